Source: an optimization exercise on an open RTL-to-GDS flow (aim: small area, a short achievable clock period and few clock cycles per item). Production flows keep margins and buffers that such runs may drop.
Only simulation tests tie the RTL to the original design; equivalence was not proved.
Runs are listed by start time; runs that overlapped did not see each other's results, and the first one shown may already differ from the original design.
Not every run is shown, and edits may drop behaviour that the tests do not exercise.

--- flow/flow/run.sh ---
#!/bin/bash
# Layout flow: the standard flow, with one extra step after synthesis that
# removes redundant inverters around full adders (fixinv.py), and with repair
# aimed at a tighter setup margin than the default. The clock and SDC are the standard flow's.
set -euo pipefail
MARGIN=${MARGIN:-6.3}
LIB=$FLOW_HOME/platforms/sky130hd/lib/sky130_fd_sc_hd__tt_025C_1v80.lib
R=orfs/results/sky130hd/systolic_array_mat_mult_8x8/base

bash standard.sh SETUP_SLACK_MARGIN=$MARGIN synth > log_1_synth.txt 2>&1

# cells the netlist may use instead of their complements (not don't-use ones)
grep -o 'cell ("sky130_fd_sc_hd__[a-z0-9_]*")' $LIB | sed 's/cell ("//;s/")//' \
  | grep -v -e lpflow -e probe > avail_cells.txt
yosys -p "read_liberty -lib $LIB; read_verilog $R/1_2_yosys.v; write_json fix_in.json" > log_2_fix_read.txt 2>&1
python3 flow/fixinv.py fix_in.json fix_out.json avail_cells.txt > log_3_fixinv.txt 2>&1
cp $R/1_2_yosys.v synth_before_fix.v
yosys -p "read_liberty -lib $LIB; read_json fix_out.json; write_verilog -noattr -nohex -nodec $R/1_2_yosys.v" > log_4_fix_write.txt 2>&1
rm -f fix_in.json fix_out.json
rm -f $R/1_synth.odb $R/1_synth.sdc

bash standard.sh SETUP_SLACK_MARGIN=$MARGIN > log_5_layout.txt 2>&1
--- flow/flow/fixinv.py ---
#!/usr/bin/env python3
"""Remove redundant inverters around full adders in a mapped sky130 netlist.

A full adder is self-dual: complementing its three inputs complements both of
its outputs. Synthesis often maps adder trees with arbitrary polarity and puts
inverters between adders. This pass chooses, for every full adder, whether it
works on true or complemented signals, and for a few gate types whether to
use the complementary cell (and2/nand2, xor2/xnor2, ...), so that as few
signals as possible need an inverter. It then rebuilds the inverters: at most
one per signal. Flip-flops, ports and all other cells keep their function.

usage: fixinv.py in.json out.json   (yosys write_json / read_json format)
"""
import json, sys, re, collections

P = "sky130_fd_sc_hd__"
# complementary cell pairs (same inputs, output complemented)
PAIRS = [("and2", "nand2"), ("or2", "nor2"), ("xor2", "xnor2"), ("and3", "nand3"),
         ("or3", "nor3"), ("a21o", "a21oi"), ("o21a", "o21ai"), ("a22o", "a22oi"),
         ("o22a", "o22ai"), ("a211o", "a211oi"), ("o211a", "o211ai"), ("a31o", "a31oi"),
         ("o31a", "o31ai"), ("a221o", "a221oi"), ("a32o", "a32oi"), ("mux2", "mux2i"),
         ("and2b", "nand2b"), ("or2b", "nor2b"), ("xor3", "xnor3"), ("and4", "nand4"),
         ("or4", "nor4")]
COMP = {}
for a, b in PAIRS:
    COMP[a] = b
    COMP[b] = a

def split(t):
    m = re.match(P + r"(\w+?)_(\d+)$", t)
    return (m.group(1), m.group(2)) if m else (None, None)

def main():
    src, dst = sys.argv[1], sys.argv[2]
    d = json.load(open(src))
    mods = [n for n, m in d["modules"].items() if m.get("cells")]
    top = [n for n in mods if d["modules"][n].get("attributes", {}).get("top")]
    top = top[0] if top else mods[0]
    m = d["modules"][top]
    cells = m["cells"]
    cell_exists = set()
    # which cell names the library has, from the types present plus a fixed list
    libcells = set(c["type"] for c in cells.values())
    avail = set(l.strip() for l in open(sys.argv[3])) if len(sys.argv) > 3 else libcells

    port_bits_out = set()
    port_bits_in = set()
    for pn, p in m["ports"].items():
        for b in p["bits"]:
            if isinstance(b, int):
                (port_bits_out if p["direction"] == "output" else port_bits_in).add(b)

    drv = {}
    loads = collections.defaultdict(list)
    for cn, c in cells.items():
        for pin, bits in c["connections"].items():
            dirn = c["port_directions"][pin]
            for i, b in enumerate(bits):
                if not isinstance(b, int):
                    continue
                if dirn == "output":
                    drv[b] = (cn, pin)
                else:
                    loads[b].append((cn, pin, i))

    def is_inv(cn):
        t = cells[cn]["type"]
        return re.match(P + r"(clk)?inv_\d+$", t) is not None

    # transparent inverters: not driving a port
    trans = set()
    for cn, c in cells.items():
        if is_inv(cn):
            y = c["connections"]["Y"][0]
            if isinstance(y, int) and y not in port_bits_out:
                trans.add(cn)

    rootc = {}
    def root(b):
        if not isinstance(b, int):
            return (b, 0)
        if b in rootc:
            return rootc[b]
        chain = []
        x, p = b, 0
        while isinstance(x, int) and x in drv and drv[x][0] in trans:
            chain.append(x)
            x = cells[drv[x][0]]["connections"]["A"][0]
            p ^= 1
        res = (x, p)
        rootc[b] = res
        return res

    # variables
    var = {}
    kind = {}
    for cn, c in cells.items():
        base, size = split(c["type"])
        if base == "fa":
            var[cn] = len(var); kind[cn] = "fa"
        elif base in COMP:
            nb = P + COMP[base] + "_" + size
            alt = [t for t in avail if t.startswith(P + COMP[base] + "_")]
            if nb in avail or alt:
                var[cn] = len(var); kind[cn] = "sw"
    nv = len(var)
    x = [0] * nv

    def fout_var(b):
        # variable whose value complements root bit b, or None
        if isinstance(b, int) and b in drv:
            cn = drv[b][0]
            if cn in var:
                return var[cn]
        return None

    # pins: (root bit, parity, fin var or None, identity)
    pins = []
    for b, ls in loads.items():
        for (cn, pin, i) in ls:
            if cn in trans:
                continue
            r, p = root(b)
            fin = var[cn] if kind.get(cn) == "fa" else None
            pins.append((r, p, fin, (cn, pin, i)))
    for b in port_bits_out:
        # output port bit: its value must stay
        pass
    # group pins by root
    byroot = collections.defaultdict(list)
    for k, (r, p, fin, ident) in enumerate(pins):
        byroot[r].append(k)
    rootvar = {r: fout_var(r) for r in byroot}

    def need(k):
        r, p, fin, ident = pins[k]
        v = p
        fv = rootvar[r]
        if fv is not None:
            v ^= x[fv]
        if fin is not None:
            v ^= x[fin]
        return v

    def rcost(r):
        return 1 if any(need(k) for k in byroot[r]) else 0

    # roots touched by each variable
    touch = collections.defaultdict(set)
    for r, ks in byroot.items():
        if rootvar[r] is not None:
            touch[rootvar[r]].add(r)
        for k in ks:
            if pins[k][2] is not None:
                touch[pins[k][2]].add(r)

    # initial solution: parity union-find over constraints, adder-to-adder first
    parent = list(range(nv)); par = [0] * nv
    def find(a):
        if parent[a] == a:
            return a, 0
        ra, pa = find(parent[a])
        parent[a] = ra; par[a] ^= pa
        return ra, par[a]
    sys.setrecursionlimit(100000)
    edges = []
    for k, (r, p, fin, ident) in enumerate(pins):
        fv = rootvar[r]
        pr = 0 if (fv is not None and fin is not None and kind.get(ident[0]) == "fa") else 1
        edges.append((pr, fv, fin, p))
    # phase 1: join variables that should agree (edges between two variables)
    edges.sort(key=lambda e: e[0])
    for pr, fv, fin, p in edges:
        if fv is None or fin is None or fv == fin:
            continue
        ra, pa = find(fv); rb, pb = find(fin)
        if ra == rb:
            continue
        parent[rb] = ra; par[rb] = pa ^ pb ^ p
    # phase 2: each class takes the parity that most edges to fixed signals want
    vote = collections.Counter()
    for pr, fv, fin, p in edges:
        if (fv is None) == (fin is None):
            continue
        v = fv if fv is not None else fin
        rv, pv = find(v)
        vote[(rv, pv ^ p)] += 1
    for v in range(nv):
        rv, pv = find(v)
        cls_par = 1 if vote[(rv, 1)] > vote[(rv, 0)] else 0
        x[v] = pv ^ cls_par
    classes = collections.defaultdict(list)
    for v in range(nv):
        classes[find(v)[0]].append(v)
    total = sum(rcost(r) for r in byroot)
    print(f"variables {nv}, pins {len(pins)}, roots {len(byroot)}, inverters before {len(trans)}, after union-find {total}")
    # local search
    improved = True
    it = 0
    while improved and it < 20:
        improved = False
        it += 1
        for v in range(nv):
            rs = touch[v]
            before = sum(rcost(r) for r in rs)
            x[v] ^= 1
            after = sum(rcost(r) for r in rs)
            if after < before or (after == before and kind_pref(v, x, var, kind)):
                total += after - before
                improved = improved or after < before
            else:
                x[v] ^= 1
        for cl, vs in classes.items():
            if len(vs) < 2:
                continue
            rs = set()
            for v in vs:
                rs |= touch[v]
            before = sum(rcost(r) for r in rs)
            for v in vs:
                x[v] ^= 1
            after = sum(rcost(r) for r in rs)
            if after < before:
                total += after - before
                improved = True
            else:
                for v in vs:
                    x[v] ^= 1
    print(f"after local search {total}")

    # rebuild
    nextbit = [max([b for b in drv] + [b for b in port_bits_in] + [0]) + 1]
    newcells = {}
    invbit = {}
    ninv = 0
    for r, ks in byroot.items():
        for k in ks:
            rr, p, fin, (cn, pin, i) = pins[k]
            if need(k):
                if r not in invbit:
                    nb = nextbit[0]; nextbit[0] += 1
                    invbit[r] = nb
                    ninv += 1
                    newcells[f"fixinv_{ninv}"] = {
                        "hide_name": 0, "type": P + "inv_1", "parameters": {}, "attributes": {},
                        "port_directions": {"A": "input", "Y": "output"},
                        "connections": {"A": [r], "Y": [nb]}}
                cells[cn]["connections"][pin][i] = invbit[r]
            else:
                cells[cn]["connections"][pin][i] = r
    for cn in trans:
        del cells[cn]
    # swap complemented gates
    inv_var = {v: cn for cn, v in var.items()}
    nsw = 0
    for cn, v in var.items():
        if kind[cn] == "sw" and x[v]:
            c = cells[cn]
            base, size = split(c["type"])
            nbase = COMP[base]
            nt = P + nbase + "_" + size
            if nt not in avail:
                cand = sorted(t for t in avail if t.startswith(P + nbase + "_"))
                nt = cand[0]
            outpin = [p for p, dd in c["port_directions"].items() if dd == "output"][0]
            newpin = "Y" if outpin == "X" else "X"
            c["type"] = nt
            c["connections"][newpin] = c["connections"].pop(outpin)
            c["port_directions"][newpin] = c["port_directions"].pop(outpin)
            nsw += 1
    cells.update(newcells)
    nfa = sum(1 for cn, v in var.items() if kind[cn] == "fa" and x[v])
    print(f"inverters now {ninv}, flipped adders {nfa}, swapped gates {nsw}")
    # drop names of bits that no longer exist
    used = set()
    for c in cells.values():
        for bits in c["connections"].values():
            used.update(b for b in bits if isinstance(b, int))
    used |= port_bits_in | port_bits_out
    for nn in list(m["netnames"].keys()):
        bits = m["netnames"][nn]["bits"]
        if not any(isinstance(b, int) and b in used for b in bits):
            del m["netnames"][nn]
        elif any(isinstance(b, int) and b not in used for b in bits):
            m["netnames"][nn]["bits"] = [b if (not isinstance(b, int) or b in used) else "x" for b in bits]
    d["modules"] = {top: m}
    json.dump(d, open(dst, "w"))

def kind_pref(v, x, var, kind):
    return False

if __name__ == "__main__":
    main()
--- flow/standard.sh ---
#!/bin/bash
# synth_recipe.tcl (not shown) runs the flow's synth.tcl, then flattens the netlist and writes it again
# the make line also repeats each setting of config.mk as NAME=value (left out here)
make -C /OpenROAD-flow-scripts/flow DESIGN_CONFIG=/design/flow/config.mk WORK_HOME=/design/flow/orfs CLKGATE_MAP_FILE= SYNTH_SCRIPT=/design/flow/synth_recipe.tcl "${@:-finish}"
--- flow/config.mk ---
export PLATFORM = sky130hd
export DESIGN_NAME = systolic_array_mat_mult_8x8
export DESIGN_NICKNAME = systolic_array_mat_mult_8x8
export VERILOG_FILES = /design/flow/design.v
export SDC_FILE = /design/flow/constraint.sdc
export NUM_CORES = 4
export LEC_CHECK = 0
export CAP_MARGIN = 20
export CORE_MARGIN = 2
export CORE_UTILIZATION = 40
export GPL_ROUTABILITY_DRIVEN = 0
export GPL_TIMING_DRIVEN = 0
export SLEW_MARGIN = 20
--- flow/constraint.sdc ---
create_clock -name core_clock -period 10.0 [get_ports {clk}]
set_input_delay 2.0000 -clock core_clock [delete_from_list [all_inputs] [get_ports {clk}]]
set_output_delay 2.0000 -clock core_clock [all_outputs]
set_load 0.01 [all_outputs]
--- flow/design.v ---
module dot8 (
  input  logic clk,
  input  logic [31:0] neg,
  input  logic [31:0] one,
  input  logic [31:0] two,
  input  logic [63:0] b,
  output logic [18:0] y
);
  logic p1;
  logic p2;
  logic p3;
  logic p4;
  logic p5;
  logic p6;
  logic p7;
  logic p8;
  logic p9;
  logic p10;
  logic p11;
  logic p12;
  logic p13;
  logic p14;
  logic p15;
  logic p16;
  logic p17;
  logic p18;
  logic p19;
  logic p20;
  logic p21;
  logic p22;
  logic p23;
  logic p24;
  logic p25;
  logic p26;
  logic p27;
  logic p28;
  logic p29;
  logic p30;
  logic p31;
  logic p32;
  logic p33;
  logic p34;
  logic p35;
  logic p36;
  logic p37;
  logic p38;
  logic p39;
  logic p40;
  logic p41;
  logic p42;
  logic p43;
  logic p44;
  logic p45;
  logic p46;
  logic p47;
  logic p48;
  logic p49;
  logic p50;
  logic p51;
  logic p52;
  logic p53;
  logic p54;
  logic p55;
  logic p56;
  logic p57;
  logic p58;
  logic p59;
  logic p60;
  logic p61;
  logic p62;
  logic p63;
  logic p64;
  logic p65;
  logic p66;
  logic p67;
  logic p68;
  logic p69;
  logic p70;
  logic p71;
  logic p72;
  logic p73;
  logic p74;
  logic p75;
  logic p76;
  logic p77;
  logic p78;
  logic p79;
  logic p80;
  logic p81;
  logic p82;
  logic p83;
  logic p84;
  logic p85;
  logic p86;
  logic p87;
  logic p88;
  logic p89;
  logic p90;
  logic p91;
  logic p92;
  logic p93;
  logic p94;
  logic p95;
  logic p96;
  logic p97;
  logic p98;
  logic p99;
  logic p100;
  logic p101;
  logic p102;
  logic p103;
  logic p104;
  logic p105;
  logic p106;
  logic p107;
  logic p108;
  logic p109;
  logic p110;
  logic p111;
  logic p112;
  logic p113;
  logic p114;
  logic p115;
  logic p116;
  logic p117;
  logic p118;
  logic p119;
  logic p120;
  logic p121;
  logic p122;
  logic p123;
  logic p124;
  logic p125;
  logic p126;
  logic p127;
  logic p128;
  logic p129;
  logic p130;
  logic p131;
  logic p132;
  logic p133;
  logic p134;
  logic p135;
  logic p136;
  logic p137;
  logic p138;
  logic p139;
  logic p140;
  logic p141;
  logic p142;
  logic p143;
  logic p144;
  logic p145;
  logic p146;
  logic p147;
  logic p148;
  logic p149;
  logic p150;
  logic p151;
  logic p152;
  logic p153;
  logic p154;
  logic p155;
  logic p156;
  logic p157;
  logic p158;
  logic p159;
  logic p160;
  logic p161;
  logic p162;
  logic p163;
  logic p164;
  logic p165;
  logic p166;
  logic p167;
  logic p168;
  logic p169;
  logic p170;
  logic p171;
  logic p172;
  logic p173;
  logic p174;
  logic p175;
  logic p176;
  logic p177;
  logic p178;
  logic p179;
  logic p180;
  logic p181;
  logic p182;
  logic p183;
  logic p184;
  logic p185;
  logic p186;
  logic p187;
  logic p188;
  logic p189;
  logic p190;
  logic p191;
  logic p192;
  logic p193;
  logic p194;
  logic p195;
  logic p196;
  logic p197;
  logic p198;
  logic p199;
  logic p200;
  logic p201;
  logic p202;
  logic p203;
  logic p204;
  logic p205;
  logic p206;
  logic p207;
  logic p208;
  logic p209;
  logic p210;
  logic p211;
  logic p212;
  logic p213;
  logic p214;
  logic p215;
  logic p216;
  logic p217;
  logic p218;
  logic p219;
  logic p220;
  logic p221;
  logic p222;
  logic p223;
  logic p224;
  logic p225;
  logic p226;
  logic p227;
  logic p228;
  logic p229;
  logic p230;
  logic p231;
  logic p232;
  logic p233;
  logic p234;
  logic p235;
  logic p236;
  logic p237;
  logic p238;
  logic p239;
  logic p240;
  logic p241;
  logic p242;
  logic p243;
  logic p244;
  logic p245;
  logic p246;
  logic p247;
  logic p248;
  logic p249;
  logic p250;
  logic p251;
  logic p252;
  logic p253;
  logic p254;
  logic p255;
  logic p256;
  logic p257;
  logic p258;
  logic p259;
  logic p260;
  logic p261;
  logic p262;
  logic p263;
  logic p264;
  logic p265;
  logic p266;
  logic p267;
  logic p268;
  logic p269;
  logic p270;
  logic p271;
  logic p272;
  logic p273;
  logic p274;
  logic p275;
  logic p276;
  logic p277;
  logic p278;
  logic p279;
  logic p280;
  logic p281;
  logic p282;
  logic p283;
  logic p284;
  logic p285;
  logic p286;
  logic p287;
  logic p288;
  logic s289;
  logic c290;
  logic s291;
  logic c292;
  logic s293;
  logic c294;
  logic s295;
  logic c296;
  logic s297;
  logic c298;
  logic s299;
  logic c300;
  logic s301;
  logic c302;
  logic s303;
  logic c304;
  logic s305;
  logic c306;
  logic s307;
  logic c308;
  logic s309;
  logic c310;
  logic s311;
  logic c312;
  logic s313;
  logic c314;
  logic s315;
  logic c316;
  logic s317;
  logic c318;
  logic s319;
  logic c320;
  logic s321;
  logic c322;
  logic s323;
  logic c324;
  logic s325;
  logic c326;
  logic s327;
  logic c328;
  logic s329;
  logic c330;
  logic s331;
  logic c332;
  logic s333;
  logic c334;
  logic s335;
  logic c336;
  logic s337;
  logic c338;
  logic s339;
  logic c340;
  logic s341;
  logic c342;
  logic s343;
  logic c344;
  logic s345;
  logic c346;
  logic s347;
  logic c348;
  logic s349;
  logic c350;
  logic s351;
  logic c352;
  logic s353;
  logic c354;
  logic s355;
  logic c356;
  logic s357;
  logic c358;
  logic s359;
  logic c360;
  logic s361;
  logic c362;
  logic s363;
  logic c364;
  logic s365;
  logic c366;
  logic s367;
  logic c368;
  logic s369;
  logic c370;
  logic s371;
  logic c372;
  logic s373;
  logic c374;
  logic s375;
  logic c376;
  logic s377;
  logic c378;
  logic s379;
  logic c380;
  logic s381;
  logic c382;
  logic s383;
  logic c384;
  logic s385;
  logic c386;
  logic s387;
  logic c388;
  logic s389;
  logic c390;
  logic s391;
  logic c392;
  logic s393;
  logic c394;
  logic s395;
  logic c396;
  logic s397;
  logic c398;
  logic s399;
  logic c400;
  logic s401;
  logic c402;
  logic s403;
  logic c404;
  logic s405;
  logic c406;
  logic s407;
  logic c408;
  logic s409;
  logic c410;
  logic s411;
  logic c412;
  logic s413;
  logic c414;
  logic s415;
  logic c416;
  logic s417;
  logic c418;
  logic s419;
  logic c420;
  logic s421;
  logic c422;
  logic s423;
  logic c424;
  logic s425;
  logic c426;
  logic s427;
  logic c428;
  logic s429;
  logic c430;
  logic s431;
  logic c432;
  logic s433;
  logic c434;
  logic s435;
  logic c436;
  logic s437;
  logic c438;
  logic s439;
  logic c440;
  logic s441;
  logic c442;
  logic s443;
  logic c444;
  logic s445;
  logic c446;
  logic s447;
  logic c448;
  logic s449;
  logic c450;
  logic s451;
  logic c452;
  logic s453;
  logic c454;
  logic s455;
  logic c456;
  logic s457;
  logic c458;
  logic s459;
  logic c460;
  logic s461;
  logic c462;
  logic s463;
  logic c464;
  logic s465;
  logic c466;
  logic s467;
  logic c468;
  logic s469;
  logic c470;
  logic s471;
  logic c472;
  logic s473;
  logic c474;
  logic s475;
  logic c476;
  logic s477;
  logic c478;
  logic s479;
  logic c480;
  logic s481;
  logic c482;
  logic s483;
  logic c484;
  logic s485;
  logic c486;
  logic s487;
  logic c488;
  logic s489;
  logic c490;
  logic s491;
  logic c492;
  logic s493;
  logic c494;
  logic s495;
  logic c496;
  logic s497;
  logic c498;
  logic s499;
  logic c500;
  logic s501;
  logic c502;
  logic s503;
  logic c504;
  logic s505;
  logic c506;
  logic s507;
  logic c508;
  logic s509;
  logic c510;
  logic s511;
  logic c512;
  logic s513;
  logic c514;
  logic s515;
  logic c516;
  logic s517;
  logic c518;
  logic s519;
  logic c520;
  logic s521;
  logic c522;
  logic s523;
  logic c524;
  logic s525;
  logic c526;
  logic s527;
  logic c528;
  logic s529;
  logic c530;
  logic s531;
  logic c532;
  logic s533;
  logic c534;
  logic s535;
  logic c536;
  logic s537;
  logic c538;
  logic s539;
  logic c540;
  logic s541;
  logic c542;
  logic s543;
  logic c544;
  logic s545;
  logic c546;
  logic s547;
  logic c548;
  logic s549;
  logic c550;
  logic s551;
  logic c552;
  logic s553;
  logic c554;
  logic s555;
  logic c556;
  logic s557;
  logic c558;
  logic s559;
  logic c560;
  logic s561;
  logic c562;
  logic s563;
  logic c564;
  logic s565;
  logic c566;
  logic s567;
  logic c568;
  logic s569;
  logic c570;
  logic s571;
  logic c572;
  logic s573;
  logic c574;
  logic s575;
  logic c576;
  logic s577;
  logic c578;
  logic s579;
  logic c580;
  logic s581;
  logic c582;
  logic s583;
  logic c584;
  logic s585;
  logic c586;
  logic s587;
  logic c588;
  logic s589;
  logic c590;
  logic s591;
  logic c592;
  logic s593;
  logic c594;
  logic s595;
  logic c596;
  logic s597;
  logic c598;
  logic s599;
  logic c600;
  logic s601;
  logic c602;
  logic s603;
  logic c604;
  logic s605;
  logic c606;
  logic s607;
  logic c608;
  logic s609;
  logic c610;
  logic s611;
  logic c612;
  logic s613;
  logic c614;
  logic s615;
  logic c616;
  logic s617;
  logic c618;
  logic s619;
  logic c620;
  logic s621;
  logic c622;
  logic s623;
  logic c624;
  logic s625;
  logic c626;
  logic s627;
  logic c628;
  logic s629;
  logic c630;
  logic s631;
  logic c632;
  logic s633;
  logic c634;
  logic s635;
  logic c636;
  logic s637;
  logic c638;
  logic s639;
  logic c640;
  logic s641;
  logic c642;
  logic s643;
  logic c644;
  logic s645;
  logic c646;
  logic s647;
  logic c648;
  logic s649;
  logic c650;
  logic s651;
  logic c652;
  logic s653;
  logic c654;
  logic s655;
  logic c656;
  logic s657;
  logic c658;
  logic s659;
  logic c660;
  logic s661;
  logic c662;
  logic s663;
  logic c664;
  logic s665;
  logic c666;
  logic s667;
  logic c668;
  logic s669;
  logic c670;
  logic s671;
  logic c672;
  logic s673;
  logic c674;
  logic s675;
  logic c676;
  logic s677;
  logic c678;
  logic s679;
  logic c680;
  logic s681;
  logic c682;
  logic s683;
  logic c684;
  logic s685;
  logic c686;
  logic s687;
  logic c688;
  logic s689;
  logic c690;
  logic s691;
  logic c692;
  logic s693;
  logic c694;
  logic s695;
  logic c696;
  logic s697;
  logic c698;
  logic s699;
  logic c700;
  logic s701;
  logic c702;
  logic s703;
  logic c704;
  logic s705;
  logic c706;
  logic s707;
  logic c708;
  logic s709;
  logic c710;
  logic s711;
  logic c712;
  logic s713;
  logic c714;
  logic s715;
  logic c716;
  logic s717;
  logic c718;
  logic s719;
  logic c720;
  logic s721;
  logic c722;
  logic s723;
  logic c724;
  logic s725;
  logic c726;
  logic s727;
  logic c728;
  logic s729;
  logic c730;
  logic s731;
  logic c732;
  logic s733;
  logic c734;
  logic s735;
  logic c736;
  logic s737;
  logic c738;
  logic s739;
  logic c740;
  logic s741;
  logic c742;
  logic s743;
  logic c744;
  logic s745;
  logic c746;
  logic s747;
  logic c748;
  logic s749;
  logic c750;
  logic s751;
  logic c752;
  logic s753;
  logic c754;
  logic s755;
  logic c756;
  logic s757;
  logic c758;
  logic s759;
  logic c760;
  logic s761;
  logic c762;
  logic s763;
  logic c764;
  logic s765;
  logic c766;
  logic s767;
  logic c768;
  logic s769;
  logic c770;
  logic s771;
  logic c772;
  logic s773;
  logic c774;
  logic m775;
  logic m776;
  logic m777;
  logic m778;
  logic m779;
  logic m780;
  logic m781;
  logic m782;
  logic m783;
  logic m784;
  logic m785;
  logic m786;
  logic m787;
  logic m788;
  logic m789;
  logic m790;
  logic m791;
  logic m792;
  logic m793;
  logic m794;
  logic m795;
  logic m796;
  logic m797;
  logic m798;
  logic m799;
  logic m800;
  logic m801;
  logic m802;
  logic m803;
  logic m804;
  logic m805;
  logic m806;
  logic m807;
  logic m808;
  logic m809;
  logic m810;
  logic m811;
  logic m812;
  logic m813;
  logic m814;
  logic m815;
  logic m816;
  logic m817;
  logic m818;
  logic m819;
  logic m820;
  logic m821;
  logic m822;
  logic m823;
  logic m824;
  logic m825;
  logic m826;
  logic m827;
  logic m828;
  logic m829;
  logic m830;
  logic m831;
  logic m832;
  logic m833;
  logic m834;
  logic m835;
  logic m836;
  logic m837;
  logic m838;
  logic m839;
  logic m840;
  logic m841;
  logic m842;
  logic m843;
  logic m844;
  logic m845;
  logic m846;
  logic m847;
  logic m848;
  logic m849;
  logic m850;
  logic m851;
  logic m852;
  logic m853;
  logic m854;
  logic m855;
  logic m856;
  logic m857;
  logic m858;
  logic m859;
  logic m860;
  logic m861;
  logic m862;
  logic m863;
  logic m864;
  logic m865;
  logic m866;
  logic m867;
  logic m868;
  logic m869;
  logic m870;
  logic s871;
  logic c872;
  logic s873;
  logic c874;
  logic s875;
  logic c876;
  logic s877;
  logic c878;
  logic s879;
  logic c880;
  logic s881;
  logic c882;
  logic s883;
  logic c884;
  logic s885;
  logic c886;
  logic s887;
  logic c888;
  logic s889;
  logic c890;
  logic s891;
  logic c892;
  logic s893;
  logic c894;
  logic s895;
  logic c896;
  logic s897;
  logic c898;
  logic s899;
  logic c900;
  logic s901;
  logic c902;
  logic s903;
  logic c904;
  logic s905;
  logic c906;
  logic s907;
  logic c908;
  logic s909;
  logic c910;
  logic s911;
  logic c912;
  logic s913;
  logic c914;
  logic s915;
  logic c916;
  logic s917;
  logic c918;
  logic s919;
  logic c920;
  logic s921;
  logic c922;
  logic s923;
  logic c924;
  logic s925;
  logic c926;
  logic s927;
  logic c928;
  logic s929;
  logic c930;
  logic s931;
  logic c932;
  logic s933;
  logic c934;
  logic s935;
  logic c936;
  logic s937;
  logic c938;
  logic s939;
  logic c940;
  logic s941;
  logic c942;
  logic s943;
  logic c944;
  logic s945;
  logic c946;
  logic s947;
  logic c948;
  logic s949;
  logic c950;
  logic s951;
  logic c952;
  logic s953;
  logic c954;
  logic s955;
  logic c956;
  logic s957;
  logic c958;
  logic s959;
  logic c960;
  logic s961;
  logic c962;
  logic s963;
  logic c964;
  logic s965;
  logic c966;
  logic s967;
  logic c968;
  logic s969;
  logic c970;
  logic s971;
  logic c972;
  logic s973;
  logic c974;
  logic s975;
  logic c976;
  logic s977;
  logic c978;
  logic s979;
  logic c980;
  logic s981;
  logic c982;
  logic s983;
  logic c984;
  logic s985;
  logic c986;
  logic s987;
  logic c988;
  logic s989;
  logic c990;
  logic s991;
  logic c992;
  logic s993;
  logic c994;
  logic s995;
  logic c996;
  logic s997;
  logic c998;
  logic s999;
  logic c1000;
  logic [18:0] r1, r2;
  assign p1 = ((b[0] & one[0])) ^ neg[0];
  assign p2 = ((b[1] & one[0]) | (b[0] & two[0])) ^ neg[0];
  assign p3 = ((b[2] & one[0]) | (b[1] & two[0])) ^ neg[0];
  assign p4 = ((b[3] & one[0]) | (b[2] & two[0])) ^ neg[0];
  assign p5 = ((b[4] & one[0]) | (b[3] & two[0])) ^ neg[0];
  assign p6 = ((b[5] & one[0]) | (b[4] & two[0])) ^ neg[0];
  assign p7 = ((b[6] & one[0]) | (b[5] & two[0])) ^ neg[0];
  assign p8 = ((b[7] & one[0]) | (b[6] & two[0])) ^ neg[0];
  assign p9 = ~(((b[7] & one[0]) | (b[7] & two[0])) ^ neg[0]);
  assign p10 = ((b[0] & one[1])) ^ neg[1];
  assign p11 = ((b[1] & one[1]) | (b[0] & two[1])) ^ neg[1];
  assign p12 = ((b[2] & one[1]) | (b[1] & two[1])) ^ neg[1];
  assign p13 = ((b[3] & one[1]) | (b[2] & two[1])) ^ neg[1];
  assign p14 = ((b[4] & one[1]) | (b[3] & two[1])) ^ neg[1];
  assign p15 = ((b[5] & one[1]) | (b[4] & two[1])) ^ neg[1];
  assign p16 = ((b[6] & one[1]) | (b[5] & two[1])) ^ neg[1];
  assign p17 = ((b[7] & one[1]) | (b[6] & two[1])) ^ neg[1];
  assign p18 = ~(((b[7] & one[1]) | (b[7] & two[1])) ^ neg[1]);
  assign p19 = ((b[0] & one[2])) ^ neg[2];
  assign p20 = ((b[1] & one[2]) | (b[0] & two[2])) ^ neg[2];
  assign p21 = ((b[2] & one[2]) | (b[1] & two[2])) ^ neg[2];
  assign p22 = ((b[3] & one[2]) | (b[2] & two[2])) ^ neg[2];
  assign p23 = ((b[4] & one[2]) | (b[3] & two[2])) ^ neg[2];
  assign p24 = ((b[5] & one[2]) | (b[4] & two[2])) ^ neg[2];
  assign p25 = ((b[6] & one[2]) | (b[5] & two[2])) ^ neg[2];
  assign p26 = ((b[7] & one[2]) | (b[6] & two[2])) ^ neg[2];
  assign p27 = ~(((b[7] & one[2]) | (b[7] & two[2])) ^ neg[2]);
  assign p28 = ((b[0] & one[3])) ^ neg[3];
  assign p29 = ((b[1] & one[3]) | (b[0] & two[3])) ^ neg[3];
  assign p30 = ((b[2] & one[3]) | (b[1] & two[3])) ^ neg[3];
  assign p31 = ((b[3] & one[3]) | (b[2] & two[3])) ^ neg[3];
  assign p32 = ((b[4] & one[3]) | (b[3] & two[3])) ^ neg[3];
  assign p33 = ((b[5] & one[3]) | (b[4] & two[3])) ^ neg[3];
  assign p34 = ((b[6] & one[3]) | (b[5] & two[3])) ^ neg[3];
  assign p35 = ((b[7] & one[3]) | (b[6] & two[3])) ^ neg[3];
  assign p36 = ~(((b[7] & one[3]) | (b[7] & two[3])) ^ neg[3]);
  assign p37 = ((b[8] & one[4])) ^ neg[4];
  assign p38 = ((b[9] & one[4]) | (b[8] & two[4])) ^ neg[4];
  assign p39 = ((b[10] & one[4]) | (b[9] & two[4])) ^ neg[4];
  assign p40 = ((b[11] & one[4]) | (b[10] & two[4])) ^ neg[4];
  assign p41 = ((b[12] & one[4]) | (b[11] & two[4])) ^ neg[4];
  assign p42 = ((b[13] & one[4]) | (b[12] & two[4])) ^ neg[4];
  assign p43 = ((b[14] & one[4]) | (b[13] & two[4])) ^ neg[4];
  assign p44 = ((b[15] & one[4]) | (b[14] & two[4])) ^ neg[4];
  assign p45 = ~(((b[15] & one[4]) | (b[15] & two[4])) ^ neg[4]);
  assign p46 = ((b[8] & one[5])) ^ neg[5];
  assign p47 = ((b[9] & one[5]) | (b[8] & two[5])) ^ neg[5];
  assign p48 = ((b[10] & one[5]) | (b[9] & two[5])) ^ neg[5];
  assign p49 = ((b[11] & one[5]) | (b[10] & two[5])) ^ neg[5];
  assign p50 = ((b[12] & one[5]) | (b[11] & two[5])) ^ neg[5];
  assign p51 = ((b[13] & one[5]) | (b[12] & two[5])) ^ neg[5];
  assign p52 = ((b[14] & one[5]) | (b[13] & two[5])) ^ neg[5];
  assign p53 = ((b[15] & one[5]) | (b[14] & two[5])) ^ neg[5];
  assign p54 = ~(((b[15] & one[5]) | (b[15] & two[5])) ^ neg[5]);
  assign p55 = ((b[8] & one[6])) ^ neg[6];
  assign p56 = ((b[9] & one[6]) | (b[8] & two[6])) ^ neg[6];
  assign p57 = ((b[10] & one[6]) | (b[9] & two[6])) ^ neg[6];
  assign p58 = ((b[11] & one[6]) | (b[10] & two[6])) ^ neg[6];
  assign p59 = ((b[12] & one[6]) | (b[11] & two[6])) ^ neg[6];
  assign p60 = ((b[13] & one[6]) | (b[12] & two[6])) ^ neg[6];
  assign p61 = ((b[14] & one[6]) | (b[13] & two[6])) ^ neg[6];
  assign p62 = ((b[15] & one[6]) | (b[14] & two[6])) ^ neg[6];
  assign p63 = ~(((b[15] & one[6]) | (b[15] & two[6])) ^ neg[6]);
  assign p64 = ((b[8] & one[7])) ^ neg[7];
  assign p65 = ((b[9] & one[7]) | (b[8] & two[7])) ^ neg[7];
  assign p66 = ((b[10] & one[7]) | (b[9] & two[7])) ^ neg[7];
  assign p67 = ((b[11] & one[7]) | (b[10] & two[7])) ^ neg[7];
  assign p68 = ((b[12] & one[7]) | (b[11] & two[7])) ^ neg[7];
  assign p69 = ((b[13] & one[7]) | (b[12] & two[7])) ^ neg[7];
  assign p70 = ((b[14] & one[7]) | (b[13] & two[7])) ^ neg[7];
  assign p71 = ((b[15] & one[7]) | (b[14] & two[7])) ^ neg[7];
  assign p72 = ~(((b[15] & one[7]) | (b[15] & two[7])) ^ neg[7]);
  assign p73 = ((b[16] & one[8])) ^ neg[8];
  assign p74 = ((b[17] & one[8]) | (b[16] & two[8])) ^ neg[8];
  assign p75 = ((b[18] & one[8]) | (b[17] & two[8])) ^ neg[8];
  assign p76 = ((b[19] & one[8]) | (b[18] & two[8])) ^ neg[8];
  assign p77 = ((b[20] & one[8]) | (b[19] & two[8])) ^ neg[8];
  assign p78 = ((b[21] & one[8]) | (b[20] & two[8])) ^ neg[8];
  assign p79 = ((b[22] & one[8]) | (b[21] & two[8])) ^ neg[8];
  assign p80 = ((b[23] & one[8]) | (b[22] & two[8])) ^ neg[8];
  assign p81 = ~(((b[23] & one[8]) | (b[23] & two[8])) ^ neg[8]);
  assign p82 = ((b[16] & one[9])) ^ neg[9];
  assign p83 = ((b[17] & one[9]) | (b[16] & two[9])) ^ neg[9];
  assign p84 = ((b[18] & one[9]) | (b[17] & two[9])) ^ neg[9];
  assign p85 = ((b[19] & one[9]) | (b[18] & two[9])) ^ neg[9];
  assign p86 = ((b[20] & one[9]) | (b[19] & two[9])) ^ neg[9];
  assign p87 = ((b[21] & one[9]) | (b[20] & two[9])) ^ neg[9];
  assign p88 = ((b[22] & one[9]) | (b[21] & two[9])) ^ neg[9];
  assign p89 = ((b[23] & one[9]) | (b[22] & two[9])) ^ neg[9];
  assign p90 = ~(((b[23] & one[9]) | (b[23] & two[9])) ^ neg[9]);
  assign p91 = ((b[16] & one[10])) ^ neg[10];
  assign p92 = ((b[17] & one[10]) | (b[16] & two[10])) ^ neg[10];
  assign p93 = ((b[18] & one[10]) | (b[17] & two[10])) ^ neg[10];
  assign p94 = ((b[19] & one[10]) | (b[18] & two[10])) ^ neg[10];
  assign p95 = ((b[20] & one[10]) | (b[19] & two[10])) ^ neg[10];
  assign p96 = ((b[21] & one[10]) | (b[20] & two[10])) ^ neg[10];
  assign p97 = ((b[22] & one[10]) | (b[21] & two[10])) ^ neg[10];
  assign p98 = ((b[23] & one[10]) | (b[22] & two[10])) ^ neg[10];
  assign p99 = ~(((b[23] & one[10]) | (b[23] & two[10])) ^ neg[10]);
  assign p100 = ((b[16] & one[11])) ^ neg[11];
  assign p101 = ((b[17] & one[11]) | (b[16] & two[11])) ^ neg[11];
  assign p102 = ((b[18] & one[11]) | (b[17] & two[11])) ^ neg[11];
  assign p103 = ((b[19] & one[11]) | (b[18] & two[11])) ^ neg[11];
  assign p104 = ((b[20] & one[11]) | (b[19] & two[11])) ^ neg[11];
  assign p105 = ((b[21] & one[11]) | (b[20] & two[11])) ^ neg[11];
  assign p106 = ((b[22] & one[11]) | (b[21] & two[11])) ^ neg[11];
  assign p107 = ((b[23] & one[11]) | (b[22] & two[11])) ^ neg[11];
  assign p108 = ~(((b[23] & one[11]) | (b[23] & two[11])) ^ neg[11]);
  assign p109 = ((b[24] & one[12])) ^ neg[12];
  assign p110 = ((b[25] & one[12]) | (b[24] & two[12])) ^ neg[12];
  assign p111 = ((b[26] & one[12]) | (b[25] & two[12])) ^ neg[12];
  assign p112 = ((b[27] & one[12]) | (b[26] & two[12])) ^ neg[12];
  assign p113 = ((b[28] & one[12]) | (b[27] & two[12])) ^ neg[12];
  assign p114 = ((b[29] & one[12]) | (b[28] & two[12])) ^ neg[12];
  assign p115 = ((b[30] & one[12]) | (b[29] & two[12])) ^ neg[12];
  assign p116 = ((b[31] & one[12]) | (b[30] & two[12])) ^ neg[12];
  assign p117 = ~(((b[31] & one[12]) | (b[31] & two[12])) ^ neg[12]);
  assign p118 = ((b[24] & one[13])) ^ neg[13];
  assign p119 = ((b[25] & one[13]) | (b[24] & two[13])) ^ neg[13];
  assign p120 = ((b[26] & one[13]) | (b[25] & two[13])) ^ neg[13];
  assign p121 = ((b[27] & one[13]) | (b[26] & two[13])) ^ neg[13];
  assign p122 = ((b[28] & one[13]) | (b[27] & two[13])) ^ neg[13];
  assign p123 = ((b[29] & one[13]) | (b[28] & two[13])) ^ neg[13];
  assign p124 = ((b[30] & one[13]) | (b[29] & two[13])) ^ neg[13];
  assign p125 = ((b[31] & one[13]) | (b[30] & two[13])) ^ neg[13];
  assign p126 = ~(((b[31] & one[13]) | (b[31] & two[13])) ^ neg[13]);
  assign p127 = ((b[24] & one[14])) ^ neg[14];
  assign p128 = ((b[25] & one[14]) | (b[24] & two[14])) ^ neg[14];
  assign p129 = ((b[26] & one[14]) | (b[25] & two[14])) ^ neg[14];
  assign p130 = ((b[27] & one[14]) | (b[26] & two[14])) ^ neg[14];
  assign p131 = ((b[28] & one[14]) | (b[27] & two[14])) ^ neg[14];
  assign p132 = ((b[29] & one[14]) | (b[28] & two[14])) ^ neg[14];
  assign p133 = ((b[30] & one[14]) | (b[29] & two[14])) ^ neg[14];
  assign p134 = ((b[31] & one[14]) | (b[30] & two[14])) ^ neg[14];
  assign p135 = ~(((b[31] & one[14]) | (b[31] & two[14])) ^ neg[14]);
  assign p136 = ((b[24] & one[15])) ^ neg[15];
  assign p137 = ((b[25] & one[15]) | (b[24] & two[15])) ^ neg[15];
  assign p138 = ((b[26] & one[15]) | (b[25] & two[15])) ^ neg[15];
  assign p139 = ((b[27] & one[15]) | (b[26] & two[15])) ^ neg[15];
  assign p140 = ((b[28] & one[15]) | (b[27] & two[15])) ^ neg[15];
  assign p141 = ((b[29] & one[15]) | (b[28] & two[15])) ^ neg[15];
  assign p142 = ((b[30] & one[15]) | (b[29] & two[15])) ^ neg[15];
  assign p143 = ((b[31] & one[15]) | (b[30] & two[15])) ^ neg[15];
  assign p144 = ~(((b[31] & one[15]) | (b[31] & two[15])) ^ neg[15]);
  assign p145 = ((b[32] & one[16])) ^ neg[16];
  assign p146 = ((b[33] & one[16]) | (b[32] & two[16])) ^ neg[16];
  assign p147 = ((b[34] & one[16]) | (b[33] & two[16])) ^ neg[16];
  assign p148 = ((b[35] & one[16]) | (b[34] & two[16])) ^ neg[16];
  assign p149 = ((b[36] & one[16]) | (b[35] & two[16])) ^ neg[16];
  assign p150 = ((b[37] & one[16]) | (b[36] & two[16])) ^ neg[16];
  assign p151 = ((b[38] & one[16]) | (b[37] & two[16])) ^ neg[16];
  assign p152 = ((b[39] & one[16]) | (b[38] & two[16])) ^ neg[16];
  assign p153 = ~(((b[39] & one[16]) | (b[39] & two[16])) ^ neg[16]);
  assign p154 = ((b[32] & one[17])) ^ neg[17];
  assign p155 = ((b[33] & one[17]) | (b[32] & two[17])) ^ neg[17];
  assign p156 = ((b[34] & one[17]) | (b[33] & two[17])) ^ neg[17];
  assign p157 = ((b[35] & one[17]) | (b[34] & two[17])) ^ neg[17];
  assign p158 = ((b[36] & one[17]) | (b[35] & two[17])) ^ neg[17];
  assign p159 = ((b[37] & one[17]) | (b[36] & two[17])) ^ neg[17];
  assign p160 = ((b[38] & one[17]) | (b[37] & two[17])) ^ neg[17];
  assign p161 = ((b[39] & one[17]) | (b[38] & two[17])) ^ neg[17];
  assign p162 = ~(((b[39] & one[17]) | (b[39] & two[17])) ^ neg[17]);
  assign p163 = ((b[32] & one[18])) ^ neg[18];
  assign p164 = ((b[33] & one[18]) | (b[32] & two[18])) ^ neg[18];
  assign p165 = ((b[34] & one[18]) | (b[33] & two[18])) ^ neg[18];
  assign p166 = ((b[35] & one[18]) | (b[34] & two[18])) ^ neg[18];
  assign p167 = ((b[36] & one[18]) | (b[35] & two[18])) ^ neg[18];
  assign p168 = ((b[37] & one[18]) | (b[36] & two[18])) ^ neg[18];
  assign p169 = ((b[38] & one[18]) | (b[37] & two[18])) ^ neg[18];
  assign p170 = ((b[39] & one[18]) | (b[38] & two[18])) ^ neg[18];
  assign p171 = ~(((b[39] & one[18]) | (b[39] & two[18])) ^ neg[18]);
  assign p172 = ((b[32] & one[19])) ^ neg[19];
  assign p173 = ((b[33] & one[19]) | (b[32] & two[19])) ^ neg[19];
  assign p174 = ((b[34] & one[19]) | (b[33] & two[19])) ^ neg[19];
  assign p175 = ((b[35] & one[19]) | (b[34] & two[19])) ^ neg[19];
  assign p176 = ((b[36] & one[19]) | (b[35] & two[19])) ^ neg[19];
  assign p177 = ((b[37] & one[19]) | (b[36] & two[19])) ^ neg[19];
  assign p178 = ((b[38] & one[19]) | (b[37] & two[19])) ^ neg[19];
  assign p179 = ((b[39] & one[19]) | (b[38] & two[19])) ^ neg[19];
  assign p180 = ~(((b[39] & one[19]) | (b[39] & two[19])) ^ neg[19]);
  assign p181 = ((b[40] & one[20])) ^ neg[20];
  assign p182 = ((b[41] & one[20]) | (b[40] & two[20])) ^ neg[20];
  assign p183 = ((b[42] & one[20]) | (b[41] & two[20])) ^ neg[20];
  assign p184 = ((b[43] & one[20]) | (b[42] & two[20])) ^ neg[20];
  assign p185 = ((b[44] & one[20]) | (b[43] & two[20])) ^ neg[20];
  assign p186 = ((b[45] & one[20]) | (b[44] & two[20])) ^ neg[20];
  assign p187 = ((b[46] & one[20]) | (b[45] & two[20])) ^ neg[20];
  assign p188 = ((b[47] & one[20]) | (b[46] & two[20])) ^ neg[20];
  assign p189 = ~(((b[47] & one[20]) | (b[47] & two[20])) ^ neg[20]);
  assign p190 = ((b[40] & one[21])) ^ neg[21];
  assign p191 = ((b[41] & one[21]) | (b[40] & two[21])) ^ neg[21];
  assign p192 = ((b[42] & one[21]) | (b[41] & two[21])) ^ neg[21];
  assign p193 = ((b[43] & one[21]) | (b[42] & two[21])) ^ neg[21];
  assign p194 = ((b[44] & one[21]) | (b[43] & two[21])) ^ neg[21];
  assign p195 = ((b[45] & one[21]) | (b[44] & two[21])) ^ neg[21];
  assign p196 = ((b[46] & one[21]) | (b[45] & two[21])) ^ neg[21];
  assign p197 = ((b[47] & one[21]) | (b[46] & two[21])) ^ neg[21];
  assign p198 = ~(((b[47] & one[21]) | (b[47] & two[21])) ^ neg[21]);
  assign p199 = ((b[40] & one[22])) ^ neg[22];
  assign p200 = ((b[41] & one[22]) | (b[40] & two[22])) ^ neg[22];
  assign p201 = ((b[42] & one[22]) | (b[41] & two[22])) ^ neg[22];
  assign p202 = ((b[43] & one[22]) | (b[42] & two[22])) ^ neg[22];
  assign p203 = ((b[44] & one[22]) | (b[43] & two[22])) ^ neg[22];
  assign p204 = ((b[45] & one[22]) | (b[44] & two[22])) ^ neg[22];
  assign p205 = ((b[46] & one[22]) | (b[45] & two[22])) ^ neg[22];
  assign p206 = ((b[47] & one[22]) | (b[46] & two[22])) ^ neg[22];
  assign p207 = ~(((b[47] & one[22]) | (b[47] & two[22])) ^ neg[22]);
  assign p208 = ((b[40] & one[23])) ^ neg[23];
  assign p209 = ((b[41] & one[23]) | (b[40] & two[23])) ^ neg[23];
  assign p210 = ((b[42] & one[23]) | (b[41] & two[23])) ^ neg[23];
  assign p211 = ((b[43] & one[23]) | (b[42] & two[23])) ^ neg[23];
  assign p212 = ((b[44] & one[23]) | (b[43] & two[23])) ^ neg[23];
  assign p213 = ((b[45] & one[23]) | (b[44] & two[23])) ^ neg[23];
  assign p214 = ((b[46] & one[23]) | (b[45] & two[23])) ^ neg[23];
  assign p215 = ((b[47] & one[23]) | (b[46] & two[23])) ^ neg[23];
  assign p216 = ~(((b[47] & one[23]) | (b[47] & two[23])) ^ neg[23]);
  assign p217 = ((b[48] & one[24])) ^ neg[24];
  assign p218 = ((b[49] & one[24]) | (b[48] & two[24])) ^ neg[24];
  assign p219 = ((b[50] & one[24]) | (b[49] & two[24])) ^ neg[24];
  assign p220 = ((b[51] & one[24]) | (b[50] & two[24])) ^ neg[24];
  assign p221 = ((b[52] & one[24]) | (b[51] & two[24])) ^ neg[24];
  assign p222 = ((b[53] & one[24]) | (b[52] & two[24])) ^ neg[24];
  assign p223 = ((b[54] & one[24]) | (b[53] & two[24])) ^ neg[24];
  assign p224 = ((b[55] & one[24]) | (b[54] & two[24])) ^ neg[24];
  assign p225 = ~(((b[55] & one[24]) | (b[55] & two[24])) ^ neg[24]);
  assign p226 = ((b[48] & one[25])) ^ neg[25];
  assign p227 = ((b[49] & one[25]) | (b[48] & two[25])) ^ neg[25];
  assign p228 = ((b[50] & one[25]) | (b[49] & two[25])) ^ neg[25];
  assign p229 = ((b[51] & one[25]) | (b[50] & two[25])) ^ neg[25];
  assign p230 = ((b[52] & one[25]) | (b[51] & two[25])) ^ neg[25];
  assign p231 = ((b[53] & one[25]) | (b[52] & two[25])) ^ neg[25];
  assign p232 = ((b[54] & one[25]) | (b[53] & two[25])) ^ neg[25];
  assign p233 = ((b[55] & one[25]) | (b[54] & two[25])) ^ neg[25];
  assign p234 = ~(((b[55] & one[25]) | (b[55] & two[25])) ^ neg[25]);
  assign p235 = ((b[48] & one[26])) ^ neg[26];
  assign p236 = ((b[49] & one[26]) | (b[48] & two[26])) ^ neg[26];
  assign p237 = ((b[50] & one[26]) | (b[49] & two[26])) ^ neg[26];
  assign p238 = ((b[51] & one[26]) | (b[50] & two[26])) ^ neg[26];
  assign p239 = ((b[52] & one[26]) | (b[51] & two[26])) ^ neg[26];
  assign p240 = ((b[53] & one[26]) | (b[52] & two[26])) ^ neg[26];
  assign p241 = ((b[54] & one[26]) | (b[53] & two[26])) ^ neg[26];
  assign p242 = ((b[55] & one[26]) | (b[54] & two[26])) ^ neg[26];
  assign p243 = ~(((b[55] & one[26]) | (b[55] & two[26])) ^ neg[26]);
  assign p244 = ((b[48] & one[27])) ^ neg[27];
  assign p245 = ((b[49] & one[27]) | (b[48] & two[27])) ^ neg[27];
  assign p246 = ((b[50] & one[27]) | (b[49] & two[27])) ^ neg[27];
  assign p247 = ((b[51] & one[27]) | (b[50] & two[27])) ^ neg[27];
  assign p248 = ((b[52] & one[27]) | (b[51] & two[27])) ^ neg[27];
  assign p249 = ((b[53] & one[27]) | (b[52] & two[27])) ^ neg[27];
  assign p250 = ((b[54] & one[27]) | (b[53] & two[27])) ^ neg[27];
  assign p251 = ((b[55] & one[27]) | (b[54] & two[27])) ^ neg[27];
  assign p252 = ~(((b[55] & one[27]) | (b[55] & two[27])) ^ neg[27]);
  assign p253 = ((b[56] & one[28])) ^ neg[28];
  assign p254 = ((b[57] & one[28]) | (b[56] & two[28])) ^ neg[28];
  assign p255 = ((b[58] & one[28]) | (b[57] & two[28])) ^ neg[28];
  assign p256 = ((b[59] & one[28]) | (b[58] & two[28])) ^ neg[28];
  assign p257 = ((b[60] & one[28]) | (b[59] & two[28])) ^ neg[28];
  assign p258 = ((b[61] & one[28]) | (b[60] & two[28])) ^ neg[28];
  assign p259 = ((b[62] & one[28]) | (b[61] & two[28])) ^ neg[28];
  assign p260 = ((b[63] & one[28]) | (b[62] & two[28])) ^ neg[28];
  assign p261 = ~(((b[63] & one[28]) | (b[63] & two[28])) ^ neg[28]);
  assign p262 = ((b[56] & one[29])) ^ neg[29];
  assign p263 = ((b[57] & one[29]) | (b[56] & two[29])) ^ neg[29];
  assign p264 = ((b[58] & one[29]) | (b[57] & two[29])) ^ neg[29];
  assign p265 = ((b[59] & one[29]) | (b[58] & two[29])) ^ neg[29];
  assign p266 = ((b[60] & one[29]) | (b[59] & two[29])) ^ neg[29];
  assign p267 = ((b[61] & one[29]) | (b[60] & two[29])) ^ neg[29];
  assign p268 = ((b[62] & one[29]) | (b[61] & two[29])) ^ neg[29];
  assign p269 = ((b[63] & one[29]) | (b[62] & two[29])) ^ neg[29];
  assign p270 = ~(((b[63] & one[29]) | (b[63] & two[29])) ^ neg[29]);
  assign p271 = ((b[56] & one[30])) ^ neg[30];
  assign p272 = ((b[57] & one[30]) | (b[56] & two[30])) ^ neg[30];
  assign p273 = ((b[58] & one[30]) | (b[57] & two[30])) ^ neg[30];
  assign p274 = ((b[59] & one[30]) | (b[58] & two[30])) ^ neg[30];
  assign p275 = ((b[60] & one[30]) | (b[59] & two[30])) ^ neg[30];
  assign p276 = ((b[61] & one[30]) | (b[60] & two[30])) ^ neg[30];
  assign p277 = ((b[62] & one[30]) | (b[61] & two[30])) ^ neg[30];
  assign p278 = ((b[63] & one[30]) | (b[62] & two[30])) ^ neg[30];
  assign p279 = ~(((b[63] & one[30]) | (b[63] & two[30])) ^ neg[30]);
  assign p280 = ((b[56] & one[31])) ^ neg[31];
  assign p281 = ((b[57] & one[31]) | (b[56] & two[31])) ^ neg[31];
  assign p282 = ((b[58] & one[31]) | (b[57] & two[31])) ^ neg[31];
  assign p283 = ((b[59] & one[31]) | (b[58] & two[31])) ^ neg[31];
  assign p284 = ((b[60] & one[31]) | (b[59] & two[31])) ^ neg[31];
  assign p285 = ((b[61] & one[31]) | (b[60] & two[31])) ^ neg[31];
  assign p286 = ((b[62] & one[31]) | (b[61] & two[31])) ^ neg[31];
  assign p287 = ((b[63] & one[31]) | (b[62] & two[31])) ^ neg[31];
  assign p288 = ~(((b[63] & one[31]) | (b[63] & two[31])) ^ neg[31]);
  assign s289 = p5 ^ p12 ^ p19;
  assign c290 = (p5 & p12) | (p5 & p19) | (p12 & p19);
  assign s291 = neg[2] ^ p41 ^ p48;
  assign c292 = (neg[2] & p41) | (neg[2] & p48) | (p41 & p48);
  assign s293 = p7 ^ p14 ^ p21;
  assign c294 = (p7 & p14) | (p7 & p21) | (p14 & p21);
  assign s295 = p28 ^ neg[3] ^ p43;
  assign c296 = (p28 & neg[3]) | (p28 & p43) | (neg[3] & p43);
  assign s297 = p50 ^ p57 ^ p64;
  assign c298 = (p50 & p57) | (p50 & p64) | (p57 & p64);
  assign s299 = neg[7] ^ p79 ^ p86;
  assign c300 = (neg[7] & p79) | (neg[7] & p86) | (p79 & p86);
  assign s301 = p93 ^ p100 ^ neg[11];
  assign c302 = (p93 & p100) | (p93 & neg[11]) | (p100 & neg[11]);
  assign s303 = p115 ^ p122 ^ p129;
  assign c304 = (p115 & p122) | (p115 & p129) | (p122 & p129);
  assign s305 = p8 ^ p15 ^ p22;
  assign c306 = (p8 & p15) | (p8 & p22) | (p15 & p22);
  assign s307 = p29 ^ p44 ^ p51;
  assign c308 = (p29 & p44) | (p29 & p51) | (p44 & p51);
  assign s309 = p58 ^ p65 ^ p80;
  assign c310 = (p58 & p65) | (p58 & p80) | (p65 & p80);
  assign s311 = p87 ^ p94 ^ p101;
  assign c312 = (p87 & p94) | (p87 & p101) | (p94 & p101);
  assign s313 = p116 ^ p123 ^ p130;
  assign c314 = (p116 & p123) | (p116 & p130) | (p123 & p130);
  assign s315 = p9 ^ p16 ^ p23;
  assign c316 = (p9 & p16) | (p9 & p23) | (p16 & p23);
  assign s317 = p30 ^ p45 ^ p52;
  assign c318 = (p30 & p45) | (p30 & p52) | (p45 & p52);
  assign s319 = p59 ^ p66 ^ p81;
  assign c320 = (p59 & p66) | (p59 & p81) | (p66 & p81);
  assign s321 = p88 ^ p95 ^ p102;
  assign c322 = (p88 & p95) | (p88 & p102) | (p95 & p102);
  assign s323 = p117 ^ p124;
  assign c324 = p117 & p124;
  assign s325 = p17 ^ p24;
  assign c326 = p17 & p24;
  assign s327 = p3 ^ p10 ^ neg[1];
  assign c328 = (p3 & p10) | (p3 & neg[1]) | (p10 & neg[1]);
  assign s329 = p39 ^ p46 ^ neg[5];
  assign c330 = (p39 & p46) | (p39 & neg[5]) | (p46 & neg[5]);
  assign s331 = p75 ^ p82;
  assign c332 = p75 & p82;
  assign s333 = p55 ^ neg[6] ^ p77;
  assign c334 = (p55 & neg[6]) | (p55 & p77) | (neg[6] & p77);
  assign s335 = p84 ^ p91 ^ neg[10];
  assign c336 = (p84 & p91) | (p84 & neg[10]) | (p91 & neg[10]);
  assign s337 = p113 ^ p120 ^ p127;
  assign c338 = (p113 & p120) | (p113 & p127) | (p120 & p127);
  assign s339 = neg[14] ^ p149 ^ p156;
  assign c340 = (neg[14] & p149) | (neg[14] & p156) | (p149 & p156);
  assign s341 = p163 ^ neg[18];
  assign c342 = p163 & neg[18];
  assign s343 = p6 ^ p13 ^ p20;
  assign c344 = (p6 & p13) | (p6 & p20) | (p13 & p20);
  assign s345 = p42 ^ p49 ^ p56;
  assign c346 = (p42 & p49) | (p42 & p56) | (p49 & p56);
  assign s347 = p78 ^ p85 ^ p92;
  assign c348 = (p78 & p85) | (p78 & p92) | (p85 & p92);
  assign s349 = p114 ^ p121 ^ p128;
  assign c350 = (p114 & p121) | (p114 & p128) | (p121 & p128);
  assign s351 = p150 ^ p157 ^ p164;
  assign c352 = (p150 & p157) | (p150 & p164) | (p157 & p164);
  assign s353 = p186 ^ p193 ^ p200;
  assign c354 = (p186 & p193) | (p186 & p200) | (p193 & p200);
  assign s355 = p136 ^ neg[15] ^ p151;
  assign c356 = (p136 & neg[15]) | (p136 & p151) | (neg[15] & p151);
  assign s357 = p158 ^ p165 ^ p172;
  assign c358 = (p158 & p165) | (p158 & p172) | (p165 & p172);
  assign s359 = neg[19] ^ p187 ^ p194;
  assign c360 = (neg[19] & p187) | (neg[19] & p194) | (p187 & p194);
  assign s361 = p201 ^ p208 ^ neg[23];
  assign c362 = (p201 & p208) | (p201 & neg[23]) | (p208 & neg[23]);
  assign s363 = p223 ^ p230 ^ p237;
  assign c364 = (p223 & p230) | (p223 & p237) | (p230 & p237);
  assign s365 = p244 ^ neg[27] ^ p259;
  assign c366 = (p244 & neg[27]) | (p244 & p259) | (neg[27] & p259);
  assign s367 = p266 ^ p273 ^ p280;
  assign c368 = (p266 & p273) | (p266 & p280) | (p273 & p280);
  assign s369 = neg[31] ^ s293;
  assign c370 = neg[31] & s293;
  assign s371 = p137 ^ p152 ^ p159;
  assign c372 = (p137 & p152) | (p137 & p159) | (p152 & p159);
  assign s373 = p166 ^ p173 ^ p188;
  assign c374 = (p166 & p173) | (p166 & p188) | (p173 & p188);
  assign s375 = p195 ^ p202 ^ p209;
  assign c376 = (p195 & p202) | (p195 & p209) | (p202 & p209);
  assign s377 = p224 ^ p231 ^ p238;
  assign c378 = (p224 & p231) | (p224 & p238) | (p231 & p238);
  assign s379 = p245 ^ p260 ^ p267;
  assign c380 = (p245 & p260) | (p245 & p267) | (p260 & p267);
  assign s381 = p274 ^ p281 ^ c294;
  assign c382 = (p274 & p281) | (p274 & c294) | (p281 & c294);
  assign s383 = c296 ^ c298 ^ c300;
  assign c384 = (c296 & c298) | (c296 & c300) | (c298 & c300);
  assign s385 = c302 ^ c304 ^ s305;
  assign c386 = (c302 & c304) | (c302 & s305) | (c304 & s305);
  assign s387 = s307 ^ s309;
  assign c388 = s307 & s309;
  assign s389 = p131 ^ p138 ^ p153;
  assign c390 = (p131 & p138) | (p131 & p153) | (p138 & p153);
  assign s391 = p160 ^ p167 ^ p174;
  assign c392 = (p160 & p167) | (p160 & p174) | (p167 & p174);
  assign s393 = p189 ^ p196 ^ p203;
  assign c394 = (p189 & p196) | (p189 & p203) | (p196 & p203);
  assign s395 = p210 ^ p225 ^ p232;
  assign c396 = (p210 & p225) | (p210 & p232) | (p225 & p232);
  assign s397 = p239 ^ p246 ^ p261;
  assign c398 = (p239 & p246) | (p239 & p261) | (p246 & p261);
  assign s399 = p268 ^ p275 ^ p282;
  assign c400 = (p268 & p275) | (p268 & p282) | (p275 & p282);
  assign s401 = c306 ^ c308 ^ c310;
  assign c402 = (c306 & c308) | (c306 & c310) | (c308 & c310);
  assign s403 = c312 ^ c314 ^ s315;
  assign c404 = (c312 & c314) | (c312 & s315) | (c314 & s315);
  assign s405 = s317 ^ s319 ^ s321;
  assign c406 = (s317 & s319) | (s317 & s321) | (s319 & s321);
  assign s407 = p31 ^ p53 ^ p60;
  assign c408 = (p31 & p53) | (p31 & p60) | (p53 & p60);
  assign s409 = p67 ^ p89 ^ p96;
  assign c410 = (p67 & p89) | (p67 & p96) | (p89 & p96);
  assign s411 = p103 ^ p125 ^ p132;
  assign c412 = (p103 & p125) | (p103 & p132) | (p125 & p132);
  assign s413 = p139 ^ p161 ^ p168;
  assign c414 = (p139 & p161) | (p139 & p168) | (p161 & p168);
  assign s415 = p175 ^ p197 ^ p204;
  assign c416 = (p175 & p197) | (p175 & p204) | (p197 & p204);
  assign s417 = p211 ^ p233 ^ p240;
  assign c418 = (p211 & p233) | (p211 & p240) | (p233 & p240);
  assign s419 = p247 ^ p269 ^ p276;
  assign c420 = (p247 & p269) | (p247 & p276) | (p269 & p276);
  assign s421 = p283 ^ c316 ^ c318;
  assign c422 = (p283 & c316) | (p283 & c318) | (c316 & c318);
  assign s423 = c320 ^ c322 ^ c324;
  assign c424 = (c320 & c322) | (c320 & c324) | (c322 & c324);
  assign s425 = p18 ^ p25 ^ p32;
  assign c426 = (p18 & p25) | (p18 & p32) | (p25 & p32);
  assign s427 = p54 ^ p61 ^ p68;
  assign c428 = (p54 & p61) | (p54 & p68) | (p61 & p68);
  assign s429 = p90 ^ p97 ^ p104;
  assign c430 = (p90 & p97) | (p90 & p104) | (p97 & p104);
  assign s431 = p126 ^ p133 ^ p140;
  assign c432 = (p126 & p133) | (p126 & p140) | (p133 & p140);
  assign s433 = p162 ^ p169 ^ p176;
  assign c434 = (p162 & p169) | (p162 & p176) | (p169 & p176);
  assign s435 = p198 ^ p205 ^ p212;
  assign c436 = (p198 & p205) | (p198 & p212) | (p205 & p212);
  assign s437 = p234 ^ p241 ^ p248;
  assign c438 = (p234 & p241) | (p234 & p248) | (p241 & p248);
  assign s439 = p270 ^ p277;
  assign c440 = p270 & p277;
  assign s441 = p26 ^ p33 ^ p62;
  assign c442 = (p26 & p33) | (p26 & p62) | (p33 & p62);
  assign s443 = p69 ^ p98 ^ p105;
  assign c444 = (p69 & p98) | (p69 & p105) | (p98 & p105);
  assign s445 = p134 ^ p141 ^ p170;
  assign c446 = (p134 & p141) | (p134 & p170) | (p141 & p170);
  assign s447 = p27 ^ p34;
  assign c448 = p27 & p34;
  assign s449 = p1 ^ neg[0] ^ p37;
  assign c450 = (p1 & neg[0]) | (p1 & p37) | (neg[0] & p37);
  assign s451 = neg[4] ^ p73;
  assign c452 = neg[4] & p73;
  assign s453 = neg[9] ^ p111 ^ p118;
  assign c454 = (neg[9] & p111) | (neg[9] & p118) | (p111 & p118);
  assign s455 = neg[13] ^ p147 ^ p154;
  assign c456 = (neg[13] & p147) | (neg[13] & p154) | (p147 & p154);
  assign s457 = neg[17] ^ p183 ^ p190;
  assign c458 = (neg[17] & p183) | (neg[17] & p190) | (p183 & p190);
  assign s459 = p4 ^ p11 ^ p40;
  assign c460 = (p4 & p11) | (p4 & p40) | (p11 & p40);
  assign s461 = p47 ^ p76 ^ p83;
  assign c462 = (p47 & p76) | (p47 & p83) | (p76 & p83);
  assign s463 = p112 ^ p119 ^ p148;
  assign c464 = (p112 & p119) | (p112 & p148) | (p119 & p148);
  assign s465 = p155 ^ p184 ^ p191;
  assign c466 = (p155 & p184) | (p155 & p191) | (p184 & p191);
  assign s467 = p220 ^ p227;
  assign c468 = p220 & p227;
  assign s469 = p185 ^ p192 ^ p199;
  assign c470 = (p185 & p192) | (p185 & p199) | (p192 & p199);
  assign s471 = neg[22] ^ p221 ^ p228;
  assign c472 = (neg[22] & p221) | (neg[22] & p228) | (p221 & p228);
  assign s473 = p235 ^ neg[26] ^ p257;
  assign c474 = (p235 & neg[26]) | (p235 & p257) | (neg[26] & p257);
  assign s475 = p264 ^ p271 ^ neg[30];
  assign c476 = (p264 & p271) | (p264 & neg[30]) | (p271 & neg[30]);
  assign s477 = s289 ^ s291 ^ s333;
  assign c478 = (s289 & s291) | (s289 & s333) | (s291 & s333);
  assign s479 = s335 ^ s337;
  assign c480 = s335 & s337;
  assign s481 = p222 ^ p229 ^ p236;
  assign c482 = (p222 & p229) | (p222 & p236) | (p229 & p236);
  assign s483 = p258 ^ p265 ^ p272;
  assign c484 = (p258 & p265) | (p258 & p272) | (p265 & p272);
  assign s485 = c290 ^ c292 ^ c334;
  assign c486 = (c290 & c292) | (c290 & c334) | (c292 & c334);
  assign s487 = c336 ^ c338 ^ c340;
  assign c488 = (c336 & c338) | (c336 & c340) | (c338 & c340);
  assign s489 = c342 ^ s343 ^ s345;
  assign c490 = (c342 & s343) | (c342 & s345) | (s343 & s345);
  assign s491 = s347 ^ s349 ^ s351;
  assign c492 = (s347 & s349) | (s347 & s351) | (s349 & s351);
  assign s493 = s295 ^ s297 ^ s299;
  assign c494 = (s295 & s297) | (s295 & s299) | (s297 & s299);
  assign s495 = s301 ^ s303 ^ c344;
  assign c496 = (s301 & s303) | (s301 & c344) | (s303 & c344);
  assign s497 = c346 ^ c348 ^ c350;
  assign c498 = (c346 & c348) | (c346 & c350) | (c348 & c350);
  assign s499 = c352 ^ c354 ^ s355;
  assign c500 = (c352 & c354) | (c352 & s355) | (c354 & s355);
  assign s501 = s357 ^ s359 ^ s361;
  assign c502 = (s357 & s359) | (s357 & s361) | (s359 & s361);
  assign s503 = s363 ^ s365 ^ s367;
  assign c504 = (s363 & s365) | (s363 & s367) | (s365 & s367);
  assign s505 = s311 ^ s313 ^ c356;
  assign c506 = (s311 & s313) | (s311 & c356) | (s313 & c356);
  assign s507 = c358 ^ c360 ^ c362;
  assign c508 = (c358 & c360) | (c358 & c362) | (c360 & c362);
  assign s509 = c364 ^ c366 ^ c368;
  assign c510 = (c364 & c366) | (c364 & c368) | (c366 & c368);
  assign s511 = c370 ^ s371 ^ s373;
  assign c512 = (c370 & s371) | (c370 & s373) | (s371 & s373);
  assign s513 = s375 ^ s377 ^ s379;
  assign c514 = (s375 & s377) | (s375 & s379) | (s377 & s379);
  assign s515 = s381 ^ s383 ^ s385;
  assign c516 = (s381 & s383) | (s381 & s385) | (s383 & s385);
  assign s517 = s323 ^ c372 ^ c374;
  assign c518 = (s323 & c372) | (s323 & c374) | (c372 & c374);
  assign s519 = c376 ^ c378 ^ c380;
  assign c520 = (c376 & c378) | (c376 & c380) | (c378 & c380);
  assign s521 = c382 ^ c384 ^ c386;
  assign c522 = (c382 & c384) | (c382 & c386) | (c384 & c386);
  assign s523 = c388 ^ s389 ^ s391;
  assign c524 = (c388 & s389) | (c388 & s391) | (s389 & s391);
  assign s525 = s393 ^ s395 ^ s397;
  assign c526 = (s393 & s395) | (s393 & s397) | (s395 & s397);
  assign s527 = s399 ^ s401 ^ s403;
  assign c528 = (s399 & s401) | (s399 & s403) | (s401 & s403);
  assign s529 = s325 ^ c390 ^ c392;
  assign c530 = (s325 & c390) | (s325 & c392) | (c390 & c392);
  assign s531 = c394 ^ c396 ^ c398;
  assign c532 = (c394 & c396) | (c394 & c398) | (c396 & c398);
  assign s533 = c400 ^ c402 ^ c404;
  assign c534 = (c400 & c402) | (c400 & c404) | (c402 & c404);
  assign s535 = c406 ^ s407 ^ s409;
  assign c536 = (c406 & s407) | (c406 & s409) | (s407 & s409);
  assign s537 = s411 ^ s413 ^ s415;
  assign c538 = (s411 & s413) | (s411 & s415) | (s413 & s415);
  assign s539 = s417 ^ s419 ^ s421;
  assign c540 = (s417 & s419) | (s417 & s421) | (s419 & s421);
  assign s541 = p284 ^ c326 ^ c408;
  assign c542 = (p284 & c326) | (p284 & c408) | (c326 & c408);
  assign s543 = c410 ^ c412 ^ c414;
  assign c544 = (c410 & c412) | (c410 & c414) | (c412 & c414);
  assign s545 = c416 ^ c418 ^ c420;
  assign c546 = (c416 & c418) | (c416 & c420) | (c418 & c420);
  assign s547 = c422 ^ c424 ^ s425;
  assign c548 = (c422 & c424) | (c422 & s425) | (c424 & s425);
  assign s549 = s427 ^ s429 ^ s431;
  assign c550 = (s427 & s429) | (s427 & s431) | (s429 & s431);
  assign s551 = s433 ^ s435 ^ s437;
  assign c552 = (s433 & s435) | (s433 & s437) | (s435 & s437);
  assign s553 = p177 ^ p206 ^ p213;
  assign c554 = (p177 & p206) | (p177 & p213) | (p206 & p213);
  assign s555 = p242 ^ p249 ^ p278;
  assign c556 = (p242 & p249) | (p242 & p278) | (p249 & p278);
  assign s557 = p285 ^ 1'b1 ^ c426;
  assign c558 = (p285 & 1'b1) | (p285 & c426) | (1'b1 & c426);
  assign s559 = c428 ^ c430 ^ c432;
  assign c560 = (c428 & c430) | (c428 & c432) | (c430 & c432);
  assign s561 = c434 ^ c436 ^ c438;
  assign c562 = (c434 & c436) | (c434 & c438) | (c436 & c438);
  assign s563 = c440 ^ s441 ^ s443;
  assign c564 = (c440 & s441) | (c440 & s443) | (s441 & s443);
  assign s565 = p63 ^ p70 ^ p99;
  assign c566 = (p63 & p70) | (p63 & p99) | (p70 & p99);
  assign s567 = p106 ^ p135 ^ p142;
  assign c568 = (p106 & p135) | (p106 & p142) | (p135 & p142);
  assign s569 = p171 ^ p178 ^ p207;
  assign c570 = (p171 & p178) | (p171 & p207) | (p178 & p207);
  assign s571 = p214 ^ p243 ^ p250;
  assign c572 = (p214 & p243) | (p214 & p250) | (p243 & p250);
  assign s573 = p279 ^ p286 ^ 1'b1;
  assign c574 = (p279 & p286) | (p279 & 1'b1) | (p286 & 1'b1);
  assign s575 = c442 ^ c444 ^ c446;
  assign c576 = (c442 & c444) | (c442 & c446) | (c444 & c446);
  assign s577 = p35 ^ p71 ^ p107;
  assign c578 = (p35 & p71) | (p35 & p107) | (p71 & p107);
  assign s579 = neg[8] ^ p109 ^ neg[12];
  assign c580 = (neg[8] & p109) | (neg[8] & neg[12]) | (p109 & neg[12]);
  assign s581 = p145 ^ neg[16] ^ p181;
  assign c582 = (p145 & neg[16]) | (p145 & p181) | (neg[16] & p181);
  assign s583 = p2 ^ p38 ^ p74;
  assign c584 = (p2 & p38) | (p2 & p74) | (p38 & p74);
  assign s585 = p110 ^ p146;
  assign c586 = p110 & p146;
  assign s587 = neg[21] ^ p219 ^ p226;
  assign c588 = (neg[21] & p219) | (neg[21] & p226) | (p219 & p226);
  assign s589 = neg[25] ^ p255 ^ p262;
  assign c590 = (neg[25] & p255) | (neg[25] & p262) | (p255 & p262);
  assign s591 = neg[29] ^ s327 ^ s329;
  assign c592 = (neg[29] & s327) | (neg[29] & s329) | (s327 & s329);
  assign s593 = p256 ^ p263 ^ c328;
  assign c594 = (p256 & p263) | (p256 & c328) | (p263 & c328);
  assign s595 = c330 ^ c332 ^ c454;
  assign c596 = (c330 & c332) | (c330 & c454) | (c332 & c454);
  assign s597 = c456 ^ c458 ^ s459;
  assign c598 = (c456 & c458) | (c456 & s459) | (c458 & s459);
  assign s599 = s461 ^ s463;
  assign c600 = s461 & s463;
  assign s601 = s339 ^ s341 ^ c460;
  assign c602 = (s339 & s341) | (s339 & c460) | (s341 & c460);
  assign s603 = c462 ^ c464 ^ c466;
  assign c604 = (c462 & c464) | (c462 & c466) | (c464 & c466);
  assign s605 = c468 ^ s469 ^ s471;
  assign c606 = (c468 & s469) | (c468 & s471) | (s469 & s471);
  assign s607 = s473 ^ s475 ^ s477;
  assign c608 = (s473 & s475) | (s473 & s477) | (s475 & s477);
  assign s609 = s353 ^ c470 ^ c472;
  assign c610 = (s353 & c470) | (s353 & c472) | (c470 & c472);
  assign s611 = c474 ^ c476 ^ c478;
  assign c612 = (c474 & c476) | (c474 & c478) | (c476 & c478);
  assign s613 = c480 ^ s481 ^ s483;
  assign c614 = (c480 & s481) | (c480 & s483) | (s481 & s483);
  assign s615 = s485 ^ s487 ^ s489;
  assign c616 = (s485 & s487) | (s485 & s489) | (s487 & s489);
  assign s617 = s369 ^ c482 ^ c484;
  assign c618 = (s369 & c482) | (s369 & c484) | (c482 & c484);
  assign s619 = c486 ^ c488 ^ c490;
  assign c620 = (c486 & c488) | (c486 & c490) | (c488 & c490);
  assign s621 = c492 ^ s493 ^ s495;
  assign c622 = (c492 & s493) | (c492 & s495) | (s493 & s495);
  assign s623 = s497 ^ s499 ^ s501;
  assign c624 = (s497 & s499) | (s497 & s501) | (s499 & s501);
  assign s625 = s387 ^ c494 ^ c496;
  assign c626 = (s387 & c494) | (s387 & c496) | (c494 & c496);
  assign s627 = c498 ^ c500 ^ c502;
  assign c628 = (c498 & c500) | (c498 & c502) | (c500 & c502);
  assign s629 = c504 ^ s505 ^ s507;
  assign c630 = (c504 & s505) | (c504 & s507) | (s505 & s507);
  assign s631 = s509 ^ s511 ^ s513;
  assign c632 = (s509 & s511) | (s509 & s513) | (s511 & s513);
  assign s633 = s405 ^ c506 ^ c508;
  assign c634 = (s405 & c506) | (s405 & c508) | (c506 & c508);
  assign s635 = c510 ^ c512 ^ c514;
  assign c636 = (c510 & c512) | (c510 & c514) | (c512 & c514);
  assign s637 = c516 ^ s517 ^ s519;
  assign c638 = (c516 & s517) | (c516 & s519) | (s517 & s519);
  assign s639 = s521 ^ s523 ^ s525;
  assign c640 = (s521 & s523) | (s521 & s525) | (s523 & s525);
  assign s641 = s423 ^ c518 ^ c520;
  assign c642 = (s423 & c518) | (s423 & c520) | (c518 & c520);
  assign s643 = c522 ^ c524 ^ c526;
  assign c644 = (c522 & c524) | (c522 & c526) | (c524 & c526);
  assign s645 = c528 ^ s529 ^ s531;
  assign c646 = (c528 & s529) | (c528 & s531) | (s529 & s531);
  assign s647 = s533 ^ s535 ^ s537;
  assign c648 = (s533 & s535) | (s533 & s537) | (s535 & s537);
  assign s649 = s439 ^ c530 ^ c532;
  assign c650 = (s439 & c530) | (s439 & c532) | (c530 & c532);
  assign s651 = c534 ^ c536 ^ c538;
  assign c652 = (c534 & c536) | (c534 & c538) | (c536 & c538);
  assign s653 = c540 ^ s541 ^ s543;
  assign c654 = (c540 & s541) | (c540 & s543) | (s541 & s543);
  assign s655 = s545 ^ s547 ^ s549;
  assign c656 = (s545 & s547) | (s545 & s549) | (s547 & s549);
  assign s657 = s445 ^ c542 ^ c544;
  assign c658 = (s445 & c542) | (s445 & c544) | (c542 & c544);
  assign s659 = c546 ^ c548 ^ c550;
  assign c660 = (c546 & c548) | (c546 & c550) | (c548 & c550);
  assign s661 = c552 ^ s553 ^ s555;
  assign c662 = (c552 & s553) | (c552 & s555) | (s553 & s555);
  assign s663 = s557 ^ s559 ^ s561;
  assign c664 = (s557 & s559) | (s557 & s561) | (s559 & s561);
  assign s665 = s447 ^ c554 ^ c556;
  assign c666 = (s447 & c554) | (s447 & c556) | (c554 & c556);
  assign s667 = c558 ^ c560 ^ c562;
  assign c668 = (c558 & c560) | (c558 & c562) | (c560 & c562);
  assign s669 = c564 ^ s565 ^ s567;
  assign c670 = (c564 & s565) | (c564 & s567) | (s565 & s567);
  assign s671 = s569 ^ s571 ^ s573;
  assign c672 = (s569 & s571) | (s569 & s573) | (s571 & s573);
  assign s673 = p143 ^ p179 ^ p215;
  assign c674 = (p143 & p179) | (p143 & p215) | (p179 & p215);
  assign s675 = p251 ^ p287 ^ c448;
  assign c676 = (p251 & p287) | (p251 & c448) | (p287 & c448);
  assign s677 = c566 ^ c568 ^ c570;
  assign c678 = (c566 & c568) | (c566 & c570) | (c568 & c570);
  assign s679 = c572 ^ c574 ^ c576;
  assign c680 = (c572 & c574) | (c572 & c576) | (c574 & c576);
  assign s681 = p36 ^ p72 ^ p108;
  assign c682 = (p36 & p72) | (p36 & p108) | (p72 & p108);
  assign s683 = p144 ^ p180 ^ p216;
  assign c684 = (p144 & p180) | (p144 & p216) | (p180 & p216);
  assign s685 = p252 ^ p288;
  assign c686 = p252 & p288;
  assign s687 = neg[20] ^ p217 ^ neg[24];
  assign c688 = (neg[20] & p217) | (neg[20] & neg[24]) | (p217 & neg[24]);
  assign s689 = p253 ^ neg[28];
  assign c690 = p253 & neg[28];
  assign s691 = p182 ^ p218 ^ p254;
  assign c692 = (p182 & p218) | (p182 & p254) | (p218 & p254);
  assign s693 = c450 ^ c452 ^ c580;
  assign c694 = (c450 & c452) | (c450 & c580) | (c452 & c580);
  assign s695 = c582 ^ s583;
  assign c696 = c582 & s583;
  assign s697 = s331 ^ s453 ^ s455;
  assign c698 = (s331 & s453) | (s331 & s455) | (s453 & s455);
  assign s699 = s457 ^ c584 ^ c586;
  assign c700 = (s457 & c584) | (s457 & c586) | (c584 & c586);
  assign s701 = s587 ^ s589 ^ s591;
  assign c702 = (s587 & s589) | (s587 & s591) | (s589 & s591);
  assign s703 = s465 ^ s467 ^ c588;
  assign c704 = (s465 & s467) | (s465 & c588) | (s467 & c588);
  assign s705 = c590 ^ c592 ^ s593;
  assign c706 = (c590 & c592) | (c590 & s593) | (c592 & s593);
  assign s707 = s595 ^ s597 ^ s599;
  assign c708 = (s595 & s597) | (s595 & s599) | (s597 & s599);
  assign s709 = s479 ^ c594 ^ c596;
  assign c710 = (s479 & c594) | (s479 & c596) | (c594 & c596);
  assign s711 = c598 ^ c600 ^ s601;
  assign c712 = (c598 & c600) | (c598 & s601) | (c600 & s601);
  assign s713 = s603 ^ s605 ^ s607;
  assign c714 = (s603 & s605) | (s603 & s607) | (s605 & s607);
  assign s715 = s491 ^ c602 ^ c604;
  assign c716 = (s491 & c602) | (s491 & c604) | (c602 & c604);
  assign s717 = c606 ^ c608 ^ s609;
  assign c718 = (c606 & c608) | (c606 & s609) | (c608 & s609);
  assign s719 = s611 ^ s613 ^ s615;
  assign c720 = (s611 & s613) | (s611 & s615) | (s613 & s615);
  assign s721 = s503 ^ c610 ^ c612;
  assign c722 = (s503 & c610) | (s503 & c612) | (c610 & c612);
  assign s723 = c614 ^ c616 ^ s617;
  assign c724 = (c614 & c616) | (c614 & s617) | (c616 & s617);
  assign s725 = s619 ^ s621 ^ s623;
  assign c726 = (s619 & s621) | (s619 & s623) | (s621 & s623);
  assign s727 = s515 ^ c618 ^ c620;
  assign c728 = (s515 & c618) | (s515 & c620) | (c618 & c620);
  assign s729 = c622 ^ c624 ^ s625;
  assign c730 = (c622 & c624) | (c622 & s625) | (c624 & s625);
  assign s731 = s627 ^ s629 ^ s631;
  assign c732 = (s627 & s629) | (s627 & s631) | (s629 & s631);
  assign s733 = s527 ^ c626 ^ c628;
  assign c734 = (s527 & c626) | (s527 & c628) | (c626 & c628);
  assign s735 = c630 ^ c632 ^ s633;
  assign c736 = (c630 & c632) | (c630 & s633) | (c632 & s633);
  assign s737 = s635 ^ s637 ^ s639;
  assign c738 = (s635 & s637) | (s635 & s639) | (s637 & s639);
  assign s739 = s539 ^ c634 ^ c636;
  assign c740 = (s539 & c634) | (s539 & c636) | (c634 & c636);
  assign s741 = c638 ^ c640 ^ s641;
  assign c742 = (c638 & c640) | (c638 & s641) | (c640 & s641);
  assign s743 = s643 ^ s645 ^ s647;
  assign c744 = (s643 & s645) | (s643 & s647) | (s645 & s647);
  assign s745 = s551 ^ c642 ^ c644;
  assign c746 = (s551 & c642) | (s551 & c644) | (c642 & c644);
  assign s747 = c646 ^ c648 ^ s649;
  assign c748 = (c646 & c648) | (c646 & s649) | (c648 & s649);
  assign s749 = s651 ^ s653 ^ s655;
  assign c750 = (s651 & s653) | (s651 & s655) | (s653 & s655);
  assign s751 = s563 ^ c650 ^ c652;
  assign c752 = (s563 & c650) | (s563 & c652) | (c650 & c652);
  assign s753 = c654 ^ c656 ^ s657;
  assign c754 = (c654 & c656) | (c654 & s657) | (c656 & s657);
  assign s755 = s659 ^ s661 ^ s663;
  assign c756 = (s659 & s661) | (s659 & s663) | (s661 & s663);
  assign s757 = s575 ^ c658 ^ c660;
  assign c758 = (s575 & c658) | (s575 & c660) | (c658 & c660);
  assign s759 = c662 ^ c664 ^ s665;
  assign c760 = (c662 & c664) | (c662 & s665) | (c664 & s665);
  assign s761 = s667 ^ s669 ^ s671;
  assign c762 = (s667 & s669) | (s667 & s671) | (s669 & s671);
  assign s763 = s577 ^ c666 ^ c668;
  assign c764 = (s577 & c666) | (s577 & c668) | (c666 & c668);
  assign s765 = c670 ^ c672 ^ s673;
  assign c766 = (c670 & c672) | (c670 & s673) | (c672 & s673);
  assign s767 = s675 ^ s677 ^ s679;
  assign c768 = (s675 & s677) | (s675 & s679) | (s677 & s679);
  assign s769 = 1'b1 ^ c578 ^ c674;
  assign c770 = (1'b1 & c578) | (1'b1 & c674) | (c578 & c674);
  assign s771 = c676 ^ c678 ^ c680;
  assign c772 = (c676 & c678) | (c676 & c680) | (c678 & c680);
  assign s773 = s681 ^ s683 ^ s685;
  assign c774 = (s681 & s683) | (s681 & s685) | (s683 & s685);
  assign s871 = m775 ^ m776 ^ m777;
  assign c872 = (m775 & m776) | (m775 & m777) | (m776 & m777);
  assign s873 = m781 ^ m782 ^ m783;
  assign c874 = (m781 & m782) | (m781 & m783) | (m782 & m783);
  assign s875 = m784 ^ m785;
  assign c876 = m784 & m785;
  assign s877 = m787 ^ m788 ^ m789;
  assign c878 = (m787 & m788) | (m787 & m789) | (m788 & m789);
  assign s879 = m790 ^ m791 ^ m792;
  assign c880 = (m790 & m791) | (m790 & m792) | (m791 & m792);
  assign s881 = m793 ^ m794 ^ m795;
  assign c882 = (m793 & m794) | (m793 & m795) | (m794 & m795);
  assign s883 = m796 ^ m797 ^ m798;
  assign c884 = (m796 & m797) | (m796 & m798) | (m797 & m798);
  assign s885 = m799 ^ m800 ^ m801;
  assign c886 = (m799 & m800) | (m799 & m801) | (m800 & m801);
  assign s887 = m802 ^ m803 ^ m804;
  assign c888 = (m802 & m803) | (m802 & m804) | (m803 & m804);
  assign s889 = m805 ^ m806 ^ m807;
  assign c890 = (m805 & m806) | (m805 & m807) | (m806 & m807);
  assign s891 = m808 ^ m809 ^ m810;
  assign c892 = (m808 & m809) | (m808 & m810) | (m809 & m810);
  assign s893 = m811 ^ m812 ^ m813;
  assign c894 = (m811 & m812) | (m811 & m813) | (m812 & m813);
  assign s895 = m814 ^ m815 ^ m816;
  assign c896 = (m814 & m815) | (m814 & m816) | (m815 & m816);
  assign s897 = m817 ^ m818 ^ m819;
  assign c898 = (m817 & m818) | (m817 & m819) | (m818 & m819);
  assign s899 = m820 ^ m821 ^ m822;
  assign c900 = (m820 & m821) | (m820 & m822) | (m821 & m822);
  assign s901 = m823 ^ m824 ^ m825;
  assign c902 = (m823 & m824) | (m823 & m825) | (m824 & m825);
  assign s903 = m826 ^ m827 ^ m828;
  assign c904 = (m826 & m827) | (m826 & m828) | (m827 & m828);
  assign s905 = m829 ^ m830 ^ m831;
  assign c906 = (m829 & m830) | (m829 & m831) | (m830 & m831);
  assign s907 = m832 ^ m833 ^ m834;
  assign c908 = (m832 & m833) | (m832 & m834) | (m833 & m834);
  assign s909 = m835 ^ m836 ^ m837;
  assign c910 = (m835 & m836) | (m835 & m837) | (m836 & m837);
  assign s911 = m838 ^ m839 ^ m840;
  assign c912 = (m838 & m839) | (m838 & m840) | (m839 & m840);
  assign s913 = m841 ^ m842 ^ m843;
  assign c914 = (m841 & m842) | (m841 & m843) | (m842 & m843);
  assign s915 = m844 ^ m845 ^ m846;
  assign c916 = (m844 & m845) | (m844 & m846) | (m845 & m846);
  assign s917 = m847 ^ m848 ^ m849;
  assign c918 = (m847 & m848) | (m847 & m849) | (m848 & m849);
  assign s919 = m850 ^ m851 ^ m852;
  assign c920 = (m850 & m851) | (m850 & m852) | (m851 & m852);
  assign s921 = m853 ^ m854 ^ m855;
  assign c922 = (m853 & m854) | (m853 & m855) | (m854 & m855);
  assign s923 = m856 ^ m857 ^ m858;
  assign c924 = (m856 & m857) | (m856 & m858) | (m857 & m858);
  assign s925 = m859 ^ m860 ^ m861;
  assign c926 = (m859 & m860) | (m859 & m861) | (m860 & m861);
  assign s927 = m862 ^ m863 ^ m864;
  assign c928 = (m862 & m863) | (m862 & m864) | (m863 & m864);
  assign s929 = m865 ^ m866 ^ m867;
  assign c930 = (m865 & m866) | (m865 & m867) | (m866 & m867);
  assign s931 = m868 ^ m869 ^ m870;
  assign c932 = (m868 & m869) | (m868 & m870) | (m869 & m870);
  assign s933 = m778 ^ m779;
  assign c934 = m778 & m779;
  assign s935 = m786 ^ c872 ^ s873;
  assign c936 = (m786 & c872) | (m786 & s873) | (c872 & s873);
  assign s937 = c874 ^ c876 ^ s877;
  assign c938 = (c874 & c876) | (c874 & s877) | (c876 & s877);
  assign s939 = c878 ^ c880 ^ s881;
  assign c940 = (c878 & c880) | (c878 & s881) | (c880 & s881);
  assign s941 = c882 ^ c884 ^ s885;
  assign c942 = (c882 & c884) | (c882 & s885) | (c884 & s885);
  assign s943 = c886 ^ c888 ^ s889;
  assign c944 = (c886 & c888) | (c886 & s889) | (c888 & s889);
  assign s945 = c890 ^ c892 ^ s893;
  assign c946 = (c890 & c892) | (c890 & s893) | (c892 & s893);
  assign s947 = c894 ^ c896 ^ s897;
  assign c948 = (c894 & c896) | (c894 & s897) | (c896 & s897);
  assign s949 = c898 ^ c900 ^ s901;
  assign c950 = (c898 & c900) | (c898 & s901) | (c900 & s901);
  assign s951 = c902 ^ c904 ^ s905;
  assign c952 = (c902 & c904) | (c902 & s905) | (c904 & s905);
  assign s953 = c906 ^ c908 ^ s909;
  assign c954 = (c906 & c908) | (c906 & s909) | (c908 & s909);
  assign s955 = c910 ^ c912 ^ s913;
  assign c956 = (c910 & c912) | (c910 & s913) | (c912 & s913);
  assign s957 = c914 ^ c916 ^ s917;
  assign c958 = (c914 & c916) | (c914 & s917) | (c916 & s917);
  assign s959 = c918 ^ c920 ^ s921;
  assign c960 = (c918 & c920) | (c918 & s921) | (c920 & s921);
  assign s961 = c922 ^ c924 ^ s925;
  assign c962 = (c922 & c924) | (c922 & s925) | (c924 & s925);
  assign s963 = c926 ^ c928 ^ s929;
  assign c964 = (c926 & c928) | (c926 & s929) | (c928 & s929);
  assign s965 = 1'b1 ^ c930;
  assign c966 = 1'b1 & c930;
  assign s967 = m780 ^ s871;
  assign c968 = m780 & s871;
  assign s969 = s875 ^ c934 ^ s935;
  assign c970 = (s875 & c934) | (s875 & s935) | (c934 & s935);
  assign s971 = s879 ^ c936 ^ s937;
  assign c972 = (s879 & c936) | (s879 & s937) | (c936 & s937);
  assign s973 = s883 ^ c938 ^ s939;
  assign c974 = (s883 & c938) | (s883 & s939) | (c938 & s939);
  assign s975 = s887 ^ c940 ^ s941;
  assign c976 = (s887 & c940) | (s887 & s941) | (c940 & s941);
  assign s977 = s891 ^ c942 ^ s943;
  assign c978 = (s891 & c942) | (s891 & s943) | (c942 & s943);
  assign s979 = s895 ^ c944 ^ s945;
  assign c980 = (s895 & c944) | (s895 & s945) | (c944 & s945);
  assign s981 = s899 ^ c946 ^ s947;
  assign c982 = (s899 & c946) | (s899 & s947) | (c946 & s947);
  assign s983 = s903 ^ c948 ^ s949;
  assign c984 = (s903 & c948) | (s903 & s949) | (c948 & s949);
  assign s985 = s907 ^ c950 ^ s951;
  assign c986 = (s907 & c950) | (s907 & s951) | (c950 & s951);
  assign s987 = s911 ^ c952 ^ s953;
  assign c988 = (s911 & c952) | (s911 & s953) | (c952 & s953);
  assign s989 = s915 ^ c954 ^ s955;
  assign c990 = (s915 & c954) | (s915 & s955) | (c954 & s955);
  assign s991 = s919 ^ c956 ^ s957;
  assign c992 = (s919 & c956) | (s919 & s957) | (c956 & s957);
  assign s993 = s923 ^ c958 ^ s959;
  assign c994 = (s923 & c958) | (s923 & s959) | (c958 & s959);
  assign s995 = s927 ^ c960 ^ s961;
  assign c996 = (s927 & c960) | (s927 & s961) | (c960 & s961);
  assign s997 = s931 ^ c962 ^ s963;
  assign c998 = (s931 & c962) | (s931 & s963) | (c962 & s963);
  assign s999 = c932 ^ c964 ^ s965;
  assign c1000 = (c932 & c964) | (c932 & s965) | (c964 & s965);
  always_ff @(posedge clk) begin
    m775 <= s449;
    m776 <= s451;
    m777 <= s579;
    m778 <= s581;
    m779 <= s687;
    m780 <= s689;
    m781 <= s585;
    m782 <= c688;
    m783 <= c690;
    m784 <= s691;
    m785 <= s693;
    m786 <= s695;
    m787 <= c692;
    m788 <= c694;
    m789 <= c696;
    m790 <= s697;
    m791 <= s699;
    m792 <= s701;
    m793 <= c698;
    m794 <= c700;
    m795 <= c702;
    m796 <= s703;
    m797 <= s705;
    m798 <= s707;
    m799 <= c704;
    m800 <= c706;
    m801 <= c708;
    m802 <= s709;
    m803 <= s711;
    m804 <= s713;
    m805 <= c710;
    m806 <= c712;
    m807 <= c714;
    m808 <= s715;
    m809 <= s717;
    m810 <= s719;
    m811 <= c716;
    m812 <= c718;
    m813 <= c720;
    m814 <= s721;
    m815 <= s723;
    m816 <= s725;
    m817 <= c722;
    m818 <= c724;
    m819 <= c726;
    m820 <= s727;
    m821 <= s729;
    m822 <= s731;
    m823 <= c728;
    m824 <= c730;
    m825 <= c732;
    m826 <= s733;
    m827 <= s735;
    m828 <= s737;
    m829 <= c734;
    m830 <= c736;
    m831 <= c738;
    m832 <= s739;
    m833 <= s741;
    m834 <= s743;
    m835 <= c740;
    m836 <= c742;
    m837 <= c744;
    m838 <= s745;
    m839 <= s747;
    m840 <= s749;
    m841 <= c746;
    m842 <= c748;
    m843 <= c750;
    m844 <= s751;
    m845 <= s753;
    m846 <= s755;
    m847 <= c752;
    m848 <= c754;
    m849 <= c756;
    m850 <= s757;
    m851 <= s759;
    m852 <= s761;
    m853 <= c758;
    m854 <= c760;
    m855 <= c762;
    m856 <= s763;
    m857 <= s765;
    m858 <= s767;
    m859 <= c764;
    m860 <= c766;
    m861 <= c768;
    m862 <= s769;
    m863 <= s771;
    m864 <= s773;
    m865 <= c682;
    m866 <= c684;
    m867 <= c686;
    m868 <= c770;
    m869 <= c772;
    m870 <= c774;
  end
  assign r1 = {1'b1, c966, c998, c996, c994, c992, c990, c988, c986, c984, c982, c980, c978, c976, c974, c972, c970, c968, s933};
  assign r2 = {1'b0, c1000, s999, s997, s995, s993, s991, s989, s987, s985, s983, s981, s979, s977, s975, s973, s971, s969, s967};
  assign y = r1 + r2;
endmodule
module a_transposer (
    input  logic        clk,
    input  logic        rst,
    input  logic        push,       
    input  logic [63:0] a_in,
    input  logic        pop,        
    output logic        row_avail,  
    output logic        row_first,  
    output logic [63:0] row,        
    output logic        room_n      
);
    logic [7:0][7:0][7:0] r;        
    logic       mode;
    logic [7:0] v;                  
    logic [3:0] oc;                 
    logic [3:0] nc;                 
    logic [7:0] m;                  
    logic       flip;
    logic       nc7, oc8;           
    logic       avail;
    logic [3:0] oc_n, nc_n;
    always_comb begin
        m[0] = pop | ~v[0];
        for (int s = 1; s < 8; s++) m[s] = m[s-1] | ~v[s];
    end
    assign flip      = push & nc7;
    assign row_avail = avail;
    assign row_first = oc8;
    assign oc_n      = flip ? 4'd8 : oc - {3'd0, pop};
    assign nc_n      = flip ? 4'd0 : nc + {3'd0, push};
    assign room_n    = (oc_n + nc_n) != 4'd8;
    always_comb begin
        for (int i = 0; i < 8; i++) row[8*i +: 8] = mode ? r[i][0] : r[0][i];
    end
    always_ff @(posedge clk or posedge rst) begin
        if (rst) begin
            mode  <= 1'b0;
            v     <= '0;
            oc    <= '0;
            nc    <= '0;
            nc7   <= 1'b0;
            oc8   <= 1'b0;
            avail <= 1'b0;
        end else begin
            for (int s = 0; s < 8; s++)
                if (m[s]) v[s] <= (s == 7) ? push : v[s+1];
            if (flip) mode <= ~mode;
            oc    <= oc_n;
            nc    <= nc_n;
            nc7   <= (nc_n == 4'd7);
            oc8   <= (oc_n == 4'd8);
            avail <= (oc_n != 4'd0);
        end
    end
    always_ff @(posedge clk) begin
        for (int x = 0; x < 8; x++)
            for (int y = 0; y < 8; y++)
                if (mode ? m[y] : m[x])
                    r[x][y] <= mode ? ((y == 7) ? a_in[8*x +: 8] : r[x][y+1])
                                    : ((x == 7) ? a_in[8*y +: 8] : r[x+1][y]);
    end
endmodule
module b_buffer (
    input  logic            clk,
    input  logic            push,
    input  logic [63:0]     b_in,
    input  logic            swap,
    output logic [7:0][63:0] act
);
    logic [7:0][63:0] stg, stg_d;
    always_comb begin
        stg_d = stg;
        if (push) begin
            for (int c = 0; c < 7; c++) stg_d[c] = stg[c+1];
            stg_d[7] = b_in;
        end
    end
    always_ff @(posedge clk) begin
        stg <= stg_d;
        if (swap) act <= stg_d;
    end
endmodule
module row_encoder (
    input  logic [63:0] row,
    output logic [31:0] neg,
    output logic [31:0] one,
    output logic [31:0] two
);
    always_comb begin
        for (int i = 0; i < 8; i++) begin
            for (int d = 0; d < 4; d++) begin
                logic h, mi, l;
                h  = row[8*i + 2*d + 1];
                mi = row[8*i + 2*d];
                l  = (d == 0) ? 1'b0 : row[8*i + 2*d - 1];
                neg[4*i + d] = h & ~(mi & l);
                one[4*i + d] = mi ^ l;
                two[4*i + d] = (h & ~mi & ~l) | (~h & mi & l);
            end
        end
    end
endmodule
module eight_x_eight (
    input  logic             clk,
    input  logic             load_row,    
    input  logic [63:0]      row,
    input  logic [7:0][63:0] b_act,       
    output logic [7:0][18:0] c_row        
);
    logic [31:0] neg_d, one_d, two_d;
    logic [31:0] neg_r, one_r, two_r;
    row_encoder enc (.row(row), .neg(neg_d), .one(one_d), .two(two_d));
    always_ff @(posedge clk) begin
        if (load_row) begin
            neg_r <= neg_d;
            one_r <= one_d;
            two_r <= two_d;
        end
    end
    for (genvar j = 0; j < 8; j++) begin : col
        dot8 dp (
            .clk(clk),
            .neg(neg_r), .one(one_r), .two(two_r),
            .b(b_act[j]),
            .y(c_row[j])
        );
    end
endmodule
module out_queue (
    input  logic             clk,
    input  logic             rst,
    input  logic             in_valid,
    input  logic             in_first,    
    input  logic [7:0][18:0] in_data,
    input  logic             c_ready,
    output logic             c_valid,
    output logic             done,
    output logic [1:0]       used_n,      
    output logic [255:0]     c_out
);
    logic [2:0]            v, f;
    logic [2:0][7:0][18:0] e;
    logic                  take;
    logic [2:0]            vs, fs;        
    logic [2:0]            vn, fn;
    logic                  new_head;
    assign take = v[0] & c_ready;
    always_comb begin
        vs = take ? {1'b0, v[2:1]} : v;
        fs = take ? {1'b0, f[2:1]} : f;
        vn = vs;
        fn = fs;
        if (in_valid) begin
            if (!vs[0])      begin vn[0] = 1'b1; fn[0] = in_first; end
            else if (!vs[1]) begin vn[1] = 1'b1; fn[1] = in_first; end
            else             begin vn[2] = 1'b1; fn[2] = in_first; end
        end
        new_head = vn[0] & (take | ~v[0]);
    end
    always_ff @(posedge clk or posedge rst) begin
        if (rst) begin
            v    <= '0;
            f    <= '0;
            done <= 1'b0;
        end else begin
            v    <= vn;
            f    <= fn;
            done <= new_head & fn[0];
        end
    end
    always_ff @(posedge clk) begin
        if (take | ~v[0]) e[0] <= (take & v[1]) ? e[1] : in_data;
        if (take | ~v[1]) e[1] <= (take & v[2]) ? e[2] : in_data;
        if (take | ~v[2]) e[2] <= in_data;
    end
    assign c_valid = v[0];
    assign used_n  = {1'b0, vn[0]} + {1'b0, vn[1]} + {1'b0, vn[2]};
    always_comb begin
        for (int j = 0; j < 8; j++)
            c_out[32*j +: 32] = {{13{e[0][j][18]}}, e[0][j]};
    end
endmodule
module systolic_array_mat_mult_8x8 (
    input logic clk,
    input logic rst,
    input logic start,
    output logic done,
    output logic ready,
    input logic a_valid,
    output logic a_ready,
    input logic [63:0] a_in,
    input logic b_valid,
    output logic b_ready,
    input logic [63:0] b_in,
    output logic c_valid,
    input logic c_ready,
    output logic [255:0] c_out
);
    logic       loading, ready_r, ab_ready_r;
    logic [2:0] lcnt;                  
    logic       start_hs, push;
    logic       loading_n;
    logic       row_avail, row_first, pop;
    logic [63:0] row;
    logic       q_room_n;
    logic [3:0] stg_cnt, act_left;     
    logic [3:0] stg_cnt_n, act_left_n;
    logic       stg7, stg8, act0, act1;  
    logic       credit;                
    logic       swap;
    logic       s0_v, s0_first, s1_v, s1_first, xfer;
    logic [1:0] o_used_n;
    logic [7:0][63:0] b_act;
    logic [7:0][18:0] c_row;
    assign start_hs = start & ready_r;
    assign push     = a_valid & b_valid & ab_ready_r;
    assign xfer = s0_v & ~act0 & credit;
    assign pop  = row_avail & (~s0_v | xfer);
    assign swap = (stg8 | (stg7 & push)) & (act0 | (act1 & xfer));
    assign stg_cnt_n  = swap ? 4'd0 : stg_cnt + {3'd0, push};
    assign act_left_n = swap ? 4'd8 : act_left - {3'd0, xfer};
    assign loading_n = start_hs ? 1'b1 : ((push & (lcnt == 3'd7)) ? 1'b0 : loading);
    always_ff @(posedge clk or posedge rst) begin
        if (rst) begin
            loading    <= 1'b0;
            ready_r    <= 1'b1;
            ab_ready_r <= 1'b0;
            lcnt       <= '0;
            stg_cnt    <= '0;
            act_left   <= '0;
            stg7       <= 1'b0;
            stg8       <= 1'b0;
            act0       <= 1'b1;
            act1       <= 1'b0;
            credit     <= 1'b1;
            s0_v       <= 1'b0;
            s0_first   <= 1'b0;
            s1_v       <= 1'b0;
            s1_first   <= 1'b0;
        end else begin
            loading    <= loading_n;
            ready_r    <= ~loading_n;
            lcnt       <= lcnt + {2'd0, push};
            stg_cnt    <= stg_cnt_n;
            act_left   <= act_left_n;
            stg7       <= (stg_cnt_n == 4'd7);
            stg8       <= (stg_cnt_n == 4'd8);
            act0       <= (act_left_n == 4'd0);
            act1       <= (act_left_n == 4'd1);
            credit     <= ({1'b0, o_used_n} + {2'b0, xfer}) <= 3'd2;
            ab_ready_r <= loading_n & q_room_n & (stg_cnt_n != 4'd8);
            if (pop) begin
                s0_v     <= 1'b1;
                s0_first <= row_first;
            end else if (xfer) begin
                s0_v     <= 1'b0;
            end
            s1_v <= xfer;
            if (xfer) s1_first <= s0_first;
        end
    end
    assign ready   = ready_r;
    assign a_ready = ab_ready_r;
    assign b_ready = ab_ready_r;
    a_transposer atr (
        .clk(clk), .rst(rst),
        .push(push), .a_in(a_in),
        .pop(pop), .row_avail(row_avail), .row_first(row_first), .row(row),
        .room_n(q_room_n)
    );
    b_buffer bbuf (
        .clk(clk), .push(push), .b_in(b_in), .swap(swap), .act(b_act)
    );
    eight_x_eight dp (
        .clk(clk), .load_row(pop), .row(row), .b_act(b_act), .c_row(c_row)
    );
    out_queue oq (
        .clk(clk), .rst(rst),
        .in_valid(s1_v), .in_first(s1_first), .in_data(c_row),
        .c_ready(c_ready), .c_valid(c_valid), .done(done), .used_n(o_used_n),
        .c_out(c_out)
    );
endmodule
==> flow_metrics.tcl, run 1 <==
set metrics [dict create \
    status "stopped before the end" \
    failing_step "5_1_grt" \
    firstError "[ERROR GRT-0232] Routing congestion too high. Check the congestion heatmap in the GUI." \
    netlist_instances 15900 \
    cts_max_level 5 \
    fp.dieW_um 692 \
    netlist_area_sq_um 189000 \
    ys_warn_count 7 \
    cts_root_buf "clkbuf_16" \
    synth_fp_nets 18600 \
    postCtsHoldBufs 0 \
    clockBufferDepth 4 \
    dp.cells 22600 \
    port_buffers 393 \
    hpwl_um 814000 \
    gr-total-overflow 3 \
    grt_usage_pct 47.9 \
    io-pin-count 395 \
    avgSynthCellArea_sq_um 11.9 \
    start_util_pct 40.2 \
    rows 252 \
    numCtsBuffers 320 \
    dpl_worst_slack_ns 2.91 \
    grt_max_degree 91 \
    die_h_um 692 \
]
-- what timing repair did --
item	4_1_cts
cloned	22
pin swaps	716
setup endpoints to repair	2826
setup buffers	385
resized for setup	4289
-- per-stage QoR --
stage / hold WS (ns) / setup TNS [ns] / area (sq um)
2_1_floorplan: 0.403 / -193.89 / 190000
3_3_place_gp: 0.423 / -2833.31 / 201000
3_5_place_dp: 0.431 / 0 / 203000
4_1_cts: 0.350 / 0 / 228000
-- how the worst max path moves through the flow --
stage | start | end | slack, ns | cells after the start
after global placement | a_valid | bbuf.act[5]$_DFFE_PP_ | -5.71 | 6
after CTS | dp.col[6].dp.m777$_DFF_P_ | oq.e[132]$_DFFE_PN_ | 5.81 | 14
after floorplan | a_valid | ab_ready_r$_DFF_PP0_ | -0.46 | 8
after detailed placement | a_valid | ab_ready_r$_DFF_PP0_ | 2.91 | 16
-- routing by layer --
metal | GRT usage [%] | overflow
met3 | 41.9 | 1
met1 | 47.9 | 0
met2 | 56.5 | 0
met4 | 41.7 | 2
met5 | 34.3 | 0
Testbench counts, summed over its fixed seeds: cycles 908, matrices 96.
==> inputs of run 2 (changes only) <==
--- a/flow/design.v
+++ b/flow/design.v
@@ -2148,48 +2148,52 @@
     input  logic             in_first,    
     input  logic [7:0][18:0] in_data,
     input  logic             c_ready,
+    input  logic             s1_v,        
+    output logic             credit,      
     output logic             c_valid,
     output logic             done,
-    output logic [1:0]       used_n,      
     output logic [255:0]     c_out
 );
-    logic [2:0]            v, f;
-    logic [2:0][7:0][18:0] e;
+    logic [1:0]            v, f;
+    logic [1:0][7:0][18:0] e;
     logic                  take;
-    logic [2:0]            vs, fs;        
-    logic [2:0]            vn, fn;
+    logic [1:0]            vs, fs;        
+    logic [1:0]            vn, fn;
     logic                  new_head;
+    logic                  c_a, c_b;      
     assign take = v[0] & c_ready;
     always_comb begin
-        vs = take ? {1'b0, v[2:1]} : v;
-        fs = take ? {1'b0, f[2:1]} : f;
+        vs = take ? {1'b0, v[1]} : v;
+        fs = take ? {1'b0, f[1]} : f;
         vn = vs;
         fn = fs;
         if (in_valid) begin
-            if (!vs[0])      begin vn[0] = 1'b1; fn[0] = in_first; end
-            else if (!vs[1]) begin vn[1] = 1'b1; fn[1] = in_first; end
-            else             begin vn[2] = 1'b1; fn[2] = in_first; end
+            if (!vs[0]) begin vn[0] = 1'b1; fn[0] = in_first; end
+            else        begin vn[1] = 1'b1; fn[1] = in_first; end
         end
         new_head = vn[0] & (take | ~v[0]);
     end
+    assign credit = c_a | (c_b & c_ready);
     always_ff @(posedge clk or posedge rst) begin
         if (rst) begin
             v    <= '0;
             f    <= '0;
             done <= 1'b0;
+            c_a  <= 1'b1;
+            c_b  <= 1'b0;
         end else begin
             v    <= vn;
             f    <= fn;
             done <= new_head & fn[0];
+            c_a  <= ~vn[0] | (~vn[1] & ~s1_v);
+            c_b  <= (~vn[1] & s1_v) | (vn[1] & ~s1_v);
         end
     end
     always_ff @(posedge clk) begin
         if (take | ~v[0]) e[0] <= (take & v[1]) ? e[1] : in_data;
-        if (take | ~v[1]) e[1] <= (take & v[2]) ? e[2] : in_data;
-        if (take | ~v[2]) e[2] <= in_data;
+        if (take | ~v[1]) e[1] <= in_data;
     end
     assign c_valid = v[0];
-    assign used_n  = {1'b0, vn[0]} + {1'b0, vn[1]} + {1'b0, vn[2]};
     always_comb begin
         for (int j = 0; j < 8; j++)
             c_out[32*j +: 32] = {{13{e[0][j][18]}}, e[0][j]};
@@ -2224,7 +2228,6 @@
     logic       credit;                
     logic       swap;
     logic       s0_v, s0_first, s1_v, s1_first, xfer;
-    logic [1:0] o_used_n;
     logic [7:0][63:0] b_act;
     logic [7:0][18:0] c_row;
     assign start_hs = start & ready_r;
@@ -2247,7 +2250,6 @@
             stg8       <= 1'b0;
             act0       <= 1'b1;
             act1       <= 1'b0;
-            credit     <= 1'b1;
             s0_v       <= 1'b0;
             s0_first   <= 1'b0;
             s1_v       <= 1'b0;
@@ -2262,7 +2264,6 @@
             stg8       <= (stg_cnt_n == 4'd8);
             act0       <= (act_left_n == 4'd0);
             act1       <= (act_left_n == 4'd1);
-            credit     <= ({1'b0, o_used_n} + {2'b0, xfer}) <= 3'd2;
             ab_ready_r <= loading_n & q_room_n & (stg_cnt_n != 4'd8);
             if (pop) begin
                 s0_v     <= 1'b1;
@@ -2292,7 +2293,8 @@
     out_queue oq (
         .clk(clk), .rst(rst),
         .in_valid(s1_v), .in_first(s1_first), .in_data(c_row),
-        .c_ready(c_ready), .c_valid(c_valid), .done(done), .used_n(o_used_n),
+        .c_ready(c_ready), .s1_v(xfer), .credit(credit),
+        .c_valid(c_valid), .done(done),
         .c_out(c_out)
     );
 endmodule
==> flow/run.sh (new file) <==
#!/bin/bash
# synth_recipe.tcl (not shown) runs the flow's synth.tcl, then flattens the netlist and writes it again
# the make line also repeats each setting of config.mk as NAME=value (left out here)
make -C /OpenROAD-flow-scripts/flow DESIGN_CONFIG=/design/flow/config.mk WORK_HOME=/design/flow/orfs CLKGATE_MAP_FILE= SYNTH_SCRIPT=/design/flow/synth_recipe.tcl finish
--- a/flow/config.mk
+++ b/flow/config.mk
@@ -7,7 +7,9 @@
 export LEC_CHECK = 0
 export CAP_MARGIN = 20
 export CORE_MARGIN = 2
-export CORE_UTILIZATION = 40
-export GPL_ROUTABILITY_DRIVEN = 0
-export GPL_TIMING_DRIVEN = 0
+export CORE_UTILIZATION = 35
+export GPL_ROUTABILITY_DRIVEN = 1
+export GPL_TIMING_DRIVEN = 1
+export PLACE_DENSITY = 0.45
+export SETUP_SLACK_MARGIN = 5
 export SLEW_MARGIN = 20
removed: flow/flow/run.sh
removed: flow/flow/fixinv.py
removed: flow/standard.sh
==> run 2 against run 1 <==
Effect of this change: now clean on timing, DRC and antenna; synthesized cell count is 14% higher; area after synthesis increased by 2.0%.
==> flow_metrics.tcl, run 2 <==
set metrics [dict create \
    finalCoreUtilization_pct 38.8 \
    area_delta_synth_final_pct 10.4 \
    ys_top_cells_by_area "fa_1 22%, edfxtp_1 22%, dfxtp_1 13%" \
    clk_latency_ns 1.11 \
    cts_max_level 5 \
    worstMarginPinSlew_ns 1.32 \
    synth_ff_type "edfxtp_1" \
    setup_viol 0 \
    finalCriticalPeriod_ns 5.08 \
    cts_tree "done" \
    gr-total-overflow 0 \
    fin_crit_sh_pct 50.8 \
    hp-class "reg -> reg" \
    drive_gt1_share_pct 8.70 \
    drv_slew 0 \
    ys_top_cells_by_count "2,951 x inv_1, 2,371 x nand2_1, 2,169 x fa_1" \
    fin_nets 20100 \
    crit_fanout 32 \
    detail_route.drc_violations 0 \
    finalClockSkew_ns 0.0912 \
    yosysTopAreaCellShare_pct 22.5 \
    io-pin-count 395 \
    die_h_um 747 \
    final_common_cell "inv_1" \
    reg_top3 "atr.r: 512 flops, bbuf.act: 512 flops, bbuf.stg: 512 flops" \
    wire_per_inst_um 35.7 \
    rows 272 \
    grt_pass1_wl_um 1200000 \
    cts_root_buf "clkbuf_16" \
    async_reset_ff_share_pct 1.78 \
    antenna_found_initial 100 \
    synth_fp_nets 20800 \
    hpwl_um 655000 \
    ys_warn_count 7 \
    place.gp.congestion 0.974 \
    avgSynthCellArea_sq_um 10.6 \
    startpoint_type "flop" \
    start_util_pct 35.2 \
    max_cap_violations 0 \
    arrival_ns 5.98 \
    fp.dieW_um 747 \
    end_kind "flop" \
    drt_iter0_markers 19700 \
    grt_max_degree 174 \
    finalHoldViolCount 0 \
    route.vias.total 138000 \
    clk_pin_slew_worst_paths_ns 0.06 \
    netlist_area_sq_um 193000 \
    netlist_instances 18200 \
    worstSetupPathType "reg -> reg" \
    ys_seq_area_share_pct 36.0 \
    ys_seq_elements 2753 \
    dr.pass1.iters 9 \
    status "finished clean" \
    final_cell_mix "2,946 x inv_1, 2,370 x nand2_1, 2,169 x fa_1" \
    wl_um 895000 \
    slew_headroom_pct 11.2 \
    synth_top_area_cell "fa_1" \
    die_area_sq_um 558000 \
    first_global_vias 138000 \
    cp.required_ns 10.90 \
    fp.coreArea_sq_um 549000 \
    synth_most_common_cell "inv_1" \
    rsz0062_at_grt "false" \
    synth_edf_count 1424 \
    port_buffers 394 \
    post_drt_via_cell_ratio 5.49 \
    numCtsBuffers 331 \
    ys_types 77 \
    clockBufferDepth 4 \
    fmax_mhz 197 \
    ant_nets 0 \
    grt_usage_pct 31.3 \
    cts_sinks 2753 \
]
-- run 2: worst paths after layout --
kind | startpoint | endpoint | slack, ns | cells after the start
setup / recovery | dp.two_r[13]$_DFFE_PP_ | dp.col[4].dp.m846$_DFF_P_ | 4.92 | 11
hold / removal | bbuf.stg[127]$_DFF_P_ | bbuf.stg[63]$_DFF_P_ | 0.40 | 2
setup reg to reg | dp.two_r[13]$_DFFE_PP_ | dp.col[4].dp.m846$_DFF_P_ | 4.92 | 11
hold reg to reg | bbuf.stg[127]$_DFF_P_ | bbuf.stg[63]$_DFF_P_ | 0.40 | 2
max in group asynchronous | rst | atr.mode$_DFFE_PP0P_ | 8.01 | 3
min in group asynchronous | rst | oq.done$_DFF_PP0_ | 1.43 | 3
-- run 2: metal layers --
layer	track usage, %	vias to the layer above	routed length (um)
met2	44.2	9387	367000
met4	18.7	34	60900
met5	0.514	-	563
li1	-	56100	-
met1	41.0	70200	359000
met3	11.2	2153	107000
-- run 2: critical path, stage by stage, from the launching register on --
cell and delay [ns]:
edfxtp_1 0.34, buf_6 0.59, buf_4 0.69, or2_4 0.64, nand2_1 0.14, xnor2_1 0.19, fa_1 0.46, fa_1 0.74
inv_1 0.11, fa_1 0.51, inv_1 0.05, fa_1 0.42
-- run 2: metrics by stage --
step           hold slack, ns  cells  instance area (sq um)  TNS (ns)  worst slack (ns)
5_1_grt                 0.425  25000                 213000         0              5.00
6_report                0.395  25100                 213000         0              4.92
4_1_cts                 0.385  25000                 213000         0              5.02
3_3_place_gp            0.425  24400                 201000         0              3.76
2_1_floorplan           0.414  18200                 193000   -347.72            -0.678
3_5_place_dp            0.428  24400                 201000         0              3.74
-- run 2: cell families after synthesis --
logic type                 after synthesis  synth area share, %
buffers and inverters                 4668                 9.80
and+or+nand+nor                       2781                 5.68
DFF                                   2753                 36.0
adders and majority gates             2525                 24.8
xor gates and xnor gates              2423                 11.0
AOI/OAI and AO/OA                     2288                 8.60
muxes                                  721                 4.14
-- run 2: repair_timing --
| item | CTS | global route |
|---|---|---|
| setup endpoints to repair | 293 | 653 |
| hold buffers | 0 | 0 |
| gates cloned | 1 | 0 |
| hold endpoints to repair | 0 | 0 |
| gates resized for setup | 8 | 12 |
| setup buffers | 0 | 1 |
-- run 2: final cells by class --
type,count,area (sq um)
multi-input cells,10700,105000
diodes,82,205
clock buffers,438,9240
flip-flops and latches,2753,69600
inverters,2955,11100
fillers,54100,336000
repair inverters,1,5.00
well taps,7261,9080
clock inverters,174,2290
repair buffers,701,6870
Testbench counts for the RTL of run 2, summed over its fixed seeds: cycles 908, matrices 96.
Power of run 2 is left out: the tool's default activity adds up to more than one toggle a clock period on the data nets, which glitch-free logic cannot reach.
==> inputs of run 3 (changes only) <==
--- a/flow/design.v
+++ b/flow/design.v
@@ -4,7 +4,7 @@
   input  logic [31:0] one,
   input  logic [31:0] two,
   input  logic [63:0] b,
-  output logic [18:0] y
+  output logic [19:0] y
 );
   logic p1;
   logic p2;
@@ -1006,7 +1006,7 @@
   logic c998;
   logic s999;
   logic c1000;
-  logic [18:0] r1, r2;
+  logic [19:0] r1, r2;
   assign p1 = ((b[0] & one[0])) ^ neg[0];
   assign p2 = ((b[1] & one[0]) | (b[0] & two[0])) ^ neg[0];
   assign p3 = ((b[2] & one[0]) | (b[1] & two[0])) ^ neg[0];
@@ -2009,8 +2009,8 @@
     m869 <= c772;
     m870 <= c774;
   end
-  assign r1 = {1'b1, c966, c998, c996, c994, c992, c990, c988, c986, c984, c982, c980, c978, c976, c974, c972, c970, c968, s933};
-  assign r2 = {1'b0, c1000, s999, s997, s995, s993, s991, s989, s987, s985, s983, s981, s979, s977, s975, s973, s971, s969, s967};
+  assign r1 = {1'b1, 1'b1, c966, c998, c996, c994, c992, c990, c988, c986, c984, c982, c980, c978, c976, c974, c972, c970, c968, s933};
+  assign r2 = {1'b0, 1'b0, c1000, s999, s997, s995, s993, s991, s989, s987, s985, s983, s981, s979, s977, s975, s973, s971, s969, s967};
   assign y = r1 + r2;
 endmodule
 module a_transposer (
@@ -2120,7 +2120,7 @@
     input  logic             load_row,    
     input  logic [63:0]      row,
     input  logic [7:0][63:0] b_act,       
-    output logic [7:0][18:0] c_row        
+    output logic [7:0][19:0] c_row        
 );
     logic [31:0] neg_d, one_d, two_d;
     logic [31:0] neg_r, one_r, two_r;
@@ -2146,7 +2146,7 @@
     input  logic             rst,
     input  logic             in_valid,
     input  logic             in_first,    
-    input  logic [7:0][18:0] in_data,
+    input  logic [7:0][19:0] in_data,     
     input  logic             c_ready,
     input  logic             s1_v,        
     output logic             credit,      
@@ -2155,7 +2155,7 @@
     output logic [255:0]     c_out
 );
     logic [1:0]            v, f;
-    logic [1:0][7:0][18:0] e;
+    logic [1:0][7:0][19:0] e;
     logic                  take;
     logic [1:0]            vs, fs;        
     logic [1:0]            vn, fn;
@@ -2196,7 +2196,7 @@
     assign c_valid = v[0];
     always_comb begin
         for (int j = 0; j < 8; j++)
-            c_out[32*j +: 32] = {{13{e[0][j][18]}}, e[0][j]};
+            c_out[32*j +: 32] = {{6{e[0][j][18]}}, {7{e[0][j][19]}}, e[0][j][18:0]};
     end
 endmodule
 module systolic_array_mat_mult_8x8 (
@@ -2229,7 +2229,7 @@
     logic       swap;
     logic       s0_v, s0_first, s1_v, s1_first, xfer;
     logic [7:0][63:0] b_act;
-    logic [7:0][18:0] c_row;
+    logic [7:0][19:0] c_row;
     assign start_hs = start & ready_r;
     assign push     = a_valid & b_valid & ab_ready_r;
     assign xfer = s0_v & ~act0 & credit;
==> flow/flow/run.sh (new file) <==
#!/bin/bash
# Layout flow: the standard flow, with one extra step after synthesis that
# removes redundant inverters around full adders (fixinv.py), and with repair
# aimed at a tighter setup margin than the default. The clock and SDC are the standard flow's.
set -euo pipefail
MARGIN=${MARGIN:-5.9}
LIB=$FLOW_HOME/platforms/sky130hd/lib/sky130_fd_sc_hd__tt_025C_1v80.lib
R=orfs/results/sky130hd/systolic_array_mat_mult_8x8/base

bash standard.sh SETUP_SLACK_MARGIN=$MARGIN synth > log_1_synth.txt 2>&1

# cells the netlist may use instead of their complements (not don't-use ones)
grep -o 'cell ("sky130_fd_sc_hd__[a-z0-9_]*")' $LIB | sed 's/cell ("//;s/")//' \
  | grep -v -e lpflow -e probe > avail_cells.txt
yosys -p "read_liberty -lib $LIB; read_verilog $R/1_2_yosys.v; write_json fix_in.json" > log_2_fix_read.txt 2>&1
python3 flow/fixinv.py fix_in.json fix_out.json avail_cells.txt > log_3_fixinv.txt 2>&1
cp $R/1_2_yosys.v synth_before_fix.v
yosys -p "read_liberty -lib $LIB; read_json fix_out.json; write_verilog -noattr -nohex -nodec $R/1_2_yosys.v" > log_4_fix_write.txt 2>&1
rm -f fix_in.json fix_out.json
rm -f $R/1_synth.odb $R/1_synth.sdc

bash standard.sh SETUP_SLACK_MARGIN=$MARGIN > log_5_layout.txt 2>&1
==> flow/flow/fixinv.py: back to that of run 1 <==
==> flow/standard.sh (new file) <==
#!/bin/bash
# synth_recipe.tcl (not shown) runs the flow's synth.tcl, then flattens the netlist and writes it again
# the make line also repeats each setting of config.mk as NAME=value (left out here)
make -C /OpenROAD-flow-scripts/flow DESIGN_CONFIG=/design/flow/config.mk WORK_HOME=/design/flow/orfs CLKGATE_MAP_FILE= SYNTH_SCRIPT=/design/flow/synth_recipe.tcl "${@:-finish}"
--- a/flow/config.mk
+++ b/flow/config.mk
@@ -11,5 +11,4 @@
 export GPL_ROUTABILITY_DRIVEN = 1
 export GPL_TIMING_DRIVEN = 1
 export PLACE_DENSITY = 0.45
-export SETUP_SLACK_MARGIN = 5
 export SLEW_MARGIN = 20
removed: flow/run.sh
==> run 3 against run 2 <==
Effect of this change: critical path type unchanged; design area down 2.4%; setup slack better by 0.82 ns; maximum frequency up 19%; clock-buffer cell count up 10; first-iteration DRC count down 9.5%; non-clock buffer count up 172; register-to-register slack better by 0.82 ns; global-route usage up 0.34 points; still clean; flip-flop and latch count up 16; clock skew up 0.017 ns; cell count down 11%; area after synthesis down 5.1%.
==> flow_metrics.tcl, run 3 <==
set metrics [dict create \
    status "finished clean" \
    clockBufferDepth 4 \
    antenna_found_initial 80 \
    synth_fp_nets 18100 \
    dr.pass1.iters 9 \
    detail_route.drc_violations 0 \
    worstSetupPathType "reg -> reg" \
    hpwl_um 614000 \
    clk_latency_ns 1.04 \
    finalSetupTns_ns 0 \
    rows 265 \
    rsz0062_at_grt "true" \
    finalCoreUtilization_pct 39.9 \
    post_drt_via_cell_ratio 5.82 \
    cts_tree "done" \
    grt_usage_pct 31.7 \
    place.gp.congestion 0.962 \
    cts_max_level 5 \
    cts_sinks 2769 \
    crit_path_max_incr_delay_ns 0.57 \
    fp.dieW_um 728 \
    reg_top3 "atr.r: 512 flops, bbuf.act: 512 flops, bbuf.stg: 512 flops" \
    area_delta_synth_final_pct 13.5 \
    dpl_worst_slack_ns 3.57 \
    drv_slew 0 \
    ys_warn_count 7 \
    cts_root_buf "clkbuf_16" \
    crit_top_cell "fa_1" \
    end_kind "flop" \
    clk_pin_slew_worst_paths_ns 0.06 \
    cp.required_ns 10.71 \
    hold_ws_ns 0.428 \
    ant_nets 0 \
    hp-class "reg -> reg" \
    avgSynthCellArea_sq_um 11.9 \
    grt_pass1_wl_um 1140000 \
    die_h_um 728 \
    wire_per_inst_um 39.2 \
    slew_headroom_pct 17.5 \
    startpoint_type "flop" \
    wl_um 871000 \
    start_util_pct 35.2 \
    finalClockSkew_ns 0.108 \
    drt_iter0_markers 17800 \
    grt_max_degree 160 \
    route.vias.total 129000 \
    final_cell_mix "2,407 x nand2_1, 2,123 x fa_1, 1,972 x xnor2_1" \
    slowest_stage "fa_1" \
    drive_gt1_share_pct 13.0 \
    numCtsBuffers 330 \
    worstMarginPinSlew_ns 1.24 \
    fin_nets 17600 \
    netlist_area_sq_um 183000 \
    fmax_mhz 235 \
    max_cap_violations 0 \
    fp.coreArea_sq_um 521000 \
    final_common_cell "nand2_1" \
    setup_viol 0 \
    finalHoldViolCount 0 \
    arrival_ns 4.97 \
    die_area_sq_um 530000 \
    io-pin-count 395 \
    first_global_vias 130000 \
    crit_fanout 4 \
    crit_chain "fa_1, fa_1, fa_1, ha_2, a21oi_2, o21ai_2, a31o_2, a2111oi_4, o31ai_4, o21a_1, o31ai_4" \
    netlist_instances 15400 \
    fin_crit_sh_pct 42.6 \
    finalCriticalPeriod_ns 4.26 \
    port_buffers 394 \
    final.setup.worst_slack_ns 5.74 \
    postCtsHoldBufs 0 \
    gr-total-overflow 0 \
]
[run 3: path summary, 6_finish.rpt]
path / from / end / slack (ns) / depth (start not counted)
worst max-delay path: dp.col[5].dp.m823$_DFF_P_ / oq.e[118]$_DFFE_PN_ / 5.74 / 11
worst max register to register: dp.col[5].dp.m823$_DFF_P_ / oq.e[118]$_DFFE_PN_ / 5.74 / 11
min in group asynchronous: rst / oq.v[1]$_DFF_PP0_ / 1.49 / 3
worst min register to register: bbuf.stg[473]$_DFF_P_ / bbuf.stg[409]$_DFF_P_ / 0.43 / 2
max in group asynchronous: rst / atr.mode$_DFFE_PP0P_ / 7.87 / 3
worst min-delay path: bbuf.stg[473]$_DFF_P_ / bbuf.stg[409]$_DFF_P_ / 0.43 / 2
[run 3: timing repair]
action                     in CTS  in global routing
pin swaps                      76                134
buffers inserted               95                 64
gates cloned                   18                 17
gates resized for setup       590                309
setup endpoints to repair    2135                453
[run 3: metrics by stage]
step / instance area, sq um / std cells
4_1_cts: 206000 / 22100
6_report: 208000 / 22200
2_1_floorplan: 183000 / 15400
5_1_grt: 208000 / 22200
3_3_place_gp: 191000 / 21300
3_5_place_dp: 191000 / 21300
[run 3: final cells by class]
type | instances | area [sq um]
Antenna cell | 82 | 205
Clock buffer | 448 | 9310
Clock inverter | 163 | 1760
Fill cell | 50000 | 313000
Inverter | 183 | 742
Multi-Input combinational cell | 10800 | 107000
Sequential cell | 2769 | 70100
Tap cell | 6942 | 8690
Timing Repair Buffer | 873 | 10500
Timing Repair inverter | 2 | 17.5
[run 3: critical path: cells and delay by family, from the launching register on]
kind	cells	cell delay, ns
flops	1	0.31
compound gates	7	1.82
fa+ha+maj	4	1.88
[run 3: routing by layer]
metal / vias to the layer above / track usage, % / part of all wire, % / wire length, um
li1: 51100 / - / - / -
met1: 67200 / 40.9 / 39 / 338000
met5: - / 0.0363 / 0.044 / 382
met2: 8831 / 46.7 / 43 / 371000
met4: 22 / 21.7 / 8.3 / 72600
met3: 2277 / 8.07 / 10 / 89800
Testbench counts for the RTL of run 3, summed over its fixed seeds: cycles 908, matrices 96.
Power of run 3 is left out for the same reason.
==> inputs of run 4 (changes only) <==
--- a/flow/flow/run.sh
+++ b/flow/flow/run.sh
@@ -3,7 +3,7 @@
 # removes redundant inverters around full adders (fixinv.py), and with repair
 # aimed at a tighter setup margin than the default. The clock and SDC are the standard flow's.
 set -euo pipefail
-MARGIN=${MARGIN:-5.9}
+MARGIN=${MARGIN:-5.6}
 LIB=$FLOW_HOME/platforms/sky130hd/lib/sky130_fd_sc_hd__tt_025C_1v80.lib
 R=orfs/results/sky130hd/systolic_array_mat_mult_8x8/base
 
==> run 4 against run 3 <==
Effect of this change: highest routed layer unchanged; clock-buffer cell count shrank 12; routed wire length down 4.2%; via count fell by 2.4%; maximum frequency down 5.6%; area after synthesis unchanged; first-iteration DRC count down 9.0%; sequential share of layout area rose by 0.70 points; cell count fell by 0.72%; register-to-register slack lost 0.25 ns; critical endpoint is now dp.col[4].dp.m834$_DFF_P_; core utilization fell by 0.82 points; design area decreased by 2.0%; flip-flop and latch count stayed put; still clean.
==> flow_metrics.tcl, run 4 <==
set metrics [dict create \
    detail_route.drc_violations 0 \
    post_drt_via_cell_ratio 5.72 \
    fillers 50200 \
    crit_fanout 21 \
    startpoint_type "flop" \
    die_h_um 728 \
    drv_slew 0 \
    wl_um 835000 \
    worstMarginPinSlew_ns 1.40 \
    finalHoldViolCount 0 \
    grt_usage_pct 30.9 \
    area_delta_synth_final_pct 11.2 \
    setup_viol 0 \
    drt_iter0_markers 16200 \
    clk_pin_slew_worst_paths_ns 0.06 \
    end_kind "flop" \
    final_cell_mix "2,415 x nand2_1, 2,164 x fa_1, 1,973 x xnor2_1" \
    clk_latency_ns 1.05 \
    fin_crit_sh_pct 45.2 \
    grt_max_degree 175 \
    avgSynthCellArea_sq_um 11.9 \
    finalCriticalPeriod_ns 4.52 \
    cp.required_ns 10.87 \
    route.vias.total 126000 \
    slowest_stage "fa_1" \
    slew_headroom_pct 6.60 \
    numCtsBuffers 328 \
    rrSetupSlack_ns 5.48 \
    postCtsHoldBufs 0 \
    place.gp.congestion 0.968 \
    io-pin-count 395 \
    worstSetupPathType "reg -> reg" \
    wire_per_inst_um 37.8 \
    port_buffers 394 \
    cts_root_buf "clkbuf_16" \
    rsz0062_at_grt "true" \
    max_cap_violations 0 \
    start_util_pct 35.2 \
    grt_pass1_wl_um 1120000 \
    gr-total-overflow 0 \
    rows 265 \
    finalClockSkew_ns 0.0934 \
    reg_top3 "atr.r: 512 flops, bbuf.act: 512 flops, bbuf.stg: 512 flops" \
    fin_nets 17500 \
    fp.dieW_um 728 \
    drive_gt1_share_pct 11.0 \
    clockBufferDepth 4 \
    arrival_ns 5.39 \
    cts_max_level 5 \
    synth_fp_nets 18100 \
    ys_warn_count 7 \
    crit_chain "buf_4, buf_6, a22oi_1, xnor2_1, fa_1, fa_1, fa_1, fa_1, fa_1" \
    hpwl_um 608000 \
    final_common_cell "nand2_1" \
    first_global_vias 129000 \
    die_area_sq_um 530000 \
    finalSetupTns_ns 0 \
    crit_top_cell "fa_1" \
    hp-class "reg -> reg" \
    fmax_mhz 221 \
    status "finished clean" \
    ant_nets 0 \
    antenna_found_initial 79 \
    netlist_instances 15400 \
    fp.coreArea_sq_um 521000 \
    cts_tree "done" \
    dr.pass1.iters 7 \
    cts_sinks 2769 \
    crit_path_max_incr_delay_ns 0.72 \
    netlist_area_sq_um 183000 \
]
==> run 4: cell types whose count changed in the layout (fill, tap and decap cells not counted), moves of 30 or more <==
cell and change:
clkdlybuf4s50_1 +64, buf_12 -54, dlygate4sd2_1 -50, fa_1 +41, fa_2 -41, buf_8 -30
==> run 4: worst max-delay path, delay by kind of cell (launching register included) <==
kind / cells / cell delay, ns
DFF: 1 / 0.35
xor gates and xnor gates: 1 / 0.19
adders and majority gates: 5 / 2.84
buffers and inverters: 2 / 0.87
AOI/OAI and AO/OA: 1 / 0.14
==> run 4: worst paths after layout <==
| check | from | end | depth (start not counted) |
|---|---|---|---|
| setup / recovery | dp.one_r[1]$_DFFE_PP_ | dp.col[4].dp.m834$_DFF_P_ | 9 |
| hold / removal | bbuf.stg[401]$_DFF_P_ | bbuf.stg[337]$_DFF_P_ | 2 |
| setup reg to reg | dp.one_r[1]$_DFFE_PP_ | dp.col[4].dp.m834$_DFF_P_ | 9 |
| hold reg to reg | bbuf.stg[401]$_DFF_P_ | bbuf.stg[337]$_DFF_P_ | 2 |
| max in group asynchronous | rst | atr.mode$_DFFE_PP0P_ | 3 |
| min in group asynchronous | rst | lcnt[0]$_DFF_PP0_ | 3 |
==> run 4: what timing repair did <==
action,4_1_cts,5_1_grt
cloned,4,0
buffers inserted,39,14
gates resized for setup,143,134
endpoints found under the setup margin,1681,363
pin swaps,7,10
==> run 4: layout make-up <==
| class | instances | area [sq um] | area share [%] |
|---|---|---|---|
| multi-input cells | 10800 | 105000 | 51.7 |
| flip-flops and latches | 2769 | 70100 | 34.4 |
| clock buffers | 436 | 9140 | 4.49 |
| well taps | 6942 | 8690 | 4.26 |
| repair buffers | 736 | 7620 | 3.74 |
| clock inverters | 173 | 1950 | 0.959 |
| inverters | 183 | 724 | 0.355 |
| diodes | 61 | 153 | 0.0749 |
| repair inverters | 1 | 8.76 | 0.00430 |
==> run 4: metrics by stage <==
step / instance area, sq um / utilization, % / hold slack (ns) / cells / setup WS, ns
after global placement: 191000 / 36.6 / 0.425 / 21300 / 2.89
after detailed placement: 191000 / 36.6 / 0.432 / 21300 / 2.86
after floorplan: 183000 / - / 0.403 / 15400 / -1.14
after CTS: 203000 / 39.0 / 0.385 / 22000 / 5.57
final: 204000 / 39.1 / 0.437 / 22100 / 5.48
after global routing: 204000 / 39.1 / 0.454 / 22000 / 5.51
==> run 4: per-layer routing <==
layer	wire [um]	up-vias	GRT usage [%]
met5	403	-	0
met4	71000	56	21.3
met1	323000	65300	39.4
li1	-	50800	-
met2	359000	7897	46.0
met3	81700	2216	7.94
Power of run 4 is left out for the same reason.
==> inputs of run 5 (changes only) <==
--- a/flow/flow/run.sh
+++ b/flow/flow/run.sh
@@ -3,7 +3,7 @@
 # removes redundant inverters around full adders (fixinv.py), and with repair
 # aimed at a tighter setup margin than the default. The clock and SDC are the standard flow's.
 set -euo pipefail
-MARGIN=${MARGIN:-5.6}
+MARGIN=${MARGIN:-5.75}
 LIB=$FLOW_HOME/platforms/sky130hd/lib/sky130_fd_sc_hd__tt_025C_1v80.lib
 R=orfs/results/sky130hd/systolic_array_mat_mult_8x8/base
 
==> run 5 against run 4 <==
Effect of this change: still clean; maximum frequency is 3.8% higher; global-route usage is 0.11 points lower; clock skew is 0.0037 ns higher; clock-buffer cell count is 3 lower; die area stayed put; synthesized cell count stayed put; core utilization is 0.30 points higher; routed wire length is 0.24% lower; non-clock buffer count is 49 higher; flip-flop and latch count stayed put.
==> flow_metrics.tcl, run 5 <==
set metrics [dict create \
    detail_route.drc_violations 0 \
    netlist_area_sq_um 183000 \
    hold_ws_ns 0.445 \
    status "finished clean" \
    fmax_mhz 230 \
    cts_max_level 5 \
    wl_um 833000 \
    clk_latency_ns 1.05 \
    finalCoreUtilization_pct 39.4 \
    final_cell_mix "2,414 x nand2_1, 2,146 x fa_1, 1,975 x xnor2_1" \
    fp.coreArea_sq_um 521000 \
    cp.required_ns 10.69 \
    slew_headroom_pct 11.9 \
    start_util_pct 35.2 \
    final_common_cell "nand2_1" \
    ant_nets 0 \
    cts_sinks 2769 \
    clockBufferDepth 4 \
    grt_usage_pct 30.8 \
    rrSetupSlack_ns 5.65 \
    reg_top3 "atr.r: 512 flops, bbuf.act: 512 flops, bbuf.stg: 512 flops" \
    antenna_found_initial 71 \
    finalClockSkew_ns 0.0971 \
    end_kind "flop" \
    regArea_sq_um 70100 \
    worstMarginPinSlew_ns 1.31 \
    startpoint_type "flop" \
    reg2reg_from "dp.col[4].dp.m783$_DFF_P_" \
    area_delta_synth_final_pct 12.0 \
    hold_depth 2 \
    drv_slew 0 \
    dr.pass1.iters 6 \
    avgSynthCellArea_sq_um 11.9 \
    route.vias.total 126000 \
    drive_gt1_share_pct 11.7 \
    fin_crit_sh_pct 43.5 \
    max_cap_violations 0 \
    holdPathEnd "bbuf.stg[40]$_DFF_P_" \
    multi_input_area_sq_um 106000 \
    rsz0062_at_grt "true" \
    fin_nets 17500 \
    arrival_ns 5.04 \
    finalSetupTns_ns 0 \
    io-pin-count 395 \
    cts_tree "done" \
    reg2regPathDepth 11 \
    numCtsBuffers 329 \
    ys_warn_count 7 \
    r2r-end "oq.e[99]$_DFFE_PN_" \
    clk_pin_slew_worst_paths_ns 0.06 \
    port_buffers 394 \
    hpwl_um 613000 \
    place.gp.congestion 0.957 \
    finalHoldViolCount 0 \
    netlist_instances 15400 \
    fp.dieW_um 728 \
    first_global_vias 129000 \
    finalCriticalPeriod_ns 4.35 \
    wire_per_inst_um 37.7 \
    synth_fp_nets 18100 \
    post_drt_via_cell_ratio 5.68 \
    rows 265 \
    hp-class "reg -> reg" \
    worstSetupPathType "reg -> reg" \
    fillers 50300 \
    die_area_sq_um 530000 \
    drt_iter0_markers 16300 \
    grt_pass1_wl_um 1120000 \
    crit_fanout 3 \
    grt_max_degree 180 \
    gr-total-overflow 0 \
    postCtsHoldBufs 0 \
    min_from "bbuf.stg[40]$_DFF_P_" \
    cts_root_buf "clkbuf_16" \
    die_h_um 728 \
    setup_viol 0 \
]
==> run 5: timing repair <==
item | in CTS | in global routing
pin swaps | 21 | 51
buffers inserted | 42 | 33
gates resized for setup | 306 | 228
setup endpoints to repair | 1412 | 238
cloned | 6 | 2
==> run 5: how the worst max path moves through the flow <==
stage | startpoint | endpoint | slack, ns | cells past startpoint
detailed placement | c_ready | atr.r[183]$_DFFE_PP_ | 3.39 | 12
global route | dp.col[4].dp.m783$_DFF_P_ | oq.e[93]$_DFFE_PN_ | 5.57 | 11
CTS | dp.col[4].dp.m781$_DFF_P_ | oq.e[93]$_DFFE_PN_ | 5.70 | 11
global placement | a_valid | bbuf.act[230]$_DFFE_PP_ | 3.43 | 7
floorplan | c_ready | stg7$_DFF_PP0_ | -1.14 | 8
finish | dp.col[4].dp.m783$_DFF_P_ | oq.e[99]$_DFFE_PN_ | 5.65 | 11
==> run 5: area by class of cell <==
class,count,share of cell area (%)
clock inverters,173,0.932
well taps,6942,4.23
clock buffers,433,4.48
diodes,60,0.0731
inverters,183,0.351
multi-input cells,10800,51.6
repair buffers,785,4.20
repair inverters,1,0.00426
flip-flops and latches,2769,34.1
==> run 5: critical path, stage by stage, from the launching register on <==
cell and delay (ns):
dfxtp_2 0.32, fa_1 0.55, fa_1 0.44, fa_2 0.64
ha_4 0.22, a211oi_4 0.29, o21a_1 0.21, o211ai_1 0.26
nand4b_1 0.23, a31o_2 0.21, a21boi_4 0.09, o31ai_4 0.58
==> run 5: per-layer routing <==
layer  up-vias  GRT usage [%]  routed length, um
met5         -              0                224
met4        30           21.2              69700
met3      2017           7.95              81500
met2      7789           45.9             359000
met1     65000           39.3             323000
li1      50900              -                  -
==> run 5: stage by stage <==
step                      setup WS [ns]  std cells  instance area (sq um)
after floorplan                   -1.14      15400                 183000
after global placement             3.43      21400                 191000
after detailed placement           3.39      21400                 191000
after CTS                          5.70      22000                 204000
after global routing               5.57      22100                 205000
final                              5.65      22100                 205000
Power of run 5 is left out for the same reason.
==> inputs of run 6 (changes only) <==
--- a/flow/flow/run.sh
+++ b/flow/flow/run.sh
@@ -3,7 +3,7 @@
 # removes redundant inverters around full adders (fixinv.py), and with repair
 # aimed at a tighter setup margin than the default. The clock and SDC are the standard flow's.
 set -euo pipefail
-MARGIN=${MARGIN:-5.75}
+MARGIN=${MARGIN:-5.9}
 LIB=$FLOW_HOME/platforms/sky130hd/lib/sky130_fd_sc_hd__tt_025C_1v80.lib
 R=orfs/results/sky130hd/systolic_array_mat_mult_8x8/base
 
--- a/flow/config.mk
+++ b/flow/config.mk
@@ -7,8 +7,8 @@
 export LEC_CHECK = 0
 export CAP_MARGIN = 20
 export CORE_MARGIN = 2
-export CORE_UTILIZATION = 35
+export CORE_UTILIZATION = 40
 export GPL_ROUTABILITY_DRIVEN = 1
 export GPL_TIMING_DRIVEN = 1
-export PLACE_DENSITY = 0.45
+export PLACE_DENSITY = 0.5
 export SLEW_MARGIN = 20
==> run 6 against run 5 <==
Effect of this change: still clean; core utilization increased by 5.6 points; worst hold slack worse by 0.016 ns; setup slack better by 0.030 ns; flip-flop and latch count unchanged; clock-buffer cell count is 1 lower; first-iteration DRC count rose by 25%; critical path type unchanged; critical endpoint is now oq.e[147]$_DFFE_PN_.
==> flow_metrics.tcl, run 6 <==
set metrics [dict create \
    fillers 42200 \
    final_cell_mix "2,412 x nand2_1, 2,138 x fa_1, 1,959 x xnor2_1" \
    final_cells 21300 \
    finalClockSkew_ns 0.0848 \
    setup_viol 0 \
    crit_buf_inv 1 \
    drive_gt1_share_pct 12.6 \
    die_h_um 681 \
    wl_um 849000 \
    hpwl_um 590000 \
    dpl_worst_slack_ns 3.51 \
    antenna_found_initial 94 \
    multi_input_area_sq_um 107000 \
    post_drt_via_cell_ratio 6.11 \
    hold_depth 1 \
    slowest_stage "o311ai_4" \
    port_buffers 394 \
    avgSynthCellArea_sq_um 11.9 \
    grt_pass1_wl_um 1130000 \
    end_kind "flop" \
    cp_top_family "adder cells" \
    cts_max_level 5 \
    reg2regPathDepth 11 \
    drt_iter0_markers 20300 \
    worstMarginPinSlew_ns 1.26 \
    route.vias.total 130000 \
    place.gp.congestion 0.992 \
    rows 248 \
    slew_headroom_pct 16.0 \
    arrival_ns 5.02 \
    gr-total-overflow 0 \
    fp.dieW_um 681 \
    worstSetupPathType "reg -> reg" \
    netlist_instances 15400 \
    fin_nets 17500 \
    fin_crit_sh_pct 43.2 \
    numCtsBuffers 318 \
    fmax_mhz 231 \
    max_cap_violations 0 \
    rsz0062_at_grt "true" \
    first_global_vias 131000 \
    cts_tree "done" \
    finalHoldViolCount 0 \
    area_delta_synth_final_pct 12.1 \
    finalCriticalPeriod_ns 4.32 \
    grt_max_degree 201 \
    hp-class "reg -> reg" \
    start_util_pct 40.2 \
    crit_fanout 3 \
    dr.pass1.iters 7 \
    clockBufferDepth 4 \
    synth_fp_nets 18100 \
    final_common_cell "nand2_1" \
    crit_chain "fa_2, fa_1, fa_1, ha_1, a21o_1, a21oi_2, buf_4, o21bai_1, a21oi_1, o21bai_1, o311ai_4" \
    cp.depth 11 \
    dp.cells 20500 \
    die_area_sq_um 464000 \
    ant_nets 0 \
    clk_latency_ns 1.04 \
    grt_usage_pct 35.8 \
    postCtsHoldBufs 0 \
    regArea_sq_um 70100 \
    cts_sinks 2769 \
    drv_slew 0 \
    crit_path_max_incr_delay_ns 0.60 \
    startpoint_type "flop" \
    netlist_area_sq_um 183000 \
    finalSetupTns_ns 0 \
    cp.required_ns 10.70 \
    ys_warn_count 7 \
    cts_root_buf "clkbuf_16" \
    clk_pin_slew_worst_paths_ns 0.06 \
    io-pin-count 395 \
    status "finished clean" \
    reg_top3 "atr.r: 512 flops, bbuf.act: 512 flops, bbuf.stg: 512 flops" \
    finalCoreUtilization_pct 45.0 \
    final.setup.worst_slack_ns 5.68 \
    fp.coreArea_sq_um 456000 \
    wire_per_inst_um 39.8 \
    detail_route.drc_violations 0 \
]
==> run 6: worst reg2reg max path, delay by kind of cell, from the launching register on <==
family	cells	cell delay (ns)
AOI/OAI and AO/OA	6	1.69
adders and majority gates	4	1.83
buffers and inverters	1	0.17
DFF	1	0.32
==> run 6: final timing paths <==
| path | from | slack, ns | to |
|---|---|---|---|
| max | dp.col[7].dp.m775$_DFF_P_ | 5.68 | oq.e[147]$_DFFE_PN_ |
| min | loading$_DFF_PP0_ | 0.43 | ready_r$_DFF_PP1_ |
| max reg2reg | dp.col[7].dp.m775$_DFF_P_ | 5.68 | oq.e[147]$_DFFE_PN_ |
| min reg2reg | loading$_DFF_PP0_ | 0.43 | ready_r$_DFF_PP1_ |
| max in group asynchronous | rst | 7.75 | atr.mode$_DFFE_PP0P_ |
| min in group asynchronous | rst | 1.56 | s0_v$_DFFE_PP0P_ |
==> run 6: layer usage <==
layer | global-route usage [%] | part of all wire, % | up-vias | wire length, um
li1 | - | - | 50900 | -
met1 | 45.4 | 37 | 66800 | 314000
met2 | 50.7 | 41 | 10000 | 349000
met3 | 12.8 | 13 | 2547 | 112000
met4 | 24.6 | 8.6 | 44 | 73300
met5 | 0.573 | 0.13 | - | 1130
==> run 6: area by class of cell <==
cell class	instances	area share [%]
clock buffers	432	4.31
repair buffers	820	4.55
diodes	69	0.0840
well taps	6125	3.73
flip-flops and latches	2769	34.1
clock inverters	151	0.752
repair inverters	2	0.00852
multi-input cells	10800	52.1
inverters	183	0.372
==> run 6: repair_timing <==
item,CTS,global route
pin swaps,66,139
setup buffers,82,60
resized for setup,440,320
cloned,12,6
endpoints found under the setup margin,2070,882
==> run 6: metrics by stage <==
step           hold slack, ns  cell area (sq um)
6_report                0.428             206000
4_1_cts                 0.424             203000
5_1_grt                 0.459             205000
2_1_floorplan           0.403             183000
3_5_place_dp            0.431             190000
3_3_place_gp            0.426             190000
Power of run 6 is left out for the same reason.

## what the ideal ports hide
The results above use ideal ports. As a check the final layouts listed here were re-extracted and re-timed, cells and wires unchanged. Step 1, drivers: a clkbuf_16 drives clk and a buf_2 each remaining input, both assumed. Step 2, shift: input delay + t, output delay - t, t = (earliest + latest rising clock arrival at the registers) / 2. This alone moves slack from input paths to output paths. Three values: ideal ports, drivers, drivers and shift; two values: the first two.
| run | t (ns) | slack for setup (ns) | worst data-port slew with drivers (ns) |
|---|---|---|---|
| run 2 | 1.159 | 4.923 / 4.923 / 4.076 | 0.19 |
| run 3 | 1.115 | 5.739 / 5.739 / 4.978 | 0.12 |
| run 4 | 1.121 | 5.484 / 5.484 / 4.556 | 0.24 |
| run 5 | 1.133 | 5.650 / 5.614 / 4.927 | 0.05 |
| run 6 | 1.118 | 5.680 / 5.680 / 4.916 | 0.25 |
After both steps setup and hold are still met in every run listed. The setup slack of run 4, which loses most, moves by 0.000 ns with the drivers and by -0.928 ns with both steps.
